From an optimization exercise on the open Yosys and OpenROAD flow, aimed at small area and a short achievable clock period; shortcuts taken in it are not production practice. Function was checked by simulation only, so behaviour that the tests miss may differ from the original. Runs are listed by start time; runs that overlapped did not see each other's results, and the first one shown may already differ from the original design. Some runs may be left out. An edit can pass the tests and still lose a function that they never use. No activity file was given, so power comes from the tool's default toggle rates.

<file path="design/flow/config.mk">
export PLATFORM = sky130hd
export DESIGN_NAME = conv_core
export DESIGN_NICKNAME = conv_core
export VERILOG_FILES = /design/flow/design.v
export SDC_FILE = /design/flow/constraint.sdc
export NUM_CORES = 4
export LEC_CHECK = 0
export CAP_MARGIN = 20
export CELL_PAD_IN_SITES_DETAIL_PLACEMENT = 1
export CELL_PAD_IN_SITES_GLOBAL_PLACEMENT = 2
export CORE_MARGIN = 2
export CORE_UTILIZATION = 40
export SLEW_MARGIN = 20
export SYNTH_HIERARCHICAL = 1
export SYNTH_MINIMUM_KEEP_SIZE = 0
</file>
<file path="design/flow/constraint.sdc">
create_clock -name core_clock -period 20.0 [get_ports {clk}]
set_input_delay 4.0000 -clock core_clock [delete_from_list [all_inputs] [get_ports {clk}]]
set_output_delay 4.0000 -clock core_clock [all_outputs]
set_load 0.01 [all_outputs]
</file>
<file path="design/flow/design.v">
module LineBuffer(
    input clk,
    input en,
    input [7:0] Y,
    output [8*118-1:0] Q
);
    reg [8*118-1:0] sr;
    always @(posedge clk) begin
        if (en) sr <= {sr[8*117-1:0], Y};
    end
    assign Q = sr;
endmodule
module PE(
    input clk,
    input kernel_load,
    input cap,                       
    input signed [15:0] kernel_data,
    output [143:0] w,                
    output [67:0] s                  
);
    reg [143:0] wr;
    reg [67:0] sr;
    wire [16:0] pair = {wr[143], wr[143:128]} + {wr[127], wr[127:112]};
    always @(posedge clk) begin
        if (kernel_load) wr <= {kernel_data, wr[143:16]};
        if (kernel_load & cap) sr <= {pair, sr[67:17]};
    end
    assign w = wr;
    assign s = sr;
endmodule
module AT(
    input clk, reset,
    input [23:0] xa, xb,       
    input [2:0] fa_n, fb_n,    
    input [50:0] wa, wb, wc,
    input [35:0] ps,
    output [62:0] ca
);
    reg [2:0] fa, fb;
    always @(posedge clk, posedge reset) begin
        if (reset) begin
            fa <= 3'd0;
            fb <= 3'd0;
        end else begin
            fa <= fa_n;
            fb <= fb_n;
        end
    end
    wire a0 = xa[0] & fa[0];
    wire a1 = xb[0] & fb[0];
    wire a2 = a0 & ~a1;
    wire a3 = ~a0 & a1;
    wire a4 = a0 & a1;
    wire a5 = ~((a2 & wa[0]) | (a3 & wb[0]) | (a4 & wc[0]));
    wire a6 = ~((a2 & wa[1]) | (a3 & wb[1]) | (a4 & wc[1]));
    wire a7 = ~((a2 & wa[2]) | (a3 & wb[2]) | (a4 & wc[2]));
    wire a8 = ~((a2 & wa[3]) | (a3 & wb[3]) | (a4 & wc[3]));
    wire a9 = ~((a2 & wa[4]) | (a3 & wb[4]) | (a4 & wc[4]));
    wire a10 = ~((a2 & wa[5]) | (a3 & wb[5]) | (a4 & wc[5]));
    wire a11 = ~((a2 & wa[6]) | (a3 & wb[6]) | (a4 & wc[6]));
    wire a12 = ~((a2 & wa[7]) | (a3 & wb[7]) | (a4 & wc[7]));
    wire a13 = ~((a2 & wa[8]) | (a3 & wb[8]) | (a4 & wc[8]));
    wire a14 = ~((a2 & wa[9]) | (a3 & wb[9]) | (a4 & wc[9]));
    wire a15 = ~((a2 & wa[10]) | (a3 & wb[10]) | (a4 & wc[10]));
    wire a16 = ~((a2 & wa[11]) | (a3 & wb[11]) | (a4 & wc[11]));
    wire a17 = ~((a2 & wa[12]) | (a3 & wb[12]) | (a4 & wc[12]));
    wire a18 = ~((a2 & wa[13]) | (a3 & wb[13]) | (a4 & wc[13]));
    wire a19 = ~((a2 & wa[14]) | (a3 & wb[14]) | (a4 & wc[14]));
    wire a20 = ~((a2 & wa[15]) | (a3 & wb[15]) | (a4 & wc[15]));
    wire a21 = (a2 & wa[16]) | (a3 & wb[16]) | (a4 & wc[16]);
    wire a22 = xa[1] & fa[0];
    wire a23 = xb[1] & fb[0];
    wire a24 = a22 & ~a23;
    wire a25 = ~a22 & a23;
    wire a26 = a22 & a23;
    wire a27 = ~((a24 & wa[0]) | (a25 & wb[0]) | (a26 & wc[0]));
    wire a28 = ~((a24 & wa[1]) | (a25 & wb[1]) | (a26 & wc[1]));
    wire a29 = ~((a24 & wa[2]) | (a25 & wb[2]) | (a26 & wc[2]));
    wire a30 = ~((a24 & wa[3]) | (a25 & wb[3]) | (a26 & wc[3]));
    wire a31 = ~((a24 & wa[4]) | (a25 & wb[4]) | (a26 & wc[4]));
    wire a32 = ~((a24 & wa[5]) | (a25 & wb[5]) | (a26 & wc[5]));
    wire a33 = ~((a24 & wa[6]) | (a25 & wb[6]) | (a26 & wc[6]));
    wire a34 = ~((a24 & wa[7]) | (a25 & wb[7]) | (a26 & wc[7]));
    wire a35 = ~((a24 & wa[8]) | (a25 & wb[8]) | (a26 & wc[8]));
    wire a36 = ~((a24 & wa[9]) | (a25 & wb[9]) | (a26 & wc[9]));
    wire a37 = ~((a24 & wa[10]) | (a25 & wb[10]) | (a26 & wc[10]));
    wire a38 = ~((a24 & wa[11]) | (a25 & wb[11]) | (a26 & wc[11]));
    wire a39 = ~((a24 & wa[12]) | (a25 & wb[12]) | (a26 & wc[12]));
    wire a40 = ~((a24 & wa[13]) | (a25 & wb[13]) | (a26 & wc[13]));
    wire a41 = ~((a24 & wa[14]) | (a25 & wb[14]) | (a26 & wc[14]));
    wire a42 = ~((a24 & wa[15]) | (a25 & wb[15]) | (a26 & wc[15]));
    wire a43 = (a24 & wa[16]) | (a25 & wb[16]) | (a26 & wc[16]);
    wire a44 = xa[2] & fa[0];
    wire a45 = xb[2] & fb[0];
    wire a46 = a44 & ~a45;
    wire a47 = ~a44 & a45;
    wire a48 = a44 & a45;
    wire a49 = ~((a46 & wa[0]) | (a47 & wb[0]) | (a48 & wc[0]));
    wire a50 = ~((a46 & wa[1]) | (a47 & wb[1]) | (a48 & wc[1]));
    wire a51 = ~((a46 & wa[2]) | (a47 & wb[2]) | (a48 & wc[2]));
    wire a52 = ~((a46 & wa[3]) | (a47 & wb[3]) | (a48 & wc[3]));
    wire a53 = ~((a46 & wa[4]) | (a47 & wb[4]) | (a48 & wc[4]));
    wire a54 = ~((a46 & wa[5]) | (a47 & wb[5]) | (a48 & wc[5]));
    wire a55 = ~((a46 & wa[6]) | (a47 & wb[6]) | (a48 & wc[6]));
    wire a56 = ~((a46 & wa[7]) | (a47 & wb[7]) | (a48 & wc[7]));
    wire a57 = ~((a46 & wa[8]) | (a47 & wb[8]) | (a48 & wc[8]));
    wire a58 = ~((a46 & wa[9]) | (a47 & wb[9]) | (a48 & wc[9]));
    wire a59 = ~((a46 & wa[10]) | (a47 & wb[10]) | (a48 & wc[10]));
    wire a60 = ~((a46 & wa[11]) | (a47 & wb[11]) | (a48 & wc[11]));
    wire a61 = ~((a46 & wa[12]) | (a47 & wb[12]) | (a48 & wc[12]));
    wire a62 = ~((a46 & wa[13]) | (a47 & wb[13]) | (a48 & wc[13]));
    wire a63 = ~((a46 & wa[14]) | (a47 & wb[14]) | (a48 & wc[14]));
    wire a64 = ~((a46 & wa[15]) | (a47 & wb[15]) | (a48 & wc[15]));
    wire a65 = (a46 & wa[16]) | (a47 & wb[16]) | (a48 & wc[16]);
    wire a66 = xa[3] & fa[0];
    wire a67 = xb[3] & fb[0];
    wire a68 = a66 & ~a67;
    wire a69 = ~a66 & a67;
    wire a70 = a66 & a67;
    wire a71 = ~((a68 & wa[0]) | (a69 & wb[0]) | (a70 & wc[0]));
    wire a72 = ~((a68 & wa[1]) | (a69 & wb[1]) | (a70 & wc[1]));
    wire a73 = ~((a68 & wa[2]) | (a69 & wb[2]) | (a70 & wc[2]));
    wire a74 = ~((a68 & wa[3]) | (a69 & wb[3]) | (a70 & wc[3]));
    wire a75 = ~((a68 & wa[4]) | (a69 & wb[4]) | (a70 & wc[4]));
    wire a76 = ~((a68 & wa[5]) | (a69 & wb[5]) | (a70 & wc[5]));
    wire a77 = ~((a68 & wa[6]) | (a69 & wb[6]) | (a70 & wc[6]));
    wire a78 = ~((a68 & wa[7]) | (a69 & wb[7]) | (a70 & wc[7]));
    wire a79 = ~((a68 & wa[8]) | (a69 & wb[8]) | (a70 & wc[8]));
    wire a80 = ~((a68 & wa[9]) | (a69 & wb[9]) | (a70 & wc[9]));
    wire a81 = ~((a68 & wa[10]) | (a69 & wb[10]) | (a70 & wc[10]));
    wire a82 = ~((a68 & wa[11]) | (a69 & wb[11]) | (a70 & wc[11]));
    wire a83 = ~((a68 & wa[12]) | (a69 & wb[12]) | (a70 & wc[12]));
    wire a84 = ~((a68 & wa[13]) | (a69 & wb[13]) | (a70 & wc[13]));
    wire a85 = ~((a68 & wa[14]) | (a69 & wb[14]) | (a70 & wc[14]));
    wire a86 = ~((a68 & wa[15]) | (a69 & wb[15]) | (a70 & wc[15]));
    wire a87 = (a68 & wa[16]) | (a69 & wb[16]) | (a70 & wc[16]);
    wire a88 = xa[4] & fa[0];
    wire a89 = xb[4] & fb[0];
    wire a90 = a88 & ~a89;
    wire a91 = ~a88 & a89;
    wire a92 = a88 & a89;
    wire a93 = ~((a90 & wa[0]) | (a91 & wb[0]) | (a92 & wc[0]));
    wire a94 = ~((a90 & wa[1]) | (a91 & wb[1]) | (a92 & wc[1]));
    wire a95 = ~((a90 & wa[2]) | (a91 & wb[2]) | (a92 & wc[2]));
    wire a96 = ~((a90 & wa[3]) | (a91 & wb[3]) | (a92 & wc[3]));
    wire a97 = ~((a90 & wa[4]) | (a91 & wb[4]) | (a92 & wc[4]));
    wire a98 = ~((a90 & wa[5]) | (a91 & wb[5]) | (a92 & wc[5]));
    wire a99 = ~((a90 & wa[6]) | (a91 & wb[6]) | (a92 & wc[6]));
    wire a100 = ~((a90 & wa[7]) | (a91 & wb[7]) | (a92 & wc[7]));
    wire a101 = ~((a90 & wa[8]) | (a91 & wb[8]) | (a92 & wc[8]));
    wire a102 = ~((a90 & wa[9]) | (a91 & wb[9]) | (a92 & wc[9]));
    wire a103 = ~((a90 & wa[10]) | (a91 & wb[10]) | (a92 & wc[10]));
    wire a104 = ~((a90 & wa[11]) | (a91 & wb[11]) | (a92 & wc[11]));
    wire a105 = ~((a90 & wa[12]) | (a91 & wb[12]) | (a92 & wc[12]));
    wire a106 = ~((a90 & wa[13]) | (a91 & wb[13]) | (a92 & wc[13]));
    wire a107 = ~((a90 & wa[14]) | (a91 & wb[14]) | (a92 & wc[14]));
    wire a108 = ~((a90 & wa[15]) | (a91 & wb[15]) | (a92 & wc[15]));
    wire a109 = (a90 & wa[16]) | (a91 & wb[16]) | (a92 & wc[16]);
    wire a110 = xa[5] & fa[0];
    wire a111 = xb[5] & fb[0];
    wire a112 = a110 & ~a111;
    wire a113 = ~a110 & a111;
    wire a114 = a110 & a111;
    wire a115 = ~((a112 & wa[0]) | (a113 & wb[0]) | (a114 & wc[0]));
    wire a116 = ~((a112 & wa[1]) | (a113 & wb[1]) | (a114 & wc[1]));
    wire a117 = ~((a112 & wa[2]) | (a113 & wb[2]) | (a114 & wc[2]));
    wire a118 = ~((a112 & wa[3]) | (a113 & wb[3]) | (a114 & wc[3]));
    wire a119 = ~((a112 & wa[4]) | (a113 & wb[4]) | (a114 & wc[4]));
    wire a120 = ~((a112 & wa[5]) | (a113 & wb[5]) | (a114 & wc[5]));
    wire a121 = ~((a112 & wa[6]) | (a113 & wb[6]) | (a114 & wc[6]));
    wire a122 = ~((a112 & wa[7]) | (a113 & wb[7]) | (a114 & wc[7]));
    wire a123 = ~((a112 & wa[8]) | (a113 & wb[8]) | (a114 & wc[8]));
    wire a124 = ~((a112 & wa[9]) | (a113 & wb[9]) | (a114 & wc[9]));
    wire a125 = ~((a112 & wa[10]) | (a113 & wb[10]) | (a114 & wc[10]));
    wire a126 = ~((a112 & wa[11]) | (a113 & wb[11]) | (a114 & wc[11]));
    wire a127 = ~((a112 & wa[12]) | (a113 & wb[12]) | (a114 & wc[12]));
    wire a128 = ~((a112 & wa[13]) | (a113 & wb[13]) | (a114 & wc[13]));
    wire a129 = ~((a112 & wa[14]) | (a113 & wb[14]) | (a114 & wc[14]));
    wire a130 = ~((a112 & wa[15]) | (a113 & wb[15]) | (a114 & wc[15]));
    wire a131 = (a112 & wa[16]) | (a113 & wb[16]) | (a114 & wc[16]);
    wire a132 = xa[6] & fa[0];
    wire a133 = xb[6] & fb[0];
    wire a134 = a132 & ~a133;
    wire a135 = ~a132 & a133;
    wire a136 = a132 & a133;
    wire a137 = ~((a134 & wa[0]) | (a135 & wb[0]) | (a136 & wc[0]));
    wire a138 = ~((a134 & wa[1]) | (a135 & wb[1]) | (a136 & wc[1]));
    wire a139 = ~((a134 & wa[2]) | (a135 & wb[2]) | (a136 & wc[2]));
    wire a140 = ~((a134 & wa[3]) | (a135 & wb[3]) | (a136 & wc[3]));
    wire a141 = ~((a134 & wa[4]) | (a135 & wb[4]) | (a136 & wc[4]));
    wire a142 = ~((a134 & wa[5]) | (a135 & wb[5]) | (a136 & wc[5]));
    wire a143 = ~((a134 & wa[6]) | (a135 & wb[6]) | (a136 & wc[6]));
    wire a144 = ~((a134 & wa[7]) | (a135 & wb[7]) | (a136 & wc[7]));
    wire a145 = ~((a134 & wa[8]) | (a135 & wb[8]) | (a136 & wc[8]));
    wire a146 = ~((a134 & wa[9]) | (a135 & wb[9]) | (a136 & wc[9]));
    wire a147 = ~((a134 & wa[10]) | (a135 & wb[10]) | (a136 & wc[10]));
    wire a148 = ~((a134 & wa[11]) | (a135 & wb[11]) | (a136 & wc[11]));
    wire a149 = ~((a134 & wa[12]) | (a135 & wb[12]) | (a136 & wc[12]));
    wire a150 = ~((a134 & wa[13]) | (a135 & wb[13]) | (a136 & wc[13]));
    wire a151 = ~((a134 & wa[14]) | (a135 & wb[14]) | (a136 & wc[14]));
    wire a152 = ~((a134 & wa[15]) | (a135 & wb[15]) | (a136 & wc[15]));
    wire a153 = (a134 & wa[16]) | (a135 & wb[16]) | (a136 & wc[16]);
    wire a154 = xa[7] & fa[0];
    wire a155 = xb[7] & fb[0];
    wire a156 = a154 & ~a155;
    wire a157 = ~a154 & a155;
    wire a158 = a154 & a155;
    wire a159 = ~((a156 & wa[0]) | (a157 & wb[0]) | (a158 & wc[0]));
    wire a160 = ~((a156 & wa[1]) | (a157 & wb[1]) | (a158 & wc[1]));
    wire a161 = ~((a156 & wa[2]) | (a157 & wb[2]) | (a158 & wc[2]));
    wire a162 = ~((a156 & wa[3]) | (a157 & wb[3]) | (a158 & wc[3]));
    wire a163 = ~((a156 & wa[4]) | (a157 & wb[4]) | (a158 & wc[4]));
    wire a164 = ~((a156 & wa[5]) | (a157 & wb[5]) | (a158 & wc[5]));
    wire a165 = ~((a156 & wa[6]) | (a157 & wb[6]) | (a158 & wc[6]));
    wire a166 = ~((a156 & wa[7]) | (a157 & wb[7]) | (a158 & wc[7]));
    wire a167 = ~((a156 & wa[8]) | (a157 & wb[8]) | (a158 & wc[8]));
    wire a168 = ~((a156 & wa[9]) | (a157 & wb[9]) | (a158 & wc[9]));
    wire a169 = ~((a156 & wa[10]) | (a157 & wb[10]) | (a158 & wc[10]));
    wire a170 = ~((a156 & wa[11]) | (a157 & wb[11]) | (a158 & wc[11]));
    wire a171 = ~((a156 & wa[12]) | (a157 & wb[12]) | (a158 & wc[12]));
    wire a172 = ~((a156 & wa[13]) | (a157 & wb[13]) | (a158 & wc[13]));
    wire a173 = ~((a156 & wa[14]) | (a157 & wb[14]) | (a158 & wc[14]));
    wire a174 = ~((a156 & wa[15]) | (a157 & wb[15]) | (a158 & wc[15]));
    wire a175 = (a156 & wa[16]) | (a157 & wb[16]) | (a158 & wc[16]);
    wire a176 = xa[8] & fa[1];
    wire a177 = xb[8] & fb[1];
    wire a178 = a176 & ~a177;
    wire a179 = ~a176 & a177;
    wire a180 = a176 & a177;
    wire a181 = ~((a178 & wa[17]) | (a179 & wb[17]) | (a180 & wc[17]));
    wire a182 = ~((a178 & wa[18]) | (a179 & wb[18]) | (a180 & wc[18]));
    wire a183 = ~((a178 & wa[19]) | (a179 & wb[19]) | (a180 & wc[19]));
    wire a184 = ~((a178 & wa[20]) | (a179 & wb[20]) | (a180 & wc[20]));
    wire a185 = ~((a178 & wa[21]) | (a179 & wb[21]) | (a180 & wc[21]));
    wire a186 = ~((a178 & wa[22]) | (a179 & wb[22]) | (a180 & wc[22]));
    wire a187 = ~((a178 & wa[23]) | (a179 & wb[23]) | (a180 & wc[23]));
    wire a188 = ~((a178 & wa[24]) | (a179 & wb[24]) | (a180 & wc[24]));
    wire a189 = ~((a178 & wa[25]) | (a179 & wb[25]) | (a180 & wc[25]));
    wire a190 = ~((a178 & wa[26]) | (a179 & wb[26]) | (a180 & wc[26]));
    wire a191 = ~((a178 & wa[27]) | (a179 & wb[27]) | (a180 & wc[27]));
    wire a192 = ~((a178 & wa[28]) | (a179 & wb[28]) | (a180 & wc[28]));
    wire a193 = ~((a178 & wa[29]) | (a179 & wb[29]) | (a180 & wc[29]));
    wire a194 = ~((a178 & wa[30]) | (a179 & wb[30]) | (a180 & wc[30]));
    wire a195 = ~((a178 & wa[31]) | (a179 & wb[31]) | (a180 & wc[31]));
    wire a196 = ~((a178 & wa[32]) | (a179 & wb[32]) | (a180 & wc[32]));
    wire a197 = (a178 & wa[33]) | (a179 & wb[33]) | (a180 & wc[33]);
    wire a198 = xa[9] & fa[1];
    wire a199 = xb[9] & fb[1];
    wire a200 = a198 & ~a199;
    wire a201 = ~a198 & a199;
    wire a202 = a198 & a199;
    wire a203 = ~((a200 & wa[17]) | (a201 & wb[17]) | (a202 & wc[17]));
    wire a204 = ~((a200 & wa[18]) | (a201 & wb[18]) | (a202 & wc[18]));
    wire a205 = ~((a200 & wa[19]) | (a201 & wb[19]) | (a202 & wc[19]));
    wire a206 = ~((a200 & wa[20]) | (a201 & wb[20]) | (a202 & wc[20]));
    wire a207 = ~((a200 & wa[21]) | (a201 & wb[21]) | (a202 & wc[21]));
    wire a208 = ~((a200 & wa[22]) | (a201 & wb[22]) | (a202 & wc[22]));
    wire a209 = ~((a200 & wa[23]) | (a201 & wb[23]) | (a202 & wc[23]));
    wire a210 = ~((a200 & wa[24]) | (a201 & wb[24]) | (a202 & wc[24]));
    wire a211 = ~((a200 & wa[25]) | (a201 & wb[25]) | (a202 & wc[25]));
    wire a212 = ~((a200 & wa[26]) | (a201 & wb[26]) | (a202 & wc[26]));
    wire a213 = ~((a200 & wa[27]) | (a201 & wb[27]) | (a202 & wc[27]));
    wire a214 = ~((a200 & wa[28]) | (a201 & wb[28]) | (a202 & wc[28]));
    wire a215 = ~((a200 & wa[29]) | (a201 & wb[29]) | (a202 & wc[29]));
    wire a216 = ~((a200 & wa[30]) | (a201 & wb[30]) | (a202 & wc[30]));
    wire a217 = ~((a200 & wa[31]) | (a201 & wb[31]) | (a202 & wc[31]));
    wire a218 = ~((a200 & wa[32]) | (a201 & wb[32]) | (a202 & wc[32]));
    wire a219 = (a200 & wa[33]) | (a201 & wb[33]) | (a202 & wc[33]);
    wire a220 = xa[10] & fa[1];
    wire a221 = xb[10] & fb[1];
    wire a222 = a220 & ~a221;
    wire a223 = ~a220 & a221;
    wire a224 = a220 & a221;
    wire a225 = ~((a222 & wa[17]) | (a223 & wb[17]) | (a224 & wc[17]));
    wire a226 = ~((a222 & wa[18]) | (a223 & wb[18]) | (a224 & wc[18]));
    wire a227 = ~((a222 & wa[19]) | (a223 & wb[19]) | (a224 & wc[19]));
    wire a228 = ~((a222 & wa[20]) | (a223 & wb[20]) | (a224 & wc[20]));
    wire a229 = ~((a222 & wa[21]) | (a223 & wb[21]) | (a224 & wc[21]));
    wire a230 = ~((a222 & wa[22]) | (a223 & wb[22]) | (a224 & wc[22]));
    wire a231 = ~((a222 & wa[23]) | (a223 & wb[23]) | (a224 & wc[23]));
    wire a232 = ~((a222 & wa[24]) | (a223 & wb[24]) | (a224 & wc[24]));
    wire a233 = ~((a222 & wa[25]) | (a223 & wb[25]) | (a224 & wc[25]));
    wire a234 = ~((a222 & wa[26]) | (a223 & wb[26]) | (a224 & wc[26]));
    wire a235 = ~((a222 & wa[27]) | (a223 & wb[27]) | (a224 & wc[27]));
    wire a236 = ~((a222 & wa[28]) | (a223 & wb[28]) | (a224 & wc[28]));
    wire a237 = ~((a222 & wa[29]) | (a223 & wb[29]) | (a224 & wc[29]));
    wire a238 = ~((a222 & wa[30]) | (a223 & wb[30]) | (a224 & wc[30]));
    wire a239 = ~((a222 & wa[31]) | (a223 & wb[31]) | (a224 & wc[31]));
    wire a240 = ~((a222 & wa[32]) | (a223 & wb[32]) | (a224 & wc[32]));
    wire a241 = (a222 & wa[33]) | (a223 & wb[33]) | (a224 & wc[33]);
    wire a242 = xa[11] & fa[1];
    wire a243 = xb[11] & fb[1];
    wire a244 = a242 & ~a243;
    wire a245 = ~a242 & a243;
    wire a246 = a242 & a243;
    wire a247 = ~((a244 & wa[17]) | (a245 & wb[17]) | (a246 & wc[17]));
    wire a248 = ~((a244 & wa[18]) | (a245 & wb[18]) | (a246 & wc[18]));
    wire a249 = ~((a244 & wa[19]) | (a245 & wb[19]) | (a246 & wc[19]));
    wire a250 = ~((a244 & wa[20]) | (a245 & wb[20]) | (a246 & wc[20]));
    wire a251 = ~((a244 & wa[21]) | (a245 & wb[21]) | (a246 & wc[21]));
    wire a252 = ~((a244 & wa[22]) | (a245 & wb[22]) | (a246 & wc[22]));
    wire a253 = ~((a244 & wa[23]) | (a245 & wb[23]) | (a246 & wc[23]));
    wire a254 = ~((a244 & wa[24]) | (a245 & wb[24]) | (a246 & wc[24]));
    wire a255 = ~((a244 & wa[25]) | (a245 & wb[25]) | (a246 & wc[25]));
    wire a256 = ~((a244 & wa[26]) | (a245 & wb[26]) | (a246 & wc[26]));
    wire a257 = ~((a244 & wa[27]) | (a245 & wb[27]) | (a246 & wc[27]));
    wire a258 = ~((a244 & wa[28]) | (a245 & wb[28]) | (a246 & wc[28]));
    wire a259 = ~((a244 & wa[29]) | (a245 & wb[29]) | (a246 & wc[29]));
    wire a260 = ~((a244 & wa[30]) | (a245 & wb[30]) | (a246 & wc[30]));
    wire a261 = ~((a244 & wa[31]) | (a245 & wb[31]) | (a246 & wc[31]));
    wire a262 = ~((a244 & wa[32]) | (a245 & wb[32]) | (a246 & wc[32]));
    wire a263 = (a244 & wa[33]) | (a245 & wb[33]) | (a246 & wc[33]);
    wire a264 = xa[12] & fa[1];
    wire a265 = xb[12] & fb[1];
    wire a266 = a264 & ~a265;
    wire a267 = ~a264 & a265;
    wire a268 = a264 & a265;
    wire a269 = ~((a266 & wa[17]) | (a267 & wb[17]) | (a268 & wc[17]));
    wire a270 = ~((a266 & wa[18]) | (a267 & wb[18]) | (a268 & wc[18]));
    wire a271 = ~((a266 & wa[19]) | (a267 & wb[19]) | (a268 & wc[19]));
    wire a272 = ~((a266 & wa[20]) | (a267 & wb[20]) | (a268 & wc[20]));
    wire a273 = ~((a266 & wa[21]) | (a267 & wb[21]) | (a268 & wc[21]));
    wire a274 = ~((a266 & wa[22]) | (a267 & wb[22]) | (a268 & wc[22]));
    wire a275 = ~((a266 & wa[23]) | (a267 & wb[23]) | (a268 & wc[23]));
    wire a276 = ~((a266 & wa[24]) | (a267 & wb[24]) | (a268 & wc[24]));
    wire a277 = ~((a266 & wa[25]) | (a267 & wb[25]) | (a268 & wc[25]));
    wire a278 = ~((a266 & wa[26]) | (a267 & wb[26]) | (a268 & wc[26]));
    wire a279 = ~((a266 & wa[27]) | (a267 & wb[27]) | (a268 & wc[27]));
    wire a280 = ~((a266 & wa[28]) | (a267 & wb[28]) | (a268 & wc[28]));
    wire a281 = ~((a266 & wa[29]) | (a267 & wb[29]) | (a268 & wc[29]));
    wire a282 = ~((a266 & wa[30]) | (a267 & wb[30]) | (a268 & wc[30]));
    wire a283 = ~((a266 & wa[31]) | (a267 & wb[31]) | (a268 & wc[31]));
    wire a284 = ~((a266 & wa[32]) | (a267 & wb[32]) | (a268 & wc[32]));
    wire a285 = (a266 & wa[33]) | (a267 & wb[33]) | (a268 & wc[33]);
    wire a286 = xa[13] & fa[1];
    wire a287 = xb[13] & fb[1];
    wire a288 = a286 & ~a287;
    wire a289 = ~a286 & a287;
    wire a290 = a286 & a287;
    wire a291 = ~((a288 & wa[17]) | (a289 & wb[17]) | (a290 & wc[17]));
    wire a292 = ~((a288 & wa[18]) | (a289 & wb[18]) | (a290 & wc[18]));
    wire a293 = ~((a288 & wa[19]) | (a289 & wb[19]) | (a290 & wc[19]));
    wire a294 = ~((a288 & wa[20]) | (a289 & wb[20]) | (a290 & wc[20]));
    wire a295 = ~((a288 & wa[21]) | (a289 & wb[21]) | (a290 & wc[21]));
    wire a296 = ~((a288 & wa[22]) | (a289 & wb[22]) | (a290 & wc[22]));
    wire a297 = ~((a288 & wa[23]) | (a289 & wb[23]) | (a290 & wc[23]));
    wire a298 = ~((a288 & wa[24]) | (a289 & wb[24]) | (a290 & wc[24]));
    wire a299 = ~((a288 & wa[25]) | (a289 & wb[25]) | (a290 & wc[25]));
    wire a300 = ~((a288 & wa[26]) | (a289 & wb[26]) | (a290 & wc[26]));
    wire a301 = ~((a288 & wa[27]) | (a289 & wb[27]) | (a290 & wc[27]));
    wire a302 = ~((a288 & wa[28]) | (a289 & wb[28]) | (a290 & wc[28]));
    wire a303 = ~((a288 & wa[29]) | (a289 & wb[29]) | (a290 & wc[29]));
    wire a304 = ~((a288 & wa[30]) | (a289 & wb[30]) | (a290 & wc[30]));
    wire a305 = ~((a288 & wa[31]) | (a289 & wb[31]) | (a290 & wc[31]));
    wire a306 = ~((a288 & wa[32]) | (a289 & wb[32]) | (a290 & wc[32]));
    wire a307 = (a288 & wa[33]) | (a289 & wb[33]) | (a290 & wc[33]);
    wire a308 = xa[14] & fa[1];
    wire a309 = xb[14] & fb[1];
    wire a310 = a308 & ~a309;
    wire a311 = ~a308 & a309;
    wire a312 = a308 & a309;
    wire a313 = ~((a310 & wa[17]) | (a311 & wb[17]) | (a312 & wc[17]));
    wire a314 = ~((a310 & wa[18]) | (a311 & wb[18]) | (a312 & wc[18]));
    wire a315 = ~((a310 & wa[19]) | (a311 & wb[19]) | (a312 & wc[19]));
    wire a316 = ~((a310 & wa[20]) | (a311 & wb[20]) | (a312 & wc[20]));
    wire a317 = ~((a310 & wa[21]) | (a311 & wb[21]) | (a312 & wc[21]));
    wire a318 = ~((a310 & wa[22]) | (a311 & wb[22]) | (a312 & wc[22]));
    wire a319 = ~((a310 & wa[23]) | (a311 & wb[23]) | (a312 & wc[23]));
    wire a320 = ~((a310 & wa[24]) | (a311 & wb[24]) | (a312 & wc[24]));
    wire a321 = ~((a310 & wa[25]) | (a311 & wb[25]) | (a312 & wc[25]));
    wire a322 = ~((a310 & wa[26]) | (a311 & wb[26]) | (a312 & wc[26]));
    wire a323 = ~((a310 & wa[27]) | (a311 & wb[27]) | (a312 & wc[27]));
    wire a324 = ~((a310 & wa[28]) | (a311 & wb[28]) | (a312 & wc[28]));
    wire a325 = ~((a310 & wa[29]) | (a311 & wb[29]) | (a312 & wc[29]));
    wire a326 = ~((a310 & wa[30]) | (a311 & wb[30]) | (a312 & wc[30]));
    wire a327 = ~((a310 & wa[31]) | (a311 & wb[31]) | (a312 & wc[31]));
    wire a328 = ~((a310 & wa[32]) | (a311 & wb[32]) | (a312 & wc[32]));
    wire a329 = (a310 & wa[33]) | (a311 & wb[33]) | (a312 & wc[33]);
    wire a330 = xa[15] & fa[1];
    wire a331 = xb[15] & fb[1];
    wire a332 = a330 & ~a331;
    wire a333 = ~a330 & a331;
    wire a334 = a330 & a331;
    wire a335 = ~((a332 & wa[17]) | (a333 & wb[17]) | (a334 & wc[17]));
    wire a336 = ~((a332 & wa[18]) | (a333 & wb[18]) | (a334 & wc[18]));
    wire a337 = ~((a332 & wa[19]) | (a333 & wb[19]) | (a334 & wc[19]));
    wire a338 = ~((a332 & wa[20]) | (a333 & wb[20]) | (a334 & wc[20]));
    wire a339 = ~((a332 & wa[21]) | (a333 & wb[21]) | (a334 & wc[21]));
    wire a340 = ~((a332 & wa[22]) | (a333 & wb[22]) | (a334 & wc[22]));
    wire a341 = ~((a332 & wa[23]) | (a333 & wb[23]) | (a334 & wc[23]));
    wire a342 = ~((a332 & wa[24]) | (a333 & wb[24]) | (a334 & wc[24]));
    wire a343 = ~((a332 & wa[25]) | (a333 & wb[25]) | (a334 & wc[25]));
    wire a344 = ~((a332 & wa[26]) | (a333 & wb[26]) | (a334 & wc[26]));
    wire a345 = ~((a332 & wa[27]) | (a333 & wb[27]) | (a334 & wc[27]));
    wire a346 = ~((a332 & wa[28]) | (a333 & wb[28]) | (a334 & wc[28]));
    wire a347 = ~((a332 & wa[29]) | (a333 & wb[29]) | (a334 & wc[29]));
    wire a348 = ~((a332 & wa[30]) | (a333 & wb[30]) | (a334 & wc[30]));
    wire a349 = ~((a332 & wa[31]) | (a333 & wb[31]) | (a334 & wc[31]));
    wire a350 = ~((a332 & wa[32]) | (a333 & wb[32]) | (a334 & wc[32]));
    wire a351 = (a332 & wa[33]) | (a333 & wb[33]) | (a334 & wc[33]);
    wire a352 = xa[16] & fa[2];
    wire a353 = xb[16] & fb[2];
    wire a354 = a352 & ~a353;
    wire a355 = ~a352 & a353;
    wire a356 = a352 & a353;
    wire a357 = ~((a354 & wa[34]) | (a355 & wb[34]) | (a356 & wc[34]));
    wire a358 = ~((a354 & wa[35]) | (a355 & wb[35]) | (a356 & wc[35]));
    wire a359 = ~((a354 & wa[36]) | (a355 & wb[36]) | (a356 & wc[36]));
    wire a360 = ~((a354 & wa[37]) | (a355 & wb[37]) | (a356 & wc[37]));
    wire a361 = ~((a354 & wa[38]) | (a355 & wb[38]) | (a356 & wc[38]));
    wire a362 = ~((a354 & wa[39]) | (a355 & wb[39]) | (a356 & wc[39]));
    wire a363 = ~((a354 & wa[40]) | (a355 & wb[40]) | (a356 & wc[40]));
    wire a364 = ~((a354 & wa[41]) | (a355 & wb[41]) | (a356 & wc[41]));
    wire a365 = ~((a354 & wa[42]) | (a355 & wb[42]) | (a356 & wc[42]));
    wire a366 = ~((a354 & wa[43]) | (a355 & wb[43]) | (a356 & wc[43]));
    wire a367 = ~((a354 & wa[44]) | (a355 & wb[44]) | (a356 & wc[44]));
    wire a368 = ~((a354 & wa[45]) | (a355 & wb[45]) | (a356 & wc[45]));
    wire a369 = ~((a354 & wa[46]) | (a355 & wb[46]) | (a356 & wc[46]));
    wire a370 = ~((a354 & wa[47]) | (a355 & wb[47]) | (a356 & wc[47]));
    wire a371 = ~((a354 & wa[48]) | (a355 & wb[48]) | (a356 & wc[48]));
    wire a372 = ~((a354 & wa[49]) | (a355 & wb[49]) | (a356 & wc[49]));
    wire a373 = (a354 & wa[50]) | (a355 & wb[50]) | (a356 & wc[50]);
    wire a374 = xa[17] & fa[2];
    wire a375 = xb[17] & fb[2];
    wire a376 = a374 & ~a375;
    wire a377 = ~a374 & a375;
    wire a378 = a374 & a375;
    wire a379 = ~((a376 & wa[34]) | (a377 & wb[34]) | (a378 & wc[34]));
    wire a380 = ~((a376 & wa[35]) | (a377 & wb[35]) | (a378 & wc[35]));
    wire a381 = ~((a376 & wa[36]) | (a377 & wb[36]) | (a378 & wc[36]));
    wire a382 = ~((a376 & wa[37]) | (a377 & wb[37]) | (a378 & wc[37]));
    wire a383 = ~((a376 & wa[38]) | (a377 & wb[38]) | (a378 & wc[38]));
    wire a384 = ~((a376 & wa[39]) | (a377 & wb[39]) | (a378 & wc[39]));
    wire a385 = ~((a376 & wa[40]) | (a377 & wb[40]) | (a378 & wc[40]));
    wire a386 = ~((a376 & wa[41]) | (a377 & wb[41]) | (a378 & wc[41]));
    wire a387 = ~((a376 & wa[42]) | (a377 & wb[42]) | (a378 & wc[42]));
    wire a388 = ~((a376 & wa[43]) | (a377 & wb[43]) | (a378 & wc[43]));
    wire a389 = ~((a376 & wa[44]) | (a377 & wb[44]) | (a378 & wc[44]));
    wire a390 = ~((a376 & wa[45]) | (a377 & wb[45]) | (a378 & wc[45]));
    wire a391 = ~((a376 & wa[46]) | (a377 & wb[46]) | (a378 & wc[46]));
    wire a392 = ~((a376 & wa[47]) | (a377 & wb[47]) | (a378 & wc[47]));
    wire a393 = ~((a376 & wa[48]) | (a377 & wb[48]) | (a378 & wc[48]));
    wire a394 = ~((a376 & wa[49]) | (a377 & wb[49]) | (a378 & wc[49]));
    wire a395 = (a376 & wa[50]) | (a377 & wb[50]) | (a378 & wc[50]);
    wire a396 = xa[18] & fa[2];
    wire a397 = xb[18] & fb[2];
    wire a398 = a396 & ~a397;
    wire a399 = ~a396 & a397;
    wire a400 = a396 & a397;
    wire a401 = ~((a398 & wa[34]) | (a399 & wb[34]) | (a400 & wc[34]));
    wire a402 = ~((a398 & wa[35]) | (a399 & wb[35]) | (a400 & wc[35]));
    wire a403 = ~((a398 & wa[36]) | (a399 & wb[36]) | (a400 & wc[36]));
    wire a404 = ~((a398 & wa[37]) | (a399 & wb[37]) | (a400 & wc[37]));
    wire a405 = ~((a398 & wa[38]) | (a399 & wb[38]) | (a400 & wc[38]));
    wire a406 = ~((a398 & wa[39]) | (a399 & wb[39]) | (a400 & wc[39]));
    wire a407 = ~((a398 & wa[40]) | (a399 & wb[40]) | (a400 & wc[40]));
    wire a408 = ~((a398 & wa[41]) | (a399 & wb[41]) | (a400 & wc[41]));
    wire a409 = ~((a398 & wa[42]) | (a399 & wb[42]) | (a400 & wc[42]));
    wire a410 = ~((a398 & wa[43]) | (a399 & wb[43]) | (a400 & wc[43]));
    wire a411 = ~((a398 & wa[44]) | (a399 & wb[44]) | (a400 & wc[44]));
    wire a412 = ~((a398 & wa[45]) | (a399 & wb[45]) | (a400 & wc[45]));
    wire a413 = ~((a398 & wa[46]) | (a399 & wb[46]) | (a400 & wc[46]));
    wire a414 = ~((a398 & wa[47]) | (a399 & wb[47]) | (a400 & wc[47]));
    wire a415 = ~((a398 & wa[48]) | (a399 & wb[48]) | (a400 & wc[48]));
    wire a416 = ~((a398 & wa[49]) | (a399 & wb[49]) | (a400 & wc[49]));
    wire a417 = (a398 & wa[50]) | (a399 & wb[50]) | (a400 & wc[50]);
    wire a418 = xa[19] & fa[2];
    wire a419 = xb[19] & fb[2];
    wire a420 = a418 & ~a419;
    wire a421 = ~a418 & a419;
    wire a422 = a418 & a419;
    wire a423 = ~((a420 & wa[34]) | (a421 & wb[34]) | (a422 & wc[34]));
    wire a424 = ~((a420 & wa[35]) | (a421 & wb[35]) | (a422 & wc[35]));
    wire a425 = ~((a420 & wa[36]) | (a421 & wb[36]) | (a422 & wc[36]));
    wire a426 = ~((a420 & wa[37]) | (a421 & wb[37]) | (a422 & wc[37]));
    wire a427 = ~((a420 & wa[38]) | (a421 & wb[38]) | (a422 & wc[38]));
    wire a428 = ~((a420 & wa[39]) | (a421 & wb[39]) | (a422 & wc[39]));
    wire a429 = ~((a420 & wa[40]) | (a421 & wb[40]) | (a422 & wc[40]));
    wire a430 = ~((a420 & wa[41]) | (a421 & wb[41]) | (a422 & wc[41]));
    wire a431 = ~((a420 & wa[42]) | (a421 & wb[42]) | (a422 & wc[42]));
    wire a432 = ~((a420 & wa[43]) | (a421 & wb[43]) | (a422 & wc[43]));
    wire a433 = ~((a420 & wa[44]) | (a421 & wb[44]) | (a422 & wc[44]));
    wire a434 = ~((a420 & wa[45]) | (a421 & wb[45]) | (a422 & wc[45]));
    wire a435 = ~((a420 & wa[46]) | (a421 & wb[46]) | (a422 & wc[46]));
    wire a436 = ~((a420 & wa[47]) | (a421 & wb[47]) | (a422 & wc[47]));
    wire a437 = ~((a420 & wa[48]) | (a421 & wb[48]) | (a422 & wc[48]));
    wire a438 = ~((a420 & wa[49]) | (a421 & wb[49]) | (a422 & wc[49]));
    wire a439 = (a420 & wa[50]) | (a421 & wb[50]) | (a422 & wc[50]);
    wire a440 = xa[20] & fa[2];
    wire a441 = xb[20] & fb[2];
    wire a442 = a440 & ~a441;
    wire a443 = ~a440 & a441;
    wire a444 = a440 & a441;
    wire a445 = ~((a442 & wa[34]) | (a443 & wb[34]) | (a444 & wc[34]));
    wire a446 = ~((a442 & wa[35]) | (a443 & wb[35]) | (a444 & wc[35]));
    wire a447 = ~((a442 & wa[36]) | (a443 & wb[36]) | (a444 & wc[36]));
    wire a448 = ~((a442 & wa[37]) | (a443 & wb[37]) | (a444 & wc[37]));
    wire a449 = ~((a442 & wa[38]) | (a443 & wb[38]) | (a444 & wc[38]));
    wire a450 = ~((a442 & wa[39]) | (a443 & wb[39]) | (a444 & wc[39]));
    wire a451 = ~((a442 & wa[40]) | (a443 & wb[40]) | (a444 & wc[40]));
    wire a452 = ~((a442 & wa[41]) | (a443 & wb[41]) | (a444 & wc[41]));
    wire a453 = ~((a442 & wa[42]) | (a443 & wb[42]) | (a444 & wc[42]));
    wire a454 = ~((a442 & wa[43]) | (a443 & wb[43]) | (a444 & wc[43]));
    wire a455 = ~((a442 & wa[44]) | (a443 & wb[44]) | (a444 & wc[44]));
    wire a456 = ~((a442 & wa[45]) | (a443 & wb[45]) | (a444 & wc[45]));
    wire a457 = ~((a442 & wa[46]) | (a443 & wb[46]) | (a444 & wc[46]));
    wire a458 = ~((a442 & wa[47]) | (a443 & wb[47]) | (a444 & wc[47]));
    wire a459 = ~((a442 & wa[48]) | (a443 & wb[48]) | (a444 & wc[48]));
    wire a460 = ~((a442 & wa[49]) | (a443 & wb[49]) | (a444 & wc[49]));
    wire a461 = (a442 & wa[50]) | (a443 & wb[50]) | (a444 & wc[50]);
    wire a462 = xa[21] & fa[2];
    wire a463 = xb[21] & fb[2];
    wire a464 = a462 & ~a463;
    wire a465 = ~a462 & a463;
    wire a466 = a462 & a463;
    wire a467 = ~((a464 & wa[34]) | (a465 & wb[34]) | (a466 & wc[34]));
    wire a468 = ~((a464 & wa[35]) | (a465 & wb[35]) | (a466 & wc[35]));
    wire a469 = ~((a464 & wa[36]) | (a465 & wb[36]) | (a466 & wc[36]));
    wire a470 = ~((a464 & wa[37]) | (a465 & wb[37]) | (a466 & wc[37]));
    wire a471 = ~((a464 & wa[38]) | (a465 & wb[38]) | (a466 & wc[38]));
    wire a472 = ~((a464 & wa[39]) | (a465 & wb[39]) | (a466 & wc[39]));
    wire a473 = ~((a464 & wa[40]) | (a465 & wb[40]) | (a466 & wc[40]));
    wire a474 = ~((a464 & wa[41]) | (a465 & wb[41]) | (a466 & wc[41]));
    wire a475 = ~((a464 & wa[42]) | (a465 & wb[42]) | (a466 & wc[42]));
    wire a476 = ~((a464 & wa[43]) | (a465 & wb[43]) | (a466 & wc[43]));
    wire a477 = ~((a464 & wa[44]) | (a465 & wb[44]) | (a466 & wc[44]));
    wire a478 = ~((a464 & wa[45]) | (a465 & wb[45]) | (a466 & wc[45]));
    wire a479 = ~((a464 & wa[46]) | (a465 & wb[46]) | (a466 & wc[46]));
    wire a480 = ~((a464 & wa[47]) | (a465 & wb[47]) | (a466 & wc[47]));
    wire a481 = ~((a464 & wa[48]) | (a465 & wb[48]) | (a466 & wc[48]));
    wire a482 = ~((a464 & wa[49]) | (a465 & wb[49]) | (a466 & wc[49]));
    wire a483 = (a464 & wa[50]) | (a465 & wb[50]) | (a466 & wc[50]);
    wire a484 = xa[22] & fa[2];
    wire a485 = xb[22] & fb[2];
    wire a486 = a484 & ~a485;
    wire a487 = ~a484 & a485;
    wire a488 = a484 & a485;
    wire a489 = ~((a486 & wa[34]) | (a487 & wb[34]) | (a488 & wc[34]));
    wire a490 = ~((a486 & wa[35]) | (a487 & wb[35]) | (a488 & wc[35]));
    wire a491 = ~((a486 & wa[36]) | (a487 & wb[36]) | (a488 & wc[36]));
    wire a492 = ~((a486 & wa[37]) | (a487 & wb[37]) | (a488 & wc[37]));
    wire a493 = ~((a486 & wa[38]) | (a487 & wb[38]) | (a488 & wc[38]));
    wire a494 = ~((a486 & wa[39]) | (a487 & wb[39]) | (a488 & wc[39]));
    wire a495 = ~((a486 & wa[40]) | (a487 & wb[40]) | (a488 & wc[40]));
    wire a496 = ~((a486 & wa[41]) | (a487 & wb[41]) | (a488 & wc[41]));
    wire a497 = ~((a486 & wa[42]) | (a487 & wb[42]) | (a488 & wc[42]));
    wire a498 = ~((a486 & wa[43]) | (a487 & wb[43]) | (a488 & wc[43]));
    wire a499 = ~((a486 & wa[44]) | (a487 & wb[44]) | (a488 & wc[44]));
    wire a500 = ~((a486 & wa[45]) | (a487 & wb[45]) | (a488 & wc[45]));
    wire a501 = ~((a486 & wa[46]) | (a487 & wb[46]) | (a488 & wc[46]));
    wire a502 = ~((a486 & wa[47]) | (a487 & wb[47]) | (a488 & wc[47]));
    wire a503 = ~((a486 & wa[48]) | (a487 & wb[48]) | (a488 & wc[48]));
    wire a504 = ~((a486 & wa[49]) | (a487 & wb[49]) | (a488 & wc[49]));
    wire a505 = (a486 & wa[50]) | (a487 & wb[50]) | (a488 & wc[50]);
    wire a506 = xa[23] & fa[2];
    wire a507 = xb[23] & fb[2];
    wire a508 = a506 & ~a507;
    wire a509 = ~a506 & a507;
    wire a510 = a506 & a507;
    wire a511 = ~((a508 & wa[34]) | (a509 & wb[34]) | (a510 & wc[34]));
    wire a512 = ~((a508 & wa[35]) | (a509 & wb[35]) | (a510 & wc[35]));
    wire a513 = ~((a508 & wa[36]) | (a509 & wb[36]) | (a510 & wc[36]));
    wire a514 = ~((a508 & wa[37]) | (a509 & wb[37]) | (a510 & wc[37]));
    wire a515 = ~((a508 & wa[38]) | (a509 & wb[38]) | (a510 & wc[38]));
    wire a516 = ~((a508 & wa[39]) | (a509 & wb[39]) | (a510 & wc[39]));
    wire a517 = ~((a508 & wa[40]) | (a509 & wb[40]) | (a510 & wc[40]));
    wire a518 = ~((a508 & wa[41]) | (a509 & wb[41]) | (a510 & wc[41]));
    wire a519 = ~((a508 & wa[42]) | (a509 & wb[42]) | (a510 & wc[42]));
    wire a520 = ~((a508 & wa[43]) | (a509 & wb[43]) | (a510 & wc[43]));
    wire a521 = ~((a508 & wa[44]) | (a509 & wb[44]) | (a510 & wc[44]));
    wire a522 = ~((a508 & wa[45]) | (a509 & wb[45]) | (a510 & wc[45]));
    wire a523 = ~((a508 & wa[46]) | (a509 & wb[46]) | (a510 & wc[46]));
    wire a524 = ~((a508 & wa[47]) | (a509 & wb[47]) | (a510 & wc[47]));
    wire a525 = ~((a508 & wa[48]) | (a509 & wb[48]) | (a510 & wc[48]));
    wire a526 = ~((a508 & wa[49]) | (a509 & wb[49]) | (a510 & wc[49]));
    wire a527 = (a508 & wa[50]) | (a509 & wb[50]) | (a510 & wc[50]);
    wire a528 = ~ps[0];
    wire a529 = ~ps[1];
    wire a530 = ~ps[2];
    wire a531 = ~ps[3];
    wire a532 = ~ps[4];
    wire a533 = ~ps[5];
    wire a534 = ~ps[6];
    wire a535 = ~ps[7];
    wire a536 = ~ps[8];
    wire a537 = ~ps[9];
    wire a538 = ~ps[10];
    wire a539 = ~ps[11];
    wire a540 = ~ps[12];
    wire a541 = ~ps[13];
    wire a542 = ~ps[14];
    wire a543 = ~ps[15];
    wire a544 = ~ps[16];
    wire a545 = ~ps[17];
    wire a546 = ~ps[18];
    wire a547 = ~ps[19];
    wire a548 = ~ps[20];
    wire a549 = ~ps[21];
    wire a550 = ~ps[22];
    wire a551 = ~ps[23];
    wire a552 = ~ps[24];
    wire a553 = ~ps[25];
    wire a554 = ~ps[26];
    wire a555 = ~ps[27];
    wire a556 = ~ps[28];
    wire a557 = ~ps[29];
    wire a558 = ~ps[30];
    wire a559 = ~ps[31];
    wire a560 = ~ps[32];
    wire a561 = ~ps[33];
    wire a562 = ~ps[34];
    wire a563 = ~ps[35];
    wire a564_s, a564_c;
    FA a564_fa(.a(a5), .b(a181), .c(a357), .s(a564_s), .co(a564_c));
    wire a565_s, a565_c;
    FA a565_fa(.a(a6), .b(a27), .c(a182), .s(a565_s), .co(a565_c));
    wire a566_s, a566_c;
    FA a566_fa(.a(a203), .b(a358), .c(a379), .s(a566_s), .co(a566_c));
    wire a567_s, a567_c;
    FA a567_fa(.a(a564_c), .b(a565_s), .c(a566_s), .s(a567_s), .co(a567_c));
    wire a568_s, a568_c;
    FA a568_fa(.a(a7), .b(a28), .c(a49), .s(a568_s), .co(a568_c));
    wire a569_s, a569_c;
    FA a569_fa(.a(a183), .b(a204), .c(a225), .s(a569_s), .co(a569_c));
    wire a570_s, a570_c;
    FA a570_fa(.a(a359), .b(a380), .c(a401), .s(a570_s), .co(a570_c));
    wire a571_s, a571_c;
    FA a571_fa(.a(a565_c), .b(a566_c), .c(a568_s), .s(a571_s), .co(a571_c));
    wire a572_s, a572_c;
    FA a572_fa(.a(a569_s), .b(a570_s), .c(a567_c), .s(a572_s), .co(a572_c));
    wire a573 = a571_s ^ a572_s;
    wire a574 = a571_s & a572_s;
    wire a575_s, a575_c;
    FA a575_fa(.a(a8), .b(a29), .c(a50), .s(a575_s), .co(a575_c));
    wire a576_s, a576_c;
    FA a576_fa(.a(a71), .b(a184), .c(a205), .s(a576_s), .co(a576_c));
    wire a577_s, a577_c;
    FA a577_fa(.a(a226), .b(a247), .c(a360), .s(a577_s), .co(a577_c));
    wire a578_s, a578_c;
    FA a578_fa(.a(a381), .b(a402), .c(a423), .s(a578_s), .co(a578_c));
    wire a579_s, a579_c;
    FA a579_fa(.a(a568_c), .b(a569_c), .c(a570_c), .s(a579_s), .co(a579_c));
    wire a580_s, a580_c;
    FA a580_fa(.a(a575_s), .b(a576_s), .c(a577_s), .s(a580_s), .co(a580_c));
    wire a581_s, a581_c;
    FA a581_fa(.a(a578_s), .b(a571_c), .c(a579_s), .s(a581_s), .co(a581_c));
    wire a582_s, a582_c;
    FA a582_fa(.a(a580_s), .b(a572_c), .c(a581_s), .s(a582_s), .co(a582_c));
    wire a583 = a574 ^ a531;
    wire a584 = a574 & a531;
    wire a585_s, a585_c;
    FA a585_fa(.a(a9), .b(a30), .c(a51), .s(a585_s), .co(a585_c));
    wire a586_s, a586_c;
    FA a586_fa(.a(a72), .b(a93), .c(a185), .s(a586_s), .co(a586_c));
    wire a587_s, a587_c;
    FA a587_fa(.a(a206), .b(a227), .c(a248), .s(a587_s), .co(a587_c));
    wire a588_s, a588_c;
    FA a588_fa(.a(a269), .b(a361), .c(a382), .s(a588_s), .co(a588_c));
    wire a589_s, a589_c;
    FA a589_fa(.a(a403), .b(a424), .c(a445), .s(a589_s), .co(a589_c));
    wire a590_s, a590_c;
    FA a590_fa(.a(a575_c), .b(a576_c), .c(a577_c), .s(a590_s), .co(a590_c));
    wire a591_s, a591_c;
    FA a591_fa(.a(a578_c), .b(a585_s), .c(a586_s), .s(a591_s), .co(a591_c));
    wire a592_s, a592_c;
    FA a592_fa(.a(a587_s), .b(a588_s), .c(a589_s), .s(a592_s), .co(a592_c));
    wire a593_s, a593_c;
    FA a593_fa(.a(a579_c), .b(a580_c), .c(a590_s), .s(a593_s), .co(a593_c));
    wire a594_s, a594_c;
    FA a594_fa(.a(a591_s), .b(a592_s), .c(a581_c), .s(a594_s), .co(a594_c));
    wire a595_s, a595_c;
    FA a595_fa(.a(a593_s), .b(a582_c), .c(a594_s), .s(a595_s), .co(a595_c));
    wire a596 = a532 ^ a584;
    wire a597 = a532 & a584;
    wire a598_s, a598_c;
    FA a598_fa(.a(a10), .b(a31), .c(a52), .s(a598_s), .co(a598_c));
    wire a599_s, a599_c;
    FA a599_fa(.a(a73), .b(a94), .c(a115), .s(a599_s), .co(a599_c));
    wire a600_s, a600_c;
    FA a600_fa(.a(a186), .b(a207), .c(a228), .s(a600_s), .co(a600_c));
    wire a601_s, a601_c;
    FA a601_fa(.a(a249), .b(a270), .c(a291), .s(a601_s), .co(a601_c));
    wire a602_s, a602_c;
    FA a602_fa(.a(a362), .b(a383), .c(a404), .s(a602_s), .co(a602_c));
    wire a603_s, a603_c;
    FA a603_fa(.a(a425), .b(a446), .c(a467), .s(a603_s), .co(a603_c));
    wire a604_s, a604_c;
    FA a604_fa(.a(a585_c), .b(a586_c), .c(a587_c), .s(a604_s), .co(a604_c));
    wire a605_s, a605_c;
    FA a605_fa(.a(a588_c), .b(a589_c), .c(a598_s), .s(a605_s), .co(a605_c));
    wire a606_s, a606_c;
    FA a606_fa(.a(a599_s), .b(a600_s), .c(a601_s), .s(a606_s), .co(a606_c));
    wire a607_s, a607_c;
    FA a607_fa(.a(a602_s), .b(a603_s), .c(a590_c), .s(a607_s), .co(a607_c));
    wire a608_s, a608_c;
    FA a608_fa(.a(a591_c), .b(a592_c), .c(a604_s), .s(a608_s), .co(a608_c));
    wire a609_s, a609_c;
    FA a609_fa(.a(a605_s), .b(a606_s), .c(a593_c), .s(a609_s), .co(a609_c));
    wire a610_s, a610_c;
    FA a610_fa(.a(a607_s), .b(a608_s), .c(a594_c), .s(a610_s), .co(a610_c));
    wire a611_s, a611_c;
    FA a611_fa(.a(a609_s), .b(a533), .c(a595_c), .s(a611_s), .co(a611_c));
    wire a612 = a610_s ^ a597;
    wire a613 = a610_s & a597;
    wire a614_s, a614_c;
    FA a614_fa(.a(a11), .b(a32), .c(a53), .s(a614_s), .co(a614_c));
    wire a615_s, a615_c;
    FA a615_fa(.a(a74), .b(a95), .c(a116), .s(a615_s), .co(a615_c));
    wire a616_s, a616_c;
    FA a616_fa(.a(a137), .b(a187), .c(a208), .s(a616_s), .co(a616_c));
    wire a617_s, a617_c;
    FA a617_fa(.a(a229), .b(a250), .c(a271), .s(a617_s), .co(a617_c));
    wire a618_s, a618_c;
    FA a618_fa(.a(a292), .b(a313), .c(a363), .s(a618_s), .co(a618_c));
    wire a619_s, a619_c;
    FA a619_fa(.a(a384), .b(a405), .c(a426), .s(a619_s), .co(a619_c));
    wire a620_s, a620_c;
    FA a620_fa(.a(a447), .b(a468), .c(a489), .s(a620_s), .co(a620_c));
    wire a621_s, a621_c;
    FA a621_fa(.a(a598_c), .b(a599_c), .c(a600_c), .s(a621_s), .co(a621_c));
    wire a622_s, a622_c;
    FA a622_fa(.a(a601_c), .b(a602_c), .c(a603_c), .s(a622_s), .co(a622_c));
    wire a623_s, a623_c;
    FA a623_fa(.a(a614_s), .b(a615_s), .c(a616_s), .s(a623_s), .co(a623_c));
    wire a624_s, a624_c;
    FA a624_fa(.a(a617_s), .b(a618_s), .c(a619_s), .s(a624_s), .co(a624_c));
    wire a625_s, a625_c;
    FA a625_fa(.a(a620_s), .b(a604_c), .c(a605_c), .s(a625_s), .co(a625_c));
    wire a626_s, a626_c;
    FA a626_fa(.a(a606_c), .b(a621_s), .c(a622_s), .s(a626_s), .co(a626_c));
    wire a627_s, a627_c;
    FA a627_fa(.a(a623_s), .b(a624_s), .c(a607_c), .s(a627_s), .co(a627_c));
    wire a628_s, a628_c;
    FA a628_fa(.a(a608_c), .b(a625_s), .c(a626_s), .s(a628_s), .co(a628_c));
    wire a629_s, a629_c;
    FA a629_fa(.a(a609_c), .b(a627_s), .c(a534), .s(a629_s), .co(a629_c));
    wire a630_s, a630_c;
    FA a630_fa(.a(a628_s), .b(a610_c), .c(a629_s), .s(a630_s), .co(a630_c));
    wire a631 = a613 ^ a611_c;
    wire a632 = a613 & a611_c;
    wire a633_s, a633_c;
    FA a633_fa(.a(a12), .b(a33), .c(a54), .s(a633_s), .co(a633_c));
    wire a634_s, a634_c;
    FA a634_fa(.a(a75), .b(a96), .c(a117), .s(a634_s), .co(a634_c));
    wire a635_s, a635_c;
    FA a635_fa(.a(a138), .b(a159), .c(a188), .s(a635_s), .co(a635_c));
    wire a636_s, a636_c;
    FA a636_fa(.a(a209), .b(a230), .c(a251), .s(a636_s), .co(a636_c));
    wire a637_s, a637_c;
    FA a637_fa(.a(a272), .b(a293), .c(a314), .s(a637_s), .co(a637_c));
    wire a638_s, a638_c;
    FA a638_fa(.a(a335), .b(a364), .c(a385), .s(a638_s), .co(a638_c));
    wire a639_s, a639_c;
    FA a639_fa(.a(a406), .b(a427), .c(a448), .s(a639_s), .co(a639_c));
    wire a640_s, a640_c;
    FA a640_fa(.a(a469), .b(a490), .c(a511), .s(a640_s), .co(a640_c));
    wire a641_s, a641_c;
    FA a641_fa(.a(a614_c), .b(a615_c), .c(a616_c), .s(a641_s), .co(a641_c));
    wire a642_s, a642_c;
    FA a642_fa(.a(a617_c), .b(a618_c), .c(a619_c), .s(a642_s), .co(a642_c));
    wire a643_s, a643_c;
    FA a643_fa(.a(a620_c), .b(a633_s), .c(a634_s), .s(a643_s), .co(a643_c));
    wire a644_s, a644_c;
    FA a644_fa(.a(a635_s), .b(a636_s), .c(a637_s), .s(a644_s), .co(a644_c));
    wire a645_s, a645_c;
    FA a645_fa(.a(a638_s), .b(a639_s), .c(a640_s), .s(a645_s), .co(a645_c));
    wire a646_s, a646_c;
    FA a646_fa(.a(a621_c), .b(a622_c), .c(a623_c), .s(a646_s), .co(a646_c));
    wire a647_s, a647_c;
    FA a647_fa(.a(a624_c), .b(a641_s), .c(a642_s), .s(a647_s), .co(a647_c));
    wire a648_s, a648_c;
    FA a648_fa(.a(a643_s), .b(a644_s), .c(a645_s), .s(a648_s), .co(a648_c));
    wire a649_s, a649_c;
    FA a649_fa(.a(a625_c), .b(a626_c), .c(a646_s), .s(a649_s), .co(a649_c));
    wire a650_s, a650_c;
    FA a650_fa(.a(a647_s), .b(a648_s), .c(a627_c), .s(a650_s), .co(a650_c));
    wire a651_s, a651_c;
    FA a651_fa(.a(a628_c), .b(a535), .c(a649_s), .s(a651_s), .co(a651_c));
    wire a652_s, a652_c;
    FA a652_fa(.a(a650_s), .b(a629_c), .c(a651_s), .s(a652_s), .co(a652_c));
    wire a653 = a630_c ^ a632;
    wire a654 = a630_c & a632;
    wire a655_s, a655_c;
    FA a655_fa(.a(a13), .b(a34), .c(a55), .s(a655_s), .co(a655_c));
    wire a656_s, a656_c;
    FA a656_fa(.a(a76), .b(a97), .c(a118), .s(a656_s), .co(a656_c));
    wire a657_s, a657_c;
    FA a657_fa(.a(a139), .b(a160), .c(a189), .s(a657_s), .co(a657_c));
    wire a658_s, a658_c;
    FA a658_fa(.a(a210), .b(a231), .c(a252), .s(a658_s), .co(a658_c));
    wire a659_s, a659_c;
    FA a659_fa(.a(a273), .b(a294), .c(a315), .s(a659_s), .co(a659_c));
    wire a660_s, a660_c;
    FA a660_fa(.a(a336), .b(a365), .c(a386), .s(a660_s), .co(a660_c));
    wire a661_s, a661_c;
    FA a661_fa(.a(a407), .b(a428), .c(a449), .s(a661_s), .co(a661_c));
    wire a662_s, a662_c;
    FA a662_fa(.a(a470), .b(a491), .c(a512), .s(a662_s), .co(a662_c));
    wire a663_s, a663_c;
    FA a663_fa(.a(a633_c), .b(a634_c), .c(a635_c), .s(a663_s), .co(a663_c));
    wire a664_s, a664_c;
    FA a664_fa(.a(a636_c), .b(a637_c), .c(a638_c), .s(a664_s), .co(a664_c));
    wire a665_s, a665_c;
    FA a665_fa(.a(a639_c), .b(a640_c), .c(a655_s), .s(a665_s), .co(a665_c));
    wire a666_s, a666_c;
    FA a666_fa(.a(a656_s), .b(a657_s), .c(a658_s), .s(a666_s), .co(a666_c));
    wire a667_s, a667_c;
    FA a667_fa(.a(a659_s), .b(a660_s), .c(a661_s), .s(a667_s), .co(a667_c));
    wire a668_s, a668_c;
    FA a668_fa(.a(a662_s), .b(a641_c), .c(a642_c), .s(a668_s), .co(a668_c));
    wire a669_s, a669_c;
    FA a669_fa(.a(a643_c), .b(a644_c), .c(a645_c), .s(a669_s), .co(a669_c));
    wire a670_s, a670_c;
    FA a670_fa(.a(a663_s), .b(a664_s), .c(a665_s), .s(a670_s), .co(a670_c));
    wire a671_s, a671_c;
    FA a671_fa(.a(a666_s), .b(a667_s), .c(a646_c), .s(a671_s), .co(a671_c));
    wire a672_s, a672_c;
    FA a672_fa(.a(a647_c), .b(a668_s), .c(a648_c), .s(a672_s), .co(a672_c));
    wire a673_s, a673_c;
    FA a673_fa(.a(a669_s), .b(a670_s), .c(a649_c), .s(a673_s), .co(a673_c));
    wire a674_s, a674_c;
    FA a674_fa(.a(a671_s), .b(a536), .c(a672_s), .s(a674_s), .co(a674_c));
    wire a675_s, a675_c;
    FA a675_fa(.a(a650_c), .b(a651_c), .c(a673_s), .s(a675_s), .co(a675_c));
    wire a676_s, a676_c;
    FA a676_fa(.a(a674_s), .b(a652_c), .c(a675_s), .s(a676_s), .co(a676_c));
    wire a677_s, a677_c;
    FA a677_fa(.a(a14), .b(a35), .c(a56), .s(a677_s), .co(a677_c));
    wire a678_s, a678_c;
    FA a678_fa(.a(a77), .b(a98), .c(a119), .s(a678_s), .co(a678_c));
    wire a679_s, a679_c;
    FA a679_fa(.a(a140), .b(a161), .c(a190), .s(a679_s), .co(a679_c));
    wire a680_s, a680_c;
    FA a680_fa(.a(a211), .b(a232), .c(a253), .s(a680_s), .co(a680_c));
    wire a681_s, a681_c;
    FA a681_fa(.a(a274), .b(a295), .c(a316), .s(a681_s), .co(a681_c));
    wire a682_s, a682_c;
    FA a682_fa(.a(a337), .b(a366), .c(a387), .s(a682_s), .co(a682_c));
    wire a683_s, a683_c;
    FA a683_fa(.a(a408), .b(a429), .c(a450), .s(a683_s), .co(a683_c));
    wire a684_s, a684_c;
    FA a684_fa(.a(a471), .b(a492), .c(a513), .s(a684_s), .co(a684_c));
    wire a685_s, a685_c;
    FA a685_fa(.a(a655_c), .b(a656_c), .c(a657_c), .s(a685_s), .co(a685_c));
    wire a686_s, a686_c;
    FA a686_fa(.a(a658_c), .b(a659_c), .c(a660_c), .s(a686_s), .co(a686_c));
    wire a687_s, a687_c;
    FA a687_fa(.a(a661_c), .b(a662_c), .c(a677_s), .s(a687_s), .co(a687_c));
    wire a688_s, a688_c;
    FA a688_fa(.a(a678_s), .b(a679_s), .c(a680_s), .s(a688_s), .co(a688_c));
    wire a689_s, a689_c;
    FA a689_fa(.a(a681_s), .b(a682_s), .c(a683_s), .s(a689_s), .co(a689_c));
    wire a690_s, a690_c;
    FA a690_fa(.a(a684_s), .b(a663_c), .c(a664_c), .s(a690_s), .co(a690_c));
    wire a691_s, a691_c;
    FA a691_fa(.a(a665_c), .b(a666_c), .c(a667_c), .s(a691_s), .co(a691_c));
    wire a692_s, a692_c;
    FA a692_fa(.a(a685_s), .b(a686_s), .c(a687_s), .s(a692_s), .co(a692_c));
    wire a693_s, a693_c;
    FA a693_fa(.a(a688_s), .b(a689_s), .c(a668_c), .s(a693_s), .co(a693_c));
    wire a694_s, a694_c;
    FA a694_fa(.a(a669_c), .b(a690_s), .c(a670_c), .s(a694_s), .co(a694_c));
    wire a695_s, a695_c;
    FA a695_fa(.a(a691_s), .b(a692_s), .c(a671_c), .s(a695_s), .co(a695_c));
    wire a696_s, a696_c;
    FA a696_fa(.a(a693_s), .b(a672_c), .c(a537), .s(a696_s), .co(a696_c));
    wire a697_s, a697_c;
    FA a697_fa(.a(a694_s), .b(a673_c), .c(a695_s), .s(a697_s), .co(a697_c));
    wire a698_s, a698_c;
    FA a698_fa(.a(a674_c), .b(a696_s), .c(a675_c), .s(a698_s), .co(a698_c));
    wire a699 = a697_s ^ a676_c;
    wire a700 = a697_s & a676_c;
    wire a701_s, a701_c;
    FA a701_fa(.a(a15), .b(a36), .c(a57), .s(a701_s), .co(a701_c));
    wire a702_s, a702_c;
    FA a702_fa(.a(a78), .b(a99), .c(a120), .s(a702_s), .co(a702_c));
    wire a703_s, a703_c;
    FA a703_fa(.a(a141), .b(a162), .c(a191), .s(a703_s), .co(a703_c));
    wire a704_s, a704_c;
    FA a704_fa(.a(a212), .b(a233), .c(a254), .s(a704_s), .co(a704_c));
    wire a705_s, a705_c;
    FA a705_fa(.a(a275), .b(a296), .c(a317), .s(a705_s), .co(a705_c));
    wire a706_s, a706_c;
    FA a706_fa(.a(a338), .b(a367), .c(a388), .s(a706_s), .co(a706_c));
    wire a707_s, a707_c;
    FA a707_fa(.a(a409), .b(a430), .c(a451), .s(a707_s), .co(a707_c));
    wire a708_s, a708_c;
    FA a708_fa(.a(a472), .b(a493), .c(a514), .s(a708_s), .co(a708_c));
    wire a709_s, a709_c;
    FA a709_fa(.a(a677_c), .b(a678_c), .c(a679_c), .s(a709_s), .co(a709_c));
    wire a710_s, a710_c;
    FA a710_fa(.a(a680_c), .b(a681_c), .c(a682_c), .s(a710_s), .co(a710_c));
    wire a711_s, a711_c;
    FA a711_fa(.a(a683_c), .b(a684_c), .c(a701_s), .s(a711_s), .co(a711_c));
    wire a712_s, a712_c;
    FA a712_fa(.a(a702_s), .b(a703_s), .c(a704_s), .s(a712_s), .co(a712_c));
    wire a713_s, a713_c;
    FA a713_fa(.a(a705_s), .b(a706_s), .c(a707_s), .s(a713_s), .co(a713_c));
    wire a714_s, a714_c;
    FA a714_fa(.a(a708_s), .b(a685_c), .c(a686_c), .s(a714_s), .co(a714_c));
    wire a715_s, a715_c;
    FA a715_fa(.a(a687_c), .b(a688_c), .c(a689_c), .s(a715_s), .co(a715_c));
    wire a716_s, a716_c;
    FA a716_fa(.a(a709_s), .b(a710_s), .c(a711_s), .s(a716_s), .co(a716_c));
    wire a717_s, a717_c;
    FA a717_fa(.a(a712_s), .b(a713_s), .c(a690_c), .s(a717_s), .co(a717_c));
    wire a718_s, a718_c;
    FA a718_fa(.a(a691_c), .b(a714_s), .c(a692_c), .s(a718_s), .co(a718_c));
    wire a719_s, a719_c;
    FA a719_fa(.a(a715_s), .b(a716_s), .c(a693_c), .s(a719_s), .co(a719_c));
    wire a720_s, a720_c;
    FA a720_fa(.a(a717_s), .b(a694_c), .c(a538), .s(a720_s), .co(a720_c));
    wire a721_s, a721_c;
    FA a721_fa(.a(a718_s), .b(a695_c), .c(a719_s), .s(a721_s), .co(a721_c));
    wire a722_s, a722_c;
    FA a722_fa(.a(a696_c), .b(a720_s), .c(a721_s), .s(a722_s), .co(a722_c));
    wire a723_s, a723_c;
    FA a723_fa(.a(a697_c), .b(a722_s), .c(a698_c), .s(a723_s), .co(a723_c));
    wire a724_s, a724_c;
    FA a724_fa(.a(a16), .b(a37), .c(a58), .s(a724_s), .co(a724_c));
    wire a725_s, a725_c;
    FA a725_fa(.a(a79), .b(a100), .c(a121), .s(a725_s), .co(a725_c));
    wire a726_s, a726_c;
    FA a726_fa(.a(a142), .b(a163), .c(a192), .s(a726_s), .co(a726_c));
    wire a727_s, a727_c;
    FA a727_fa(.a(a213), .b(a234), .c(a255), .s(a727_s), .co(a727_c));
    wire a728_s, a728_c;
    FA a728_fa(.a(a276), .b(a297), .c(a318), .s(a728_s), .co(a728_c));
    wire a729_s, a729_c;
    FA a729_fa(.a(a339), .b(a368), .c(a389), .s(a729_s), .co(a729_c));
    wire a730_s, a730_c;
    FA a730_fa(.a(a410), .b(a431), .c(a452), .s(a730_s), .co(a730_c));
    wire a731_s, a731_c;
    FA a731_fa(.a(a473), .b(a494), .c(a515), .s(a731_s), .co(a731_c));
    wire a732_s, a732_c;
    FA a732_fa(.a(a701_c), .b(a702_c), .c(a703_c), .s(a732_s), .co(a732_c));
    wire a733_s, a733_c;
    FA a733_fa(.a(a704_c), .b(a705_c), .c(a706_c), .s(a733_s), .co(a733_c));
    wire a734_s, a734_c;
    FA a734_fa(.a(a707_c), .b(a708_c), .c(a724_s), .s(a734_s), .co(a734_c));
    wire a735_s, a735_c;
    FA a735_fa(.a(a725_s), .b(a726_s), .c(a727_s), .s(a735_s), .co(a735_c));
    wire a736_s, a736_c;
    FA a736_fa(.a(a728_s), .b(a729_s), .c(a730_s), .s(a736_s), .co(a736_c));
    wire a737_s, a737_c;
    FA a737_fa(.a(a731_s), .b(a709_c), .c(a710_c), .s(a737_s), .co(a737_c));
    wire a738_s, a738_c;
    FA a738_fa(.a(a711_c), .b(a712_c), .c(a713_c), .s(a738_s), .co(a738_c));
    wire a739_s, a739_c;
    FA a739_fa(.a(a732_s), .b(a733_s), .c(a734_s), .s(a739_s), .co(a739_c));
    wire a740_s, a740_c;
    FA a740_fa(.a(a735_s), .b(a736_s), .c(a714_c), .s(a740_s), .co(a740_c));
    wire a741_s, a741_c;
    FA a741_fa(.a(a715_c), .b(a737_s), .c(a716_c), .s(a741_s), .co(a741_c));
    wire a742_s, a742_c;
    FA a742_fa(.a(a738_s), .b(a739_s), .c(a717_c), .s(a742_s), .co(a742_c));
    wire a743_s, a743_c;
    FA a743_fa(.a(a740_s), .b(a718_c), .c(a539), .s(a743_s), .co(a743_c));
    wire a744_s, a744_c;
    FA a744_fa(.a(a741_s), .b(a719_c), .c(a742_s), .s(a744_s), .co(a744_c));
    wire a745_s, a745_c;
    FA a745_fa(.a(a720_c), .b(a743_s), .c(a721_c), .s(a745_s), .co(a745_c));
    wire a746_s, a746_c;
    FA a746_fa(.a(a744_s), .b(a722_c), .c(a745_s), .s(a746_s), .co(a746_c));
    wire a747_s, a747_c;
    FA a747_fa(.a(a17), .b(a38), .c(a59), .s(a747_s), .co(a747_c));
    wire a748_s, a748_c;
    FA a748_fa(.a(a80), .b(a101), .c(a122), .s(a748_s), .co(a748_c));
    wire a749_s, a749_c;
    FA a749_fa(.a(a143), .b(a164), .c(a193), .s(a749_s), .co(a749_c));
    wire a750_s, a750_c;
    FA a750_fa(.a(a214), .b(a235), .c(a256), .s(a750_s), .co(a750_c));
    wire a751_s, a751_c;
    FA a751_fa(.a(a277), .b(a298), .c(a319), .s(a751_s), .co(a751_c));
    wire a752_s, a752_c;
    FA a752_fa(.a(a340), .b(a369), .c(a390), .s(a752_s), .co(a752_c));
    wire a753_s, a753_c;
    FA a753_fa(.a(a411), .b(a432), .c(a453), .s(a753_s), .co(a753_c));
    wire a754_s, a754_c;
    FA a754_fa(.a(a474), .b(a495), .c(a516), .s(a754_s), .co(a754_c));
    wire a755_s, a755_c;
    FA a755_fa(.a(a724_c), .b(a725_c), .c(a726_c), .s(a755_s), .co(a755_c));
    wire a756_s, a756_c;
    FA a756_fa(.a(a727_c), .b(a728_c), .c(a729_c), .s(a756_s), .co(a756_c));
    wire a757_s, a757_c;
    FA a757_fa(.a(a730_c), .b(a731_c), .c(a747_s), .s(a757_s), .co(a757_c));
    wire a758_s, a758_c;
    FA a758_fa(.a(a748_s), .b(a749_s), .c(a750_s), .s(a758_s), .co(a758_c));
    wire a759_s, a759_c;
    FA a759_fa(.a(a751_s), .b(a752_s), .c(a753_s), .s(a759_s), .co(a759_c));
    wire a760_s, a760_c;
    FA a760_fa(.a(a754_s), .b(a732_c), .c(a733_c), .s(a760_s), .co(a760_c));
    wire a761_s, a761_c;
    FA a761_fa(.a(a734_c), .b(a735_c), .c(a736_c), .s(a761_s), .co(a761_c));
    wire a762_s, a762_c;
    FA a762_fa(.a(a755_s), .b(a756_s), .c(a757_s), .s(a762_s), .co(a762_c));
    wire a763_s, a763_c;
    FA a763_fa(.a(a758_s), .b(a759_s), .c(a737_c), .s(a763_s), .co(a763_c));
    wire a764_s, a764_c;
    FA a764_fa(.a(a738_c), .b(a760_s), .c(a739_c), .s(a764_s), .co(a764_c));
    wire a765_s, a765_c;
    FA a765_fa(.a(a761_s), .b(a762_s), .c(a740_c), .s(a765_s), .co(a765_c));
    wire a766_s, a766_c;
    FA a766_fa(.a(a763_s), .b(a741_c), .c(a540), .s(a766_s), .co(a766_c));
    wire a767_s, a767_c;
    FA a767_fa(.a(a764_s), .b(a742_c), .c(a765_s), .s(a767_s), .co(a767_c));
    wire a768_s, a768_c;
    FA a768_fa(.a(a743_c), .b(a766_s), .c(a744_c), .s(a768_s), .co(a768_c));
    wire a769_s, a769_c;
    FA a769_fa(.a(a767_s), .b(a745_c), .c(a768_s), .s(a769_s), .co(a769_c));
    wire a770_s, a770_c;
    FA a770_fa(.a(a18), .b(a39), .c(a60), .s(a770_s), .co(a770_c));
    wire a771_s, a771_c;
    FA a771_fa(.a(a81), .b(a102), .c(a123), .s(a771_s), .co(a771_c));
    wire a772_s, a772_c;
    FA a772_fa(.a(a144), .b(a165), .c(a194), .s(a772_s), .co(a772_c));
    wire a773_s, a773_c;
    FA a773_fa(.a(a215), .b(a236), .c(a257), .s(a773_s), .co(a773_c));
    wire a774_s, a774_c;
    FA a774_fa(.a(a278), .b(a299), .c(a320), .s(a774_s), .co(a774_c));
    wire a775_s, a775_c;
    FA a775_fa(.a(a341), .b(a370), .c(a391), .s(a775_s), .co(a775_c));
    wire a776_s, a776_c;
    FA a776_fa(.a(a412), .b(a433), .c(a454), .s(a776_s), .co(a776_c));
    wire a777_s, a777_c;
    FA a777_fa(.a(a475), .b(a496), .c(a517), .s(a777_s), .co(a777_c));
    wire a778_s, a778_c;
    FA a778_fa(.a(a747_c), .b(a748_c), .c(a749_c), .s(a778_s), .co(a778_c));
    wire a779_s, a779_c;
    FA a779_fa(.a(a750_c), .b(a751_c), .c(a752_c), .s(a779_s), .co(a779_c));
    wire a780_s, a780_c;
    FA a780_fa(.a(a753_c), .b(a754_c), .c(a770_s), .s(a780_s), .co(a780_c));
    wire a781_s, a781_c;
    FA a781_fa(.a(a771_s), .b(a772_s), .c(a773_s), .s(a781_s), .co(a781_c));
    wire a782_s, a782_c;
    FA a782_fa(.a(a774_s), .b(a775_s), .c(a776_s), .s(a782_s), .co(a782_c));
    wire a783_s, a783_c;
    FA a783_fa(.a(a777_s), .b(a755_c), .c(a756_c), .s(a783_s), .co(a783_c));
    wire a784_s, a784_c;
    FA a784_fa(.a(a757_c), .b(a758_c), .c(a759_c), .s(a784_s), .co(a784_c));
    wire a785_s, a785_c;
    FA a785_fa(.a(a778_s), .b(a779_s), .c(a780_s), .s(a785_s), .co(a785_c));
    wire a786_s, a786_c;
    FA a786_fa(.a(a781_s), .b(a782_s), .c(a760_c), .s(a786_s), .co(a786_c));
    wire a787_s, a787_c;
    FA a787_fa(.a(a761_c), .b(a783_s), .c(a762_c), .s(a787_s), .co(a787_c));
    wire a788_s, a788_c;
    FA a788_fa(.a(a784_s), .b(a785_s), .c(a763_c), .s(a788_s), .co(a788_c));
    wire a789_s, a789_c;
    FA a789_fa(.a(a786_s), .b(a764_c), .c(a541), .s(a789_s), .co(a789_c));
    wire a790_s, a790_c;
    FA a790_fa(.a(a787_s), .b(a765_c), .c(a788_s), .s(a790_s), .co(a790_c));
    wire a791_s, a791_c;
    FA a791_fa(.a(a766_c), .b(a789_s), .c(a767_c), .s(a791_s), .co(a791_c));
    wire a792_s, a792_c;
    FA a792_fa(.a(a790_s), .b(a768_c), .c(a791_s), .s(a792_s), .co(a792_c));
    wire a793_s, a793_c;
    FA a793_fa(.a(a19), .b(a40), .c(a61), .s(a793_s), .co(a793_c));
    wire a794_s, a794_c;
    FA a794_fa(.a(a82), .b(a103), .c(a124), .s(a794_s), .co(a794_c));
    wire a795_s, a795_c;
    FA a795_fa(.a(a145), .b(a166), .c(a195), .s(a795_s), .co(a795_c));
    wire a796_s, a796_c;
    FA a796_fa(.a(a216), .b(a237), .c(a258), .s(a796_s), .co(a796_c));
    wire a797_s, a797_c;
    FA a797_fa(.a(a279), .b(a300), .c(a321), .s(a797_s), .co(a797_c));
    wire a798_s, a798_c;
    FA a798_fa(.a(a342), .b(a371), .c(a392), .s(a798_s), .co(a798_c));
    wire a799_s, a799_c;
    FA a799_fa(.a(a413), .b(a434), .c(a455), .s(a799_s), .co(a799_c));
    wire a800_s, a800_c;
    FA a800_fa(.a(a476), .b(a497), .c(a518), .s(a800_s), .co(a800_c));
    wire a801_s, a801_c;
    FA a801_fa(.a(a770_c), .b(a771_c), .c(a772_c), .s(a801_s), .co(a801_c));
    wire a802_s, a802_c;
    FA a802_fa(.a(a773_c), .b(a774_c), .c(a775_c), .s(a802_s), .co(a802_c));
    wire a803_s, a803_c;
    FA a803_fa(.a(a776_c), .b(a777_c), .c(a793_s), .s(a803_s), .co(a803_c));
    wire a804_s, a804_c;
    FA a804_fa(.a(a794_s), .b(a795_s), .c(a796_s), .s(a804_s), .co(a804_c));
    wire a805_s, a805_c;
    FA a805_fa(.a(a797_s), .b(a798_s), .c(a799_s), .s(a805_s), .co(a805_c));
    wire a806_s, a806_c;
    FA a806_fa(.a(a800_s), .b(a778_c), .c(a779_c), .s(a806_s), .co(a806_c));
    wire a807_s, a807_c;
    FA a807_fa(.a(a780_c), .b(a781_c), .c(a782_c), .s(a807_s), .co(a807_c));
    wire a808_s, a808_c;
    FA a808_fa(.a(a801_s), .b(a802_s), .c(a803_s), .s(a808_s), .co(a808_c));
    wire a809_s, a809_c;
    FA a809_fa(.a(a804_s), .b(a805_s), .c(a783_c), .s(a809_s), .co(a809_c));
    wire a810_s, a810_c;
    FA a810_fa(.a(a784_c), .b(a806_s), .c(a785_c), .s(a810_s), .co(a810_c));
    wire a811_s, a811_c;
    FA a811_fa(.a(a807_s), .b(a808_s), .c(a786_c), .s(a811_s), .co(a811_c));
    wire a812_s, a812_c;
    FA a812_fa(.a(a809_s), .b(a787_c), .c(a542), .s(a812_s), .co(a812_c));
    wire a813_s, a813_c;
    FA a813_fa(.a(a810_s), .b(a788_c), .c(a811_s), .s(a813_s), .co(a813_c));
    wire a814_s, a814_c;
    FA a814_fa(.a(a789_c), .b(a812_s), .c(a790_c), .s(a814_s), .co(a814_c));
    wire a815_s, a815_c;
    FA a815_fa(.a(a813_s), .b(a791_c), .c(a814_s), .s(a815_s), .co(a815_c));
    wire a816_s, a816_c;
    FA a816_fa(.a(a20), .b(a41), .c(a62), .s(a816_s), .co(a816_c));
    wire a817_s, a817_c;
    FA a817_fa(.a(a83), .b(a104), .c(a125), .s(a817_s), .co(a817_c));
    wire a818_s, a818_c;
    FA a818_fa(.a(a146), .b(a167), .c(a196), .s(a818_s), .co(a818_c));
    wire a819_s, a819_c;
    FA a819_fa(.a(a217), .b(a238), .c(a259), .s(a819_s), .co(a819_c));
    wire a820_s, a820_c;
    FA a820_fa(.a(a280), .b(a301), .c(a322), .s(a820_s), .co(a820_c));
    wire a821_s, a821_c;
    FA a821_fa(.a(a343), .b(a372), .c(a393), .s(a821_s), .co(a821_c));
    wire a822_s, a822_c;
    FA a822_fa(.a(a414), .b(a435), .c(a456), .s(a822_s), .co(a822_c));
    wire a823_s, a823_c;
    FA a823_fa(.a(a477), .b(a498), .c(a519), .s(a823_s), .co(a823_c));
    wire a824_s, a824_c;
    FA a824_fa(.a(a793_c), .b(a794_c), .c(a795_c), .s(a824_s), .co(a824_c));
    wire a825_s, a825_c;
    FA a825_fa(.a(a796_c), .b(a797_c), .c(a798_c), .s(a825_s), .co(a825_c));
    wire a826_s, a826_c;
    FA a826_fa(.a(a799_c), .b(a800_c), .c(a816_s), .s(a826_s), .co(a826_c));
    wire a827_s, a827_c;
    FA a827_fa(.a(a817_s), .b(a818_s), .c(a819_s), .s(a827_s), .co(a827_c));
    wire a828_s, a828_c;
    FA a828_fa(.a(a820_s), .b(a821_s), .c(a822_s), .s(a828_s), .co(a828_c));
    wire a829_s, a829_c;
    FA a829_fa(.a(a823_s), .b(a801_c), .c(a802_c), .s(a829_s), .co(a829_c));
    wire a830_s, a830_c;
    FA a830_fa(.a(a803_c), .b(a804_c), .c(a805_c), .s(a830_s), .co(a830_c));
    wire a831_s, a831_c;
    FA a831_fa(.a(a824_s), .b(a825_s), .c(a826_s), .s(a831_s), .co(a831_c));
    wire a832_s, a832_c;
    FA a832_fa(.a(a827_s), .b(a828_s), .c(a806_c), .s(a832_s), .co(a832_c));
    wire a833_s, a833_c;
    FA a833_fa(.a(a807_c), .b(a829_s), .c(a808_c), .s(a833_s), .co(a833_c));
    wire a834_s, a834_c;
    FA a834_fa(.a(a830_s), .b(a831_s), .c(a809_c), .s(a834_s), .co(a834_c));
    wire a835_s, a835_c;
    FA a835_fa(.a(a832_s), .b(a810_c), .c(a543), .s(a835_s), .co(a835_c));
    wire a836_s, a836_c;
    FA a836_fa(.a(a833_s), .b(a811_c), .c(a834_s), .s(a836_s), .co(a836_c));
    wire a837_s, a837_c;
    FA a837_fa(.a(a812_c), .b(a835_s), .c(a813_c), .s(a837_s), .co(a837_c));
    wire a838_s, a838_c;
    FA a838_fa(.a(a836_s), .b(a814_c), .c(a837_s), .s(a838_s), .co(a838_c));
    wire a839_s, a839_c;
    FA a839_fa(.a(a42), .b(a63), .c(a84), .s(a839_s), .co(a839_c));
    wire a840_s, a840_c;
    FA a840_fa(.a(a105), .b(a126), .c(a147), .s(a840_s), .co(a840_c));
    wire a841_s, a841_c;
    FA a841_fa(.a(a168), .b(a218), .c(a239), .s(a841_s), .co(a841_c));
    wire a842_s, a842_c;
    FA a842_fa(.a(a260), .b(a281), .c(a302), .s(a842_s), .co(a842_c));
    wire a843_s, a843_c;
    FA a843_fa(.a(a323), .b(a344), .c(a394), .s(a843_s), .co(a843_c));
    wire a844_s, a844_c;
    FA a844_fa(.a(a415), .b(a436), .c(a457), .s(a844_s), .co(a844_c));
    wire a845_s, a845_c;
    FA a845_fa(.a(a478), .b(a499), .c(a520), .s(a845_s), .co(a845_c));
    wire a846_s, a846_c;
    FA a846_fa(.a(a21), .b(a197), .c(a373), .s(a846_s), .co(a846_c));
    wire a847_s, a847_c;
    FA a847_fa(.a(a816_c), .b(a817_c), .c(a818_c), .s(a847_s), .co(a847_c));
    wire a848_s, a848_c;
    FA a848_fa(.a(a819_c), .b(a820_c), .c(a821_c), .s(a848_s), .co(a848_c));
    wire a849_s, a849_c;
    FA a849_fa(.a(a822_c), .b(a823_c), .c(a839_s), .s(a849_s), .co(a849_c));
    wire a850_s, a850_c;
    FA a850_fa(.a(a840_s), .b(a841_s), .c(a842_s), .s(a850_s), .co(a850_c));
    wire a851_s, a851_c;
    FA a851_fa(.a(a843_s), .b(a844_s), .c(a845_s), .s(a851_s), .co(a851_c));
    wire a852_s, a852_c;
    FA a852_fa(.a(a846_s), .b(a824_c), .c(a825_c), .s(a852_s), .co(a852_c));
    wire a853_s, a853_c;
    FA a853_fa(.a(a826_c), .b(a827_c), .c(a828_c), .s(a853_s), .co(a853_c));
    wire a854_s, a854_c;
    FA a854_fa(.a(a847_s), .b(a848_s), .c(a849_s), .s(a854_s), .co(a854_c));
    wire a855_s, a855_c;
    FA a855_fa(.a(a850_s), .b(a851_s), .c(a829_c), .s(a855_s), .co(a855_c));
    wire a856_s, a856_c;
    FA a856_fa(.a(a830_c), .b(a852_s), .c(a831_c), .s(a856_s), .co(a856_c));
    wire a857_s, a857_c;
    FA a857_fa(.a(a853_s), .b(a854_s), .c(a832_c), .s(a857_s), .co(a857_c));
    wire a858_s, a858_c;
    FA a858_fa(.a(a855_s), .b(a833_c), .c(a544), .s(a858_s), .co(a858_c));
    wire a859_s, a859_c;
    FA a859_fa(.a(a856_s), .b(a834_c), .c(a857_s), .s(a859_s), .co(a859_c));
    wire a860_s, a860_c;
    FA a860_fa(.a(a835_c), .b(a858_s), .c(a836_c), .s(a860_s), .co(a860_c));
    wire a861_s, a861_c;
    FA a861_fa(.a(a859_s), .b(a837_c), .c(a860_s), .s(a861_s), .co(a861_c));
    wire a862_s, a862_c;
    FA a862_fa(.a(a64), .b(a85), .c(a106), .s(a862_s), .co(a862_c));
    wire a863_s, a863_c;
    FA a863_fa(.a(a127), .b(a148), .c(a169), .s(a863_s), .co(a863_c));
    wire a864_s, a864_c;
    FA a864_fa(.a(a240), .b(a261), .c(a282), .s(a864_s), .co(a864_c));
    wire a865_s, a865_c;
    FA a865_fa(.a(a303), .b(a324), .c(a345), .s(a865_s), .co(a865_c));
    wire a866_s, a866_c;
    FA a866_fa(.a(a416), .b(a437), .c(a458), .s(a866_s), .co(a866_c));
    wire a867_s, a867_c;
    FA a867_fa(.a(a479), .b(a500), .c(a521), .s(a867_s), .co(a867_c));
    wire a868_s, a868_c;
    FA a868_fa(.a(a43), .b(a219), .c(a395), .s(a868_s), .co(a868_c));
    wire a869_s, a869_c;
    FA a869_fa(.a(a839_c), .b(a840_c), .c(a841_c), .s(a869_s), .co(a869_c));
    wire a870_s, a870_c;
    FA a870_fa(.a(a842_c), .b(a843_c), .c(a844_c), .s(a870_s), .co(a870_c));
    wire a871_s, a871_c;
    FA a871_fa(.a(a845_c), .b(a846_c), .c(a862_s), .s(a871_s), .co(a871_c));
    wire a872_s, a872_c;
    FA a872_fa(.a(a863_s), .b(a864_s), .c(a865_s), .s(a872_s), .co(a872_c));
    wire a873_s, a873_c;
    FA a873_fa(.a(a866_s), .b(a867_s), .c(a868_s), .s(a873_s), .co(a873_c));
    wire a874_s, a874_c;
    FA a874_fa(.a(a847_c), .b(a848_c), .c(a849_c), .s(a874_s), .co(a874_c));
    wire a875_s, a875_c;
    FA a875_fa(.a(a850_c), .b(a851_c), .c(a869_s), .s(a875_s), .co(a875_c));
    wire a876_s, a876_c;
    FA a876_fa(.a(a870_s), .b(a871_s), .c(a872_s), .s(a876_s), .co(a876_c));
    wire a877_s, a877_c;
    FA a877_fa(.a(a873_s), .b(a852_c), .c(a853_c), .s(a877_s), .co(a877_c));
    wire a878_s, a878_c;
    FA a878_fa(.a(a854_c), .b(a874_s), .c(a875_s), .s(a878_s), .co(a878_c));
    wire a879_s, a879_c;
    FA a879_fa(.a(a876_s), .b(a855_c), .c(a856_c), .s(a879_s), .co(a879_c));
    wire a880_s, a880_c;
    FA a880_fa(.a(a877_s), .b(a545), .c(a878_s), .s(a880_s), .co(a880_c));
    wire a881_s, a881_c;
    FA a881_fa(.a(a857_c), .b(a858_c), .c(a879_s), .s(a881_s), .co(a881_c));
    wire a882_s, a882_c;
    FA a882_fa(.a(a880_s), .b(a859_c), .c(a881_s), .s(a882_s), .co(a882_c));
    wire a883 = a860_c ^ a882_s;
    wire a884 = a860_c & a882_s;
    wire a885_s, a885_c;
    FA a885_fa(.a(a86), .b(a107), .c(a128), .s(a885_s), .co(a885_c));
    wire a886_s, a886_c;
    FA a886_fa(.a(a149), .b(a170), .c(a262), .s(a886_s), .co(a886_c));
    wire a887_s, a887_c;
    FA a887_fa(.a(a283), .b(a304), .c(a325), .s(a887_s), .co(a887_c));
    wire a888_s, a888_c;
    FA a888_fa(.a(a346), .b(a438), .c(a459), .s(a888_s), .co(a888_c));
    wire a889_s, a889_c;
    FA a889_fa(.a(a480), .b(a501), .c(a522), .s(a889_s), .co(a889_c));
    wire a890_s, a890_c;
    FA a890_fa(.a(a65), .b(a241), .c(a417), .s(a890_s), .co(a890_c));
    wire a891_s, a891_c;
    FA a891_fa(.a(a862_c), .b(a863_c), .c(a864_c), .s(a891_s), .co(a891_c));
    wire a892_s, a892_c;
    FA a892_fa(.a(a865_c), .b(a866_c), .c(a867_c), .s(a892_s), .co(a892_c));
    wire a893_s, a893_c;
    FA a893_fa(.a(a868_c), .b(a885_s), .c(a886_s), .s(a893_s), .co(a893_c));
    wire a894_s, a894_c;
    FA a894_fa(.a(a887_s), .b(a888_s), .c(a889_s), .s(a894_s), .co(a894_c));
    wire a895_s, a895_c;
    FA a895_fa(.a(a890_s), .b(a869_c), .c(a870_c), .s(a895_s), .co(a895_c));
    wire a896_s, a896_c;
    FA a896_fa(.a(a871_c), .b(a872_c), .c(a891_s), .s(a896_s), .co(a896_c));
    wire a897_s, a897_c;
    FA a897_fa(.a(a892_s), .b(a873_c), .c(a893_s), .s(a897_s), .co(a897_c));
    wire a898_s, a898_c;
    FA a898_fa(.a(a894_s), .b(a874_c), .c(a875_c), .s(a898_s), .co(a898_c));
    wire a899_s, a899_c;
    FA a899_fa(.a(a895_s), .b(a876_c), .c(a896_s), .s(a899_s), .co(a899_c));
    wire a900_s, a900_c;
    FA a900_fa(.a(a897_s), .b(a877_c), .c(a878_c), .s(a900_s), .co(a900_c));
    wire a901_s, a901_c;
    FA a901_fa(.a(a898_s), .b(a546), .c(a899_s), .s(a901_s), .co(a901_c));
    wire a902_s, a902_c;
    FA a902_fa(.a(a879_c), .b(a880_c), .c(a900_s), .s(a902_s), .co(a902_c));
    wire a903_s, a903_c;
    FA a903_fa(.a(a901_s), .b(a881_c), .c(a902_s), .s(a903_s), .co(a903_c));
    wire a904 = a882_c ^ a903_s;
    wire a905 = a882_c & a903_s;
    wire a906_s, a906_c;
    FA a906_fa(.a(a108), .b(a129), .c(a150), .s(a906_s), .co(a906_c));
    wire a907_s, a907_c;
    FA a907_fa(.a(a171), .b(a284), .c(a305), .s(a907_s), .co(a907_c));
    wire a908_s, a908_c;
    FA a908_fa(.a(a326), .b(a347), .c(a460), .s(a908_s), .co(a908_c));
    wire a909_s, a909_c;
    FA a909_fa(.a(a481), .b(a502), .c(a523), .s(a909_s), .co(a909_c));
    wire a910_s, a910_c;
    FA a910_fa(.a(a87), .b(a263), .c(a439), .s(a910_s), .co(a910_c));
    wire a911_s, a911_c;
    FA a911_fa(.a(a885_c), .b(a886_c), .c(a887_c), .s(a911_s), .co(a911_c));
    wire a912_s, a912_c;
    FA a912_fa(.a(a888_c), .b(a889_c), .c(a890_c), .s(a912_s), .co(a912_c));
    wire a913_s, a913_c;
    FA a913_fa(.a(a906_s), .b(a907_s), .c(a908_s), .s(a913_s), .co(a913_c));
    wire a914_s, a914_c;
    FA a914_fa(.a(a909_s), .b(a910_s), .c(a891_c), .s(a914_s), .co(a914_c));
    wire a915_s, a915_c;
    FA a915_fa(.a(a892_c), .b(a893_c), .c(a894_c), .s(a915_s), .co(a915_c));
    wire a916_s, a916_c;
    FA a916_fa(.a(a911_s), .b(a912_s), .c(a913_s), .s(a916_s), .co(a916_c));
    wire a917_s, a917_c;
    FA a917_fa(.a(a895_c), .b(a896_c), .c(a914_s), .s(a917_s), .co(a917_c));
    wire a918_s, a918_c;
    FA a918_fa(.a(a897_c), .b(a915_s), .c(a916_s), .s(a918_s), .co(a918_c));
    wire a919_s, a919_c;
    FA a919_fa(.a(a898_c), .b(a899_c), .c(a917_s), .s(a919_s), .co(a919_c));
    wire a920_s, a920_c;
    FA a920_fa(.a(a547), .b(a918_s), .c(a900_c), .s(a920_s), .co(a920_c));
    wire a921_s, a921_c;
    FA a921_fa(.a(a901_c), .b(a919_s), .c(a902_c), .s(a921_s), .co(a921_c));
    wire a922_s, a922_c;
    FA a922_fa(.a(a920_s), .b(a903_c), .c(a921_s), .s(a922_s), .co(a922_c));
    wire a923_s, a923_c;
    FA a923_fa(.a(a130), .b(a151), .c(a172), .s(a923_s), .co(a923_c));
    wire a924_s, a924_c;
    FA a924_fa(.a(a306), .b(a327), .c(a348), .s(a924_s), .co(a924_c));
    wire a925_s, a925_c;
    FA a925_fa(.a(a482), .b(a503), .c(a524), .s(a925_s), .co(a925_c));
    wire a926_s, a926_c;
    FA a926_fa(.a(a109), .b(a285), .c(a461), .s(a926_s), .co(a926_c));
    wire a927_s, a927_c;
    FA a927_fa(.a(a906_c), .b(a907_c), .c(a908_c), .s(a927_s), .co(a927_c));
    wire a928_s, a928_c;
    FA a928_fa(.a(a909_c), .b(a910_c), .c(a923_s), .s(a928_s), .co(a928_c));
    wire a929_s, a929_c;
    FA a929_fa(.a(a924_s), .b(a925_s), .c(a926_s), .s(a929_s), .co(a929_c));
    wire a930_s, a930_c;
    FA a930_fa(.a(a911_c), .b(a912_c), .c(a913_c), .s(a930_s), .co(a930_c));
    wire a931_s, a931_c;
    FA a931_fa(.a(a927_s), .b(a928_s), .c(a929_s), .s(a931_s), .co(a931_c));
    wire a932_s, a932_c;
    FA a932_fa(.a(a914_c), .b(a915_c), .c(a916_c), .s(a932_s), .co(a932_c));
    wire a933_s, a933_c;
    FA a933_fa(.a(a930_s), .b(a931_s), .c(a917_c), .s(a933_s), .co(a933_c));
    wire a934_s, a934_c;
    FA a934_fa(.a(a548), .b(a918_c), .c(a932_s), .s(a934_s), .co(a934_c));
    wire a935_s, a935_c;
    FA a935_fa(.a(a919_c), .b(a933_s), .c(a934_s), .s(a935_s), .co(a935_c));
    wire a936_s, a936_c;
    FA a936_fa(.a(a920_c), .b(a935_s), .c(a921_c), .s(a936_s), .co(a936_c));
    wire a937_s, a937_c;
    FA a937_fa(.a(a152), .b(a173), .c(a328), .s(a937_s), .co(a937_c));
    wire a938_s, a938_c;
    FA a938_fa(.a(a349), .b(a504), .c(a525), .s(a938_s), .co(a938_c));
    wire a939_s, a939_c;
    FA a939_fa(.a(a131), .b(a307), .c(a483), .s(a939_s), .co(a939_c));
    wire a940_s, a940_c;
    FA a940_fa(.a(a923_c), .b(a924_c), .c(a925_c), .s(a940_s), .co(a940_c));
    wire a941_s, a941_c;
    FA a941_fa(.a(a926_c), .b(a937_s), .c(a938_s), .s(a941_s), .co(a941_c));
    wire a942_s, a942_c;
    FA a942_fa(.a(a939_s), .b(a927_c), .c(a928_c), .s(a942_s), .co(a942_c));
    wire a943_s, a943_c;
    FA a943_fa(.a(a940_s), .b(a929_c), .c(a941_s), .s(a943_s), .co(a943_c));
    wire a944_s, a944_c;
    FA a944_fa(.a(a930_c), .b(a942_s), .c(a931_c), .s(a944_s), .co(a944_c));
    wire a945_s, a945_c;
    FA a945_fa(.a(a943_s), .b(a932_c), .c(a549), .s(a945_s), .co(a945_c));
    wire a946_s, a946_c;
    FA a946_fa(.a(a944_s), .b(a933_c), .c(a934_c), .s(a946_s), .co(a946_c));
    wire a947_s, a947_c;
    FA a947_fa(.a(a945_s), .b(a935_c), .c(a946_s), .s(a947_s), .co(a947_c));
    wire a948_s, a948_c;
    FA a948_fa(.a(a174), .b(a350), .c(a526), .s(a948_s), .co(a948_c));
    wire a949_s, a949_c;
    FA a949_fa(.a(a153), .b(a329), .c(a505), .s(a949_s), .co(a949_c));
    wire a950_s, a950_c;
    FA a950_fa(.a(a937_c), .b(a938_c), .c(a939_c), .s(a950_s), .co(a950_c));
    wire a951_s, a951_c;
    FA a951_fa(.a(a948_s), .b(a949_s), .c(a940_c), .s(a951_s), .co(a951_c));
    wire a952_s, a952_c;
    FA a952_fa(.a(a941_c), .b(a950_s), .c(a942_c), .s(a952_s), .co(a952_c));
    wire a953_s, a953_c;
    FA a953_fa(.a(a951_s), .b(a943_c), .c(a952_s), .s(a953_s), .co(a953_c));
    wire a954_s, a954_c;
    FA a954_fa(.a(a550), .b(a944_c), .c(a945_c), .s(a954_s), .co(a954_c));
    wire a955_s, a955_c;
    FA a955_fa(.a(a953_s), .b(a946_c), .c(a954_s), .s(a955_s), .co(a955_c));
    wire a956_s, a956_c;
    FA a956_fa(.a(a175), .b(a351), .c(a527), .s(a956_s), .co(a956_c));
    wire a957_s, a957_c;
    FA a957_fa(.a(a948_c), .b(a949_c), .c(a956_s), .s(a957_s), .co(a957_c));
    wire a958_s, a958_c;
    FA a958_fa(.a(a950_c), .b(a957_s), .c(a951_c), .s(a958_s), .co(a958_c));
    wire a959_s, a959_c;
    FA a959_fa(.a(a952_c), .b(a958_s), .c(a551), .s(a959_s), .co(a959_c));
    wire a960_s, a960_c;
    FA a960_fa(.a(a953_c), .b(a959_s), .c(a954_c), .s(a960_s), .co(a960_c));
    wire a961_s, a961_c;
    FA a961_fa(.a(a956_c), .b(a957_c), .c(a958_c), .s(a961_s), .co(a961_c));
    wire a962_s, a962_c;
    FA a962_fa(.a(a552), .b(a961_s), .c(a959_c), .s(a962_s), .co(a962_c));
    wire a963 = a553 ^ a961_c;
    wire a964 = a553 & a961_c;
    assign ca[0] = a528;    
    assign ca[1] = a564_s;    
    assign ca[2] = a529;    
    assign ca[3] = a567_s;    
    assign ca[4] = a530;    
    assign ca[5] = a573;    
    assign ca[6] = a582_s;    
    assign ca[7] = a583;    
    assign ca[8] = a595_s;    
    assign ca[9] = a596;    
    assign ca[10] = a611_s;    
    assign ca[11] = a612;    
    assign ca[12] = a630_s;    
    assign ca[13] = a631;    
    assign ca[14] = a652_s;    
    assign ca[15] = a653;    
    assign ca[16] = a654;    
    assign ca[17] = a676_s;    
    assign ca[18] = a698_s;    
    assign ca[19] = a699;    
    assign ca[20] = a700;    
    assign ca[21] = a723_s;    
    assign ca[22] = a723_c;    
    assign ca[23] = a746_s;    
    assign ca[24] = a746_c;    
    assign ca[25] = a769_s;    
    assign ca[26] = a769_c;    
    assign ca[27] = a792_s;    
    assign ca[28] = a792_c;    
    assign ca[29] = a815_s;    
    assign ca[30] = a815_c;    
    assign ca[31] = a838_s;    
    assign ca[32] = a838_c;    
    assign ca[33] = a861_s;    
    assign ca[34] = a861_c;    
    assign ca[35] = a883;    
    assign ca[36] = a884;    
    assign ca[37] = a904;    
    assign ca[38] = a905;    
    assign ca[39] = a922_s;    
    assign ca[40] = a922_c;    
    assign ca[41] = a936_s;    
    assign ca[42] = a936_c;    
    assign ca[43] = a947_s;    
    assign ca[44] = a947_c;    
    assign ca[45] = a955_s;    
    assign ca[46] = a955_c;    
    assign ca[47] = a960_s;    
    assign ca[48] = a960_c;    
    assign ca[49] = a962_s;    
    assign ca[50] = a962_c;    
    assign ca[51] = a963;    
    assign ca[52] = a554;    
    assign ca[53] = a964;    
    assign ca[54] = a555;    
    assign ca[55] = a556;    
    assign ca[56] = a557;    
    assign ca[57] = a558;    
    assign ca[58] = a559;    
    assign ca[59] = a560;    
    assign ca[60] = a561;    
    assign ca[61] = a562;    
    assign ca[62] = a563;    
endmodule
module FA(input a, b, c, output s, co);
    assign s = a ^ b ^ c;
    assign co = (a & b) | (a & c) | (b & c);
endmodule
module BT(
    input clk, reset,
    input [62:0] ca,
    input [7:0] xa, xb,
    input [0:0] fa_n, fb_n,
    input [16:0] wa, wb, wc,
    input [7:0] x,
    input [15:0] w,
    input [15:0] bias,
    input act,
    output [63:0] cb
);
    reg [0:0] fa, fb;
    always @(posedge clk, posedge reset) begin
        if (reset) begin
            fa <= 1'b0;
            fb <= 1'b0;
        end else begin
            fa <= fa_n;
            fb <= fb_n;
        end
    end
    wire b0 = xa[0] & fa[0];
    wire b1 = xb[0] & fb[0];
    wire b2 = b0 & ~b1;
    wire b3 = ~b0 & b1;
    wire b4 = b0 & b1;
    wire b5 = ~((b2 & wa[0]) | (b3 & wb[0]) | (b4 & wc[0]));
    wire b6 = ~((b2 & wa[1]) | (b3 & wb[1]) | (b4 & wc[1]));
    wire b7 = ~((b2 & wa[2]) | (b3 & wb[2]) | (b4 & wc[2]));
    wire b8 = ~((b2 & wa[3]) | (b3 & wb[3]) | (b4 & wc[3]));
    wire b9 = ~((b2 & wa[4]) | (b3 & wb[4]) | (b4 & wc[4]));
    wire b10 = ~((b2 & wa[5]) | (b3 & wb[5]) | (b4 & wc[5]));
    wire b11 = ~((b2 & wa[6]) | (b3 & wb[6]) | (b4 & wc[6]));
    wire b12 = ~((b2 & wa[7]) | (b3 & wb[7]) | (b4 & wc[7]));
    wire b13 = ~((b2 & wa[8]) | (b3 & wb[8]) | (b4 & wc[8]));
    wire b14 = ~((b2 & wa[9]) | (b3 & wb[9]) | (b4 & wc[9]));
    wire b15 = ~((b2 & wa[10]) | (b3 & wb[10]) | (b4 & wc[10]));
    wire b16 = ~((b2 & wa[11]) | (b3 & wb[11]) | (b4 & wc[11]));
    wire b17 = ~((b2 & wa[12]) | (b3 & wb[12]) | (b4 & wc[12]));
    wire b18 = ~((b2 & wa[13]) | (b3 & wb[13]) | (b4 & wc[13]));
    wire b19 = ~((b2 & wa[14]) | (b3 & wb[14]) | (b4 & wc[14]));
    wire b20 = ~((b2 & wa[15]) | (b3 & wb[15]) | (b4 & wc[15]));
    wire b21 = (b2 & wa[16]) | (b3 & wb[16]) | (b4 & wc[16]);
    wire b22 = xa[1] & fa[0];
    wire b23 = xb[1] & fb[0];
    wire b24 = b22 & ~b23;
    wire b25 = ~b22 & b23;
    wire b26 = b22 & b23;
    wire b27 = ~((b24 & wa[0]) | (b25 & wb[0]) | (b26 & wc[0]));
    wire b28 = ~((b24 & wa[1]) | (b25 & wb[1]) | (b26 & wc[1]));
    wire b29 = ~((b24 & wa[2]) | (b25 & wb[2]) | (b26 & wc[2]));
    wire b30 = ~((b24 & wa[3]) | (b25 & wb[3]) | (b26 & wc[3]));
    wire b31 = ~((b24 & wa[4]) | (b25 & wb[4]) | (b26 & wc[4]));
    wire b32 = ~((b24 & wa[5]) | (b25 & wb[5]) | (b26 & wc[5]));
    wire b33 = ~((b24 & wa[6]) | (b25 & wb[6]) | (b26 & wc[6]));
    wire b34 = ~((b24 & wa[7]) | (b25 & wb[7]) | (b26 & wc[7]));
    wire b35 = ~((b24 & wa[8]) | (b25 & wb[8]) | (b26 & wc[8]));
    wire b36 = ~((b24 & wa[9]) | (b25 & wb[9]) | (b26 & wc[9]));
    wire b37 = ~((b24 & wa[10]) | (b25 & wb[10]) | (b26 & wc[10]));
    wire b38 = ~((b24 & wa[11]) | (b25 & wb[11]) | (b26 & wc[11]));
    wire b39 = ~((b24 & wa[12]) | (b25 & wb[12]) | (b26 & wc[12]));
    wire b40 = ~((b24 & wa[13]) | (b25 & wb[13]) | (b26 & wc[13]));
    wire b41 = ~((b24 & wa[14]) | (b25 & wb[14]) | (b26 & wc[14]));
    wire b42 = ~((b24 & wa[15]) | (b25 & wb[15]) | (b26 & wc[15]));
    wire b43 = (b24 & wa[16]) | (b25 & wb[16]) | (b26 & wc[16]);
    wire b44 = xa[2] & fa[0];
    wire b45 = xb[2] & fb[0];
    wire b46 = b44 & ~b45;
    wire b47 = ~b44 & b45;
    wire b48 = b44 & b45;
    wire b49 = ~((b46 & wa[0]) | (b47 & wb[0]) | (b48 & wc[0]));
    wire b50 = ~((b46 & wa[1]) | (b47 & wb[1]) | (b48 & wc[1]));
    wire b51 = ~((b46 & wa[2]) | (b47 & wb[2]) | (b48 & wc[2]));
    wire b52 = ~((b46 & wa[3]) | (b47 & wb[3]) | (b48 & wc[3]));
    wire b53 = ~((b46 & wa[4]) | (b47 & wb[4]) | (b48 & wc[4]));
    wire b54 = ~((b46 & wa[5]) | (b47 & wb[5]) | (b48 & wc[5]));
    wire b55 = ~((b46 & wa[6]) | (b47 & wb[6]) | (b48 & wc[6]));
    wire b56 = ~((b46 & wa[7]) | (b47 & wb[7]) | (b48 & wc[7]));
    wire b57 = ~((b46 & wa[8]) | (b47 & wb[8]) | (b48 & wc[8]));
    wire b58 = ~((b46 & wa[9]) | (b47 & wb[9]) | (b48 & wc[9]));
    wire b59 = ~((b46 & wa[10]) | (b47 & wb[10]) | (b48 & wc[10]));
    wire b60 = ~((b46 & wa[11]) | (b47 & wb[11]) | (b48 & wc[11]));
    wire b61 = ~((b46 & wa[12]) | (b47 & wb[12]) | (b48 & wc[12]));
    wire b62 = ~((b46 & wa[13]) | (b47 & wb[13]) | (b48 & wc[13]));
    wire b63 = ~((b46 & wa[14]) | (b47 & wb[14]) | (b48 & wc[14]));
    wire b64 = ~((b46 & wa[15]) | (b47 & wb[15]) | (b48 & wc[15]));
    wire b65 = (b46 & wa[16]) | (b47 & wb[16]) | (b48 & wc[16]);
    wire b66 = xa[3] & fa[0];
    wire b67 = xb[3] & fb[0];
    wire b68 = b66 & ~b67;
    wire b69 = ~b66 & b67;
    wire b70 = b66 & b67;
    wire b71 = ~((b68 & wa[0]) | (b69 & wb[0]) | (b70 & wc[0]));
    wire b72 = ~((b68 & wa[1]) | (b69 & wb[1]) | (b70 & wc[1]));
    wire b73 = ~((b68 & wa[2]) | (b69 & wb[2]) | (b70 & wc[2]));
    wire b74 = ~((b68 & wa[3]) | (b69 & wb[3]) | (b70 & wc[3]));
    wire b75 = ~((b68 & wa[4]) | (b69 & wb[4]) | (b70 & wc[4]));
    wire b76 = ~((b68 & wa[5]) | (b69 & wb[5]) | (b70 & wc[5]));
    wire b77 = ~((b68 & wa[6]) | (b69 & wb[6]) | (b70 & wc[6]));
    wire b78 = ~((b68 & wa[7]) | (b69 & wb[7]) | (b70 & wc[7]));
    wire b79 = ~((b68 & wa[8]) | (b69 & wb[8]) | (b70 & wc[8]));
    wire b80 = ~((b68 & wa[9]) | (b69 & wb[9]) | (b70 & wc[9]));
    wire b81 = ~((b68 & wa[10]) | (b69 & wb[10]) | (b70 & wc[10]));
    wire b82 = ~((b68 & wa[11]) | (b69 & wb[11]) | (b70 & wc[11]));
    wire b83 = ~((b68 & wa[12]) | (b69 & wb[12]) | (b70 & wc[12]));
    wire b84 = ~((b68 & wa[13]) | (b69 & wb[13]) | (b70 & wc[13]));
    wire b85 = ~((b68 & wa[14]) | (b69 & wb[14]) | (b70 & wc[14]));
    wire b86 = ~((b68 & wa[15]) | (b69 & wb[15]) | (b70 & wc[15]));
    wire b87 = (b68 & wa[16]) | (b69 & wb[16]) | (b70 & wc[16]);
    wire b88 = xa[4] & fa[0];
    wire b89 = xb[4] & fb[0];
    wire b90 = b88 & ~b89;
    wire b91 = ~b88 & b89;
    wire b92 = b88 & b89;
    wire b93 = ~((b90 & wa[0]) | (b91 & wb[0]) | (b92 & wc[0]));
    wire b94 = ~((b90 & wa[1]) | (b91 & wb[1]) | (b92 & wc[1]));
    wire b95 = ~((b90 & wa[2]) | (b91 & wb[2]) | (b92 & wc[2]));
    wire b96 = ~((b90 & wa[3]) | (b91 & wb[3]) | (b92 & wc[3]));
    wire b97 = ~((b90 & wa[4]) | (b91 & wb[4]) | (b92 & wc[4]));
    wire b98 = ~((b90 & wa[5]) | (b91 & wb[5]) | (b92 & wc[5]));
    wire b99 = ~((b90 & wa[6]) | (b91 & wb[6]) | (b92 & wc[6]));
    wire b100 = ~((b90 & wa[7]) | (b91 & wb[7]) | (b92 & wc[7]));
    wire b101 = ~((b90 & wa[8]) | (b91 & wb[8]) | (b92 & wc[8]));
    wire b102 = ~((b90 & wa[9]) | (b91 & wb[9]) | (b92 & wc[9]));
    wire b103 = ~((b90 & wa[10]) | (b91 & wb[10]) | (b92 & wc[10]));
    wire b104 = ~((b90 & wa[11]) | (b91 & wb[11]) | (b92 & wc[11]));
    wire b105 = ~((b90 & wa[12]) | (b91 & wb[12]) | (b92 & wc[12]));
    wire b106 = ~((b90 & wa[13]) | (b91 & wb[13]) | (b92 & wc[13]));
    wire b107 = ~((b90 & wa[14]) | (b91 & wb[14]) | (b92 & wc[14]));
    wire b108 = ~((b90 & wa[15]) | (b91 & wb[15]) | (b92 & wc[15]));
    wire b109 = (b90 & wa[16]) | (b91 & wb[16]) | (b92 & wc[16]);
    wire b110 = xa[5] & fa[0];
    wire b111 = xb[5] & fb[0];
    wire b112 = b110 & ~b111;
    wire b113 = ~b110 & b111;
    wire b114 = b110 & b111;
    wire b115 = ~((b112 & wa[0]) | (b113 & wb[0]) | (b114 & wc[0]));
    wire b116 = ~((b112 & wa[1]) | (b113 & wb[1]) | (b114 & wc[1]));
    wire b117 = ~((b112 & wa[2]) | (b113 & wb[2]) | (b114 & wc[2]));
    wire b118 = ~((b112 & wa[3]) | (b113 & wb[3]) | (b114 & wc[3]));
    wire b119 = ~((b112 & wa[4]) | (b113 & wb[4]) | (b114 & wc[4]));
    wire b120 = ~((b112 & wa[5]) | (b113 & wb[5]) | (b114 & wc[5]));
    wire b121 = ~((b112 & wa[6]) | (b113 & wb[6]) | (b114 & wc[6]));
    wire b122 = ~((b112 & wa[7]) | (b113 & wb[7]) | (b114 & wc[7]));
    wire b123 = ~((b112 & wa[8]) | (b113 & wb[8]) | (b114 & wc[8]));
    wire b124 = ~((b112 & wa[9]) | (b113 & wb[9]) | (b114 & wc[9]));
    wire b125 = ~((b112 & wa[10]) | (b113 & wb[10]) | (b114 & wc[10]));
    wire b126 = ~((b112 & wa[11]) | (b113 & wb[11]) | (b114 & wc[11]));
    wire b127 = ~((b112 & wa[12]) | (b113 & wb[12]) | (b114 & wc[12]));
    wire b128 = ~((b112 & wa[13]) | (b113 & wb[13]) | (b114 & wc[13]));
    wire b129 = ~((b112 & wa[14]) | (b113 & wb[14]) | (b114 & wc[14]));
    wire b130 = ~((b112 & wa[15]) | (b113 & wb[15]) | (b114 & wc[15]));
    wire b131 = (b112 & wa[16]) | (b113 & wb[16]) | (b114 & wc[16]);
    wire b132 = xa[6] & fa[0];
    wire b133 = xb[6] & fb[0];
    wire b134 = b132 & ~b133;
    wire b135 = ~b132 & b133;
    wire b136 = b132 & b133;
    wire b137 = ~((b134 & wa[0]) | (b135 & wb[0]) | (b136 & wc[0]));
    wire b138 = ~((b134 & wa[1]) | (b135 & wb[1]) | (b136 & wc[1]));
    wire b139 = ~((b134 & wa[2]) | (b135 & wb[2]) | (b136 & wc[2]));
    wire b140 = ~((b134 & wa[3]) | (b135 & wb[3]) | (b136 & wc[3]));
    wire b141 = ~((b134 & wa[4]) | (b135 & wb[4]) | (b136 & wc[4]));
    wire b142 = ~((b134 & wa[5]) | (b135 & wb[5]) | (b136 & wc[5]));
    wire b143 = ~((b134 & wa[6]) | (b135 & wb[6]) | (b136 & wc[6]));
    wire b144 = ~((b134 & wa[7]) | (b135 & wb[7]) | (b136 & wc[7]));
    wire b145 = ~((b134 & wa[8]) | (b135 & wb[8]) | (b136 & wc[8]));
    wire b146 = ~((b134 & wa[9]) | (b135 & wb[9]) | (b136 & wc[9]));
    wire b147 = ~((b134 & wa[10]) | (b135 & wb[10]) | (b136 & wc[10]));
    wire b148 = ~((b134 & wa[11]) | (b135 & wb[11]) | (b136 & wc[11]));
    wire b149 = ~((b134 & wa[12]) | (b135 & wb[12]) | (b136 & wc[12]));
    wire b150 = ~((b134 & wa[13]) | (b135 & wb[13]) | (b136 & wc[13]));
    wire b151 = ~((b134 & wa[14]) | (b135 & wb[14]) | (b136 & wc[14]));
    wire b152 = ~((b134 & wa[15]) | (b135 & wb[15]) | (b136 & wc[15]));
    wire b153 = (b134 & wa[16]) | (b135 & wb[16]) | (b136 & wc[16]);
    wire b154 = xa[7] & fa[0];
    wire b155 = xb[7] & fb[0];
    wire b156 = b154 & ~b155;
    wire b157 = ~b154 & b155;
    wire b158 = b154 & b155;
    wire b159 = ~((b156 & wa[0]) | (b157 & wb[0]) | (b158 & wc[0]));
    wire b160 = ~((b156 & wa[1]) | (b157 & wb[1]) | (b158 & wc[1]));
    wire b161 = ~((b156 & wa[2]) | (b157 & wb[2]) | (b158 & wc[2]));
    wire b162 = ~((b156 & wa[3]) | (b157 & wb[3]) | (b158 & wc[3]));
    wire b163 = ~((b156 & wa[4]) | (b157 & wb[4]) | (b158 & wc[4]));
    wire b164 = ~((b156 & wa[5]) | (b157 & wb[5]) | (b158 & wc[5]));
    wire b165 = ~((b156 & wa[6]) | (b157 & wb[6]) | (b158 & wc[6]));
    wire b166 = ~((b156 & wa[7]) | (b157 & wb[7]) | (b158 & wc[7]));
    wire b167 = ~((b156 & wa[8]) | (b157 & wb[8]) | (b158 & wc[8]));
    wire b168 = ~((b156 & wa[9]) | (b157 & wb[9]) | (b158 & wc[9]));
    wire b169 = ~((b156 & wa[10]) | (b157 & wb[10]) | (b158 & wc[10]));
    wire b170 = ~((b156 & wa[11]) | (b157 & wb[11]) | (b158 & wc[11]));
    wire b171 = ~((b156 & wa[12]) | (b157 & wb[12]) | (b158 & wc[12]));
    wire b172 = ~((b156 & wa[13]) | (b157 & wb[13]) | (b158 & wc[13]));
    wire b173 = ~((b156 & wa[14]) | (b157 & wb[14]) | (b158 & wc[14]));
    wire b174 = ~((b156 & wa[15]) | (b157 & wb[15]) | (b158 & wc[15]));
    wire b175 = (b156 & wa[16]) | (b157 & wb[16]) | (b158 & wc[16]);
    wire b176 = ~(x[0] & w[0]);
    wire b177 = ~(x[0] & w[1]);
    wire b178 = ~(x[0] & w[2]);
    wire b179 = ~(x[0] & w[3]);
    wire b180 = ~(x[0] & w[4]);
    wire b181 = ~(x[0] & w[5]);
    wire b182 = ~(x[0] & w[6]);
    wire b183 = ~(x[0] & w[7]);
    wire b184 = ~(x[0] & w[8]);
    wire b185 = ~(x[0] & w[9]);
    wire b186 = ~(x[0] & w[10]);
    wire b187 = ~(x[0] & w[11]);
    wire b188 = ~(x[0] & w[12]);
    wire b189 = ~(x[0] & w[13]);
    wire b190 = ~(x[0] & w[14]);
    wire b191 = x[0] & w[15];
    wire b192 = ~(x[1] & w[0]);
    wire b193 = ~(x[1] & w[1]);
    wire b194 = ~(x[1] & w[2]);
    wire b195 = ~(x[1] & w[3]);
    wire b196 = ~(x[1] & w[4]);
    wire b197 = ~(x[1] & w[5]);
    wire b198 = ~(x[1] & w[6]);
    wire b199 = ~(x[1] & w[7]);
    wire b200 = ~(x[1] & w[8]);
    wire b201 = ~(x[1] & w[9]);
    wire b202 = ~(x[1] & w[10]);
    wire b203 = ~(x[1] & w[11]);
    wire b204 = ~(x[1] & w[12]);
    wire b205 = ~(x[1] & w[13]);
    wire b206 = ~(x[1] & w[14]);
    wire b207 = x[1] & w[15];
    wire b208 = ~(x[2] & w[0]);
    wire b209 = ~(x[2] & w[1]);
    wire b210 = ~(x[2] & w[2]);
    wire b211 = ~(x[2] & w[3]);
    wire b212 = ~(x[2] & w[4]);
    wire b213 = ~(x[2] & w[5]);
    wire b214 = ~(x[2] & w[6]);
    wire b215 = ~(x[2] & w[7]);
    wire b216 = ~(x[2] & w[8]);
    wire b217 = ~(x[2] & w[9]);
    wire b218 = ~(x[2] & w[10]);
    wire b219 = ~(x[2] & w[11]);
    wire b220 = ~(x[2] & w[12]);
    wire b221 = ~(x[2] & w[13]);
    wire b222 = ~(x[2] & w[14]);
    wire b223 = x[2] & w[15];
    wire b224 = ~(x[3] & w[0]);
    wire b225 = ~(x[3] & w[1]);
    wire b226 = ~(x[3] & w[2]);
    wire b227 = ~(x[3] & w[3]);
    wire b228 = ~(x[3] & w[4]);
    wire b229 = ~(x[3] & w[5]);
    wire b230 = ~(x[3] & w[6]);
    wire b231 = ~(x[3] & w[7]);
    wire b232 = ~(x[3] & w[8]);
    wire b233 = ~(x[3] & w[9]);
    wire b234 = ~(x[3] & w[10]);
    wire b235 = ~(x[3] & w[11]);
    wire b236 = ~(x[3] & w[12]);
    wire b237 = ~(x[3] & w[13]);
    wire b238 = ~(x[3] & w[14]);
    wire b239 = x[3] & w[15];
    wire b240 = ~(x[4] & w[0]);
    wire b241 = ~(x[4] & w[1]);
    wire b242 = ~(x[4] & w[2]);
    wire b243 = ~(x[4] & w[3]);
    wire b244 = ~(x[4] & w[4]);
    wire b245 = ~(x[4] & w[5]);
    wire b246 = ~(x[4] & w[6]);
    wire b247 = ~(x[4] & w[7]);
    wire b248 = ~(x[4] & w[8]);
    wire b249 = ~(x[4] & w[9]);
    wire b250 = ~(x[4] & w[10]);
    wire b251 = ~(x[4] & w[11]);
    wire b252 = ~(x[4] & w[12]);
    wire b253 = ~(x[4] & w[13]);
    wire b254 = ~(x[4] & w[14]);
    wire b255 = x[4] & w[15];
    wire b256 = ~(x[5] & w[0]);
    wire b257 = ~(x[5] & w[1]);
    wire b258 = ~(x[5] & w[2]);
    wire b259 = ~(x[5] & w[3]);
    wire b260 = ~(x[5] & w[4]);
    wire b261 = ~(x[5] & w[5]);
    wire b262 = ~(x[5] & w[6]);
    wire b263 = ~(x[5] & w[7]);
    wire b264 = ~(x[5] & w[8]);
    wire b265 = ~(x[5] & w[9]);
    wire b266 = ~(x[5] & w[10]);
    wire b267 = ~(x[5] & w[11]);
    wire b268 = ~(x[5] & w[12]);
    wire b269 = ~(x[5] & w[13]);
    wire b270 = ~(x[5] & w[14]);
    wire b271 = x[5] & w[15];
    wire b272 = ~(x[6] & w[0]);
    wire b273 = ~(x[6] & w[1]);
    wire b274 = ~(x[6] & w[2]);
    wire b275 = ~(x[6] & w[3]);
    wire b276 = ~(x[6] & w[4]);
    wire b277 = ~(x[6] & w[5]);
    wire b278 = ~(x[6] & w[6]);
    wire b279 = ~(x[6] & w[7]);
    wire b280 = ~(x[6] & w[8]);
    wire b281 = ~(x[6] & w[9]);
    wire b282 = ~(x[6] & w[10]);
    wire b283 = ~(x[6] & w[11]);
    wire b284 = ~(x[6] & w[12]);
    wire b285 = ~(x[6] & w[13]);
    wire b286 = ~(x[6] & w[14]);
    wire b287 = x[6] & w[15];
    wire b288 = ~(x[7] & w[0]);
    wire b289 = ~(x[7] & w[1]);
    wire b290 = ~(x[7] & w[2]);
    wire b291 = ~(x[7] & w[3]);
    wire b292 = ~(x[7] & w[4]);
    wire b293 = ~(x[7] & w[5]);
    wire b294 = ~(x[7] & w[6]);
    wire b295 = ~(x[7] & w[7]);
    wire b296 = ~(x[7] & w[8]);
    wire b297 = ~(x[7] & w[9]);
    wire b298 = ~(x[7] & w[10]);
    wire b299 = ~(x[7] & w[11]);
    wire b300 = ~(x[7] & w[12]);
    wire b301 = ~(x[7] & w[13]);
    wire b302 = ~(x[7] & w[14]);
    wire b303 = x[7] & w[15];
    wire b304 = ~(act & bias[0]);
    wire b305 = ~(act & bias[1]);
    wire b306 = ~(act & bias[2]);
    wire b307 = ~(act & bias[3]);
    wire b308 = ~(act & bias[4]);
    wire b309 = ~(act & bias[5]);
    wire b310 = ~(act & bias[6]);
    wire b311 = ~(act & bias[7]);
    wire b312 = ~(act & bias[8]);
    wire b313 = ~(act & bias[9]);
    wire b314 = ~(act & bias[10]);
    wire b315 = ~(act & bias[11]);
    wire b316 = ~(act & bias[12]);
    wire b317 = ~(act & bias[13]);
    wire b318 = ~(act & bias[14]);
    wire b319 = act & bias[15];
    wire b320_s, b320_c;
    FA b320_fa(.a(ca[0]), .b(ca[1]), .c(b176), .s(b320_s), .co(b320_c));
    wire b321 = b304 ^ b320_s;
    wire b322 = b304 & b320_s;
    wire b323_s, b323_c;
    FA b323_fa(.a(ca[2]), .b(ca[3]), .c(b177), .s(b323_s), .co(b323_c));
    wire b324_s, b324_c;
    FA b324_fa(.a(b192), .b(b305), .c(b320_c), .s(b324_s), .co(b324_c));
    wire b325_s, b325_c;
    FA b325_fa(.a(b323_s), .b(b6), .c(b27), .s(b325_s), .co(b325_c));
    wire b326 = b322 ^ b324_s;
    wire b327 = b322 & b324_s;
    wire b328 = ~(ca[4] ^ ca[5]);
    wire b329 = ca[4] | ca[5];
    wire b330_s, b330_c;
    FA b330_fa(.a(b328), .b(b178), .c(b193), .s(b330_s), .co(b330_c));
    wire b331_s, b331_c;
    FA b331_fa(.a(b208), .b(b306), .c(b323_c), .s(b331_s), .co(b331_c));
    wire b332_s, b332_c;
    FA b332_fa(.a(b330_s), .b(b7), .c(b28), .s(b332_s), .co(b332_c));
    wire b333_s, b333_c;
    FA b333_fa(.a(b49), .b(b324_c), .c(b331_s), .s(b333_s), .co(b333_c));
    wire b334_s, b334_c;
    FA b334_fa(.a(b325_c), .b(b332_s), .c(b327), .s(b334_s), .co(b334_c));
    wire b335 = ~(ca[6] ^ ca[7]);
    wire b336 = ca[6] | ca[7];
    wire b337_s, b337_c;
    FA b337_fa(.a(b329), .b(b335), .c(b179), .s(b337_s), .co(b337_c));
    wire b338_s, b338_c;
    FA b338_fa(.a(b194), .b(b209), .c(b224), .s(b338_s), .co(b338_c));
    wire b339_s, b339_c;
    FA b339_fa(.a(b307), .b(b330_c), .c(b337_s), .s(b339_s), .co(b339_c));
    wire b340_s, b340_c;
    FA b340_fa(.a(b338_s), .b(b8), .c(b29), .s(b340_s), .co(b340_c));
    wire b341_s, b341_c;
    FA b341_fa(.a(b50), .b(b71), .c(b331_c), .s(b341_s), .co(b341_c));
    wire b342_s, b342_c;
    FA b342_fa(.a(b332_c), .b(b339_s), .c(b340_s), .s(b342_s), .co(b342_c));
    wire b343_s, b343_c;
    FA b343_fa(.a(b333_c), .b(b341_s), .c(b334_c), .s(b343_s), .co(b343_c));
    wire b344 = ~(ca[8] ^ ca[9]);
    wire b345 = ca[8] | ca[9];
    wire b346_s, b346_c;
    FA b346_fa(.a(b336), .b(b344), .c(b180), .s(b346_s), .co(b346_c));
    wire b347_s, b347_c;
    FA b347_fa(.a(b195), .b(b210), .c(b225), .s(b347_s), .co(b347_c));
    wire b348_s, b348_c;
    FA b348_fa(.a(b240), .b(b308), .c(b337_c), .s(b348_s), .co(b348_c));
    wire b349_s, b349_c;
    FA b349_fa(.a(b338_c), .b(b346_s), .c(b347_s), .s(b349_s), .co(b349_c));
    wire b350_s, b350_c;
    FA b350_fa(.a(b9), .b(b30), .c(b51), .s(b350_s), .co(b350_c));
    wire b351_s, b351_c;
    FA b351_fa(.a(b72), .b(b93), .c(b339_c), .s(b351_s), .co(b351_c));
    wire b352_s, b352_c;
    FA b352_fa(.a(b348_s), .b(b340_c), .c(b349_s), .s(b352_s), .co(b352_c));
    wire b353_s, b353_c;
    FA b353_fa(.a(b350_s), .b(b341_c), .c(b351_s), .s(b353_s), .co(b353_c));
    wire b354_s, b354_c;
    FA b354_fa(.a(b342_c), .b(b352_s), .c(b353_s), .s(b354_s), .co(b354_c));
    wire b355 = ~(ca[10] ^ ca[11]);
    wire b356 = ca[10] | ca[11];
    wire b357_s, b357_c;
    FA b357_fa(.a(b345), .b(b355), .c(b181), .s(b357_s), .co(b357_c));
    wire b358_s, b358_c;
    FA b358_fa(.a(b196), .b(b211), .c(b226), .s(b358_s), .co(b358_c));
    wire b359_s, b359_c;
    FA b359_fa(.a(b241), .b(b256), .c(b309), .s(b359_s), .co(b359_c));
    wire b360_s, b360_c;
    FA b360_fa(.a(b346_c), .b(b347_c), .c(b357_s), .s(b360_s), .co(b360_c));
    wire b361_s, b361_c;
    FA b361_fa(.a(b358_s), .b(b359_s), .c(b10), .s(b361_s), .co(b361_c));
    wire b362_s, b362_c;
    FA b362_fa(.a(b31), .b(b52), .c(b73), .s(b362_s), .co(b362_c));
    wire b363_s, b363_c;
    FA b363_fa(.a(b94), .b(b115), .c(b348_c), .s(b363_s), .co(b363_c));
    wire b364_s, b364_c;
    FA b364_fa(.a(b349_c), .b(b350_c), .c(b360_s), .s(b364_s), .co(b364_c));
    wire b365_s, b365_c;
    FA b365_fa(.a(b361_s), .b(b362_s), .c(b351_c), .s(b365_s), .co(b365_c));
    wire b366_s, b366_c;
    FA b366_fa(.a(b363_s), .b(b352_c), .c(b364_s), .s(b366_s), .co(b366_c));
    wire b367_s, b367_c;
    FA b367_fa(.a(b353_c), .b(b365_s), .c(b366_s), .s(b367_s), .co(b367_c));
    wire b368 = ~(ca[12] ^ ca[13]);
    wire b369 = ca[12] | ca[13];
    wire b370_s, b370_c;
    FA b370_fa(.a(b356), .b(b368), .c(b182), .s(b370_s), .co(b370_c));
    wire b371_s, b371_c;
    FA b371_fa(.a(b197), .b(b212), .c(b227), .s(b371_s), .co(b371_c));
    wire b372_s, b372_c;
    FA b372_fa(.a(b242), .b(b257), .c(b272), .s(b372_s), .co(b372_c));
    wire b373_s, b373_c;
    FA b373_fa(.a(b310), .b(b357_c), .c(b358_c), .s(b373_s), .co(b373_c));
    wire b374_s, b374_c;
    FA b374_fa(.a(b359_c), .b(b370_s), .c(b371_s), .s(b374_s), .co(b374_c));
    wire b375_s, b375_c;
    FA b375_fa(.a(b372_s), .b(b11), .c(b32), .s(b375_s), .co(b375_c));
    wire b376_s, b376_c;
    FA b376_fa(.a(b53), .b(b74), .c(b95), .s(b376_s), .co(b376_c));
    wire b377_s, b377_c;
    FA b377_fa(.a(b116), .b(b137), .c(b360_c), .s(b377_s), .co(b377_c));
    wire b378_s, b378_c;
    FA b378_fa(.a(b373_s), .b(b361_c), .c(b362_c), .s(b378_s), .co(b378_c));
    wire b379_s, b379_c;
    FA b379_fa(.a(b374_s), .b(b375_s), .c(b376_s), .s(b379_s), .co(b379_c));
    wire b380_s, b380_c;
    FA b380_fa(.a(b363_c), .b(b377_s), .c(b364_c), .s(b380_s), .co(b380_c));
    wire b381_s, b381_c;
    FA b381_fa(.a(b378_s), .b(b379_s), .c(b365_c), .s(b381_s), .co(b381_c));
    wire b382_s, b382_c;
    FA b382_fa(.a(b366_c), .b(b380_s), .c(b381_s), .s(b382_s), .co(b382_c));
    wire b383 = ~(ca[14] ^ ca[15]);
    wire b384 = ca[14] | ca[15];
    wire b385_s, b385_c;
    FA b385_fa(.a(b369), .b(b383), .c(b183), .s(b385_s), .co(b385_c));
    wire b386_s, b386_c;
    FA b386_fa(.a(b198), .b(b213), .c(b228), .s(b386_s), .co(b386_c));
    wire b387_s, b387_c;
    FA b387_fa(.a(b243), .b(b258), .c(b273), .s(b387_s), .co(b387_c));
    wire b388_s, b388_c;
    FA b388_fa(.a(b288), .b(b311), .c(b370_c), .s(b388_s), .co(b388_c));
    wire b389_s, b389_c;
    FA b389_fa(.a(b371_c), .b(b372_c), .c(b385_s), .s(b389_s), .co(b389_c));
    wire b390_s, b390_c;
    FA b390_fa(.a(b386_s), .b(b387_s), .c(b12), .s(b390_s), .co(b390_c));
    wire b391_s, b391_c;
    FA b391_fa(.a(b33), .b(b54), .c(b75), .s(b391_s), .co(b391_c));
    wire b392_s, b392_c;
    FA b392_fa(.a(b96), .b(b117), .c(b138), .s(b392_s), .co(b392_c));
    wire b393_s, b393_c;
    FA b393_fa(.a(b159), .b(b373_c), .c(b374_c), .s(b393_s), .co(b393_c));
    wire b394_s, b394_c;
    FA b394_fa(.a(b388_s), .b(b375_c), .c(b376_c), .s(b394_s), .co(b394_c));
    wire b395_s, b395_c;
    FA b395_fa(.a(b389_s), .b(b390_s), .c(b391_s), .s(b395_s), .co(b395_c));
    wire b396_s, b396_c;
    FA b396_fa(.a(b392_s), .b(b377_c), .c(b378_c), .s(b396_s), .co(b396_c));
    wire b397_s, b397_c;
    FA b397_fa(.a(b393_s), .b(b379_c), .c(b394_s), .s(b397_s), .co(b397_c));
    wire b398_s, b398_c;
    FA b398_fa(.a(b395_s), .b(b380_c), .c(b396_s), .s(b398_s), .co(b398_c));
    wire b399_s, b399_c;
    FA b399_fa(.a(b397_s), .b(b381_c), .c(b398_s), .s(b399_s), .co(b399_c));
    wire b400_s, b400_c;
    FA b400_fa(.a(ca[16]), .b(ca[17]), .c(b384), .s(b400_s), .co(b400_c));
    wire b401_s, b401_c;
    FA b401_fa(.a(b184), .b(b199), .c(b214), .s(b401_s), .co(b401_c));
    wire b402_s, b402_c;
    FA b402_fa(.a(b229), .b(b244), .c(b259), .s(b402_s), .co(b402_c));
    wire b403_s, b403_c;
    FA b403_fa(.a(b274), .b(b289), .c(b312), .s(b403_s), .co(b403_c));
    wire b404_s, b404_c;
    FA b404_fa(.a(b400_s), .b(b385_c), .c(b386_c), .s(b404_s), .co(b404_c));
    wire b405_s, b405_c;
    FA b405_fa(.a(b387_c), .b(b401_s), .c(b402_s), .s(b405_s), .co(b405_c));
    wire b406_s, b406_c;
    FA b406_fa(.a(b403_s), .b(b13), .c(b34), .s(b406_s), .co(b406_c));
    wire b407_s, b407_c;
    FA b407_fa(.a(b55), .b(b76), .c(b97), .s(b407_s), .co(b407_c));
    wire b408_s, b408_c;
    FA b408_fa(.a(b118), .b(b139), .c(b160), .s(b408_s), .co(b408_c));
    wire b409_s, b409_c;
    FA b409_fa(.a(b388_c), .b(b389_c), .c(b404_s), .s(b409_s), .co(b409_c));
    wire b410_s, b410_c;
    FA b410_fa(.a(b390_c), .b(b391_c), .c(b392_c), .s(b410_s), .co(b410_c));
    wire b411_s, b411_c;
    FA b411_fa(.a(b405_s), .b(b406_s), .c(b407_s), .s(b411_s), .co(b411_c));
    wire b412_s, b412_c;
    FA b412_fa(.a(b408_s), .b(b393_c), .c(b394_c), .s(b412_s), .co(b412_c));
    wire b413_s, b413_c;
    FA b413_fa(.a(b409_s), .b(b395_c), .c(b410_s), .s(b413_s), .co(b413_c));
    wire b414_s, b414_c;
    FA b414_fa(.a(b411_s), .b(b396_c), .c(b397_c), .s(b414_s), .co(b414_c));
    wire b415_s, b415_c;
    FA b415_fa(.a(b412_s), .b(b413_s), .c(b398_c), .s(b415_s), .co(b415_c));
    wire b416 = b414_s ^ b399_c;
    wire b417 = b414_s & b399_c;
    wire b418_s, b418_c;
    FA b418_fa(.a(ca[18]), .b(ca[19]), .c(b185), .s(b418_s), .co(b418_c));
    wire b419_s, b419_c;
    FA b419_fa(.a(b200), .b(b215), .c(b230), .s(b419_s), .co(b419_c));
    wire b420_s, b420_c;
    FA b420_fa(.a(b245), .b(b260), .c(b275), .s(b420_s), .co(b420_c));
    wire b421_s, b421_c;
    FA b421_fa(.a(b290), .b(b313), .c(b400_c), .s(b421_s), .co(b421_c));
    wire b422_s, b422_c;
    FA b422_fa(.a(b401_c), .b(b402_c), .c(b403_c), .s(b422_s), .co(b422_c));
    wire b423_s, b423_c;
    FA b423_fa(.a(b418_s), .b(b419_s), .c(b420_s), .s(b423_s), .co(b423_c));
    wire b424_s, b424_c;
    FA b424_fa(.a(b14), .b(b35), .c(b56), .s(b424_s), .co(b424_c));
    wire b425_s, b425_c;
    FA b425_fa(.a(b77), .b(b98), .c(b119), .s(b425_s), .co(b425_c));
    wire b426_s, b426_c;
    FA b426_fa(.a(b140), .b(b161), .c(b421_s), .s(b426_s), .co(b426_c));
    wire b427_s, b427_c;
    FA b427_fa(.a(b404_c), .b(b405_c), .c(b422_s), .s(b427_s), .co(b427_c));
    wire b428_s, b428_c;
    FA b428_fa(.a(b406_c), .b(b407_c), .c(b408_c), .s(b428_s), .co(b428_c));
    wire b429_s, b429_c;
    FA b429_fa(.a(b423_s), .b(b424_s), .c(b425_s), .s(b429_s), .co(b429_c));
    wire b430_s, b430_c;
    FA b430_fa(.a(b426_s), .b(b409_c), .c(b410_c), .s(b430_s), .co(b430_c));
    wire b431_s, b431_c;
    FA b431_fa(.a(b427_s), .b(b411_c), .c(b428_s), .s(b431_s), .co(b431_c));
    wire b432_s, b432_c;
    FA b432_fa(.a(b429_s), .b(b412_c), .c(b413_c), .s(b432_s), .co(b432_c));
    wire b433_s, b433_c;
    FA b433_fa(.a(b430_s), .b(b431_s), .c(b414_c), .s(b433_s), .co(b433_c));
    wire b434_s, b434_c;
    FA b434_fa(.a(b432_s), .b(b415_c), .c(b433_s), .s(b434_s), .co(b434_c));
    wire b435 = ~(ca[20] ^ ca[21]);
    wire b436 = ca[20] | ca[21];
    wire b437_s, b437_c;
    FA b437_fa(.a(b435), .b(b186), .c(b201), .s(b437_s), .co(b437_c));
    wire b438_s, b438_c;
    FA b438_fa(.a(b216), .b(b231), .c(b246), .s(b438_s), .co(b438_c));
    wire b439_s, b439_c;
    FA b439_fa(.a(b261), .b(b276), .c(b291), .s(b439_s), .co(b439_c));
    wire b440_s, b440_c;
    FA b440_fa(.a(b314), .b(b418_c), .c(b419_c), .s(b440_s), .co(b440_c));
    wire b441_s, b441_c;
    FA b441_fa(.a(b420_c), .b(b437_s), .c(b438_s), .s(b441_s), .co(b441_c));
    wire b442_s, b442_c;
    FA b442_fa(.a(b439_s), .b(b15), .c(b36), .s(b442_s), .co(b442_c));
    wire b443_s, b443_c;
    FA b443_fa(.a(b57), .b(b78), .c(b99), .s(b443_s), .co(b443_c));
    wire b444_s, b444_c;
    FA b444_fa(.a(b120), .b(b141), .c(b162), .s(b444_s), .co(b444_c));
    wire b445_s, b445_c;
    FA b445_fa(.a(b421_c), .b(b422_c), .c(b423_c), .s(b445_s), .co(b445_c));
    wire b446_s, b446_c;
    FA b446_fa(.a(b440_s), .b(b424_c), .c(b425_c), .s(b446_s), .co(b446_c));
    wire b447_s, b447_c;
    FA b447_fa(.a(b441_s), .b(b442_s), .c(b443_s), .s(b447_s), .co(b447_c));
    wire b448_s, b448_c;
    FA b448_fa(.a(b444_s), .b(b426_c), .c(b427_c), .s(b448_s), .co(b448_c));
    wire b449_s, b449_c;
    FA b449_fa(.a(b428_c), .b(b445_s), .c(b429_c), .s(b449_s), .co(b449_c));
    wire b450_s, b450_c;
    FA b450_fa(.a(b446_s), .b(b447_s), .c(b430_c), .s(b450_s), .co(b450_c));
    wire b451_s, b451_c;
    FA b451_fa(.a(b448_s), .b(b431_c), .c(b449_s), .s(b451_s), .co(b451_c));
    wire b452_s, b452_c;
    FA b452_fa(.a(b432_c), .b(b450_s), .c(b451_s), .s(b452_s), .co(b452_c));
    wire b453 = b433_c ^ b452_s;
    wire b454 = b433_c & b452_s;
    wire b455_s, b455_c;
    FA b455_fa(.a(ca[22]), .b(ca[23]), .c(b436), .s(b455_s), .co(b455_c));
    wire b456_s, b456_c;
    FA b456_fa(.a(b187), .b(b202), .c(b217), .s(b456_s), .co(b456_c));
    wire b457_s, b457_c;
    FA b457_fa(.a(b232), .b(b247), .c(b262), .s(b457_s), .co(b457_c));
    wire b458_s, b458_c;
    FA b458_fa(.a(b277), .b(b292), .c(b315), .s(b458_s), .co(b458_c));
    wire b459_s, b459_c;
    FA b459_fa(.a(b455_s), .b(b437_c), .c(b438_c), .s(b459_s), .co(b459_c));
    wire b460_s, b460_c;
    FA b460_fa(.a(b439_c), .b(b456_s), .c(b457_s), .s(b460_s), .co(b460_c));
    wire b461_s, b461_c;
    FA b461_fa(.a(b458_s), .b(b16), .c(b37), .s(b461_s), .co(b461_c));
    wire b462_s, b462_c;
    FA b462_fa(.a(b58), .b(b79), .c(b100), .s(b462_s), .co(b462_c));
    wire b463_s, b463_c;
    FA b463_fa(.a(b121), .b(b142), .c(b163), .s(b463_s), .co(b463_c));
    wire b464_s, b464_c;
    FA b464_fa(.a(b440_c), .b(b441_c), .c(b459_s), .s(b464_s), .co(b464_c));
    wire b465_s, b465_c;
    FA b465_fa(.a(b442_c), .b(b443_c), .c(b444_c), .s(b465_s), .co(b465_c));
    wire b466_s, b466_c;
    FA b466_fa(.a(b460_s), .b(b461_s), .c(b462_s), .s(b466_s), .co(b466_c));
    wire b467_s, b467_c;
    FA b467_fa(.a(b463_s), .b(b445_c), .c(b446_c), .s(b467_s), .co(b467_c));
    wire b468_s, b468_c;
    FA b468_fa(.a(b464_s), .b(b447_c), .c(b465_s), .s(b468_s), .co(b468_c));
    wire b469_s, b469_c;
    FA b469_fa(.a(b466_s), .b(b448_c), .c(b449_c), .s(b469_s), .co(b469_c));
    wire b470_s, b470_c;
    FA b470_fa(.a(b467_s), .b(b468_s), .c(b450_c), .s(b470_s), .co(b470_c));
    wire b471_s, b471_c;
    FA b471_fa(.a(b451_c), .b(b469_s), .c(b470_s), .s(b471_s), .co(b471_c));
    wire b472 = b452_c ^ b471_s;
    wire b473 = b452_c & b471_s;
    wire b474_s, b474_c;
    FA b474_fa(.a(ca[24]), .b(ca[25]), .c(b188), .s(b474_s), .co(b474_c));
    wire b475_s, b475_c;
    FA b475_fa(.a(b203), .b(b218), .c(b233), .s(b475_s), .co(b475_c));
    wire b476_s, b476_c;
    FA b476_fa(.a(b248), .b(b263), .c(b278), .s(b476_s), .co(b476_c));
    wire b477_s, b477_c;
    FA b477_fa(.a(b293), .b(b316), .c(b455_c), .s(b477_s), .co(b477_c));
    wire b478_s, b478_c;
    FA b478_fa(.a(b456_c), .b(b457_c), .c(b458_c), .s(b478_s), .co(b478_c));
    wire b479_s, b479_c;
    FA b479_fa(.a(b474_s), .b(b475_s), .c(b476_s), .s(b479_s), .co(b479_c));
    wire b480_s, b480_c;
    FA b480_fa(.a(b17), .b(b38), .c(b59), .s(b480_s), .co(b480_c));
    wire b481_s, b481_c;
    FA b481_fa(.a(b80), .b(b101), .c(b122), .s(b481_s), .co(b481_c));
    wire b482_s, b482_c;
    FA b482_fa(.a(b143), .b(b164), .c(b477_s), .s(b482_s), .co(b482_c));
    wire b483_s, b483_c;
    FA b483_fa(.a(b459_c), .b(b460_c), .c(b478_s), .s(b483_s), .co(b483_c));
    wire b484_s, b484_c;
    FA b484_fa(.a(b461_c), .b(b462_c), .c(b463_c), .s(b484_s), .co(b484_c));
    wire b485_s, b485_c;
    FA b485_fa(.a(b479_s), .b(b480_s), .c(b481_s), .s(b485_s), .co(b485_c));
    wire b486_s, b486_c;
    FA b486_fa(.a(b482_s), .b(b464_c), .c(b465_c), .s(b486_s), .co(b486_c));
    wire b487_s, b487_c;
    FA b487_fa(.a(b483_s), .b(b466_c), .c(b484_s), .s(b487_s), .co(b487_c));
    wire b488_s, b488_c;
    FA b488_fa(.a(b485_s), .b(b467_c), .c(b468_c), .s(b488_s), .co(b488_c));
    wire b489_s, b489_c;
    FA b489_fa(.a(b486_s), .b(b487_s), .c(b469_c), .s(b489_s), .co(b489_c));
    wire b490_s, b490_c;
    FA b490_fa(.a(b488_s), .b(b470_c), .c(b489_s), .s(b490_s), .co(b490_c));
    wire b491 = b471_c ^ b490_s;
    wire b492 = b471_c & b490_s;
    wire b493_s, b493_c;
    FA b493_fa(.a(ca[26]), .b(ca[27]), .c(b189), .s(b493_s), .co(b493_c));
    wire b494_s, b494_c;
    FA b494_fa(.a(b204), .b(b219), .c(b234), .s(b494_s), .co(b494_c));
    wire b495_s, b495_c;
    FA b495_fa(.a(b249), .b(b264), .c(b279), .s(b495_s), .co(b495_c));
    wire b496_s, b496_c;
    FA b496_fa(.a(b294), .b(b317), .c(b474_c), .s(b496_s), .co(b496_c));
    wire b497_s, b497_c;
    FA b497_fa(.a(b475_c), .b(b476_c), .c(b493_s), .s(b497_s), .co(b497_c));
    wire b498_s, b498_c;
    FA b498_fa(.a(b494_s), .b(b495_s), .c(b18), .s(b498_s), .co(b498_c));
    wire b499_s, b499_c;
    FA b499_fa(.a(b39), .b(b60), .c(b81), .s(b499_s), .co(b499_c));
    wire b500_s, b500_c;
    FA b500_fa(.a(b102), .b(b123), .c(b144), .s(b500_s), .co(b500_c));
    wire b501_s, b501_c;
    FA b501_fa(.a(b165), .b(b477_c), .c(b478_c), .s(b501_s), .co(b501_c));
    wire b502_s, b502_c;
    FA b502_fa(.a(b479_c), .b(b496_s), .c(b480_c), .s(b502_s), .co(b502_c));
    wire b503_s, b503_c;
    FA b503_fa(.a(b481_c), .b(b497_s), .c(b498_s), .s(b503_s), .co(b503_c));
    wire b504_s, b504_c;
    FA b504_fa(.a(b499_s), .b(b500_s), .c(b482_c), .s(b504_s), .co(b504_c));
    wire b505_s, b505_c;
    FA b505_fa(.a(b483_c), .b(b501_s), .c(b484_c), .s(b505_s), .co(b505_c));
    wire b506_s, b506_c;
    FA b506_fa(.a(b485_c), .b(b502_s), .c(b503_s), .s(b506_s), .co(b506_c));
    wire b507_s, b507_c;
    FA b507_fa(.a(b504_s), .b(b486_c), .c(b487_c), .s(b507_s), .co(b507_c));
    wire b508_s, b508_c;
    FA b508_fa(.a(b505_s), .b(b506_s), .c(b488_c), .s(b508_s), .co(b508_c));
    wire b509_s, b509_c;
    FA b509_fa(.a(b507_s), .b(b489_c), .c(b508_s), .s(b509_s), .co(b509_c));
    wire b510 = b490_c ^ b509_s;
    wire b511 = b490_c & b509_s;
    wire b512_s, b512_c;
    FA b512_fa(.a(ca[28]), .b(ca[29]), .c(b190), .s(b512_s), .co(b512_c));
    wire b513_s, b513_c;
    FA b513_fa(.a(b205), .b(b220), .c(b235), .s(b513_s), .co(b513_c));
    wire b514_s, b514_c;
    FA b514_fa(.a(b250), .b(b265), .c(b280), .s(b514_s), .co(b514_c));
    wire b515_s, b515_c;
    FA b515_fa(.a(b295), .b(b318), .c(b493_c), .s(b515_s), .co(b515_c));
    wire b516_s, b516_c;
    FA b516_fa(.a(b494_c), .b(b495_c), .c(b512_s), .s(b516_s), .co(b516_c));
    wire b517_s, b517_c;
    FA b517_fa(.a(b513_s), .b(b514_s), .c(b19), .s(b517_s), .co(b517_c));
    wire b518_s, b518_c;
    FA b518_fa(.a(b40), .b(b61), .c(b82), .s(b518_s), .co(b518_c));
    wire b519_s, b519_c;
    FA b519_fa(.a(b103), .b(b124), .c(b145), .s(b519_s), .co(b519_c));
    wire b520_s, b520_c;
    FA b520_fa(.a(b166), .b(b496_c), .c(b497_c), .s(b520_s), .co(b520_c));
    wire b521_s, b521_c;
    FA b521_fa(.a(b515_s), .b(b498_c), .c(b499_c), .s(b521_s), .co(b521_c));
    wire b522_s, b522_c;
    FA b522_fa(.a(b500_c), .b(b516_s), .c(b517_s), .s(b522_s), .co(b522_c));
    wire b523_s, b523_c;
    FA b523_fa(.a(b518_s), .b(b519_s), .c(b501_c), .s(b523_s), .co(b523_c));
    wire b524_s, b524_c;
    FA b524_fa(.a(b502_c), .b(b520_s), .c(b503_c), .s(b524_s), .co(b524_c));
    wire b525_s, b525_c;
    FA b525_fa(.a(b521_s), .b(b504_c), .c(b522_s), .s(b525_s), .co(b525_c));
    wire b526_s, b526_c;
    FA b526_fa(.a(b523_s), .b(b505_c), .c(b506_c), .s(b526_s), .co(b526_c));
    wire b527_s, b527_c;
    FA b527_fa(.a(b524_s), .b(b525_s), .c(b507_c), .s(b527_s), .co(b527_c));
    wire b528_s, b528_c;
    FA b528_fa(.a(b526_s), .b(b508_c), .c(b527_s), .s(b528_s), .co(b528_c));
    wire b529 = b509_c ^ b528_s;
    wire b530 = b509_c & b528_s;
    wire b531_s, b531_c;
    FA b531_fa(.a(ca[30]), .b(ca[31]), .c(b191), .s(b531_s), .co(b531_c));
    wire b532_s, b532_c;
    FA b532_fa(.a(b206), .b(b221), .c(b236), .s(b532_s), .co(b532_c));
    wire b533_s, b533_c;
    FA b533_fa(.a(b251), .b(b266), .c(b281), .s(b533_s), .co(b533_c));
    wire b534_s, b534_c;
    FA b534_fa(.a(b296), .b(b319), .c(b512_c), .s(b534_s), .co(b534_c));
    wire b535_s, b535_c;
    FA b535_fa(.a(b513_c), .b(b514_c), .c(b531_s), .s(b535_s), .co(b535_c));
    wire b536_s, b536_c;
    FA b536_fa(.a(b532_s), .b(b533_s), .c(b20), .s(b536_s), .co(b536_c));
    wire b537_s, b537_c;
    FA b537_fa(.a(b41), .b(b62), .c(b83), .s(b537_s), .co(b537_c));
    wire b538_s, b538_c;
    FA b538_fa(.a(b104), .b(b125), .c(b146), .s(b538_s), .co(b538_c));
    wire b539_s, b539_c;
    FA b539_fa(.a(b167), .b(b515_c), .c(b516_c), .s(b539_s), .co(b539_c));
    wire b540_s, b540_c;
    FA b540_fa(.a(b534_s), .b(b517_c), .c(b518_c), .s(b540_s), .co(b540_c));
    wire b541_s, b541_c;
    FA b541_fa(.a(b519_c), .b(b535_s), .c(b536_s), .s(b541_s), .co(b541_c));
    wire b542_s, b542_c;
    FA b542_fa(.a(b537_s), .b(b538_s), .c(b520_c), .s(b542_s), .co(b542_c));
    wire b543_s, b543_c;
    FA b543_fa(.a(b521_c), .b(b539_s), .c(b522_c), .s(b543_s), .co(b543_c));
    wire b544_s, b544_c;
    FA b544_fa(.a(b540_s), .b(b541_s), .c(b523_c), .s(b544_s), .co(b544_c));
    wire b545_s, b545_c;
    FA b545_fa(.a(b542_s), .b(b524_c), .c(b525_c), .s(b545_s), .co(b545_c));
    wire b546_s, b546_c;
    FA b546_fa(.a(b543_s), .b(b544_s), .c(b526_c), .s(b546_s), .co(b546_c));
    wire b547_s, b547_c;
    FA b547_fa(.a(b545_s), .b(b527_c), .c(b546_s), .s(b547_s), .co(b547_c));
    wire b548 = b528_c ^ b547_s;
    wire b549 = b528_c & b547_s;
    wire b550_s, b550_c;
    FA b550_fa(.a(ca[32]), .b(ca[33]), .c(b207), .s(b550_s), .co(b550_c));
    wire b551_s, b551_c;
    FA b551_fa(.a(b222), .b(b237), .c(b252), .s(b551_s), .co(b551_c));
    wire b552_s, b552_c;
    FA b552_fa(.a(b267), .b(b282), .c(b297), .s(b552_s), .co(b552_c));
    wire b553_s, b553_c;
    FA b553_fa(.a(b531_c), .b(b532_c), .c(b533_c), .s(b553_s), .co(b553_c));
    wire b554_s, b554_c;
    FA b554_fa(.a(b550_s), .b(b551_s), .c(b552_s), .s(b554_s), .co(b554_c));
    wire b555_s, b555_c;
    FA b555_fa(.a(b42), .b(b63), .c(b84), .s(b555_s), .co(b555_c));
    wire b556_s, b556_c;
    FA b556_fa(.a(b105), .b(b126), .c(b147), .s(b556_s), .co(b556_c));
    wire b557_s, b557_c;
    FA b557_fa(.a(b168), .b(b21), .c(b534_c), .s(b557_s), .co(b557_c));
    wire b558_s, b558_c;
    FA b558_fa(.a(b535_c), .b(b553_s), .c(b536_c), .s(b558_s), .co(b558_c));
    wire b559_s, b559_c;
    FA b559_fa(.a(b537_c), .b(b538_c), .c(b554_s), .s(b559_s), .co(b559_c));
    wire b560_s, b560_c;
    FA b560_fa(.a(b555_s), .b(b556_s), .c(b539_c), .s(b560_s), .co(b560_c));
    wire b561_s, b561_c;
    FA b561_fa(.a(b557_s), .b(b540_c), .c(b541_c), .s(b561_s), .co(b561_c));
    wire b562_s, b562_c;
    FA b562_fa(.a(b558_s), .b(b559_s), .c(b542_c), .s(b562_s), .co(b562_c));
    wire b563_s, b563_c;
    FA b563_fa(.a(b560_s), .b(b543_c), .c(b561_s), .s(b563_s), .co(b563_c));
    wire b564_s, b564_c;
    FA b564_fa(.a(b544_c), .b(b562_s), .c(b545_c), .s(b564_s), .co(b564_c));
    wire b565_s, b565_c;
    FA b565_fa(.a(b563_s), .b(b546_c), .c(b564_s), .s(b565_s), .co(b565_c));
    wire b566 = b547_c ^ b565_s;
    wire b567 = b547_c & b565_s;
    wire b568_s, b568_c;
    FA b568_fa(.a(ca[34]), .b(ca[35]), .c(b223), .s(b568_s), .co(b568_c));
    wire b569_s, b569_c;
    FA b569_fa(.a(b238), .b(b253), .c(b268), .s(b569_s), .co(b569_c));
    wire b570_s, b570_c;
    FA b570_fa(.a(b283), .b(b298), .c(b550_c), .s(b570_s), .co(b570_c));
    wire b571_s, b571_c;
    FA b571_fa(.a(b551_c), .b(b552_c), .c(b568_s), .s(b571_s), .co(b571_c));
    wire b572_s, b572_c;
    FA b572_fa(.a(b569_s), .b(b64), .c(b85), .s(b572_s), .co(b572_c));
    wire b573_s, b573_c;
    FA b573_fa(.a(b106), .b(b127), .c(b148), .s(b573_s), .co(b573_c));
    wire b574_s, b574_c;
    FA b574_fa(.a(b169), .b(b43), .c(b553_c), .s(b574_s), .co(b574_c));
    wire b575_s, b575_c;
    FA b575_fa(.a(b554_c), .b(b570_s), .c(b555_c), .s(b575_s), .co(b575_c));
    wire b576_s, b576_c;
    FA b576_fa(.a(b556_c), .b(b571_s), .c(b572_s), .s(b576_s), .co(b576_c));
    wire b577_s, b577_c;
    FA b577_fa(.a(b573_s), .b(b557_c), .c(b574_s), .s(b577_s), .co(b577_c));
    wire b578_s, b578_c;
    FA b578_fa(.a(b558_c), .b(b559_c), .c(b575_s), .s(b578_s), .co(b578_c));
    wire b579_s, b579_c;
    FA b579_fa(.a(b576_s), .b(b560_c), .c(b577_s), .s(b579_s), .co(b579_c));
    wire b580_s, b580_c;
    FA b580_fa(.a(b561_c), .b(b578_s), .c(b562_c), .s(b580_s), .co(b580_c));
    wire b581_s, b581_c;
    FA b581_fa(.a(b579_s), .b(b563_c), .c(b580_s), .s(b581_s), .co(b581_c));
    wire b582_s, b582_c;
    FA b582_fa(.a(b564_c), .b(b581_s), .c(b565_c), .s(b582_s), .co(b582_c));
    wire b583 = ~(ca[36] ^ ca[37]);
    wire b584 = ca[36] | ca[37];
    wire b585_s, b585_c;
    FA b585_fa(.a(b583), .b(b239), .c(b254), .s(b585_s), .co(b585_c));
    wire b586_s, b586_c;
    FA b586_fa(.a(b269), .b(b284), .c(b299), .s(b586_s), .co(b586_c));
    wire b587_s, b587_c;
    FA b587_fa(.a(b568_c), .b(b569_c), .c(b585_s), .s(b587_s), .co(b587_c));
    wire b588_s, b588_c;
    FA b588_fa(.a(b586_s), .b(b86), .c(b107), .s(b588_s), .co(b588_c));
    wire b589_s, b589_c;
    FA b589_fa(.a(b128), .b(b149), .c(b170), .s(b589_s), .co(b589_c));
    wire b590_s, b590_c;
    FA b590_fa(.a(b65), .b(b570_c), .c(b571_c), .s(b590_s), .co(b590_c));
    wire b591_s, b591_c;
    FA b591_fa(.a(b572_c), .b(b573_c), .c(b587_s), .s(b591_s), .co(b591_c));
    wire b592_s, b592_c;
    FA b592_fa(.a(b588_s), .b(b589_s), .c(b574_c), .s(b592_s), .co(b592_c));
    wire b593_s, b593_c;
    FA b593_fa(.a(b575_c), .b(b590_s), .c(b576_c), .s(b593_s), .co(b593_c));
    wire b594_s, b594_c;
    FA b594_fa(.a(b591_s), .b(b577_c), .c(b592_s), .s(b594_s), .co(b594_c));
    wire b595_s, b595_c;
    FA b595_fa(.a(b578_c), .b(b593_s), .c(b579_c), .s(b595_s), .co(b595_c));
    wire b596_s, b596_c;
    FA b596_fa(.a(b594_s), .b(b580_c), .c(b595_s), .s(b596_s), .co(b596_c));
    wire b597 = b581_c ^ b596_s;
    wire b598 = b581_c & b596_s;
    wire b599_s, b599_c;
    FA b599_fa(.a(ca[38]), .b(ca[39]), .c(b584), .s(b599_s), .co(b599_c));
    wire b600_s, b600_c;
    FA b600_fa(.a(b255), .b(b270), .c(b285), .s(b600_s), .co(b600_c));
    wire b601_s, b601_c;
    FA b601_fa(.a(b300), .b(b599_s), .c(b585_c), .s(b601_s), .co(b601_c));
    wire b602_s, b602_c;
    FA b602_fa(.a(b586_c), .b(b600_s), .c(b108), .s(b602_s), .co(b602_c));
    wire b603_s, b603_c;
    FA b603_fa(.a(b129), .b(b150), .c(b171), .s(b603_s), .co(b603_c));
    wire b604_s, b604_c;
    FA b604_fa(.a(b87), .b(b587_c), .c(b601_s), .s(b604_s), .co(b604_c));
    wire b605_s, b605_c;
    FA b605_fa(.a(b588_c), .b(b589_c), .c(b602_s), .s(b605_s), .co(b605_c));
    wire b606_s, b606_c;
    FA b606_fa(.a(b603_s), .b(b590_c), .c(b604_s), .s(b606_s), .co(b606_c));
    wire b607_s, b607_c;
    FA b607_fa(.a(b591_c), .b(b605_s), .c(b592_c), .s(b607_s), .co(b607_c));
    wire b608_s, b608_c;
    FA b608_fa(.a(b593_c), .b(b606_s), .c(b594_c), .s(b608_s), .co(b608_c));
    wire b609_s, b609_c;
    FA b609_fa(.a(b607_s), .b(b595_c), .c(b608_s), .s(b609_s), .co(b609_c));
    wire b610 = b596_c ^ b609_s;
    wire b611 = b596_c & b609_s;
    wire b612_s, b612_c;
    FA b612_fa(.a(ca[40]), .b(ca[41]), .c(b271), .s(b612_s), .co(b612_c));
    wire b613_s, b613_c;
    FA b613_fa(.a(b286), .b(b301), .c(b599_c), .s(b613_s), .co(b613_c));
    wire b614_s, b614_c;
    FA b614_fa(.a(b600_c), .b(b612_s), .c(b130), .s(b614_s), .co(b614_c));
    wire b615_s, b615_c;
    FA b615_fa(.a(b151), .b(b172), .c(b109), .s(b615_s), .co(b615_c));
    wire b616_s, b616_c;
    FA b616_fa(.a(b613_s), .b(b601_c), .c(b602_c), .s(b616_s), .co(b616_c));
    wire b617_s, b617_c;
    FA b617_fa(.a(b603_c), .b(b614_s), .c(b615_s), .s(b617_s), .co(b617_c));
    wire b618_s, b618_c;
    FA b618_fa(.a(b604_c), .b(b605_c), .c(b616_s), .s(b618_s), .co(b618_c));
    wire b619_s, b619_c;
    FA b619_fa(.a(b617_s), .b(b606_c), .c(b618_s), .s(b619_s), .co(b619_c));
    wire b620_s, b620_c;
    FA b620_fa(.a(b607_c), .b(b619_s), .c(b608_c), .s(b620_s), .co(b620_c));
    wire b621 = b609_c ^ b620_s;
    wire b622 = b609_c & b620_s;
    wire b623_s, b623_c;
    FA b623_fa(.a(ca[42]), .b(ca[43]), .c(b287), .s(b623_s), .co(b623_c));
    wire b624_s, b624_c;
    FA b624_fa(.a(b302), .b(b612_c), .c(b623_s), .s(b624_s), .co(b624_c));
    wire b625_s, b625_c;
    FA b625_fa(.a(b152), .b(b173), .c(b613_c), .s(b625_s), .co(b625_c));
    wire b626_s, b626_c;
    FA b626_fa(.a(b131), .b(b614_c), .c(b624_s), .s(b626_s), .co(b626_c));
    wire b627_s, b627_c;
    FA b627_fa(.a(b615_c), .b(b625_s), .c(b616_c), .s(b627_s), .co(b627_c));
    wire b628_s, b628_c;
    FA b628_fa(.a(b626_s), .b(b617_c), .c(b618_c), .s(b628_s), .co(b628_c));
    wire b629_s, b629_c;
    FA b629_fa(.a(b627_s), .b(b619_c), .c(b628_s), .s(b629_s), .co(b629_c));
    wire b630 = b629_s ^ b620_c;
    wire b631 = b629_s & b620_c;
    wire b632_s, b632_c;
    FA b632_fa(.a(ca[44]), .b(ca[45]), .c(b303), .s(b632_s), .co(b632_c));
    wire b633_s, b633_c;
    FA b633_fa(.a(b623_c), .b(b632_s), .c(b174), .s(b633_s), .co(b633_c));
    wire b634_s, b634_c;
    FA b634_fa(.a(b153), .b(b624_c), .c(b625_c), .s(b634_s), .co(b634_c));
    wire b635_s, b635_c;
    FA b635_fa(.a(b633_s), .b(b626_c), .c(b634_s), .s(b635_s), .co(b635_c));
    wire b636_s, b636_c;
    FA b636_fa(.a(b627_c), .b(b635_s), .c(b628_c), .s(b636_s), .co(b636_c));
    wire b637 = b629_c ^ b636_s;
    wire b638 = b629_c & b636_s;
    wire b639 = ~(ca[46] ^ ca[47]);
    wire b640 = ca[46] | ca[47];
    wire b641_s, b641_c;
    FA b641_fa(.a(b639), .b(b632_c), .c(b175), .s(b641_s), .co(b641_c));
    wire b642_s, b642_c;
    FA b642_fa(.a(b633_c), .b(b641_s), .c(b634_c), .s(b642_s), .co(b642_c));
    wire b643_s, b643_c;
    FA b643_fa(.a(b635_c), .b(b642_s), .c(b636_c), .s(b643_s), .co(b643_c));
    wire b644 = ~(ca[48] ^ ca[49]);
    wire b645 = ca[48] | ca[49];
    wire b646_s, b646_c;
    FA b646_fa(.a(b640), .b(b644), .c(b641_c), .s(b646_s), .co(b646_c));
    wire b647 = b646_s ^ b642_c;
    wire b648 = b646_s & b642_c;
    wire b649 = ~(ca[50] ^ ca[51]);
    wire b650 = ca[50] | ca[51];
    wire b651_s, b651_c;
    FA b651_fa(.a(b645), .b(b649), .c(b646_c), .s(b651_s), .co(b651_c));
    wire b652_s, b652_c;
    FA b652_fa(.a(ca[52]), .b(ca[53]), .c(b650), .s(b652_s), .co(b652_c));
    assign cb[0] = b5;    
    assign cb[1] = b321;    
    assign cb[2] = b325_s;    
    assign cb[3] = b326;    
    assign cb[4] = b333_s;    
    assign cb[5] = b334_s;    
    assign cb[6] = b342_s;    
    assign cb[7] = b343_s;    
    assign cb[8] = b343_c;    
    assign cb[9] = b354_s;    
    assign cb[10] = b354_c;    
    assign cb[11] = b367_s;    
    assign cb[12] = b367_c;    
    assign cb[13] = b382_s;    
    assign cb[14] = b382_c;    
    assign cb[15] = b399_s;    
    assign cb[16] = b415_s;    
    assign cb[17] = b416;    
    assign cb[18] = b417;    
    assign cb[19] = b434_s;    
    assign cb[20] = b434_c;    
    assign cb[21] = b453;    
    assign cb[22] = b454;    
    assign cb[23] = b472;    
    assign cb[24] = b473;    
    assign cb[25] = b491;    
    assign cb[26] = b492;    
    assign cb[27] = b510;    
    assign cb[28] = b511;    
    assign cb[29] = b529;    
    assign cb[30] = b530;    
    assign cb[31] = b548;    
    assign cb[32] = b549;    
    assign cb[33] = b566;    
    assign cb[34] = b567;    
    assign cb[35] = b582_s;    
    assign cb[36] = b582_c;    
    assign cb[37] = b597;    
    assign cb[38] = b598;    
    assign cb[39] = b610;    
    assign cb[40] = b611;    
    assign cb[41] = b621;    
    assign cb[42] = b622;    
    assign cb[43] = b630;    
    assign cb[44] = b631;    
    assign cb[45] = b637;    
    assign cb[46] = b638;    
    assign cb[47] = b643_s;    
    assign cb[48] = b643_c;    
    assign cb[49] = b647;    
    assign cb[50] = b648;    
    assign cb[51] = b651_s;    
    assign cb[52] = b651_c;    
    assign cb[53] = b652_s;    
    assign cb[54] = ca[54];    
    assign cb[55] = b652_c;    
    assign cb[56] = ca[55];    
    assign cb[57] = ca[56];    
    assign cb[58] = ca[57];    
    assign cb[59] = ca[58];    
    assign cb[60] = ca[59];    
    assign cb[61] = ca[60];    
    assign cb[62] = ca[61];    
    assign cb[63] = ca[62];    
endmodule
module ReLU(
    input [63:0] cb,
    input act,
    output [35:0] result
);
    wire c0 = ~(cb[54] ^ cb[55]);
    wire c1 = cb[54] | cb[55];
    wire c2 = ~cb[56];
    wire c3 = ~cb[57];
    wire c4 = ~cb[58];
    wire c5 = ~cb[59];
    wire c6 = ~cb[60];
    wire c7 = ~cb[61];
    wire c8 = ~cb[62];
    wire c9 = ~cb[63];
    wire [35:0] zx = {c9, c8, c7, c6, c5, c4, c3, c2, c0, cb[52], cb[50], cb[48], cb[46], cb[44], cb[42], cb[40], cb[38], cb[36], cb[34], cb[32], cb[30], cb[28], cb[26], cb[24], cb[22], cb[20], cb[18], cb[16], cb[14], cb[12], cb[10], cb[8], cb[6], cb[4], cb[2], cb[0]};
    wire [35:0] zy = {cb[62], cb[61], cb[60], cb[59], cb[58], cb[57], cb[56], c1, 1'b0, cb[53], cb[51], cb[49], cb[47], cb[45], cb[43], cb[41], cb[39], cb[37], cb[35], cb[33], cb[31], cb[29], cb[27], cb[25], cb[23], cb[21], cb[19], cb[17], cb[15], cb[13], cb[11], cb[9], cb[7], cb[5], cb[3], cb[1]};
    wire [35:0] z = zx + zy;
    wire clr = act & ~z[35];
    assign result = ~(z | {36{clr}});
endmodule
module conv_core(
    input clk,reset,
    input in_valid,
    input [7:0]pixel,
    input signed[35:0]ps1,ps2,ps3,ps4,
    input signed[15:0]bias1,bias2,bias3,bias4,
    input act,
    input kernel_load,
    input signed[15:0]kernel1_data,kernel2_data,kernel3_data,kernel4_data,
    output out_valid,
    output signed[35:0]result1,result2,result3,result4
);
    wire [8*118-1:0] lb;     
    LineBuffer LB(.clk(clk), .en(in_valid), .Y(pixel), .Q(lb));
    reg [6:0] cnt;
    wire [6:0] cnt_n = (in_valid && cnt != 7'd118) ? cnt + 7'd1 : cnt;
    always @(posedge clk, posedge reset) begin
        if (reset) cnt <= 7'd0;
        else cnt <= cnt_n;
    end
    wire [7:0] fl_n = {cnt_n >= 7'd2, cnt_n >= 7'd3,
                       cnt_n >= 7'd58, cnt_n >= 7'd59, cnt_n >= 7'd60,
                       cnt_n >= 7'd116, cnt_n >= 7'd117, cnt_n >= 7'd118};
    wire [7:0] x [0:8];
    assign x[0] = lb[8*117 +: 8];
    assign x[1] = lb[8*116 +: 8];
    assign x[2] = lb[8*115 +: 8];
    assign x[3] = lb[8*59  +: 8];
    assign x[4] = lb[8*58  +: 8];
    assign x[5] = lb[8*57  +: 8];
    assign x[6] = lb[8*2   +: 8];
    assign x[7] = lb[8*1   +: 8];
    assign x[8] = lb[8*0   +: 8];
    wire [31:0] xa = {x[6], x[4], x[2], x[0]};
    wire [31:0] xb = {x[7], x[5], x[3], x[1]};
    genvar p, c;
    reg phase;
    always @(posedge clk, posedge reset) begin
        if (reset) phase <= 1'b0;
        else phase <= kernel_load & ~phase;
    end
    wire [15:0] kd [0:3];
    assign kd[0] = kernel1_data;
    assign kd[1] = kernel2_data;
    assign kd[2] = kernel3_data;
    assign kd[3] = kernel4_data;
    wire [35:0] psv [0:3];
    assign psv[0] = ps1;
    assign psv[1] = ps2;
    assign psv[2] = ps3;
    assign psv[3] = ps4;
    wire [15:0] bv [0:3];
    assign bv[0] = bias1;
    assign bv[1] = bias2;
    assign bv[2] = bias3;
    assign bv[3] = bias4;
    reg v1, v2, v3;
    reg act1, act2;
    always @(posedge clk, posedge reset) begin
        if (reset) begin
            v1 <= 1'b0;
            v2 <= 1'b0;
            v3 <= 1'b0;
        end else begin
            v1 <= in_valid;
            v2 <= v1;
            v3 <= v2;
        end
    end
    always @(posedge clk) begin
        act1 <= act;
        act2 <= act1;
    end
    wire [143:0] res_all;
    generate
        for (c = 0; c < 4; c = c + 1) begin : g_ch
            wire [143:0] w;
            wire [67:0] s;
            PE pe(.clk(clk), .kernel_load(kernel_load), .cap(~phase),
                  .kernel_data(kd[c]), .w(w), .s(s));
            wire [67:0] wa, wb;
            for (p = 0; p < 4; p = p + 1) begin : g_w
                assign wa[17*p +: 17] = {w[32*p+15], w[32*p +: 16]};
                assign wb[17*p +: 17] = {w[32*p+31], w[32*p+16 +: 16]};
            end
            wire [63-1:0] ca;
            reg [63-1:0] ca_r;
            AT at(.clk(clk), .reset(reset), .xa(xa[23:0]), .xb(xb[23:0]),
                  .fa_n({fl_n[4], fl_n[2], fl_n[0]}), .fb_n({fl_n[5], fl_n[3], fl_n[1]}),
                   .wa(wa[50:0]), .wb(wb[50:0]), .wc(s[50:0]),
                  .ps(psv[c]), .ca(ca));
            always @(posedge clk) ca_r <= ca;
            reg [15:0] b_r;
            always @(posedge clk) b_r <= bv[c];
            wire [64-1:0] cb;
            reg [64-1:0] cb_r;
            BT bt(.clk(clk), .reset(reset), .ca(ca_r), .xa(xa[31:24]), .xb(xb[31:24]),
                  .fa_n(fl_n[6]), .fb_n(fl_n[7]),
                   .wa(wa[67:51]), .wb(wb[67:51]), .wc(s[67:51]),
                  .x(x[8]), .w(w[143:128]), .bias(b_r), .act(act1), .cb(cb));
            always @(posedge clk) cb_r <= cb;
            wire [35:0] res;
            reg [35:0] res_r;
            ReLU rl(.cb(cb_r), .act(act2), .result(res));
            always @(posedge clk) res_r <= res;
            assign res_all[36*c +: 36] = res_r;
        end
    endgenerate
    assign out_valid = v3;
    assign result1 = res_all[35:0];
    assign result2 = res_all[71:36];
    assign result3 = res_all[107:72];
    assign result4 = res_all[143:108];
endmodule
</file>
<file path="design/flow/flow/run.sh">
#!/bin/bash
# The standard layout (standard.sh, unchanged synthesis), with the
# resizer's setup repair aimed below the loose clock period: the design's
# clock and constraints stay as they are; only the timing repair works harder
# so that the achieved period (period less setup slack) shrinks.
set -o pipefail
cp standard.sh standard_sh_copy.log
export SETUP_SLACK_MARGIN=${SETUP_SLACK_MARGIN_OVERRIDE:-14.5}
bash standard.sh > standard_sh.log 2>&1
</file>
<file path="design/flow/standard.sh">
#!/bin/bash
# synth_recipe.tcl (not shown) runs the flow's synth.tcl, then flattens the netlist and writes it again
# the make line also repeats each setting of config.mk as NAME=value (left out here)
make -C /OpenROAD-flow-scripts/flow DESIGN_CONFIG=/design/flow/config.mk WORK_HOME=/design/flow/orfs CLKGATE_MAP_FILE= SYNTH_SCRIPT=/design/flow/synth_recipe.tcl "${@:-finish}"
</file>
==> results.ini, run 1 <==
[run_status]
outcome=no timing/DRC/antenna violations

[layout]
drive_above_1_share=0.147
final_cells=18300
multi_input_area_um2=96500
seq_area_um2=69400
area_delta_synth_final_pct=8.98
finalNetCount=15400
nFillCells=44000

[power]
p_switching_mw=16.8
total_leakage_power_nw=60.3
switching_share=0.447
pwr-share-comb=0.630
ir_drop_uv=671
p_int_mw=20.8
total_power_mw=37.6
p_seq_frac=0.213
powerDensity_nw_per_um2=193
p_clk_frac=0.157

[route]
ant_nets=0
viasPerCell=6.68
first_pass_iters=22
post_drt_wl_per_cell_um=37.4
vias=122000
route.detailed.drc=0
drt_iter0_drc=25800
wirelength_mm=684

[timing]
fmax_ghz=0.179
max-slew-margin-rel=0.330
final_hold_viol_count=0
slew_viol_final=0
finalCriticalPeriod_ns=5.57
fin_crit_sh=0.279
fin_ws_ns=14.43
setup_tns_ns=0
worst_slew_pin_slew_ns=1.01
setup_viol=0
fin_skew_ns=0.0828
rsz0062_at_grt=true

[synthesis]
synthCells=13000
yosysSeqAreaShare=0.388
synth_cell_types=88
synth-seq-cells=2553
syn_area_um2=179000
synthArstFlopShare=0.0168
yosysWarningCount=11
syn-num-nets=16300
avgSynthCellArea_um2=13.8
synth_edf_count=1792
ys.flop_type=edfxtp_1

[grt]
grt_pass1_wl_mm=988
grt_max_degree=124
grt_pass1_vias=130000
grtUsageTotal=0.299
antenna_found_initial=35
grt_overflow=0

[placement]
gp_congestion=0.927
dp_hpwl_mm=495
place_inst=17400
portBuffers=429
post-place-ws_ns=12.25

[critical_path]
path_buf_inv=1
crit_chain=buf_6
r2r_start=LB.sr[935]
arrival_ns=1.57
rrSetupSlack_ns=14.47
critical_path_class=reg2out
cp.depth=1
cp-end-kind=primary output
start_kind=flop
crit_end=out_valid
cp_slowest_cell=dfrtp_2
worstPathRequired_ns=16.00
crit_start=v3
path_delay_family=flip-flops
rr_endpoint=g_ch[0].ca_r[39]
r2r_cells=13
crit_path_max_fanout=1
max_stage_delay_ns=0.46

[clocking]
cts_sinks=2553
tritoncts=built
cts_buffers=312
ctsHoldBuffers=0
cts_buffer_depth=4
cts.root.buffer_cell=clkbuf_16
clk_latency_ns=0.99
htreeDepth=5
cts.clk_slew.worst_paths_ns=0.06

[die]
core-area_um2=445000
io_pins=430
initial_utilization=0.401
die_w_um=672
dieArea_um2=452000
fp.dieH_um=672
core.rowCount=245

[hold_path]
min_path_type=reg2reg

[run]
max_cap_violations=0

-- routing by layer --
layer,share of wire,wire [µm],global-route usage,vias to the layer above
met1,0.40,273000,0.416,64900
met2,0.46,313000,0.469,8391
met5,0.00037,253,0,-
met3,0.10,71200,0.0615,1336
met4,0.039,26800,0.0948,10
li1,-,-,-,47500
-- worst min-delay path by stage --
stage               slack [ns]  cells after the start               end        startpoint
CTS                       0.29                      0  g_ch[2].cb_r[54]  g_ch[2].ca_r[54]
global route              0.30                      0  g_ch[2].cb_r[54]  g_ch[2].ca_r[54]
floorplan                 0.33                      0                v2                v1
finish                    0.27                      0  g_ch[2].cb_r[54]  g_ch[2].ca_r[54]
global placement          0.31                      0  g_ch[1].cb_r[62]  g_ch[1].ca_r[61]
detailed placement        0.31                      0  g_ch[1].cb_r[54]  g_ch[1].ca_r[54]
-- cell usage in the layout (no fill, tap or decap), types with 61 or more instances in the layout --
cell type | Yosys | routed
buf_2 | 239 | 139
o21ai_0 | 85 | 85
buf_12 | 0 | 104
a221o_1 | 92 | 92
fa_1 | 2648 | 2523
dfxtp_1 | 718 | 706
nand2_1 | 790 | 788
buf_4 | 512 | 352
inv_1 | 440 | 424
and2_1 | 168 | 164
edfxtp_1 | 1792 | 1792
nor2_1 | 216 | 216
a21oi_4 | 0 | 69
a21o_1 | 61 | 61
clkdlybuf4s50_1 | 0 | 280
and4_4 | 0 | 72
a222oi_1 | 2048 | 2048
xnor2_1 | 93 | 93
a21oi_1 | 201 | 201
xor2_1 | 72 | 72
ha_1 | 354 | 342
fa_2 | 0 | 125
clkbuf_16 | 0 | 321
-- state kept, by name (all words and copies together), names as in the netlist, 4 cells and up --
register,flops
g_ch.cb_r,256
g_ch.bt.fa,4
g_ch.at.fa,12
cnt,7
g_ch.res_r,144
g_ch.pe.wr,576
g_ch.at.fb,12
g_ch.bt.fb,4
g_ch.b_r,64
g_ch.ca_r,252
LB.sr,944
g_ch.pe.sr,272
-- modules after synthesis (local to each module, per instance) --
module	copies in the design	area, µm²	cells inside
FA	2640	20.0	1
PE	4	7240	334
AT	4	7310	923
ReLU	4	2150	318
LineBuffer	1	28300	944
BT	4	3870	575
conv_core	1	15200	803
-- cells by family (layout without fill, tap and decap cells) --
group / after synthesis / count (layout) / share of synthesized area
other cells: 0 / 21 / 0
xor+xnor: 165 / 165 / 0.00809
mux: 1 / 1 / 0.0000630
buf+inv: 2589 / 1950 / 0.0802
compound gates: 2925 / 2925 / 0.152
simple gates: 1752 / 1755 / 0.0503
fa+ha+maj: 3002 / 3002 / 0.322
flops: 2553 / 2553 / 0.388
-- through the flow --
step                utilization  area [µm²]  hold WS (ns)
floorplan                     -      179000         0.331
global placement          0.403      180000         0.311
detailed placement        0.403      180000         0.313
CTS                       0.434      193000         0.292
global route              0.437      195000         0.297
finish                    0.437      195000         0.273
-- Yosys cell counts (13+ instances only) --
cell type | n | area share
clkbuf_1 | 168 | 0.0035
dfxtp_1 | 718 | 0.080
o211ai_1 | 30 | 0.0013
o21ai_0 | 85 | 0.0024
nor3_1 | 17 | 0.00048
nand2_1 | 790 | 0.017
a211oi_1 | 17 | 0.00071
buf_2 | 239 | 0.0067
and4_2 | 68 | 0.0038
nor2b_1 | 41 | 0.0014
xnor2_1 | 93 | 0.0046
nand2b_1 | 50 | 0.0018
o21a_1 | 20 | 0.00084
a31oi_1 | 32 | 0.0011
nand3b_1 | 16 | 0.00067
o21bai_1 | 16 | 0.00067
nor2_1 | 216 | 0.0045
a21oi_1 | 201 | 0.0056
buf_4 | 512 | 0.022
nand4_1 | 29 | 0.0010
fa_1 | 2648 | 0.30
a221o_2 | 36 | 0.0023
edfxtp_1 | 1792 | 0.30
buf_6 | 265 | 0.017
a21o_1 | 61 | 0.0026
and4_1 | 68 | 0.0033
xor2_1 | 72 | 0.0035
ha_1 | 354 | 0.025
and3_1 | 152 | 0.0053
a21oi_2 | 129 | 0.0063
nand3_1 | 51 | 0.0014
dfrtp_1 | 43 | 0.0060
a222oi_1 | 2048 | 0.11
clkbuf_2 | 36 | 0.0010
a221o_1 | 92 | 0.0052
buf_1 | 892 | 0.019
and2_1 | 168 | 0.0059
or2_2 | 13 | 0.00046
inv_1 | 440 | 0.0092
or3_1 | 13 | 0.00046
clkbuf_8 | 36 | 0.0028
o21ai_1 | 27 | 0.00076
-- area by class of cell --
cell class	count	area share
multi-input combinational	7848	0.496
antenna	21	0.000270
clock buffer	395	0.0438
clock inverter	179	0.0101
tap	5928	0.0381
sequential	2553	0.356
inverter	441	0.00922
timing repair buffer	935	0.0466
-- power groups by stage --
stage | registers (mW) | logic [mW] | clock network [mW]
floorplan | 7.65 | 23.2 | 0
global placement | 8.12 | 23.8 | 0
detailed placement | 8.13 | 23.8 | 0
CTS | 8.00 | 24.3 | 6.06
global route | 8.10 | 26.7 | 6.24
finish | 8.02 | 23.7 | 5.90
-- repair_timing --
item | in CTS | in global routing
pin swaps | 39 | 118
resized for setup | 944 | 157
endpoints found under the hold margin | 0 | 0
setup buffers | 236 | 93
gates cloned | 5 | 2
setup endpoints to repair | 1105 | 570
==> run 2, diff against run 1 <==
--- a/design/flow/config.mk
+++ b/design/flow/config.mk
@@ -7,8 +7,9 @@
 export LEC_CHECK = 0
 export CAP_MARGIN = 20
-export CELL_PAD_IN_SITES_DETAIL_PLACEMENT = 1
+export CELL_PAD_IN_SITES_DETAIL_PLACEMENT = 2
 export CELL_PAD_IN_SITES_GLOBAL_PLACEMENT = 2
 export CORE_MARGIN = 2
-export CORE_UTILIZATION = 40
+export CORE_UTILIZATION = 35
+export PLACE_DENSITY = 0.5
 export SLEW_MARGIN = 20
 export SYNTH_HIERARCHICAL = 1
==> run 2 against run 1 <==
- still clean
- die area is 14% higher
- worst hold slack better by 0.052 ns
- cell count is 4.9% higher
- via count is 0.65% higher
- clock power is 2% higher
- setup slack worse by 0.021 ns
- critical path depth stayed put
- first-iteration DRC count is 6.1% lower
- flip-flop and latch count stayed put
- fmax is 0.37% lower
- count of clock-buffer cells in the layout is 29 higher
==> results.ini, run 2 <==
[synthesis]
synth_top_area_cell=edfxtp_1
synthArstFlopShare=0.0168  ; unchanged
synthCells=13000  ; unchanged
syn-num-nets=16300  ; unchanged
yosysWarningCount=11  ; unchanged
synthTopCellsByCount=fa_1 (2648), a222oi_1 (2048), edfxtp_1 (1792), buf_1 (892), nand2_1 (790)
synth_cell_types=88  ; unchanged
ys.flop_type=edfxtp_1
yosysTopAreaCellShare=0.301  ; unchanged
synth_top_cells_by_area=edfxtp_1 (30%), fa_1 (30%), a222oi_1 (11%)
avgSynthCellArea_um2=13.8  ; unchanged
yosys.cell_count.top_type=fa_1
yosysSeqAreaShare=0.388  ; unchanged
synth_edf_count=1792  ; unchanged
synth-seq-cells=2553  ; unchanged
syn_area_um2=179000  ; unchanged

[die]
fp.dieH_um=718  ; +6.9%
core-area_um2=509000  ; +14%
io_pins=430  ; unchanged
core.rowCount=262  ; +6.9%
die_w_um=718  ; +6.9%
initial_utilization=0.351  ; -0.0502
dieArea_um2=516000  ; +14%

[layout]
area_delta_synth_final_pct=10.5
regMostFlops=LB.sr
largest_reg_flops=944  ; unchanged
final_cells=19200  ; +4.9%
layout_common_cells=fa_1 (2481), a222oi_1 (2048), edfxtp_1 (1792)
postLayoutCoreUtil=0.388  ; -0.0495
nFillCells=50100  ; +14%
top_regs=LB.sr: 944 flops, g_ch.pe.wr: 576 flops, g_ch.pe.sr: 272 flops
finalNetCount=15500  ; +0.59%
final_area_um2=197000  ; +1.4%
final_common_cell=fa_1
drive_above_1_share=0.158  ; +0.0108

[placement]
post-place-ws_ns=11.98  ; -0.270 ns
place_area_um2=181000  ; +0.71%
gp_congestion=0.898  ; -3.2%
dp_hpwl_mm=552  ; +11%
place_inst=18200  ; +4.8%
portBuffers=429  ; unchanged

[route]
vias=123000  ; +0.65%
post_drt_wl_per_cell_um=38.6  ; +3.5%
first_pass_iters=17  ; -23%
dr.max_layer_used=met5
met2_length_mm=347  ; +11%
wirelength_mm=742  ; +8.6%
drt_iter0_drc=24300  ; -6.1%
wl_met1_mm=305  ; +12%
ant_nets=0  ; unchanged
wl_met3_mm=59.3  ; -17%
route.detailed.drc=0  ; unchanged
viasPerCell=6.40  ; -4.1%

[critical_path]
worstPathRequired_ns=16.00  ; about the same
cp.depth=1  ; unchanged
path_buf_inv=1  ; unchanged
arrival_ns=1.59  ; +0.02 ns
max_stage_delay_ns=0.47  ; about the same
crit_path_max_fanout=1  ; unchanged
crit_start=g_ch[1].res_r[20]
r2r_cells=13  ; unchanged
cp_slowest_cell=dfxtp_4
critical_path_class=reg2out
start_kind=flop
crit_chain=buf_6
path_delay_family=flip-flops
cp-end-kind=primary output
r2r_start=LB.sr[479]
rr_endpoint=g_ch[3].ca_r[39]
rrSetupSlack_ns=14.44  ; -0.03 ns
crit_end=result2[20]

[timing]
finalCriticalPeriod_ns=5.59  ; +0.0205 ns
fin_skew_ns=0.0941  ; +0.0114 ns
worst_slew_pin_slew_ns=1.17  ; +0.161 ns
fin_ws_ns=14.41  ; -0.0205 ns
holdWs_ns=0.325  ; +0.0521 ns
setup_viol=0  ; unchanged
rsz0062_at_grt=true
fmax_ghz=0.179  ; -0.37%
slew_viol_final=0  ; unchanged
max-slew-margin-rel=0.219  ; -0.111
final_hold_viol_count=0  ; unchanged
setup_tns_ns=0  ; unchanged
fin_crit_sh=0.280  ; +0.00102

[clocking]
htreeDepth=5  ; unchanged
cts_buffers=318  ; +1.9%
cts.root.buffer_cell=clkbuf_16
cts_sinks=2553  ; unchanged
cts_buffer_depth=4  ; unchanged
tritoncts=built
cts.clk_slew.worst_paths_ns=0.05  ; about the same
clk_latency_ns=1.01  ; +0.02 ns

[hold_path]
min_path_type=reg2reg

[grt]
antenna_found_initial=57  ; +63%
grtUsageTotal=0.281  ; -0.0180
grt_max_degree=75  ; -40%
grt_pass1_wl_mm=1060  ; +7.0%
grt_pass1_vias=135000  ; +3.5%
grt_overflow=0  ; unchanged

[power]
total_leakage_power_nw=61.0  ; +1.2%
ir_drop_uv=307  ; -54%
p_clk_frac=0.166  ; +0.009
p_seq_frac=0.223  ; +0.010
total_power_mw=36.2  ; -3.7%
pwr-share-comb=0.612  ; -0.018
p_switching_mw=15.7  ; -6.6%
powerDensity_nw_per_um2=183  ; -5.0%
switching_share=0.434  ; -0.0133
p_int_mw=20.5  ; -1.4%

[run]
max_cap_violations=0  ; unchanged

[run_status]
outcome=no timing/DRC/antenna violations

==> run 2: cell count changes in the layout (fill, tap and decap cells not counted), moves of 8 or more <==
cell | before | now
clkinv_2 | 54 | 42
dfxtp_1 | 706 | 695
fa_2 | 125 | 167
nand2_1 | 788 | 779
clkbuf_1 | 53 | 70
buf_8 | 7 | 24
buf_4 | 352 | 375
buf_6 | 37 | 74
dfxtp_2 | 10 | 19
fa_1 | 2523 | 2481
buf_2 | 139 | 124
and3_4 | 55 | 63
buf_12 | 104 | 129
==> run 2: kinds of logic after synthesis <==
| group | Yosys count | synth area share |
|---|---|---|
| mux | 1 | 0.0000630 |
| simple gates | 1752 | 0.0503 |
| fa+ha+maj | 3002 | 0.322 |
| xor+xnor | 165 | 0.00809 |
| compound gates | 2925 | 0.152 |
| flops | 2553 | 0.388 |
| buf+inv | 2589 | 0.0802 |
==> run 2: power groups by stage <==
stage               Sequential (mW)  Clock, mW  Combinational [mW]
finish                         8.05       6.00                22.1
global route                   8.14       6.37                25.5
CTS                            8.06       6.19                22.9
detailed placement             8.18          0                22.6
global placement               8.16          0                22.1
floorplan                      7.65          0                23.2
==> run 2: how the worst min path moves through the flow <==
stage | from | to | slack (ns) | depth (start not counted)
global route | g_ch[0].ca_r[55] | g_ch[0].cb_r[56] | 0.34 | 0
detailed placement | g_ch[3].ca_r[56] | g_ch[3].cb_r[57] | 0.31 | 0
finish | g_ch[3].ca_r[60] | g_ch[3].cb_r[61] | 0.33 | 0
global placement | g_ch[2].ca_r[56] | g_ch[2].cb_r[57] | 0.32 | 0
floorplan | v1 | v2 | 0.33 | 0
CTS | g_ch[0].ca_r[55] | g_ch[0].cb_r[56] | 0.33 | 0
==> run 2: routing by layer <==
layer | up-vias | global-route usage
li1 | 47700 | -
met1 | 66700 | 0.386
met2 | 7154 | 0.454
met3 | 1363 | 0.0417
met4 | 22 | 0.0966
met5 | - | 0
==> run 2: cell type report <==
class	instances	area [µm²]	area share
Multi-Input combinational cell	7848	96700	0.490
Sequential cell	2553	69400	0.351
Timing Repair Buffer	1019	10300	0.0521
Clock buffer	424	8790	0.0446
Tap cell	6732	8420	0.0427
Clock inverter	161	1920	0.00975
Inverter	441	1800	0.00910
Antenna cell	27	67.6	0.000342
==> run 2: Yosys stat by module, one instance, submodules excluded <==
module | flops+latches | times used | area, µm²
FA | 0 | 2640 | 20.0
ReLU | 0 | 4 | 2150
conv_core | 729 | 1 | 15200
BT | 2 | 4 | 3870
PE | 212 | 4 | 7240
AT | 6 | 4 | 7310
LineBuffer | 944 | 1 | 28300
==> run 2: timing repair <==
item | CTS | global route
endpoints found under the setup margin | 1198 | 563
pin swaps | 117 | 199
buffers inserted | 244 | 133
cloned | 2 | 4
resized for setup | 1116 | 210
hold buffers | 0 | 0
==> run 3, diff against run 2 <==
==> design/flow/flow/run.sh (replaced) <==
#!/bin/bash
# The standard layout (standard.sh, unchanged synthesis), with two
# changes to how the layout is made: the resizer's setup repair aims below the
# loose clock period (the design's clock and constraints stay as they are;
# only the timing repair works harder, so the achieved period shrinks), and
# the port buffers that the standard flow inserts on every input and output
# are plain buf_2 cells instead of delay cells.
set -o pipefail
cp standard.sh standard_sh_copy.log
export SETUP_SLACK_MARGIN=${SETUP_SLACK_MARGIN_OVERRIDE:-14.5}
export BUFFER_PORTS_ARGS="-buffer_cell sky130_fd_sc_hd__buf_2"
bash standard.sh > standard_sh.log 2>&1
--- a/design/flow/config.mk
+++ b/design/flow/config.mk
@@ -7,9 +7,11 @@
 export LEC_CHECK = 0
 export CAP_MARGIN = 20
-export CELL_PAD_IN_SITES_DETAIL_PLACEMENT = 2
+export CELL_PAD_IN_SITES_DETAIL_PLACEMENT = 1
 export CELL_PAD_IN_SITES_GLOBAL_PLACEMENT = 2
 export CORE_MARGIN = 2
-export CORE_UTILIZATION = 35
-export PLACE_DENSITY = 0.5
+export CORE_UTILIZATION = 52
+export CTS_CLUSTER_DIAMETER = 80
+export CTS_CLUSTER_SIZE = 28
+export PLACE_DENSITY = 0.66
 export SLEW_MARGIN = 20
 export SYNTH_HIERARCHICAL = 1
==> run 3 against run 2 <==
- power is 3.0% lower
- still clean on timing, DRC and antenna
- global-route usage is 8.7 points higher
- largest cell class unchanged
- setup slack better by 0.041 ns
==> results.ini, run 3 <==
[run_status]
outcome=no timing/DRC/antenna violations

[route]
first_pass_iters=19  ; +2
wirelength_mm=650  ; -12%
ant_nets=0  ; unchanged
vias=123000  ; +0.37%
post_drt_wl_per_cell_um=38.9  ; +0.73%
route.detailed.drc=0  ; unchanged
drt_iter0_drc=28600  ; +18%
viasPerCell=7.39  ; +15%

[clocking]
cts.root.buffer_cell=clkbuf_16
htreeDepth=4  ; -1
cts_buffers=168  ; -47%
cts.clk_slew.worst_paths_ns=0.09  ; +0.04 ns
clk_latency_ns=0.98  ; -0.03 ns
cts_buffer_depth=4  ; unchanged
ctsHoldBuffers=0  ; unchanged
tritoncts=built
cts_sinks=2553  ; unchanged

[power]
powerDensity_nw_per_um2=187  ; +2.1%
p_switching_mw=16.1  ; +2.4%
p_int_mw=19.0  ; -7.2%
ir_drop_uv=365  ; +19%
p_clk_frac=0.113  ; -0.053
p_seq_frac=0.228  ; +0.005
switching_share=0.458  ; +0.0243
pwr-share-comb=0.659  ; +0.047
total_leakage_power_nw=58.2  ; -4.6%

[synthesis]
synth_top_area_cell=edfxtp_1
yosysSeqAreaShare=0.388  ; unchanged
synthMuxAreaShare=0.0000630  ; unchanged
syn_area_um2=179000  ; unchanged
yosys.cell_count.top_type=fa_1
syn-num-nets=16300  ; unchanged
yosysTopAreaCellShare=0.301  ; unchanged
synth_top_family_by_area=adder cells
synth_xor_area_frac=0.00809  ; unchanged
synth_fa_ha_area_frac=0.322  ; unchanged
synthCells=13000  ; unchanged
synthArstFlopShare=0.0168  ; unchanged
ys.flop_type=edfxtp_1
synthTopCellsByCount=fa_1 (2648), a222oi_1 (2048), edfxtp_1 (1792), buf_1 (892), nand2_1 (790)
synth_simple_gate_area_frac=0.0503  ; unchanged
synth-seq-cells=2553  ; unchanged
synth_cell_types=88  ; unchanged
synth_top_cells_by_area=edfxtp_1 (30%), fa_1 (30%), a222oi_1 (11%)
yosysWarningCount=11  ; unchanged
synth_compound_area_frac=0.152  ; unchanged
avgSynthCellArea_um2=13.8  ; unchanged
synth_edf_count=1792  ; unchanged

[layout]
nFillCells=32400  ; -35%
area_delta_synth_final_pct=4.90
drive_above_1_share=0.158  ; about the same
finalNetCount=15300  ; -1.3%
final_cells=16700  ; -13%
seq_area_um2=69300  ; about the same
top_regs=LB.sr: 944 flops, g_ch.pe.wr: 576 flops, g_ch.pe.sr: 272 flops
final_common_cell=fa_1
multi_input_area_um2=96600  ; about the same
largest_reg_flops=944  ; unchanged
layout_common_cells=fa_1 (2523), a222oi_1 (2048), edfxtp_1 (1792)
regMostFlops=LB.sr
final_area_um2=187000  ; -5.1%

[timing]
setup_viol=0  ; unchanged
worst_slew_pin_slew_ns=1.25  ; +0.0801 ns
slew_viol_final=0  ; unchanged
fin_crit_sh=0.278  ; -0.00204
fmax_ghz=0.180  ; +0.73%
fin_skew_ns=0.0519  ; -0.0422 ns
max-slew-margin-rel=0.169  ; -0.0505
holdWs_ns=0.329  ; +0.00392 ns
finalCriticalPeriod_ns=5.55  ; -0.0408 ns
final_hold_viol_count=0  ; unchanged
setup_tns_ns=0  ; unchanged
rsz0062_at_grt=true

[grt]
grt_overflow=0  ; unchanged
grtUsageTotal=0.368  ; +0.0870
antenna_found_initial=36  ; -37%
grt_pass1_wl_mm=935  ; -12%
grt_max_degree=176  ; +130%
grt_pass1_vias=129000  ; -4.6%

[die]
fp.dieH_um=590  ; -18%
initial_utilization=0.522  ; +0.171
die_w_um=590  ; -18%
core-area_um2=342000  ; -33%
core.rowCount=215  ; -18%
dieArea_um2=348000  ; -33%
io_pins=430  ; unchanged

[hold_path]
min_path_type=reg2reg

[placement]
gp_congestion=0.970  ; +8.1%
dp_hpwl_mm=469  ; -15%
place_area_um2=176000  ; -2.9%
place_inst=16000  ; -12%
portBuffers=429  ; unchanged

[critical_path]
critical_path_class=in2reg
cp-end-kind=flop
worstPathRequired_ns=20.55  ; +4.55 ns
crit_path_max_fanout=175  ; +174
cp_slowest_cell=buf_6
start_kind=primary input
rrSetupSlack_ns=14.48  ; +0.04 ns
arrival_ns=6.10  ; +4.51 ns
crit_chain=buf_8 > buf_6 > buf_16
max_stage_delay_ns=0.55  ; +0.08 ns

[run]
max_cap_violations=0  ; unchanged

-- run 3: changes by cell type in the layout (fill, tap and decap cells not counted), sizes merged, moves of 27 or more --
cell	delta
clkdlybuf4s50	-281
buf	+225
clkbuf	-223
clkinv	-53
bufinv	-27
inv	+38
-- run 3: worst paths after layout --
kind | start | endpoint | cells past startpoint
max | in_valid | LB.sr[545] | 3
min | g_ch[3].ca_r[54] | g_ch[3].cb_r[54] | 0
max reg2reg | LB.sr[934] | g_ch[2].ca_r[21] | 14
min reg2reg | g_ch[3].ca_r[54] | g_ch[3].cb_r[54] | 0
max in group asynchronous | reset | v2 | 2
min in group asynchronous | reset | g_ch[3].bt.fb | 2
-- run 3: kinds of logic after synthesis --
kind of cell    Yosys count
buf+inv                2589
xor+xnor                165
fa+ha+maj              3002
flops                  2553
simple gates           1752
compound gates         2925
mux                       1
-- run 3: Yosys stat by module, one instance, submodules excluded --
module	cells inside	flip-flops and latches	cell area, µm²
AT	923	6	7310
BT	575	2	3870
FA	1	0	20.0
LineBuffer	944	944	28300
PE	334	212	7240
ReLU	318	0	2150
conv_core	803	729	15200
-- run 3: layout make-up --
class                      count  area share
tap                         4557      0.0304
timing repair buffer         962      0.0418
sequential                  2553       0.370
clock buffer                 201      0.0236
antenna                       29    0.000387
clock inverter               106     0.00856
multi-input combinational   7851       0.516
inverter                     441     0.00958
-- run 3: power by group through the flow --
stage                     combinational [mW]  sequential [mW]  clock [mW]
after floorplan                         23.2             7.65           0
after global placement                  22.2             8.09           0
after detailed placement                22.8             8.11           0
after CTS                               23.3             7.98        4.07
after global routing                    25.9             8.07        4.22
final                                   23.1             8.00        3.97
-- run 3: routing by layer --
layer / wire length, µm / up-vias / GRT usage
met5: 472 / - / 0
met4: 31800 / 16 / 0.141
met3: 84900 / 1804 / 0.106
met2: 292000 / 9865 / 0.563
met1: 241000 / 64600 / 0.498
li1: - / 47200 / -
-- run 3: what timing repair did --
action                     in CTS  in global routing
cloned                          1                  8
gates resized for setup       325                211
pin swaps                      53                175
setup endpoints to repair    1073                549
buffers inserted              223                151
-- run 3: stage by stage --
step | total power, mW | setup WS [ns] | utilization
6_report | 35.1 | 14.45 | 0.547
5_1_grt | 38.2 | 14.37 | 0.547
4_1_cts | 35.3 | 14.47 | 0.540
3_5_place_dp | 30.9 | 12.31 | 0.513
3_3_place_gp | 30.3 | 12.56 | 0.513
2_1_floorplan | 30.8 | 14.11 | -
-- run 3: critical path, delay by kind of cell --
kind | cells | cell delay (ns)
buffers and inverters | 3 | 1.36
==> run 4, diff against run 3 <==
--- a/design/flow/design.v
+++ b/design/flow/design.v
@@ -2497,5 +2497,135 @@
     wire [35:0] zx = {c9, c8, c7, c6, c5, c4, c3, c2, c0, cb[52], cb[50], cb[48], cb[46], cb[44], cb[42], cb[40], cb[38], cb[36], cb[34], cb[32], cb[30], cb[28], cb[26], cb[24], cb[22], cb[20], cb[18], cb[16], cb[14], cb[12], cb[10], cb[8], cb[6], cb[4], cb[2], cb[0]};
     wire [35:0] zy = {cb[62], cb[61], cb[60], cb[59], cb[58], cb[57], cb[56], c1, 1'b0, cb[53], cb[51], cb[49], cb[47], cb[45], cb[43], cb[41], cb[39], cb[37], cb[35], cb[33], cb[31], cb[29], cb[27], cb[25], cb[23], cb[21], cb[19], cb[17], cb[15], cb[13], cb[11], cb[9], cb[7], cb[5], cb[3], cb[1]};
-    wire [35:0] z = zx + zy;
+    wire [35:0] g0 = zx & zy;
+    wire [35:0] p0 = zx ^ zy;
+    wire bg1 = g0[1] | (p0[1] & g0[0]);
+    wire bp1 = p0[1] & p0[0];
+    wire bg2 = g0[3] | (p0[3] & g0[2]);
+    wire bp2 = p0[3] & p0[2];
+    wire bg3 = g0[5] | (p0[5] & g0[4]);
+    wire bp3 = p0[5] & p0[4];
+    wire bg4 = g0[7] | (p0[7] & g0[6]);
+    wire bp4 = p0[7] & p0[6];
+    wire bg5 = g0[9] | (p0[9] & g0[8]);
+    wire bp5 = p0[9] & p0[8];
+    wire bg6 = g0[11] | (p0[11] & g0[10]);
+    wire bp6 = p0[11] & p0[10];
+    wire bg7 = g0[13] | (p0[13] & g0[12]);
+    wire bp7 = p0[13] & p0[12];
+    wire bg8 = g0[15] | (p0[15] & g0[14]);
+    wire bp8 = p0[15] & p0[14];
+    wire bg9 = g0[17] | (p0[17] & g0[16]);
+    wire bp9 = p0[17] & p0[16];
+    wire bg10 = g0[19] | (p0[19] & g0[18]);
+    wire bp10 = p0[19] & p0[18];
+    wire bg11 = g0[21] | (p0[21] & g0[20]);
+    wire bp11 = p0[21] & p0[20];
+    wire bg12 = g0[23] | (p0[23] & g0[22]);
+    wire bp12 = p0[23] & p0[22];
+    wire bg13 = g0[25] | (p0[25] & g0[24]);
+    wire bp13 = p0[25] & p0[24];
+    wire bg14 = g0[27] | (p0[27] & g0[26]);
+    wire bp14 = p0[27] & p0[26];
+    wire bg15 = g0[29] | (p0[29] & g0[28]);
+    wire bp15 = p0[29] & p0[28];
+    wire bg16 = g0[31] | (p0[31] & g0[30]);
+    wire bp16 = p0[31] & p0[30];
+    wire bg17 = g0[33] | (p0[33] & g0[32]);
+    wire bp17 = p0[33] & p0[32];
+    wire bg18 = g0[35] | (p0[35] & g0[34]);
+    wire bp18 = p0[35] & p0[34];
+    wire bg19 = bg2 | (bp2 & bg1);
+    wire bp19 = bp2 & bp1;
+    wire bg20 = bg4 | (bp4 & bg3);
+    wire bp20 = bp4 & bp3;
+    wire bg21 = bg6 | (bp6 & bg5);
+    wire bp21 = bp6 & bp5;
+    wire bg22 = bg8 | (bp8 & bg7);
+    wire bp22 = bp8 & bp7;
+    wire bg23 = bg10 | (bp10 & bg9);
+    wire bp23 = bp10 & bp9;
+    wire bg24 = bg12 | (bp12 & bg11);
+    wire bp24 = bp12 & bp11;
+    wire bg25 = bg14 | (bp14 & bg13);
+    wire bp25 = bp14 & bp13;
+    wire bg26 = bg16 | (bp16 & bg15);
+    wire bp26 = bp16 & bp15;
+    wire bg27 = bg18 | (bp18 & bg17);
+    wire bp27 = bp18 & bp17;
+    wire bg28 = bg20 | (bp20 & bg19);
+    wire bp28 = bp20 & bp19;
+    wire bg29 = bg22 | (bp22 & bg21);
+    wire bp29 = bp22 & bp21;
+    wire bg30 = bg24 | (bp24 & bg23);
+    wire bp30 = bp24 & bp23;
+    wire bg31 = bg26 | (bp26 & bg25);
+    wire bp31 = bp26 & bp25;
+    wire bg32 = bg29 | (bp29 & bg28);
+    wire bp32 = bp29 & bp28;
+    wire bg33 = bg31 | (bp31 & bg30);
+    wire bp33 = bp31 & bp30;
+    wire bg34 = bg33 | (bp33 & bg32);
+    wire bp34 = bp33 & bp32;
+    wire bg35 = bg30 | (bp30 & bg32);
+    wire bp35 = bp30 & bp32;
+    wire bg36 = bg21 | (bp21 & bg28);
+    wire bp36 = bp21 & bp28;
+    wire bg37 = bg23 | (bp23 & bg32);
+    wire bp37 = bp23 & bp32;
+    wire bg38 = bg25 | (bp25 & bg35);
+    wire bp38 = bp25 & bp35;
+    wire bg39 = bg27 | (bp27 & bg34);
+    wire bp39 = bp27 & bp34;
+    wire bg40 = bg3 | (bp3 & bg19);
+    wire bp40 = bp3 & bp19;
+    wire bg41 = bg5 | (bp5 & bg28);
+    wire bp41 = bp5 & bp28;
+    wire bg42 = bg7 | (bp7 & bg36);
+    wire bp42 = bp7 & bp36;
+    wire bg43 = bg9 | (bp9 & bg32);
+    wire bp43 = bp9 & bp32;
+    wire bg44 = bg11 | (bp11 & bg37);
+    wire bp44 = bp11 & bp37;
+    wire bg45 = bg13 | (bp13 & bg35);
+    wire bp45 = bp13 & bp35;
+    wire bg46 = bg15 | (bp15 & bg38);
+    wire bp46 = bp15 & bp38;
+    wire bg47 = bg17 | (bp17 & bg34);
+    wire bp47 = bp17 & bp34;
+    wire bg48 = g0[2] | (p0[2] & bg1);
+    wire bp48 = p0[2] & bp1;
+    wire bg49 = g0[4] | (p0[4] & bg19);
+    wire bp49 = p0[4] & bp19;
+    wire bg50 = g0[6] | (p0[6] & bg40);
+    wire bp50 = p0[6] & bp40;
+    wire bg51 = g0[8] | (p0[8] & bg28);
+    wire bp51 = p0[8] & bp28;
+    wire bg52 = g0[10] | (p0[10] & bg41);
+    wire bp52 = p0[10] & bp41;
+    wire bg53 = g0[12] | (p0[12] & bg36);
+    wire bp53 = p0[12] & bp36;
+    wire bg54 = g0[14] | (p0[14] & bg42);
+    wire bp54 = p0[14] & bp42;
+    wire bg55 = g0[16] | (p0[16] & bg32);
+    wire bp55 = p0[16] & bp32;
+    wire bg56 = g0[18] | (p0[18] & bg43);
+    wire bp56 = p0[18] & bp43;
+    wire bg57 = g0[20] | (p0[20] & bg37);
+    wire bp57 = p0[20] & bp37;
+    wire bg58 = g0[22] | (p0[22] & bg44);
+    wire bp58 = p0[22] & bp44;
+    wire bg59 = g0[24] | (p0[24] & bg35);
+    wire bp59 = p0[24] & bp35;
+    wire bg60 = g0[26] | (p0[26] & bg45);
+    wire bp60 = p0[26] & bp45;
+    wire bg61 = g0[28] | (p0[28] & bg38);
+    wire bp61 = p0[28] & bp38;
+    wire bg62 = g0[30] | (p0[30] & bg46);
+    wire bp62 = p0[30] & bp46;
+    wire bg63 = g0[32] | (p0[32] & bg34);
+    wire bp63 = p0[32] & bp34;
+    wire bg64 = g0[34] | (p0[34] & bg47);
+    wire bp64 = p0[34] & bp47;
+    wire [35:0] z = p0 ^ {bg64, bg47, bg63, bg34, bg62, bg46, bg61, bg38, bg60, bg45, bg59, bg35, bg58, bg44, bg57, bg37, bg56, bg43, bg55, bg32, bg54, bg42, bg53, bg36, bg52, bg41, bg51, bg28, bg50, bg40, bg49, bg19, bg48, bg1, g0[0], 1'b0};
     wire clr = act & ~z[35];
     assign result = ~(z | {36{clr}});
==> run 4 against run 3 <==
- fmax shrank 1.7%
- register-to-register slack lost 0.13 ns
- combinational power grew 8%
- synthesized cell count shrank 3.4%
- count of clock-buffer cells in the layout grew 4
- die area shrank 1.1%
- utilization grew 0.24 points
- clock power grew 3%
- setup slack lost 0.094 ns
- cell count shrank 2.8%
- clock skew grew 0.073 ns
- critical path depth grew 10
- largest power group unchanged
==> results.ini, run 4 <==
[run_status]
outcome=no timing/DRC/antenna violations

[synthesis]
yosysSeqAreaShare=0.392  ; +0.00428
yosys.cell_count.top_type=fa_1
synth_fa_ha_area_frac=0.332  ; +0.0107
syn_area_um2=177000  ; -1.1%
synth_edf_count=1792  ; unchanged
synth_top_family_by_area=adder cells
yosysTopAreaCellShare=0.308  ; +0.00650
synthTopCellsByCount=fa_1 (2716), a222oi_1 (2048), edfxtp_1 (1792), buf_1 (888), nand2_1 (726)
synth_top_area_cell=fa_1
synthMuxAreaShare=0.0000637  ; +0.000000696
synth_xor_area_frac=0.00560  ; -0.00249
synth_compound_area_frac=0.145  ; -0.00665
synth_top_cells_by_area=fa_1 (31%), edfxtp_1 (30%), a222oi_1 (12%)
syn-num-nets=15900  ; -2.3%
synth_cell_types=75  ; -15%
ys.flop_type=edfxtp_1
synthCells=12500  ; -3.4%
yosysWarningCount=11  ; unchanged
synth_simple_gate_area_frac=0.0435  ; -0.00678
avgSynthCellArea_um2=14.1  ; +2.4%
synth-seq-cells=2553  ; unchanged
synthArstFlopShare=0.0168  ; unchanged

[layout]
nFillCells=31800  ; -1.7%
drive_above_1_share=0.168  ; +0.0103
area_delta_synth_final_pct=5.44
finalNetCount=14900  ; -2.5%
regMostFlops=LB.sr
final_common_cell=fa_1
largest_reg_flops=944  ; unchanged
top_regs=LB.sr: 944 flops, g_ch.pe.wr: 576 flops, g_ch.pe.sr: 272 flops
layout_common_cells=fa_1 (2554), a222oi_1 (2048), edfxtp_1 (1792)

[clocking]
htreeDepth=4  ; unchanged
tritoncts=built
clk_latency_ns=1.00  ; +0.02 ns
cts.root.buffer_cell=clkbuf_16
cts.clk_slew.worst_paths_ns=0.11  ; +0.02 ns
cts_buffers=170  ; +1.2%
cts_buffer_depth=4  ; unchanged
cts_sinks=2553  ; unchanged

[placement]
dp_hpwl_mm=497  ; +5.9%
portBuffers=429  ; unchanged
gp_congestion=0.998  ; +2.9%

[timing]
worst_slew_pin_slew_ns=1.23  ; -0.0153 ns
setup_viol=0  ; unchanged
rsz0062_at_grt=true
fin_skew_ns=0.125  ; +0.0730 ns
holdWs_ns=0.335  ; +0.00534 ns
finalCriticalPeriod_ns=5.65  ; +0.0941 ns
max-slew-margin-rel=0.179  ; +0.0102
fin_crit_sh=0.282  ; +0.00470
slew_viol_final=0  ; unchanged
final_hold_viol_count=0  ; unchanged
setup_tns_ns=0  ; unchanged
fmax_ghz=0.177  ; -1.7%

[die]
core.rowCount=214  ; -0.47%
io_pins=430  ; unchanged
die_w_um=587  ; -0.54%
core-area_um2=339000  ; -1.0%
dieArea_um2=344000  ; -1.1%
fp.dieH_um=587  ; -0.54%
initial_utilization=0.521  ; about the same

[power]
ir_drop_uv=443  ; +21%
powerDensity_nw_per_um2=200  ; +6.6%
total_leakage_power_nw=58.1  ; -0.17%

[route]
viasPerCell=7.40  ; +0.14%
wirelength_mm=669  ; +2.9%
vias=120000  ; -2.7%
first_pass_iters=17  ; -2
route.detailed.drc=0  ; unchanged
drt_iter0_drc=29500  ; +3.0%
ant_nets=0  ; unchanged
post_drt_wl_per_cell_um=41.2  ; +5.9%

[hold_path]
min_path_type=reg2reg

[grt]
antenna_found_initial=52  ; +44%
grt_max_degree=187  ; +6.3%
grtUsageTotal=0.384  ; +0.0160
grt_pass1_wl_mm=956  ; +2.2%
grt_pass1_vias=125000  ; -2.8%
grt_overflow=0  ; unchanged

[critical_path]
cp-end-kind=flop
critical_path_class=reg2reg
crit_path_max_fanout=10  ; -94%
worstPathRequired_ns=20.77  ; +0.22 ns
start_kind=flop
arrival_ns=6.42  ; +0.32 ns

[run]
max_cap_violations=0  ; unchanged

-- run 4: changes by cell type in the layout (fill, tap and decap cells not counted), sizes merged, moves of 28 or more --
cell    previous run  this run
a21oi            332       249
o21ai            117        53
nor2b             41        69
nor2             221       137
nand2b            51        19
nand2            791       727
nand3             59        27
fa              2648      2716
buf              956       920
inv              501       556
xor2              72        36
-- run 4: layer usage --
metal	global-route usage	up-vias	wire length [µm]
met1	0.529	63100	248000
met3	0.106	1799	88000
met4	0.150	22	36200
met2	0.580	9869	297000
li1	-	45300	-
met5	0	-	137
-- run 4: path summary, 6_finish.rpt --
path	startpoint	endpoint	cells after the start	slack, ns
setup reg to reg	g_ch[2].at.fb[0]	g_ch[2].ca_r[21]	13	14.35
setup / recovery	g_ch[2].at.fb[0]	g_ch[2].ca_r[21]	13	14.35
hold / removal	g_ch[1].ca_r[59]	g_ch[1].cb_r[60]	0	0.33
min in group asynchronous	reset	g_ch[3].bt.fb	3	3.21
hold reg to reg	g_ch[1].ca_r[59]	g_ch[1].cb_r[60]	0	0.33
max in group asynchronous	reset	v3	3	16.16
-- run 4: cell families (layout without fill, tap and decap cells) --
family	count (synthesis)	after routing
xor gates and xnor gates	113	113
DFF	2553	2553
adders and majority gates	3062	3062
buffers and inverters	2621	1736
and+or+nand+nor	1504	1507
AOI/OAI and AO/OA	2693	2704
other	0	16
muxes	1	1
-- run 4: timing repair --
action,CTS,global route
hold buffers,0,0
cloned,2,13
setup endpoints to repair,712,332
setup buffers,207,166
gates resized for setup,497,253
pin swaps,55,234
-- run 4: area by class of cell --
type,count,area [µm²],share of cell area
clock inverters,108,1820,0.00979
flip-flops and latches,2553,69400,0.373
inverters,497,2010,0.0108
repair buffers,926,7740,0.0415
well taps,4536,5680,0.0305
diodes,16,40.0,0.000215
clock buffers,205,4470,0.0240
multi-input cells,7387,95100,0.511
-- run 4: modules after synthesis (local to each module, per instance) --
module / copies in the design / cells inside
PE: 4 / 334
LineBuffer: 1 / 944
FA: 2640 / 1
conv_core: 1 / 803
ReLU: 4 / 208
BT: 4 / 575
AT: 4 / 923
-- run 4: where the power goes --
part           leakage [nW]  switching (mW)  internal, mW
logic                  31.1            14.4          10.6
clock network          2.98            2.25          1.83
registers              24.0           0.914          7.22
total                  58.1            17.6          19.6
-- run 4: stage by stage --
step / setup slack, ns / power (mW) / area [µm²] / util / cells
final: 14.35 / 37.2 / 186000 / 0.550 / 16200
after CTS: 14.33 / 37.1 / 184000 / 0.541 / 16000
after detailed placement: 13.04 / 32.2 / 174000 / 0.512 / 15500
after global routing: 14.27 / 39.9 / 186000 / 0.550 / 16200
after floorplan: 14.11 / 30.4 / 177000 / - / 12500
after global placement: 13.14 / 32.0 / 173000 / 0.512 / 15500
-- run 4: critical path, stage by stage (launching register included) --
cell      delay [ns]
dfrtp_2         0.44
buf_4           0.19
buf_4           0.16
nand2_1         0.12
a21oi_4         0.07
buf_4           0.21
a222oi_1        0.62
fa_2            0.65
fa_1            0.53
fa_1            0.47
fa_1            0.50
fa_1            0.54
fa_1            0.57
fa_2            0.43

==> afterwards: timing with drivers on the ports <==
The results above use ideal ports. As a check the final layouts listed here were re-extracted and re-timed, cells and wires unchanged. Step 1: set_driving_cell puts a clkbuf_16 on clk and a buf_2 on each other input, an assumption about the parent block. Step 2 times the ports against the registers' clock, not the clock port: input delays grow and output delays shrink by t, the midpoint of the rising clock arrivals with the driver on. Slacks: ideal ports / drivers / drivers and shift; pairs: ideal ports / drivers.
run | shift t [ns] | setup slack, ns | latest minus earliest clock arrival (ns) | worst data-port slew with drivers (ns) | cell pins on the clock port's net
run 1 | 1.067 | 14.427 / 14.314 / 13.520 | 0.101 / 0.101 | 0.11 | 1
run 2 | 1.095 | 14.407 / 14.282 / 13.420 | 0.101 / 0.100 | 0.18 | 1
run 3 | 1.047 | 14.447 / 14.418 / 13.448 | 0.070 / 0.070 | 0.21 | 1
run 4 | 1.054 | 14.353 / 14.286 / 13.439 | 0.134 / 0.135 | 0.18 | 1
After both steps every run listed still meets setup and hold. The setup slack of run 3, which loses most, moves by -0.029 ns with the drivers and by -0.999 ns with both steps.
